From an optimization exercise on the open Yosys and OpenROAD flow, aimed at a short achievable clock period and few clock cycles; shortcuts taken in it are not production practice.
At most, simulation tests tie the RTL to the original design; equivalence was not proved.
Runs are listed by start time; runs that overlapped did not see each other's results, and the first one shown may already differ from the original design.
Some runs may be left out. An edit can pass the tests and still lose a function that they never use.
Function not checked in run 3: the RTL went through the layout flow alone.

==> flow/design.v <==
`timescale 1ns / 1ps
module M_datapath(input clk,
                  input reset,
                  input MIO_ready,
                  input IorD,
                  input IRWrite,
                  input [1:0] RegDst,
                  input RegWrite,
                  input [1:0] MemtoReg,
                  input ALUSrcA,
                  input[1:0]ALUSrcB,
                  input[1:0]PCSource,
                  input PCWrite,
                  input PCWriteCond,
                  input Branch,
                  input[3:0]ALU_operation,
                  output[31:0]PC_Current,
                  input[31:0]data2CPU,
                  output[31:0]Inst,
                  output[31:0]data_out,
                  output[31:0]M_addr,
                  output zero,
                  output overflow);
    wire [31:0] ALUout;
    wire [31:0] Imm32;
    wire [31:0] res;
    wire [4:0]  Wt_addr;
    wire [31:0] MD;
    wire [31:0] Wt_data;
    wire [31:0] data_B;
    wire [31:0] rdata_A;
    wire [31:0] data_A;
    wire [31:0] PC_out;
    wire [31:0] lui;
    wire [4:0] ra;
    assign ra = 5'd31;
    assign Imm32 = {Inst[15] ? 16'hFFFF : 16'h0, Inst[15:0]};
    assign data_A = ALUSrcA ? rdata_A[31:0] : PC_Current[31:0];
    assign M_addr = IorD ? ALUout[31:0] : PC_Current[31:0];
    assign lui = {Inst[15:0], data_out[15:0]};
    ALU  U1 (.A(data_A[31:0]),
             .ALU_operation(ALU_operation),
             .B(data_B[31:0]),
             .shamt(Inst[10:6]),
             .overflow(overflow),
             .res(res[31:0]),
             .zero(zero));
    Regs U2 (.clk(clk),
             .we(RegWrite),
             .rst(reset),
             .R_addr_A(Inst[25:21]),
             .R_addr_B(Inst[20:16]),
             .Wt_addr(Wt_addr[4:0]),
             .Wt_data(Wt_data[31:0]),
             .rdata_A(rdata_A[31:0]),
             .rdata_B(data_out[31:0]));
    REG32 IR (.CE(IRWrite),
              .clk(clk),
              .D(data2CPU[31:0]),
              .rst(reset),
              .Q(Inst[31:0]));
    REG32 MDR (.CE(1'b1),
               .clk(clk),
               .D(data2CPU[31:0]),
               .rst(1'b0),
               .Q(MD[31:0]));
    REG32 PC_Reg (.CE(((~(zero ^ Branch) & PCWriteCond) | PCWrite) & MIO_ready),
                  .clk(clk),
                  .D(PC_out[31:0]),
                  .rst(reset),
                  .Q(PC_Current[31:0]));
    REG32 ALU_Out_Reg (.CE(1'b1),
                       .clk(clk),
                       .D(res[31:0]),
                       .rst(1'b0),
                       .Q(ALUout[31:0]));
    MUX4T1_32 WtData_4t1 (.I0(ALUout[31:0]),
                          .I1(MD[31:0]),
                          .I2(lui[31:0]),
                          .I3(PC_Current[31:0]),
                          .s(MemtoReg[1:0]),
                          .o(Wt_data[31:0]));
    MUX4T1_32 ALUB_2t1 (.I0(data_out[31:0]),
                        .I1(32'h4),
                        .I2(Imm32[31:0]),
                        .I3({Imm32[29:0], 1'b0, 1'b0}),
                        .s(ALUSrcB[1:0]),
                        .o(data_B[31:0]));
    MUX4T1_32 PC_4t1 (.I0(res[31:0]),
                      .I1(ALUout[31:0]),
                      .I2({PC_Current[31:28], Inst[25:0], 2'b00}),
                      .I3(ALUout[31:0]),
                      .s(PCSource[1:0]),
                      .o(PC_out[31:0]));
    MUX4T1_5 WtAddr_4t1 (.I0(Inst[20:16]),
                         .I1(Inst[15:11]),
                         .I2(ra[4:0]),
                         .I3(5'b0),
                         .s(RegDst[1:0]),
                         .o(Wt_addr[4:0]));
endmodule
module REG32(
           input clk,
           input rst,
           input CE,
           input [31:0] D,
           output reg [31:0] Q);
    always @(posedge clk or posedge rst) begin
        if (rst) begin
                Q <= 0;
            end else if (CE) begin
                Q <= D;
            end
    end
endmodule
module ALU(input [31:0] A, B,
           input [3:0] ALU_operation,
           input [4:0] shamt,
           output reg [31:0] res,
           output zero,
           output reg overflow);
    wire [31:0] res_and, res_or, res_add, res_sub, res_nor, res_slt, res_srl, res_sll, res_xor;
    assign res_and = A & B;
    assign res_or  = A | B;
    assign res_add = A + B;
    assign res_sub = A - B;
    assign res_slt =($signed(A) < $signed(B)) ? 32'h1 : 32'h0;
    wire [31:0] res_sltu;
    assign res_sltu =(A < B) ? 32'h1 : 32'h0;
    assign res_srl = B >> shamt;
    assign res_sll = B << shamt;
    assign res_xor = A ^ B;
    assign zero = (res == 0)? 1: 0;
    always @*
        if(ALU_operation[3] == 1'b0) begin
            case (ALU_operation[2:0])
                3'b000: begin
                    res = res_and;
                    overflow = 1'b0;
                end
                3'b001: begin
                    res = res_or;
                    overflow = 1'b0;
                end
                3'b010: begin
                    res = res_add;
                    overflow = A[31] & ~res[31] | A[31] & B [31] | B[31] & ~res[31];
                end
                3'b110: begin
                    res = res_sub;
                    overflow = ~A[31] & res[31] | ~A[31] & B [31] | B[31] & res[31];
                end
                3'b111: begin
                    res = res_slt;
                    overflow = 1'b0;
                end
                3'b100: begin
                    res = ~res_or;
                    overflow = 1'b0;
                end
                3'b101: begin
                    res = res_srl;
                    overflow = 1'b0;
                end
                3'b011: begin
                    res = res_xor;
                    overflow = 1'b0;
                end
                default: begin
                    res = 32'h0;
                    overflow = 1'b0;
                end
            endcase
        end
        else begin
            case(ALU_operation)
                4'b1000: begin 
                    res = res_sll;
                    overflow = 1'b0;
                end
                4'b1001: begin
                    res = res_sltu;
                    overflow = 1'b0;
                end
                default: begin
                    res = 32'h0;
                    overflow = 1'b0;
                end
            endcase
        end
endmodule
module Regs(input clk, rst, we,
            input [4:0] R_addr_A, R_addr_B, Wt_addr,
            input [31:0] Wt_data,
            output [31:0] rdata_A, rdata_B);
    reg [31:0] register [1:31];
    integer i;
	assign rdata_A = (R_addr_A == 0) ? 32'h0 : register[R_addr_A];
	assign rdata_B = (R_addr_B == 0) ? 32'h0 : register[R_addr_B];
	always @(posedge clk or posedge rst) begin
        if (rst == 1)
            for(i = 1; i < 32; i = i + 1)
                register[i] <= 32'h0;
        else if (Wt_addr != 0 && we == 1)
            register[Wt_addr] <= Wt_data;
    end
endmodule
module MUX4T1_5(input [4:0] I0, I1, I2, I3,
                input [1:0] s,
                output [4:0] o);
    assign o = s[1] ? (s[0] ? I3 :I2) : (s[0] ? I1 : I0);
endmodule
module MUX4T1_32(input [31:0] I0, I1, I2, I3,
                 input [1:0] s,
                 output [31:0] o);
    assign o = s[1] ? (s[0] ? I3 :I2) : (s[0] ? I1 : I0);
endmodule
`timescale 1ns / 1ps
module ctrl(input clk,
            input reset,
            input [31:0] Inst_in,
            input zero,
            input overflow,
            input MIO_ready,
            output reg MemRead,
            output reg MemWrite,
            output reg [3:0] ALU_operation,
            output [4:0] state_out,
            output reg CPU_MIO,
            output reg IorD,
            output reg IRWrite,
            output reg [1:0] RegDst,
            output reg RegWrite,
            output reg [1:0] MemtoReg,
            output reg ALUSrcA,
            output reg [1:0] ALUSrcB,
            output reg [1:0] PCSource,
            output reg PCWrite,
            output reg PCWriteCond,
            output reg Branch);
    localparam
    IF = 4'b0000,
    ID = 4'b0001,
    Mem_Ex = 4'b0010,
    Mem_RD = 4'b0011,
    LW_WB = 4'b0100,
    Mem_WD = 4'b0101,
    R_Exe = 4'b0110,
    R_WB = 4'b0111,
    Beq_Exe = 4'b1000,
    J = 4'b1001,
    I_Exe = 4'b1010,
    I_WB = 4'b1011,
    Lui_WB = 4'b1100,
    Bne_Exe = 4'b1101,
    Jr = 4'b1110,
    Jal = 4'b1111;
    localparam
    ALU_AND = 3'b000,
    ALU_OR = 3'b001,
    ALU_ADD = 3'b010,
    ALU_XOR = 3'b011,
    ALU_NOR = 3'b100,
    ALU_SRL = 3'b101,
    ALU_SUB = 3'b110,
    ALU_SLT = 3'b111,
    ALU_SLL = 4'b1000,
    ALU_SLLV = 4'b1000,
    ALU_SLTU = 4'b1001;
    reg [3:0] state;
    assign state_out = {1'b0, state};
    task GoToIF;
        begin
            {PCWrite, PCWriteCond, IorD, MemRead, MemWrite, IRWrite, MemtoReg[1:0], PCSource[1:0], ALUSrcB[1:0], ALUSrcA, RegWrite, RegDst[1:0], CPU_MIO} <= 17'h12821;
            ALU_operation     <= ALU_ADD;
            state             <= IF;
        end
    endtask
    always @(posedge clk or posedge reset) begin
        if (reset) begin
            GoToIF;
            Branch <= 0;
        end
        else begin
            ALU_operation <= ALU_ADD;
            case (state)
                IF: begin
                    if (MIO_ready) begin
                        {PCWrite, PCWriteCond, IorD, MemRead, MemWrite, IRWrite, MemtoReg[1:0], PCSource[1:0], ALUSrcB[1:0], ALUSrcA, RegWrite, RegDst[1:0], CPU_MIO} <= 17'h00060;
                        ALU_operation     <= ALU_ADD;
                        state             <= ID;
                    end
                    else begin
                        GoToIF;
                    end
                end
                ID: begin
                    case (Inst_in[31:26])
                        6'b000000: begin   
                            {PCWrite, PCWriteCond, IorD, MemRead, MemWrite, IRWrite, MemtoReg[1:0], PCSource[1:0], ALUSrcB[1:0], ALUSrcA, RegWrite, RegDst[1:0], CPU_MIO} <= 17'h00010;
                            state             <= R_Exe;
                            case (Inst_in[5:0])
                                6'b100000: ALU_operation <= ALU_ADD;
                                6'b100010: ALU_operation <= ALU_SUB;
                                6'b100100: ALU_operation <= ALU_AND;
                                6'b100101: ALU_operation <= ALU_OR;
                                6'b100110: ALU_operation <= ALU_XOR;
                                6'b100111: ALU_operation <= ALU_NOR;
                                6'b101010: ALU_operation <= ALU_SLT;
                                6'b101011: ALU_operation <= ALU_SLTU;
                                6'b000010: ALU_operation <= ALU_SRL;
                                6'b000100: ALU_operation <= ALU_SLL;
                                6'b000000: ALU_operation <= ALU_SLLV;
                                6'b001000: begin   
                                    {PCWrite, PCWriteCond, IorD, MemRead, MemWrite, IRWrite, MemtoReg[1:0], PCSource[1:0], ALUSrcB[1:0], ALUSrcA, RegWrite, RegDst[1:0], CPU_MIO} <= 17'h10010;
                                    state             <= Jr;
                                end
                                default: begin
                                    GoToIF;   
                                end
                            endcase
                        end
                        6'b001000: begin   
                            {PCWrite, PCWriteCond, IorD, MemRead, MemWrite, IRWrite, MemtoReg[1:0], PCSource[1:0], ALUSrcB[1:0], ALUSrcA, RegWrite, RegDst[1:0], CPU_MIO} <= 17'h00050;
                            ALU_operation     <= ALU_ADD;
                            state             <= I_Exe;
                        end
                        6'b001100: begin   
                            {PCWrite, PCWriteCond, IorD, MemRead, MemWrite, IRWrite, MemtoReg[1:0], PCSource[1:0], ALUSrcB[1:0], ALUSrcA, RegWrite, RegDst[1:0], CPU_MIO} <= 17'h00050;
                            ALU_operation     <= ALU_AND;
                            state             <= I_Exe;
                        end
                        6'b001101: begin   
                            {PCWrite, PCWriteCond, IorD, MemRead, MemWrite, IRWrite, MemtoReg[1:0], PCSource[1:0], ALUSrcB[1:0], ALUSrcA, RegWrite, RegDst[1:0], CPU_MIO} <= 17'h00050;
                            ALU_operation     <= ALU_OR;
                            state             <= I_Exe;
                        end
                        6'b001110: begin   
                            {PCWrite, PCWriteCond, IorD, MemRead, MemWrite, IRWrite, MemtoReg[1:0], PCSource[1:0], ALUSrcB[1:0], ALUSrcA, RegWrite, RegDst[1:0], CPU_MIO} <= 17'h00050;
                            ALU_operation     <= ALU_XOR;
                            state             <= I_Exe;
                        end
                        6'b001010: begin   
                            {PCWrite, PCWriteCond, IorD, MemRead, MemWrite, IRWrite, MemtoReg[1:0], PCSource[1:0], ALUSrcB[1:0], ALUSrcA, RegWrite, RegDst[1:0], CPU_MIO} <= 17'h00050;
                            ALU_operation     <= ALU_SLT;
                            state             <= I_Exe;
                        end
                        6'b001011: begin   
                            {PCWrite, PCWriteCond, IorD, MemRead, MemWrite, IRWrite, MemtoReg[1:0], PCSource[1:0], ALUSrcB[1:0], ALUSrcA, RegWrite, RegDst[1:0], CPU_MIO} <= 17'h00050;
                            ALU_operation     <= ALU_SLTU;
                            state             <= I_Exe;
                        end
                        6'b001111: begin   
                            {PCWrite, PCWriteCond, IorD, MemRead, MemWrite, IRWrite, MemtoReg[1:0], PCSource[1:0], ALUSrcB[1:0], ALUSrcA, RegWrite, RegDst[1:0], CPU_MIO} <= 17'h00468;
                            state             <= Lui_WB;
                        end
                        6'b100011, 6'b101011: begin   
                            {PCWrite, PCWriteCond, IorD, MemRead, MemWrite, IRWrite, MemtoReg[1:0], PCSource[1:0], ALUSrcB[1:0], ALUSrcA, RegWrite, RegDst[1:0], CPU_MIO} <= 17'h00050;
                            ALU_operation     <= ALU_ADD;
                            state             <= Mem_Ex;
                        end
                        6'b000100: begin   
                            Branch            <= 1;
                            {PCWrite, PCWriteCond, IorD, MemRead, MemWrite, IRWrite, MemtoReg[1:0], PCSource[1:0], ALUSrcB[1:0], ALUSrcA, RegWrite, RegDst[1:0], CPU_MIO} <= 17'h08090;
                            ALU_operation     <= ALU_SUB;
                            state             <= Beq_Exe;
                        end
                        6'b000101: begin   
                            Branch            <= 0;
                            {PCWrite, PCWriteCond, IorD, MemRead, MemWrite, IRWrite, MemtoReg[1:0], PCSource[1:0], ALUSrcB[1:0], ALUSrcA, RegWrite, RegDst[1:0], CPU_MIO} <= 17'h08090;
                            ALU_operation     <= ALU_SUB;
                            state             <= Bne_Exe;
                        end
                        6'b000010: begin   
                            {PCWrite, PCWriteCond, IorD, MemRead, MemWrite, IRWrite, MemtoReg[1:0], PCSource[1:0], ALUSrcB[1:0], ALUSrcA, RegWrite, RegDst[1:0], CPU_MIO} <= 17'h10160;
                            state             <= J;
                        end
                        6'b000011: begin   
                            {PCWrite, PCWriteCond, IorD, MemRead, MemWrite, IRWrite, MemtoReg[1:0], PCSource[1:0], ALUSrcB[1:0], ALUSrcA, RegWrite, RegDst[1:0], CPU_MIO} <= 17'h1076C;
                            state             <= Jal;
                        end
                        default: begin   
                            GoToIF;
                        end
                    endcase
                end
                Mem_Ex: begin
                    case (Inst_in[31:26])
                        6'b100011: begin   
                            {PCWrite, PCWriteCond, IorD, MemRead, MemWrite, IRWrite, MemtoReg[1:0], PCSource[1:0], ALUSrcB[1:0], ALUSrcA, RegWrite, RegDst[1:0], CPU_MIO} <= 17'h06051;
                            state             <= Mem_RD;
                        end
                        6'b101011: begin   
                            {PCWrite, PCWriteCond, IorD, MemRead, MemWrite, IRWrite, MemtoReg[1:0], PCSource[1:0], ALUSrcB[1:0], ALUSrcA, RegWrite, RegDst[1:0], CPU_MIO} <= 17'h05051;
                            state             <= Mem_WD;
                        end
                        default: begin   
                            GoToIF;
                        end
                    endcase
                end
                Mem_RD: begin
                    if (MIO_ready) begin
                        {PCWrite, PCWriteCond, IorD, MemRead, MemWrite, IRWrite, MemtoReg[1:0], PCSource[1:0], ALUSrcB[1:0], ALUSrcA, RegWrite, RegDst[1:0], CPU_MIO} <= 17'h00208;
                        state             <= LW_WB;
                        end else begin
                            {PCWrite, PCWriteCond, IorD, MemRead, MemWrite, IRWrite, MemtoReg[1:0], PCSource[1:0], ALUSrcB[1:0], ALUSrcA, RegWrite, RegDst[1:0], CPU_MIO} <= 17'h06051;
                            state             <= Mem_RD;
                        end
                    end
                    LW_WB: begin
                        GoToIF;
                    end
                    Mem_WD: begin
                        if (MIO_ready) begin
                            GoToIF;
                        end
                        else begin
                            {PCWrite, PCWriteCond, IorD, MemRead, MemWrite, IRWrite, MemtoReg[1:0], PCSource[1:0], ALUSrcB[1:0], ALUSrcA, RegWrite, RegDst[1:0], CPU_MIO} <= 17'h05051;
                            state             <= Mem_WD;
                        end
                    end
                    R_Exe: begin
                        {PCWrite, PCWriteCond, IorD, MemRead, MemWrite, IRWrite, MemtoReg[1:0], PCSource[1:0], ALUSrcB[1:0], ALUSrcA, RegWrite, RegDst[1:0], CPU_MIO} <= 17'h0001A;
                        state             <= R_WB;
                    end
                    R_WB: begin
                        GoToIF;
                    end
                    Beq_Exe: begin
                        GoToIF;
                    end
                    J: begin
                        GoToIF;
                    end
                    I_Exe: begin
                        {PCWrite, PCWriteCond, IorD, MemRead, MemWrite, IRWrite, MemtoReg[1:0], PCSource[1:0], ALUSrcB[1:0], ALUSrcA, RegWrite, RegDst[1:0], CPU_MIO} <= 17'h00058;
                        state             <= I_WB;
                    end
                    I_WB: begin
                        GoToIF;
                    end
                    Lui_WB: begin
                        GoToIF;
                    end
                    Bne_Exe: begin
                        GoToIF;
                    end
                    Jr: begin
                        GoToIF;
                    end
                    Jal: begin
                        GoToIF;
                    end
                    default begin   
                        GoToIF;
                    end
            endcase
        end
    end
endmodule
`timescale 1ns / 1ps
module MCPU(input INT,
            input clk,
            input reset,
            input MIO_ready,
            input [31:0] Data_in,
            output mem_w,
            output [31:0] PC_out,
            output [31:0] inst_out,
            output [31:0] Data_out,
            output [31:0] Addr_out,
            output CPU_MIO,
            output [4:0] state);
    wire MemRead, MemWrite, IorD, IRWrite, RegWrite, ALUSrcA, PCWrite, PCWriteCond, Branch;
    wire zero, overflow;
    wire [1:0] RegDst, MemtoReg, ALUSrcB, PCSource;
    wire [3:0] ALU_operation;
    assign mem_w = (~MemRead) & MemWrite;
    ctrl Controller(.clk(clk), .reset(reset), .zero(zero), .overflow(overflow),
    .MIO_ready(MIO_ready), .Inst_in(inst_out), .MemRead(MemRead), .MemWrite(MemWrite),
    .CPU_MIO(CPU_MIO), .IorD(IorD), .IRWrite(IRWrite), .RegWrite(RegWrite),
    .ALUSrcA(ALUSrcA), .PCWrite(PCWrite), .PCWriteCond(PCWriteCond), .Branch(Branch),
    .RegDst(RegDst), .MemtoReg(MemtoReg), .ALUSrcB(ALUSrcB), .PCSource(PCSource),
    .ALU_operation(ALU_operation), .state_out(state));
    M_datapath Datapath(.clk(clk), .reset(reset), .MIO_ready(MIO_ready), .IorD(IorD),
    .IRWrite(IRWrite), .RegWrite(RegWrite), .ALUSrcA(ALUSrcA), .PCWrite(PCWrite),
    .PCWriteCond(PCWriteCond), .Branch(Branch), .RegDst(RegDst), .MemtoReg(MemtoReg),
    .ALUSrcB(ALUSrcB), .PCSource(PCSource), .ALU_operation(ALU_operation), .data2CPU(Data_in),
    .zero(zero), .overflow(overflow), .PC_Current(PC_out), .Inst(inst_out), .data_out(Data_out),
    .M_addr(Addr_out));
endmodule
`timescale 1ns / 1ps
module mcpu_top(input clk,
                input reset,
                input [31:0] Data_in,
                output mem_w,
                output [31:0] Addr_out,
                output [31:0] Data_out);
    MCPU cpu(.INT(1'b0), .clk(clk), .reset(reset), .MIO_ready(1'b1),
             .Data_in(Data_in), .mem_w(mem_w), .PC_out(), .inst_out(),
             .Data_out(Data_out), .Addr_out(Addr_out), .CPU_MIO(), .state());
endmodule
==> flow/run.sh <==
#!/bin/bash
# synth_recipe.tcl (not shown) runs the flow's synth.tcl, then flattens the netlist and writes it again
# the make line also repeats each setting of config.mk as NAME=value (left out here)
make -C /OpenROAD-flow-scripts/flow DESIGN_CONFIG=/design/flow/config.mk WORK_HOME=/design/flow/orfs CLKGATE_MAP_FILE= SYNTH_SCRIPT=/design/flow/synth_recipe.tcl finish
==> flow/config.mk <==
export PLATFORM = sky130hd
export DESIGN_NAME = mcpu_top
export DESIGN_NICKNAME = mcpu_top
export VERILOG_FILES = /design/flow/design.v
export SDC_FILE = /design/flow/constraint.sdc
export NUM_CORES = 4
export LEC_CHECK = 0
export CAP_MARGIN = 20
export CORE_MARGIN = 2
export CORE_UTILIZATION = 30
export PLACE_DENSITY = 0.45
export SLEW_MARGIN = 20
==> flow/constraint.sdc <==
create_clock -name core_clock -period 12.0 [get_ports {clk}]
set_input_delay 2.4000 -clock core_clock [delete_from_list [all_inputs] [get_ports {clk}]]
set_output_delay 2.4000 -clock core_clock [all_outputs]
set_load 0.01 [all_outputs]
==> notes.md, run 1 <==
fraction of layout cells with a size suffix above 1=0.1180; number of global-route vias before repair=70,020; CTS sink cnt=1,144; dominant synthesized flop cell=dfrtp_1; reg-to-reg startpoint=cpu.Datapath.IR.Q[20]; Synth cell types=107; share of the synthesized area in the top cell type=0.3897; crit path launch type=flip-flop; # setup viols final=0; setup bufs post-CTS=0; pin count of the biggest net entering global routing=157; grt total ovfl=0; DRT antenna net count=0; EDFF count, synth=0; Setup crit start=cpu.Datapath.IR.Q[20]; most common cell after layout, fill and taps aside=nand2_1; wirelength, routed=478.5 mm; Cell Rows=176; CTS resizes=0; post-synth net total=8,396; adder-cell share of the synthesized area=0.02070; sequential cell area=28,350 um^2; Vias per Instance=6.743; Tmin final=10,330 ps; Core ar.=229,500 um^2; R2R depth=27; combinational family with the most area after synthesis=compound AO/OA/AOI/OAI gates; global-route wire length before repair=639.5 mm; Setup crit end kind=flip-flop; initial DRC count=12,380; Synth async-reset ratio=0.9441; most frequent cells in the layout=nand2_1, o21ai_0, dfrtp_1, a22oi_1, nor2_1; Mapped Cells=8,249; final-report max-slew violation count=0; Setup CP Type=reg -> reg; io pins=99; # port buffers=98; cell taking the most area after synthesis=dfrtp_1; worst path arrival time=11,010 ps; post-layout util=0.3470; Die Y=483.7 um; Synth Area in Compound Gates=0.2619; first-pass detailed-route iteration total=10; most used cell, CP=buf_4; maxcap violations=0; CP Data Required Time=12,680 ps; Initial Utilization=0.3009; crit path max fanout=41; Crit Reg-Reg Endpoint=cpu.Datapath.PC_Reg.Q[4]; Syn Std Cell Area=69,040 um^2; CTS tree=done; slew margin rel.=0.08454; Final period util=0.8609; Placer Congestion=1.067; Crit-path slowest cell=mux2i_1; Yosys warning count=5; overall global routing resource usage=0.3950; R2R setup slack=1670 ps; ranking of synthesized cells by area=dfrtp_1, o21ai_0, nand2_1; unrepaired setup endpoints after global routing=false; Max Buffers Root-to-Sink=3; cts hold-fix bufs=0; hpwl dp=334.5 mm; mux contribution to synthesized area=0.04727; flop and latch count out of synthesis=1,144; post-route DRC violation count=0; Final Hold Fails=0; max incr delay on CP=1000 ps; area grow syn2layout=15.34%; die area=234,000 um^2; Setup Skew=78.48 ps; crit path to=cpu.Datapath.PC_Reg.Q[4]; die width=483.7 um; Post-Synth Simple-Gate Area=0.2036; Root Driver=clkbuf_16; # fillers=23,920; via count=75,840; total CTS buffers=141; fin nets=8,216; multi-input logic area=37,960 um^2; Seq/Total Area, Yosys=0.4101; H-tree Lvls=4; Worst-Margin Slew=1363 ps; Hold Crit Class=reg -> reg; antenna violations before repair=62; XOR/XNOR share of the synthesized area=0.002791; Avg Inst Size Synth=8.369 um^2; clock latency (worst-skew pair)=860 ps; Clk pin slew, worst setup/hold paths=60 ps; status=no timing/DRC/antenna violations; Achievable Freq=96.79 MHz; Avg WL per Cell=42.54 um
[critical path: cells and delay by family, from the launching register on]
kind	cells	cell delay [ps]
mux	1	1000
fa+ha+maj	1	390
flops	1	840
buf+inv	6	1530
simple gates	7	2810
compound gates	12	3430
[cells by family after synthesis]
| logic type | Yosys count |
|---|---|
| AND/OR/NAND/NOR | 2958 |
| AO/OA/AOI/OAI | 2792 |
| buffers and inverters | 920 |
| multiplexers | 300 |
| adder cells (fa/ha/maj) | 113 |
| flip-flops | 1144 |
| XOR/XNOR | 22 |
[Yosys cell counts, types with 78 or more instances]
master and instances:
a221oi_1 94, inv_1 142, a2111oi_0 78, a21oi_1 257, mux2i_1 191, a22oi_1 419
nor3_1 102, and3_1 238, a22o_1 79, nor2_1 399, o21ai_0 1215, ha_1 111
mux2_2 97, dfrtp_1 1075, nand4_1 154, nand2_1 1394, clkbuf_1 649, nand3_1 235
[state kept, by name (all words and copies together), names as in the netlist, 2 cells and up]
register / flops
cpu.Controller.state: 4
cpu.Controller.ALU_operation: 4
cpu.Datapath.ALU_Out_Reg.Q: 32
cpu.Datapath.IR.Q: 32
cpu.Datapath.U2.register: 992
cpu.Controller.ALUSrcB: 2
cpu.Controller.MemtoReg: 2
cpu.Datapath.MDR.Q: 32
cpu.Datapath.PC_Reg.Q: 32
cpu.Controller.RegDst: 2
cpu.Controller.PCSource: 2
[worst min path at each step]
stage                                           from                                to  cells past startpoint
floorplan           cpu.Datapath.U2.register[17][25]  cpu.Datapath.U2.register[17][25]                      2
global placement     cpu.Datapath.U2.register[1][13]   cpu.Datapath.U2.register[1][13]                      2
detailed placement  cpu.Datapath.U2.register[12][27]  cpu.Datapath.U2.register[12][27]                      2
CTS                 cpu.Datapath.U2.register[12][27]  cpu.Datapath.U2.register[12][27]                      2
global route        cpu.Datapath.U2.register[11][14]  cpu.Datapath.U2.register[11][14]                      2
finish              cpu.Datapath.U2.register[12][27]  cpu.Datapath.U2.register[12][27]                      2
[per-layer routing]
metal | global-route usage | vias up | part of all wire
met3 | 0.1458 | 1907 | 0.12
met1 | 0.4866 | 37470 | 0.38
met4 | 0.2732 | 54 | 0.085
li1 | - | 30100 | -
met5 | 0.01470 | - | 0.0015
met2 | 0.5690 | 6316 | 0.41
[final cells by class]
type / instances / share of cell area
clock buffers: 199 / 0.05148
diodes: 45 / 0.001414
flip-flops and latches: 1144 / 0.3560
multi-input cells: 6185 / 0.4767
inverters: 145 / 0.006882
clock inverters: 51 / 0.01136
repair buffers: 452 / 0.04862
well taps: 3026 / 0.04755
[stage by stage]
stage,cells,hold slack [ps],setup WS [ps],TNS (ps),area [um^2]
3_3_place_gp,10950,480.3,2186,0,74380
4_1_cts,11200,502.5,2370,0,79440
3_5_place_dp,10950,489.8,2370,0,74440
5_1_grt,11210,528.9,1747,0,79530
6_report,11250,495.5,1669,0,79630
2_1_floorplan,8249,462.2,-5293,-5695210,69040
Testbench counts, summed over its fixed seeds: cycles 39,835.
Power of run 1 is not shown: the default activity estimate is doubtful for this run.
==> run 2: changes to the inputs <==
==> flow/design.v (replaced) <==
`timescale 1ns / 1ps
module mcpu_top(input clk,
                input reset,
                input [31:0] Data_in,
                output mem_w,
                output [31:0] Addr_out,
                output [31:0] Data_out);
    localparam [3:0] A_ADD = 4'd0, A_SUB = 4'd1, A_AND = 4'd2, A_OR = 4'd3,
                     A_XOR = 4'd4, A_NOR = 4'd5, A_SLT = 4'd6, A_SLTU = 4'd7,
                     A_SLL = 4'd8, A_SRL = 4'd9, A_LUI = 4'd10;
    reg [31:0] abus;
    reg [31:0] pcF;
    reg        mw;
    reg [31:0] dout;
    assign Addr_out = abus;
    assign mem_w    = mw;
    assign Data_out = dout;
    reg        mcyc;
    reg        m_we;
    reg [4:0]  m_rd;
    reg        dv;
    reg [31:0] dir;
    reg [31:0] dpc4;
    reg        ev;
    reg [3:0]  eop;
    reg [31:0] ea, eb, esd;
    reg [4:0]  esh;
    reg [4:0]  erd;
    reg        ewe;       
    reg        eldwe;     
    reg        emem, est;
    reg        ebr, ebne, epred;
    reg [31:0] ealt;
    reg [4:0]  ea_idx, eb_idx, ert_idx;
    reg        wwe;
    reg [4:0]  wrd;
    reg [31:0] wval;
    reg [31:0] rf [1:31];
    wire [31:0] e_add = ea + eb;
    wire [32:0] e_dif = {1'b0, ea} - {1'b0, eb};
    wire        e_ltu = e_dif[32];
    wire        e_lts = (ea[31] ^ eb[31]) ? ea[31] : e_dif[31];
    reg  [31:0] alu;
    always @* begin
        case (eop)
            A_ADD:   alu = e_add;
            A_SUB:   alu = e_dif[31:0];
            A_AND:   alu = ea & eb;
            A_OR:    alu = ea | eb;
            A_XOR:   alu = ea ^ eb;
            A_NOR:   alu = ~(ea | eb);
            A_SLT:   alu = {31'b0, e_lts};
            A_SLTU:  alu = {31'b0, e_ltu};
            A_SLL:   alu = eb << esh;
            A_SRL:   alu = eb >> esh;
            A_LUI:   alu = {eb[31:16], ea[15:0]};
            default: alu = 32'b0;
        endcase
    end
    wire e_exec  = ev & ~mcyc;
    wire e_taken = (ea == eb) ^ ebne;
    wire e_redir = e_exec & ebr & (e_taken ^ epred);
    wire e_memst = e_exec & emem;
    wire e_wr    = ewe | eldwe;
    wire [5:0]  d_op = dir[31:26];
    wire [5:0]  d_fn = dir[5:0];
    wire [4:0]  d_rs = dir[25:21];
    wire [4:0]  d_rt = dir[20:16];
    wire [4:0]  d_rdf = dir[15:11];
    wire [31:0] d_imm = {{16{dir[15]}}, dir[15:0]};
    wire d_R    = d_op == 6'h00;
    wire d_jr   = d_R & (d_fn == 6'h08);
    wire d_addi = d_op == 6'h08;
    wire d_andi = d_op == 6'h0c;
    wire d_ori  = d_op == 6'h0d;
    wire d_xori = d_op == 6'h0e;
    wire d_slti = d_op == 6'h0a;
    wire d_sltiu = d_op == 6'h0b;
    wire d_lui  = d_op == 6'h0f;
    wire d_lw   = d_op == 6'h23;
    wire d_sw   = d_op == 6'h2b;
    wire d_beq  = d_op == 6'h04;
    wire d_bne  = d_op == 6'h05;
    wire d_j    = d_op == 6'h02;
    wire d_jal  = d_op == 6'h03;
    wire d_br   = d_beq | d_bne;
    wire d_ialu = d_addi | d_andi | d_ori | d_xori | d_slti | d_sltiu;
    reg [3:0] d_rop;
    reg       d_rok;
    always @* begin
        d_rok = 1'b1;
        case (d_fn)
            6'h20: d_rop = A_ADD;
            6'h22: d_rop = A_SUB;
            6'h24: d_rop = A_AND;
            6'h25: d_rop = A_OR;
            6'h26: d_rop = A_XOR;
            6'h27: d_rop = A_NOR;
            6'h2a: d_rop = A_SLT;
            6'h2b: d_rop = A_SLTU;
            6'h00: d_rop = A_SLL;
            6'h04: d_rop = A_SLL;
            6'h02: d_rop = A_SRL;
            default: begin d_rop = A_ADD; d_rok = 1'b0; end
        endcase
    end
    reg [3:0] d_iop;
    always @* begin
        case (d_op)
            6'h0c:   d_iop = A_AND;
            6'h0d:   d_iop = A_OR;
            6'h0e:   d_iop = A_XOR;
            6'h0a:   d_iop = A_SLT;
            6'h0b:   d_iop = A_SLTU;
            default: d_iop = A_ADD;
        endcase
    end
    wire [3:0] d_aop = d_R ? d_rop : d_lui ? A_LUI : d_jal ? A_OR : d_iop;
    wire [4:0] d_dst = d_R ? d_rdf : d_jal ? 5'd31 : d_rt;
    wire       d_we  = ((d_R & d_rok) | d_ialu | d_lui | d_jal) & (d_dst != 5'd0);
    wire       d_ldwe = d_lw & (d_rt != 5'd0);
    wire [31:0] rf_s = (d_rs == 5'd0) ? 32'b0 : rf[d_rs];
    wire [31:0] rf_t = (d_rt == 5'd0) ? 32'b0 : rf[d_rt];
    wire [31:0] w_s  = (wwe & (wrd == d_rs)) ? wval : rf_s;
    wire [31:0] w_t  = (wwe & (wrd == d_rt)) ? wval : rf_t;
    wire        fe_s = ev & ewe & (erd == d_rs);
    wire        fe_t = ev & ewe & (erd == d_rt);
    wire        a_fe = d_jal ? 1'b0 : d_lui ? fe_t : fe_s;
    wire [31:0] a_ot = d_jal ? dpc4 : d_lui ? w_t : w_s;
    wire [31:0] ea_n = a_fe ? alu : a_ot;
    wire [4:0]  a_ix = d_jal ? 5'd0 : d_lui ? d_rt : d_rs;
    wire        b_reg = d_R | d_br;
    wire        b_fe  = b_reg & fe_t;
    wire [31:0] b_ot  = b_reg ? w_t : d_lui ? {dir[15:0], 16'b0} : d_jal ? 32'b0 : d_imm;
    wire [31:0] eb_n  = b_fe ? alu : b_ot;
    wire [4:0]  b_ix  = b_reg ? d_rt : 5'd0;
    wire [31:0] sd_n  = fe_t ? alu : w_t;
    wire [31:0] d_btgt = dpc4 + {d_imm[29:0], 2'b00};
    wire        d_pred = (d_rs == d_rt) ? d_beq : dir[15];
    wire [31:0] d_jtgt = {dpc4[31:28], dir[25:0], 2'b00};
    wire jr_haz  = d_jr & ev & e_wr & (erd == d_rs);
    wire d_adv   = dv & ~mcyc & ~jr_haz & ~e_redir;
    wire d_redir = d_adv & (d_j | d_jal | d_jr | (d_br & d_pred));
    wire [31:0] d_tgt = (d_j | d_jal) ? d_jtgt : d_jr ? w_s : d_btgt;
    wire        f_acc  = ~mcyc & ~e_redir & ~d_redir & (~dv | d_adv);
    wire [31:0] pcF4   = pcF + 32'd4;
    wire [31:0] pcF_n  = e_redir ? ealt : d_redir ? d_tgt : f_acc ? pcF4 : pcF;
    integer i;
    always @(posedge clk or posedge reset) begin
        if (reset) begin
            abus <= 32'b0; pcF <= 32'b0; mw <= 1'b0; dout <= 32'b0;
            mcyc <= 1'b0; m_we <= 1'b0; m_rd <= 5'b0;
            dv <= 1'b0; dir <= 32'b0; dpc4 <= 32'b0;
            ev <= 1'b0; eop <= 4'b0; ea <= 32'b0; eb <= 32'b0; esd <= 32'b0;
            esh <= 5'b0; erd <= 5'b0; ewe <= 1'b0; eldwe <= 1'b0;
            emem <= 1'b0; est <= 1'b0; ebr <= 1'b0; ebne <= 1'b0; epred <= 1'b0;
            ealt <= 32'b0; ea_idx <= 5'b0; eb_idx <= 5'b0; ert_idx <= 5'b0;
            wwe <= 1'b0; wrd <= 5'b0; wval <= 32'b0;
            for (i = 1; i < 32; i = i + 1)
                rf[i] <= 32'b0;
        end else begin
            pcF  <= pcF_n;
            abus <= e_memst ? alu : pcF_n;
            mw   <= e_memst & est;
            if (e_memst) dout <= esd;
            mcyc <= e_memst;
            m_we <= e_memst & eldwe;
            m_rd <= erd;
            if (f_acc) begin
                dv   <= 1'b1;
                dir  <= Data_in;
                dpc4 <= pcF4;
            end else if (d_adv | e_redir) begin
                dv   <= 1'b0;
            end
            if (mcyc) begin
                if (m_we & (ea_idx == m_rd)) ea <= Data_in;
                if (m_we & (eb_idx == m_rd)) eb <= Data_in;
                if (m_we & (ert_idx == m_rd)) esd <= Data_in;
            end else begin
                ev      <= d_adv;
                eop     <= d_aop;
                ea      <= ea_n;
                eb      <= eb_n;
                esd     <= sd_n;
                esh     <= dir[10:6];
                erd     <= d_dst;
                ewe     <= d_we;
                eldwe   <= d_ldwe;
                emem    <= d_lw | d_sw;
                est     <= d_sw;
                ebr     <= d_br;
                ebne    <= d_bne;
                epred   <= d_pred;
                ealt    <= d_pred ? dpc4 : d_btgt;
                ea_idx  <= a_ix;
                eb_idx  <= b_ix;
                ert_idx <= d_rt;
            end
            if (mcyc) begin
                wwe  <= m_we;
                wrd  <= m_rd;
                wval <= Data_in;
            end else begin
                wwe  <= ev & ewe;
                wrd  <= erd;
                wval <= alu;
            end
            if (wwe)
                rf[wrd] <= wval;
        end
    end
endmodule
==> notes.md, run 2 <==
final-report max-slew violation count=0 (unchanged); post-synth net total=7,922 (-5.6%); Synth async-reset ratio=1.000 (+0.05594); CP Data Required Time=12,710 ps (+30 ps); Setup crit end kind=flip-flop; dominant synthesized flop cell=dfrtp_1; R2R setup slack=5840 ps (+4170 ps); CTS sink cnt=1,364 (+19%); flop and latch count out of synthesis=1,364 (+19%); number of global-route vias before repair=70,570 (+0.78%); # fillers=26,380 (+10%); Yosys warning count=2 (-3); # placed instances=10,920 (-0.27%); most common cell in the netlist=dfrtp_1; Final Hold Fails=0 (unchanged); final worst slack=5836 ps (+4168 ps); share of the synthesized area in the top cell type=0.4332 (+0.04354); maxcap violations=0 (unchanged); Worst-Margin Slew=1389 ps (+26.05 ps); reg-to-reg startpoint=dir[16]; post-place setup slack=6306 ps (+3936 ps); grt total ovfl=0 (unchanged); setup bufs post-CTS=0 (unchanged); Hold Crit Class=reg -> reg; post-route DRC violation count=0 (unchanged); io pins=99 (unchanged); Setup crit start=dir[16]; area grow syn2layout=14.20%; Die Y=516.5 um (+6.8%); status=no timing/DRC/antenna violations; Tmin final=6164 ps (-4168 ps); Avg Inst Size Synth=10.17 um^2 (+21%); wirelength, routed=451.1 mm (-5.7%); slew margin rel.=0.06646 (-0.01808); Clk pin slew, worst setup/hold paths=70 ps (about the same); ranking of synthesized cells by area=dfrtp_1, mux2_2, a22oi_1; die area=266,800 um^2 (+14%); via count=74,090 (-2.3%); Synth cell types=96 (-10%); # setup viols final=0 (unchanged); crit path max fanout=34 (-17%); R2R depth=11 (-59%); Setup Skew=60.71 ps (-17.77 ps); initial DRC count=12,950 (+4.6%); Crit Reg-Reg Endpoint=eb[13]; H-tree Lvls=4 (unchanged); die width=516.5 um (+6.8%); crit path launch type=flip-flop; Cell Rows=188 (+6.8%); Most flops, register=rf; Core ar.=261,800 um^2 (+14%); Vias per Instance=6.604 (-2.1%); Syn Std Cell Area=78,790 um^2 (+14%); Sum Neg Setup Slack=0 ps (unchanged); Seq/Total Area, Yosys=0.4332 (+0.02308); pin count of the biggest net entering global routing=169 (+7.6%); Initial Utilization=0.3010 (about the same); first-pass detailed-route iteration total=11 (+1); antenna violations before repair=23 (-63%); Synth top cells by count=dfrtp_1, mux2_2, a22oi_1, nand2_1, clkbuf_1; CTS resizes=0 (unchanged); Mapped Cells=7,749 (-6.1%); Root Driver=clkbuf_16; Max Buffers Root-to-Sink=3 (unchanged); total CTS buffers=160 (+13%); Avg WL per Cell=40.21 um (-5.5%); fraction of layout cells with a size suffix above 1=0.2404 (+0.1224); cts hold-fix bufs=0 (unchanged); overall global routing resource usage=0.3283 (-0.06673); Final period util=0.5136 (-0.3473); Setup CP Type=reg -> reg; # port buffers=98 (unchanged); unrepaired setup endpoints after global routing=false; max FFs per register=992 (unchanged); EDFF count, synth=0 (unchanged); most frequent cells in the layout=dfrtp_1, mux2_2, a22oi_1, nand2_1, a21oi_1; fin nets=7,742 (-5.8%); Final Non-Filler Cells=11,220 (-0.25%); clock latency (worst-skew pair)=870 ps (about the same); CTS tree=done; Placer Congestion=0.9756 (-8.6%); worst path arrival time=6870 ps (-4140 ps); Achievable Freq=162.2 MHz (+68%); cell taking the most area after synthesis=dfrtp_1; DRT antenna net count=0 (unchanged); hpwl dp=290.3 mm (-13%); global-route wire length before repair=611.0 mm (-4.5%); crit path to=eb[13]; most common cell after layout, fill and taps aside=dfrtp_1
run 2: cell count changes in the layout (fill, tap and decap cells not counted), moves of 112 or more:
| cell | before | now |
|---|---|---|
| a21oi_1 | 254 | 458 |
| a22oi_1 | 419 | 838 |
| and3_1 | 237 | 69 |
| dfrtp_1 | 1061 | 1353 |
| mux2_2 | 97 | 1061 |
| nand2_1 | 1363 | 584 |
| nand3_1 | 235 | 123 |
| o21ai_0 | 1182 | 238 |
run 2: cell families (layout without fill, tap and decap cells):
logic type	count (synthesis)	in the layout	share of synthesized area
AOI/OAI and AO/OA	2271	2271	0.1995
adders and majority gates	139	139	0.02245
muxes	1232	1232	0.1814
buffers and inverters	851	798	0.04281
other	0	8	0
xor gates and xnor gates	139	139	0.01563
and+or+nand+nor	1753	1753	0.1050
DFF	1364	1364	0.4332
run 2: critical path, stage by stage, from the launching register on:
cell and delay (ps):
dfrtp_2 640, buf_4 630, nand2b_1 650, nor2_4 310, buf_4 390, a21oi_1 250
nand4_1 130, nor4_2 990, nor3_1 110, a21oi_1 740, o221ai_1 580, mux2_2 460
run 2: layout make-up:
class	count	area, um^2	share of cell area
antenna	8	20.02	0.0002225
sequential	1364	34150	0.3796
multi-input combinational	5534	42010	0.4669
timing repair buffer	374	3139	0.03489
inverter	135	511.7	0.005687
tap	3515	4398	0.04888
clock inverter	58	1040	0.01156
clock buffer	231	4703	0.05227
run 2: layer usage:
| metal | part of all wire | vias up | track usage |
|---|---|---|---|
| met3 | 0.12 | 1511 | 0.1073 |
| met4 | 0.066 | 20 | 0.1745 |
| met2 | 0.42 | 5901 | 0.4778 |
| met5 | 0.00043 | - | 0.0005407 |
| met1 | 0.39 | 37870 | 0.4295 |
| li1 | - | 28790 | - |
run 2: worst min path at each step:
stage	from	to	depth (start not counted)
final	dout[18]	dout[18]	2
after global routing	dout[2]	dout[2]	2
after CTS	pcF[1]	dpc4[1]	2
after detailed placement	pcF[1]	dpc4[1]	2
after global placement	pcF[1]	dpc4[1]	2
after floorplan	esd[22]	dout[22]	2
run 2: through the flow:
| stage | cell area (um^2) | utilization | hold WS, ps |
|---|---|---|---|
| 4_1_cts | 89920 | 0.3434 | 472.0 |
| 3_3_place_gp | 84110 | 0.3213 | 454.7 |
| 5_1_grt | 89960 | 0.3436 | 504.3 |
| 6_report | 89980 | 0.3437 | 471.9 |
| 2_1_floorplan | 78800 | - | 433.4 |
| 3_5_place_dp | 84170 | 0.3215 | 459.2 |
Testbench counts for the RTL of run 2, summed over its fixed seeds: cycles 13,835.
Power of run 2 is not shown: the default activity estimate is doubtful for this run.
==> run 3: changes to the inputs <==
--- a/flow/design.v
+++ b/flow/design.v
@@ -37,4 +37,9 @@
     reg [31:0] wval;
     reg [31:0] rf [1:31];
+    reg [31:1] rfv;       
+    reg        btv;
+    reg [31:0] btpc, bttgt;
+    reg        dpf;       
+    reg [31:0] dpc;
     wire [31:0] e_add = ea + eb;
     wire [32:0] e_dif = {1'b0, ea} - {1'b0, eb};
@@ -120,6 +125,6 @@
     wire       d_we  = ((d_R & d_rok) | d_ialu | d_lui | d_jal) & (d_dst != 5'd0);
     wire       d_ldwe = d_lw & (d_rt != 5'd0);
-    wire [31:0] rf_s = (d_rs == 5'd0) ? 32'b0 : rf[d_rs];
-    wire [31:0] rf_t = (d_rt == 5'd0) ? 32'b0 : rf[d_rt];
+    wire [31:0] rf_s = ((d_rs != 5'd0) & rfv[d_rs]) ? rf[d_rs] : 32'b0;
+    wire [31:0] rf_t = ((d_rt != 5'd0) & rfv[d_rt]) ? rf[d_rt] : 32'b0;
     wire [31:0] w_s  = (wwe & (wrd == d_rs)) ? wval : rf_s;
     wire [31:0] w_t  = (wwe & (wrd == d_rt)) ? wval : rf_t;
@@ -141,72 +146,79 @@
     wire jr_haz  = d_jr & ev & e_wr & (erd == d_rs);
     wire d_adv   = dv & ~mcyc & ~jr_haz & ~e_redir;
-    wire d_redir = d_adv & (d_j | d_jal | d_jr | (d_br & d_pred));
-    wire [31:0] d_tgt = (d_j | d_jal) ? d_jtgt : d_jr ? w_s : d_btgt;
+    wire d_bp    = d_br & d_pred;
+    wire d_ctl   = d_j | d_jal | d_jr | d_bp;
+    wire d_redir = d_adv & (d_ctl ? ~(dpf & d_bp) : dpf);
+    wire [31:0] d_tgt = (d_j | d_jal) ? d_jtgt : d_jr ? w_s : d_bp ? d_btgt : dpc4;
+    wire d_btw   = d_adv & d_bp & ~dpf & dir[15];
     wire        f_acc  = ~mcyc & ~e_redir & ~d_redir & (~dv | d_adv);
     wire [31:0] pcF4   = pcF + 32'd4;
-    wire [31:0] pcF_n  = e_redir ? ealt : d_redir ? d_tgt : f_acc ? pcF4 : pcF;
-    integer i;
+    wire        f_hit  = btv & (pcF == btpc);
+    wire [31:0] pcF_n  = e_redir ? ealt : d_redir ? d_tgt : f_acc ? (f_hit ? bttgt : pcF4) : pcF;
+    always @(posedge clk) begin
+        if (wwe)
+            rf[wrd] <= wval;
+    end
     always @(posedge clk or posedge reset) begin
         if (reset) begin
-            abus <= 32'b0; pcF <= 32'b0; mw <= 1'b0; dout <= 32'b0;
-            mcyc <= 1'b0; m_we <= 1'b0; m_rd <= 5'b0;
-            dv <= 1'b0; dir <= 32'b0; dpc4 <= 32'b0;
-            ev <= 1'b0; eop <= 4'b0; ea <= 32'b0; eb <= 32'b0; esd <= 32'b0;
-            esh <= 5'b0; erd <= 5'b0; ewe <= 1'b0; eldwe <= 1'b0;
-            emem <= 1'b0; est <= 1'b0; ebr <= 1'b0; ebne <= 1'b0; epred <= 1'b0;
-            ealt <= 32'b0; ea_idx <= 5'b0; eb_idx <= 5'b0; ert_idx <= 5'b0;
-            wwe <= 1'b0; wrd <= 5'b0; wval <= 32'b0;
-            for (i = 1; i < 32; i = i + 1)
-                rf[i] <= 32'b0;
+            abus <= 32'b0; pcF <= 32'b0; mw <= 1'b0;
+            mcyc <= 1'b0; m_we <= 1'b0;
+            dv <= 1'b0; ev <= 1'b0; wwe <= 1'b0;
+            rfv <= 31'b0; btv <= 1'b0;
         end else begin
             pcF  <= pcF_n;
             abus <= e_memst ? alu : pcF_n;
             mw   <= e_memst & est;
-            if (e_memst) dout <= esd;
             mcyc <= e_memst;
             m_we <= e_memst & eldwe;
-            m_rd <= erd;
-            if (f_acc) begin
-                dv   <= 1'b1;
-                dir  <= Data_in;
-                dpc4 <= pcF4;
-            end else if (d_adv | e_redir) begin
-                dv   <= 1'b0;
-            end
-            if (mcyc) begin
-                if (m_we & (ea_idx == m_rd)) ea <= Data_in;
-                if (m_we & (eb_idx == m_rd)) eb <= Data_in;
-                if (m_we & (ert_idx == m_rd)) esd <= Data_in;
-            end else begin
-                ev      <= d_adv;
-                eop     <= d_aop;
-                ea      <= ea_n;
-                eb      <= eb_n;
-                esd     <= sd_n;
-                esh     <= dir[10:6];
-                erd     <= d_dst;
-                ewe     <= d_we;
-                eldwe   <= d_ldwe;
-                emem    <= d_lw | d_sw;
-                est     <= d_sw;
-                ebr     <= d_br;
-                ebne    <= d_bne;
-                epred   <= d_pred;
-                ealt    <= d_pred ? dpc4 : d_btgt;
-                ea_idx  <= a_ix;
-                eb_idx  <= b_ix;
-                ert_idx <= d_rt;
-            end
-            if (mcyc) begin
-                wwe  <= m_we;
-                wrd  <= m_rd;
-                wval <= Data_in;
-            end else begin
-                wwe  <= ev & ewe;
-                wrd  <= erd;
-                wval <= alu;
-            end
+            if (f_acc)
+                dv <= 1'b1;
+            else if (d_adv | e_redir)
+                dv <= 1'b0;
+            if (!mcyc)
+                ev <= d_adv;
+            wwe <= mcyc ? m_we : (ev & ewe);
             if (wwe)
-                rf[wrd] <= wval;
+                rfv[wrd] <= 1'b1;
+            if (d_btw)
+                btv <= 1'b1;
+        end
+    end
+    always @(posedge clk) begin
+        if (e_memst) dout <= esd;
+        m_rd <= erd;
+        if (f_acc) begin
+            dir  <= Data_in;
+            dpc4 <= pcF4;
+            dpc  <= pcF;
+            dpf  <= f_hit;
+        end
+        if (mcyc) begin
+            if (m_we & (ea_idx == m_rd)) ea <= Data_in;
+            if (m_we & (eb_idx == m_rd)) eb <= Data_in;
+            if (m_we & (ert_idx == m_rd)) esd <= Data_in;
+        end else begin
+            eop     <= d_aop;
+            ea      <= ea_n;
+            eb      <= eb_n;
+            esd     <= sd_n;
+            esh     <= dir[10:6];
+            erd     <= d_dst;
+            ewe     <= d_we;
+            eldwe   <= d_ldwe;
+            emem    <= d_lw | d_sw;
+            est     <= d_sw;
+            ebr     <= d_br;
+            ebne    <= d_bne;
+            epred   <= d_pred;
+            ealt    <= d_pred ? dpc4 : d_btgt;
+            ea_idx  <= a_ix;
+            eb_idx  <= b_ix;
+            ert_idx <= d_rt;
+        end
+        wrd  <= mcyc ? m_rd : erd;
+        wval <= mcyc ? Data_in : alu;
+        if (d_btw) begin
+            btpc  <= dpc;
+            bttgt <= d_btgt;
         end
     end
==> notes.md, run 3 <==
hpwl dp=219.4 mm (-24%); initial DRC count=7,496 (-42%); die width=521.4 um (+0.95%); # placed instances=9,033 (-17%); via count=55,350 (-25%); worst path arrival time=7020 ps (+150 ps); Cell Rows=189 (+0.53%); fraction of layout cells with a size suffix above 1=0.2288 (-0.01154); CTS resizes=0 (unchanged); Max Buffers Root-to-Sink=3 (unchanged); Hold Startpoint=esd[5]; antenna violations before repair=28 (+22%); cts hold-fix bufs=0 (unchanged); maxcap violations=0 (unchanged); Synth async-reset ratio=0.06805 (-0.9320); Final Hold Fails=0 (unchanged); cell taking the most area after synthesis=edfxtp_1; pin count of the biggest net entering global routing=113 (-33%); Yosys warning count=1 (-1); slew margin rel.=0.1368 (+0.07035); dominant synthesized flop cell=edfxtp_1; CP Buf/Inv Count=1 (-1); crit path launch type=flip-flop; max FFs per register=992 (unchanged); Final Cell Area=91,690 um^2 (+1.9%); Initial Utilization=0.3021 (+0.001188); Achievable Freq=156.1 MHz (-3.8%); Crit-path slowest cell=o31ai_1; crit path max fanout=12 (-65%); CTS tree=done; # port buffers=98 (unchanged); Syn Std Cell Area=80,310 um^2 (+1.9%); DRT antenna net count=0 (unchanged); wirelength, routed=335.5 mm (-26%); cells along the critical path=inv_1, ha_1, or4_1, nor3_1, a21o_1, o31ai_1, a31oi_1, a2111oi_2, nor3_1, o211ai_1, nand2_1, fa_1, nor3b_1, a21oi_1, o311ai_0, a221oi_1, o2111a_1, a21o_1, a221oi_1; Crit path max-delay family=compound AO/OA/AOI/OAI gates; most frequent cells in the layout=edfxtp_1, mux4_2, nand2_1, nor2_1, a21oi_1; EDFF count, synth=1,345 (+1,345); Vias per Instance=5.910 (-11%); Core ar.=265,800 um^2 (+1.5%); Setup CP Type=reg -> reg; Final Non-Filler Cells=9,366 (-17%); Synth cell types=103 (+7.3%); max incr delay on CP=770 ps (-220 ps); Clk pin slew, worst setup/hold paths=60 ps (about the same); Synth top cells by count=edfxtp_1, mux4_2, nand2_1, nor2_1, a21oi_1; clock latency (worst-skew pair)=890 ps (+20 ps); Placed Area=85,910 um^2 (+2.1%); Setup crit start=eb[6]; Sum Neg Setup Slack=0 ps (unchanged); Placer Congestion=0.9845 (+0.91%); total CTS buffers=175 (+9.4%); Hold Crit Class=reg -> reg; Worst-Margin Slew=1259 ps (-130.0 ps); first-pass detailed-route iteration total=10 (-1); Avg WL per Cell=35.82 um (-11%); CP Data Required Time=12,620 ps (-90 ps); Setup crit end kind=flip-flop; Die Y=521.4 um (+0.95%); setup bufs post-CTS=0 (unchanged); H-tree Lvls=4 (unchanged); share of the synthesized area in the top cell type=0.5029 (+0.06971); # setup viols final=0 (unchanged); unrepaired setup endpoints after global routing=false; Mapped Cells=5,610 (-28%); area grow syn2layout=14.18% (about the same); status=no timing/DRC/antenna violations; Most flops, register=rf; Setup Skew=89.40 ps (+28.70 ps); Root Driver=clkbuf_16; flop and latch count out of synthesis=1,499 (+9.9%); overall global routing resource usage=0.2421 (-0.08620); # fillers=25,600 (-3.0%); grt total ovfl=0 (unchanged); Avg Inst Size Synth=14.32 um^2 (+41%); number of global-route vias before repair=54,090 (-23%); most common cell after layout, fill and taps aside=edfxtp_1; Final period util=0.5339 (+0.02031); post-route DRC violation count=0 (unchanged); ranking of synthesized cells by area=edfxtp_1, mux4_2, dfrtp_1; global-route wire length before repair=458.0 mm (-25%); fin nets=5,855 (-24%); most common cell in the netlist=edfxtp_1; post-synth net total=5,788 (-27%); Tmin final=6407 ps (+243.7 ps); final-report max-slew violation count=0 (unchanged); CTS sink cnt=1,499 (+9.9%); io pins=99 (unchanged); die area=271,900 um^2 (+1.9%); Seq/Total Area, Yosys=0.5477 (+0.1145); reg-to-reg startpoint=eb[6]; post-layout util=0.3450 (+0.001289)
[run 3: cell count changes in the layout (fill, tap and decap cells not counted), moves of 205 or more]
cell,change
mux4_2,+599
a22oi_1,-825
nand2_1,-205
mux2_2,-982
dfrtp_1,-1252
edfxtp_1,+1345
[run 3: worst reg2reg max path: stages (launching register included)]
cell and delay [ps]:
edfxtp_1 590, inv_1 120, ha_1 500, or4_1 240
nor3_1 60, a21o_1 280, o31ai_1 770, a31oi_1 350
a2111oi_2 640, nor3_1 110, o211ai_1 210, nand2_1 100
fa_1 370, nor3b_1 390, a21oi_1 70, o311ai_0 300
a221oi_1 90, o2111a_1 370, a21o_1 300, a221oi_1 340
[run 3: kinds of logic after synthesis]
kind of cell	count (synthesis)	share of synthesized area
AOI/OAI and AO/OA	1133	0.09423
xor gates and xnor gates	150	0.01636
adders and majority gates	145	0.02293
buffers and inverters	561	0.02960
DFF	1499	0.5477
muxes	953	0.2217
and+or+nand+nor	1169	0.06748
[run 3: worst paths after layout]
path | end | slack [ps] | cells past startpoint
setup / recovery | eb[0] | 5590 | 19
hold / removal | dout[5] | 420 | 0
setup reg to reg | eb[0] | 5590 | 19
hold reg to reg | dout[5] | 420 | 0
max in group asynchronous | mcyc | 8520 | 4
min in group asynchronous | abus[2] | 1910 | 2
[run 3: area by class of cell]
cell class | count | area, um^2 | share of cell area
clock buffers | 218 | 4696 | 0.05121
diodes | 8 | 20.02 | 0.0002183
clock inverters | 107 | 1066 | 0.01163
flip-flops and latches | 1499 | 44030 | 0.4802
inverters | 148 | 565.5 | 0.006168
well taps | 3533 | 4420 | 0.04821
repair buffers | 303 | 2570 | 0.02803
multi-input cells | 3550 | 34330 | 0.3744
[run 3: through the flow]
stage | hold slack (ps) | setup slack [ps]
after global routing | 422.5 | 5277
after CTS | 417.1 | 5801
after global placement | 400.4 | 5970
after floorplan | 400.3 | 2932
final | 417.0 | 5593
after detailed placement | 404.5 | 5848
[run 3: routing by layer]
layer  share of wire  vias up  global-route usage  wire length, um
met3           0.078      589             0.04494            26060
met4           0.049       12              0.1048            16330
li1                -    22700                   -                -
met1            0.42    29270              0.3285           139500
met5         0.00024        -                   0               80
met2            0.46     2780              0.3788           153500
Power of run 3 is not shown: the default activity estimate is doubtful for this run.
==> run 4: changes to the inputs <==
==> flow/design.v (replaced) <==
`timescale 1ns / 1ps
module mcpu_top(input clk,
                input reset,
                input [31:0] Data_in,
                output mem_w,
                output [31:0] Addr_out,
                output [31:0] Data_out);
    localparam S_ADD = 0, S_SUB = 1, S_AND = 2, S_OR = 3, S_XOR = 4, S_NOR = 5,
               S_SLT = 6, S_SLTU = 7, S_SLL = 8, S_SRL = 9, S_LUI = 10, NSEL = 11;
    function [32:0] ksadd;
        input [31:0] a, b;
        input        ci;
        reg   [31:0] g, p, g2, p2, c;
        integer k, l, d;
        begin
            p = a ^ b;
            g = a & b;
            g[0] = g[0] | (p[0] & ci);
            for (l = 0; l < 5; l = l + 1) begin
                d = 1 << l;
                g2 = g;
                p2 = p;
                for (k = 0; k < 32; k = k + 1)
                    if (k >= d) begin
                        g2[k] = g[k] | (p[k] & g[k - d]);
                        p2[k] = p[k] & p[k - d];
                    end
                g = g2;
                p = p2;
            end
            c = {g[30:0], ci};
            ksadd = {g[31], (a ^ b) ^ c};
        end
    endfunction
    reg [31:0] abus;
    reg [31:0] pcF;
    reg        mw;
    reg [31:0] dout;
    assign Addr_out = abus;
    assign mem_w    = mw;
    assign Data_out = dout;
    reg        mcyc;
    reg        m_we;
    reg [4:0]  m_rd;
    reg        dv;
    reg [31:0] dir;
    reg [31:0] dpc4;
    reg [31:0] dpc;
    reg        dpf;       
    reg        run;       
    reg [31:0] ras;       
    reg [31:0] djr;       
    reg        ev;
    reg [NSEL-1:0] esel;
    reg [31:0] ea, eb, esd;
    reg [4:0]  esh;
    reg [4:0]  erd;
    reg        ewe;       
    reg        eldwe;     
    reg        emem, est;
    reg        ebr, ebne, epred, ejr;
    reg [31:0] ealt;
    reg [4:0]  ea_idx, eb_idx, ert_idx;
    reg        wwe;
    reg [4:0]  wrd;
    reg [31:0] wval;
    reg [32*32-1:32] rfq;   
    reg [31:1] rfv;       
    reg        btv;
    reg [31:0] btpc, bttgt;
    wire [32:0] e_addc = ksadd(ea, eb, 1'b0);
    wire [32:0] e_subc = ksadd(ea, ~eb, 1'b1);
    wire [31:0] e_sum  = e_addc[31:0];
    wire [31:0] e_dif  = e_subc[31:0];
    wire        e_ltu  = ~e_subc[32];
    wire        e_lts  = (ea[31] ^ eb[31]) ? ea[31] : e_dif[31];
    wire [31:0] alu =
          ({32{esel[S_ADD]}}  & e_sum)
        | ({32{esel[S_SUB]}}  & e_dif)
        | ({32{esel[S_AND]}}  & (ea & eb))
        | ({32{esel[S_OR]}}   & (ea | eb))
        | ({32{esel[S_XOR]}}  & (ea ^ eb))
        | ({32{esel[S_NOR]}}  & ~(ea | eb))
        | {31'b0, (esel[S_SLT] & e_lts) | (esel[S_SLTU] & e_ltu)}
        | ({32{esel[S_SLL]}}  & (eb << esh))
        | ({32{esel[S_SRL]}}  & (eb >> esh))
        | ({32{esel[S_LUI]}}  & {eb[31:16], ea[15:0]});
    wire e_exec  = ev & ~mcyc;
    wire e_eq    = ea == eb;
    wire e_redir = e_exec & ((ebr & (e_eq ^ ebne ^ epred)) | (ejr & ~e_eq));
    wire [31:0] e_tgt = ejr ? ea : ealt;
    wire e_memst = e_exec & emem;
    wire e_wr    = ewe | eldwe;
    wire [5:0]  d_op = dir[31:26];
    wire [5:0]  d_fn = dir[5:0];
    wire [4:0]  d_rs = dir[25:21];
    wire [4:0]  d_rt = dir[20:16];
    wire [4:0]  d_rdf = dir[15:11];
    wire [31:0] d_imm = {{16{dir[15]}}, dir[15:0]};
    wire d_R    = d_op == 6'h00;
    wire d_jr   = d_R & (d_fn == 6'h08);
    wire d_addi = d_op == 6'h08;
    wire d_andi = d_op == 6'h0c;
    wire d_ori  = d_op == 6'h0d;
    wire d_xori = d_op == 6'h0e;
    wire d_slti = d_op == 6'h0a;
    wire d_sltiu = d_op == 6'h0b;
    wire d_lui  = d_op == 6'h0f;
    wire d_lw   = d_op == 6'h23;
    wire d_sw   = d_op == 6'h2b;
    wire d_beq  = d_op == 6'h04;
    wire d_bne  = d_op == 6'h05;
    wire d_j    = d_op == 6'h02;
    wire d_jal  = d_op == 6'h03;
    wire d_br   = d_beq | d_bne;
    wire d_ialu = d_addi | d_andi | d_ori | d_xori | d_slti | d_sltiu;
    reg [NSEL-1:0] d_sel;
    reg            d_rok;
    always @* begin
        d_sel = {NSEL{1'b0}};
        d_rok = 1'b0;
        if (d_R) begin
            d_rok = 1'b1;
            case (d_fn)
                6'h20: d_sel[S_ADD] = 1'b1;
                6'h22: d_sel[S_SUB] = 1'b1;
                6'h24: d_sel[S_AND] = 1'b1;
                6'h25: d_sel[S_OR] = 1'b1;
                6'h26: d_sel[S_XOR] = 1'b1;
                6'h27: d_sel[S_NOR] = 1'b1;
                6'h2a: d_sel[S_SLT] = 1'b1;
                6'h2b: d_sel[S_SLTU] = 1'b1;
                6'h00: d_sel[S_SLL] = 1'b1;
                6'h04: d_sel[S_SLL] = 1'b1;
                6'h02: d_sel[S_SRL] = 1'b1;
                default: d_rok = 1'b0;
            endcase
        end else begin
            case (d_op)
                6'h0c: d_sel[S_AND] = 1'b1;
                6'h0d: d_sel[S_OR] = 1'b1;
                6'h0e: d_sel[S_XOR] = 1'b1;
                6'h0a: d_sel[S_SLT] = 1'b1;
                6'h0b: d_sel[S_SLTU] = 1'b1;
                6'h0f: d_sel[S_LUI] = 1'b1;
                6'h03: d_sel[S_OR] = 1'b1;     
                default: d_sel[S_ADD] = 1'b1;
            endcase
        end
    end
    wire [4:0] d_dst = d_R ? d_rdf : d_jal ? 5'd31 : d_rt;
    wire       d_we  = (d_rok | d_ialu | d_lui | d_jal) & (d_dst != 5'd0);
    wire       d_ldwe = d_lw & (d_rt != 5'd0);
    wire [32*32-1:0] rf_all = {rfq, 32'b0};
    wire [31:0] rf_s = ((d_rs != 5'd0) & rfv[d_rs]) ? rf_all[32*d_rs +: 32] : 32'b0;
    wire [31:0] rf_t = ((d_rt != 5'd0) & rfv[d_rt]) ? rf_all[32*d_rt +: 32] : 32'b0;
    wire [31:0] w_s  = (wwe & (wrd == d_rs)) ? wval : rf_s;
    wire [31:0] w_t  = (wwe & (wrd == d_rt)) ? wval : rf_t;
    wire        fe_s = ev & ewe & (erd == d_rs);
    wire        fe_t = ev & ewe & (erd == d_rt);
    wire        a_fe = d_jal ? 1'b0 : d_lui ? fe_t : fe_s;
    wire [31:0] a_ot = d_jal ? dpc4 : d_lui ? w_t : w_s;
    wire [31:0] ea_n = a_fe ? alu : a_ot;
    wire [4:0]  a_ix = d_jal ? 5'd0 : d_lui ? d_rt : d_rs;
    wire        b_reg = (d_R & ~d_jr) | d_br;
    wire        b_fe  = b_reg & fe_t;
    wire [31:0] b_ot  = b_reg ? w_t : d_lui ? {dir[15:0], 16'b0} : d_jal ? 32'b0 :
                        d_jr ? djr : d_imm;
    wire [31:0] eb_n  = b_fe ? alu : b_ot;
    wire [4:0]  b_ix  = b_reg ? d_rt : 5'd0;
    wire [31:0] sd_n  = fe_t ? alu : w_t;
    wire [32:0] d_btc  = ksadd(dpc4, {d_imm[29:0], 2'b00}, 1'b0);
    wire [31:0] d_btgt = d_btc[31:0];
    wire        d_pred = (d_rs == d_rt) ? d_beq : dir[15];
    wire d_hold  = mcyc | ~run;
    wire d_adv   = dv & ~d_hold & ~e_redir;
    wire d_bp    = d_br & d_pred;
    wire d_redir = d_adv & (d_bp ? ~dpf : dpf);
    wire [31:0] d_tgt = d_bp ? d_btgt : dpc4;
    wire d_btw   = d_adv & d_bp & ~dpf & dir[15];
    wire        f_hit  = btv & (pcF == btpc);
    wire [32:0] pcF4c  = ksadd(pcF, 32'd4, 1'b0);
    wire [31:0] pcF4   = pcF4c[31:0];
    wire [5:0]  f_op   = Data_in[31:26];
    wire        f_jmp  = f_op[5:1] == 5'b00001;                  
    wire        f_jr   = (f_op == 6'h00) & (Data_in[5:0] == 6'h08);
    wire [31:0] f_jtgt = {pcF4[31:28], Data_in[25:0], 2'b00};
    wire        f_bth  = f_hit & ~f_jmp & ~f_jr;
    wire [31:0] f_next = f_jmp ? f_jtgt : f_jr ? ras : f_hit ? bttgt : pcF4;
    wire [31:0] pcF_n  = e_redir ? e_tgt : d_redir ? d_tgt : d_hold ? pcF : f_next;
    integer r;
    always @(posedge clk) begin
        for (r = 1; r < 32; r = r + 1)
            if (wwe && wrd == r)
                rfq[32*r +: 32] <= wval;
    end
    always @(posedge clk or posedge reset) begin
        if (reset) begin
            pcF <= 32'b0; mw <= 1'b0; run <= 1'b0;
            mcyc <= 1'b0; m_we <= 1'b0;
            dv <= 1'b0; ev <= 1'b0; wwe <= 1'b0;
            rfv <= 31'b0; btv <= 1'b0;
        end else begin
            run  <= 1'b1;
            pcF  <= pcF_n;
            mw   <= e_memst & est;
            mcyc <= e_memst;
            m_we <= e_memst & eldwe;
            dv   <= d_hold ? (dv & ~e_redir) : ~(e_redir | d_redir);
            if (!mcyc)
                ev <= d_adv;
            wwe <= mcyc ? m_we : (ev & ewe);
            if (wwe)
                rfv[wrd] <= 1'b1;
            if (d_btw)
                btv <= 1'b1;
        end
    end
    always @(posedge clk) begin
        abus <= e_memst ? e_sum : pcF_n;
        dout <= esd;
        m_rd <= erd;
        if (!d_hold) begin
            dir  <= Data_in;
            dpc4 <= pcF4;
            dpc  <= pcF;
            dpf  <= f_bth;
            djr  <= ras;
            if (f_op == 6'h03)
                ras <= pcF4;
        end
        if (mcyc) begin
            if (m_we & (ea_idx == m_rd)) ea <= Data_in;
            if (m_we & (eb_idx == m_rd)) eb <= Data_in;
            if (m_we & (ert_idx == m_rd)) esd <= Data_in;
        end else begin
            esel    <= d_sel;
            ea      <= ea_n;
            eb      <= eb_n;
            esd     <= sd_n;
            esh     <= dir[10:6];
            erd     <= d_dst;
            ewe     <= d_we;
            eldwe   <= d_ldwe;
            emem    <= d_lw | d_sw;
            est     <= d_sw;
            ebr     <= d_br;
            ebne    <= d_bne;
            ejr     <= d_jr;
            epred   <= d_pred;
            ealt    <= d_pred ? dpc4 : d_btgt;
            ea_idx  <= a_ix;
            eb_idx  <= b_ix;
            ert_idx <= d_rt;
        end
        wrd  <= mcyc ? m_rd : erd;
        wval <= mcyc ? Data_in : alu;
        if (d_btw) begin
            btpc  <= dpc;
            bttgt <= d_btgt;
        end
    end
endmodule
==> flow/flow/run.sh (new file) <==
#!/bin/bash
# Own flow: the standard layout script (standard.sh: the standard flow's synthesis
# script, SDC and ORFS steps) with two ORFS settings changed on its command line:
#  - ADDER_MAP_FILE empty: adders are left to ABC instead of being mapped to
#    full-adder cells, which gives much faster carry logic;
#  - SETUP_SLACK_MARGIN: the timing repair aims for this much extra setup slack,
#    so that the paths come out well below the clock period.
# The SDC (clock period, I/O delays, loads) is the standard flow's, unchanged.
set -uo pipefail
MARGIN=$(cat flow/margin.txt 2>/dev/null || echo 8.5)
bash standard.sh ADDER_MAP_FILE= SETUP_SLACK_MARGIN=$MARGIN finish > standard_flow.log 2>&1
rc=$?
tail -20 standard_flow.log
exit $rc
==> flow/flow/margin.txt (new file) <==
8.5
==> flow/standard.sh (new file) <==
#!/bin/bash
# synth_recipe.tcl (not shown) runs the flow's synth.tcl, then flattens the netlist and writes it again
# the make line also repeats each setting of config.mk as NAME=value (left out here)
make -C /OpenROAD-flow-scripts/flow DESIGN_CONFIG=/design/flow/config.mk WORK_HOME=/design/flow/orfs CLKGATE_MAP_FILE= SYNTH_SCRIPT=/design/flow/synth_recipe.tcl "${@:-finish}"
removed: flow/run.sh
==> notes.md, run 4 <==
Placer Congestion=0.9557 (-2.9%); crit path launch type=flip-flop; Most flops, register=rfq; CTS tree=done; # placed instances=9,189 (+1.7%); Root Driver=clkbuf_16; Mapped Cells=5,814 (+3.6%); post-place setup slack=5619 ps (-229.2 ps); overall global routing resource usage=0.2619 (+0.01983); max FFs per register=992 (unchanged); Hold Startpoint=esd[10]; Avg Inst Size Synth=14.11 um^2 (-1.4%); Setup CP Type=reg -> out; hpwl dp=223.9 mm (+2.0%); dominant synthesized flop cell=edfxtp_1; final worst slack=8196 ps (+2603 ps); die area=277,700 um^2 (+2.2%); total CTS buffers=178 (+1.7%); io pins=99 (unchanged); # port buffers=98 (unchanged); cell taking the most area after synthesis=edfxtp_1; Final period util=0.3170 (-0.2169); hold_ws=340.5 ps (-76.52 ps); Clk pin slew, worst setup/hold paths=60 ps (about the same); Setup crit start=abus[26]; clock latency (worst-skew pair)=880 ps (about the same); Yosys warning count=1 (unchanged); Die Y=527.0 um (+1.1%); Sum Neg Setup Slack=0 ps (unchanged); slew margin rel.=0.2042 (+0.06744); EDFF count, synth=1,385 (+3.0%); first-pass detailed-route iteration total=5 (-5); initial DRC count=8,609 (+15%); Setup crit end kind=output pin; status=no timing/DRC/antenna violations; most frequent cells in the layout=edfxtp_1, mux4_2, buf_4, nand2_1, nor2_1; Achievable Freq=262.9 MHz (+68%); Max Buffers Root-to-Sink=3 (unchanged); H-tree Lvls=4 (unchanged); via count=61,250 (+11%); share of the synthesized area in the top cell type=0.5068 (+0.003933); number of global-route vias before repair=58,680 (+8.5%); grt total ovfl=0 (unchanged); Vias per Instance=6.086 (+3.0%); die width=527.0 um (+1.1%); Core ar.=272,900 um^2 (+2.7%); fraction of layout cells with a size suffix above 1=0.3866 (+0.1578); global-route wire length before repair=505.0 mm (+10%); Final Non-Filler Cells=10,060 (+7.5%); antenna violations before repair=19 (-32%); area grow syn2layout=28.06%; Initial Utilization=0.3007 (-0.001462); crit path max fanout=1 (-11); Crit-path slowest cell=dfxtp_4; Synth top cells by count=edfxtp_1, mux4_2, nand2_1, clkbuf_1, nor2_1; Hold Crit Class=reg -> reg; Avg WL per Cell=37.49 um (+4.7%); maxcap violations=0 (unchanged); Syn Std Cell Area=82,060 um^2 (+2.2%); Seq/Total Area, Yosys=0.5544 (+0.006701); DRT antenna net count=0 (unchanged); post-synth net total=5,848 (+1.0%); worst path arrival time=1400 ps (-5620 ps); CTS sink cnt=1,562 (+4.2%); max incr delay on CP=410 ps (-360 ps); final-report max-slew violation count=0 (unchanged); CP Data Required Time=9600 ps (-3020 ps); ranking of synthesized cells by area=edfxtp_1, mux4_2, mux2i_1; Crit path max-delay family=flip-flops; pin count of the biggest net entering global routing=59 (-48%); reg-to-reg startpoint=ea[11]; CP Buf/Inv Count=1 (unchanged); fin nets=6,348 (+8.4%); Final Hold Fails=0 (unchanged); Cell Rows=192 (+1.6%); cells along the critical path=buf_6; cts hold-fix bufs=0 (unchanged); flop and latch count out of synthesis=1,562 (+4.2%); # setup viols final=0 (unchanged); Tmin final=3804 ps (-2603 ps); Synth async-reset ratio=0.04545 (-0.02259); Setup Skew=72.34 ps (-17.06 ps); unrepaired setup endpoints after global routing=true; most common cell after layout, fill and taps aside=edfxtp_1; wirelength, routed=377.3 mm (+12%); Worst-Margin Slew=1191 ps (-67.59 ps); post-route DRC violation count=0 (unchanged); most common cell in the netlist=edfxtp_1; Synth cell types=101 (-1.9%)
==> run 4: stage by stage <==
step,area (um^2),utilization
finish,105100,0.3851
global route,105100,0.3850
CTS,101300,0.3712
detailed placement,87830,0.3218
global placement,87790,0.3217
floorplan,82490,-
==> run 4: path summary, 6_finish.rpt <==
check	to	slack, ps	cells past startpoint
setup / recovery	Addr_out[26]	8200	1
hold / removal	dout[10]	340	0
setup reg to reg	abus[14]	8300	16
hold reg to reg	dout[10]	340	0
max in group asynchronous	pcF[2]	8790	3
min in group asynchronous	rfv[4]	2060	2
==> run 4: cell type report <==
cell class | count | area [um^2]
antenna | 9 | 22.52
clock buffer | 234 | 4826
clock inverter | 98 | 1031
fill | 25350 | 167800
inverter | 95 | 439.2
multi-input combinational | 3647 | 38670
sequential | 1562 | 45630
tap | 3589 | 4491
timing repair buffer | 828 | 9967
timing repair inverter | 2 | 17.52
==> run 4: timing repair <==
| item | CTS | global route |
|---|---|---|
| resized for setup | 1117 | 419 |
| buffers inserted | 290 | 161 |
| pin swaps | 105 | 213 |
| cloned | 58 | 24 |
| setup endpoints to repair | 412 | 274 |
==> run 4: kinds of logic (layout without fill, tap and decap cells) <==
family                     count (synthesis)  after routing  synth area share
buffers and inverters                    611           1257           0.02932
adders and majority gates                 52             52          0.006435
other                                      1             10        0.00004570
muxes                                    959            959            0.2171
AOI/OAI and AO/OA                       1169           1170           0.09562
and+or+nand+nor                         1179           1184           0.06706
DFF                                     1562           1562            0.5544
xor gates and xnor gates                 281            281           0.03008
==> run 4: routing by layer <==
layer  part of all wire  GRT usage
met1               0.39     0.3432
met2               0.45     0.4092
met3              0.088    0.04514
met4              0.071     0.1505
met5            0.00013          0
Testbench counts for the RTL of run 4, summed over its fixed seeds: cycles 13,055.
Power of run 4 is not shown: the default activity estimate is doubtful for this run.
==> run 5: changes to the inputs <==
--- a/flow/design.v
+++ b/flow/design.v
@@ -61,8 +61,10 @@
     reg        ebr, ebne, epred, ejr;
     reg [31:0] ealt;
-    reg [4:0]  ea_idx, eb_idx, ert_idx;
     reg        wwe;
     reg [4:0]  wrd;
     reg [31:0] wval;
+    reg        wlwe;
+    reg [4:0]  wlrd;
+    reg [31:0] wlval;
     reg [32*32-1:32] rfq;   
     reg [31:1] rfv;       
@@ -86,5 +88,5 @@
         | ({32{esel[S_SRL]}}  & (eb >> esh))
         | ({32{esel[S_LUI]}}  & {eb[31:16], ea[15:0]});
-    wire e_exec  = ev & ~mcyc;
+    wire e_exec  = ev;
     wire e_eq    = ea == eb;
     wire e_redir = e_exec & ((ebr & (e_eq ^ ebne ^ epred)) | (ejr & ~e_eq));
@@ -155,6 +157,10 @@
     wire [31:0] rf_s = ((d_rs != 5'd0) & rfv[d_rs]) ? rf_all[32*d_rs +: 32] : 32'b0;
     wire [31:0] rf_t = ((d_rt != 5'd0) & rfv[d_rt]) ? rf_all[32*d_rt +: 32] : 32'b0;
-    wire [31:0] w_s  = (wwe & (wrd == d_rs)) ? wval : rf_s;
-    wire [31:0] w_t  = (wwe & (wrd == d_rt)) ? wval : rf_t;
+    wire [31:0] l_s  = (wlwe & (wlrd == d_rs)) ? wlval : rf_s;
+    wire [31:0] l_t  = (wlwe & (wlrd == d_rt)) ? wlval : rf_t;
+    wire [31:0] v_s  = (wwe & (wrd == d_rs)) ? wval : l_s;
+    wire [31:0] v_t  = (wwe & (wrd == d_rt)) ? wval : l_t;
+    wire [31:0] w_s  = (mcyc & m_we & (m_rd == d_rs)) ? Data_in : v_s;
+    wire [31:0] w_t  = (mcyc & m_we & (m_rd == d_rt)) ? Data_in : v_t;
     wire        fe_s = ev & ewe & (erd == d_rs);
     wire        fe_t = ev & ewe & (erd == d_rt);
@@ -162,5 +168,4 @@
     wire [31:0] a_ot = d_jal ? dpc4 : d_lui ? w_t : w_s;
     wire [31:0] ea_n = a_fe ? alu : a_ot;
-    wire [4:0]  a_ix = d_jal ? 5'd0 : d_lui ? d_rt : d_rs;
     wire        b_reg = (d_R & ~d_jr) | d_br;
     wire        b_fe  = b_reg & fe_t;
@@ -168,15 +173,16 @@
                         d_jr ? djr : d_imm;
     wire [31:0] eb_n  = b_fe ? alu : b_ot;
-    wire [4:0]  b_ix  = b_reg ? d_rt : 5'd0;
     wire [31:0] sd_n  = fe_t ? alu : w_t;
     wire [32:0] d_btc  = ksadd(dpc4, {d_imm[29:0], 2'b00}, 1'b0);
     wire [31:0] d_btgt = d_btc[31:0];
     wire        d_pred = (d_rs == d_rt) ? d_beq : dir[15];
-    wire d_hold  = mcyc | ~run;
-    wire d_adv   = dv & ~d_hold & ~e_redir;
+    wire d_urs   = ~(d_j | d_jal | d_lui);
+    wire d_urt   = d_R | d_br | d_sw | d_lui;
+    wire ld_use  = ev & eldwe & (((erd == d_rs) & d_urs) | ((erd == d_rt) & d_urt));
+    wire d_adv   = dv & run & ~ld_use & ~e_redir;
     wire d_bp    = d_br & d_pred;
     wire d_redir = d_adv & (d_bp ? ~dpf : dpf);
     wire [31:0] d_tgt = d_bp ? d_btgt : dpc4;
-    wire d_btw   = d_adv & d_bp & ~dpf & dir[15];
+    wire d_btw   = dv & d_bp & ~dpf & dir[15];     
     wire        f_hit  = btv & (pcF == btpc);
     wire [32:0] pcF4c  = ksadd(pcF, 32'd4, 1'b0);
@@ -188,5 +194,6 @@
     wire        f_bth  = f_hit & ~f_jmp & ~f_jr;
     wire [31:0] f_next = f_jmp ? f_jtgt : f_jr ? ras : f_hit ? bttgt : pcF4;
-    wire [31:0] pcF_n  = e_redir ? e_tgt : d_redir ? d_tgt : d_hold ? pcF : f_next;
+    wire        f_acc  = run & ~mcyc & (~dv | d_adv);            
+    wire [31:0] pcF_n  = e_redir ? e_tgt : d_redir ? d_tgt : f_acc ? f_next : pcF;
     integer r;
     always @(posedge clk) begin
@@ -194,4 +201,6 @@
             if (wwe && wrd == r)
                 rfq[32*r +: 32] <= wval;
+            else if (wlwe && wlrd == r)
+                rfq[32*r +: 32] <= wlval;
     end
     always @(posedge clk or posedge reset) begin
@@ -199,5 +208,5 @@
             pcF <= 32'b0; mw <= 1'b0; run <= 1'b0;
             mcyc <= 1'b0; m_we <= 1'b0;
-            dv <= 1'b0; ev <= 1'b0; wwe <= 1'b0;
+            dv <= 1'b0; ev <= 1'b0; wwe <= 1'b0; wlwe <= 1'b0;
             rfv <= 31'b0; btv <= 1'b0;
         end else begin
@@ -207,10 +216,12 @@
             mcyc <= e_memst;
             m_we <= e_memst & eldwe;
-            dv   <= d_hold ? (dv & ~e_redir) : ~(e_redir | d_redir);
-            if (!mcyc)
-                ev <= d_adv;
-            wwe <= mcyc ? m_we : (ev & ewe);
+            dv   <= (e_redir | d_redir) ? 1'b0 : f_acc ? 1'b1 : d_adv ? 1'b0 : dv;
+            ev   <= d_adv;
+            wwe  <= ev & ewe;
+            wlwe <= mcyc & m_we;
             if (wwe)
                 rfv[wrd] <= 1'b1;
+            if (wlwe)
+                rfv[wlrd] <= 1'b1;
             if (d_btw)
                 btv <= 1'b1;
@@ -221,5 +232,5 @@
         dout <= esd;
         m_rd <= erd;
-        if (!d_hold) begin
+        if (f_acc) begin
             dir  <= Data_in;
             dpc4 <= pcF4;
@@ -230,9 +241,5 @@
                 ras <= pcF4;
         end
-        if (mcyc) begin
-            if (m_we & (ea_idx == m_rd)) ea <= Data_in;
-            if (m_we & (eb_idx == m_rd)) eb <= Data_in;
-            if (m_we & (ert_idx == m_rd)) esd <= Data_in;
-        end else begin
+        begin
             esel    <= d_sel;
             ea      <= ea_n;
@@ -250,10 +257,9 @@
             epred   <= d_pred;
             ealt    <= d_pred ? dpc4 : d_btgt;
-            ea_idx  <= a_ix;
-            eb_idx  <= b_ix;
-            ert_idx <= d_rt;
-        end
-        wrd  <= mcyc ? m_rd : erd;
-        wval <= mcyc ? Data_in : alu;
+        end
+        wrd   <= erd;
+        wval  <= alu;
+        wlrd  <= m_rd;
+        wlval <= Data_in;
         if (d_btw) begin
             btpc  <= dpc;
--- a/flow/config.mk
+++ b/flow/config.mk
@@ -8,5 +8,5 @@
 export CAP_MARGIN = 20
 export CORE_MARGIN = 2
-export CORE_UTILIZATION = 30
-export PLACE_DENSITY = 0.45
+export CORE_UTILIZATION = 55
+export PLACE_DENSITY = 0.65
 export SLEW_MARGIN = 20
==> notes.md, run 5 <==
status=no timing/DRC/antenna violations; via count=72,880 (+19%); worst path arrival time=1480 ps (+80 ps); die area=173,600 um^2 (-38%); overall global routing resource usage=0.4515 (+0.1896); CP Data Required Time=9600 ps (about the same); Sum Neg Setup Slack=0 ps (unchanged); wirelength, routed=407.9 mm (+8.1%); Setup CP Type=reg -> out; hold_ws=326.6 ps (-13.90 ps); Syn Std Cell Area=93,630 um^2 (+14%); area grow syn2layout=16.80%; Hold Crit Class=reg -> reg; most common cell after layout, fill and taps aside=edfxtp_1; crit path launch type=flip-flop; Synth cell types=113 (+12%); Crit-path slowest cell=dfxtp_4; slew margin rel.=0.1921 (-0.01213); Seq/Total Area, Yosys=0.4713 (-0.08301); CTS sink cnt=1,580 (+1.2%); Crit path max-delay family=flip-flops; flop and latch count out of synthesis=1,580 (+1.2%); Synth async-reset ratio=0.04557 (+0.0001151); dominant synthesized flop cell=edfxtp_1; Clk pin slew, worst setup/hold paths=70 ps (about the same); # port buffers=98 (unchanged); most frequent cells in the layout=edfxtp_1, mux2_2, mux4_2, buf_4, nand2_1; max FFs per register=992 (unchanged); CTS tree=done; # placed instances=8,877 (-3.4%); # fillers=12,600 (-50%); reg-to-reg startpoint=dpc4[24]; Mapped Cells=7,131 (+23%); Tmin final=3884 ps (+79.12 ps); Most flops, register=rfq; Yosys warning count=1 (unchanged); Final period util=0.3236 (+0.006593); Setup Skew=59.08 ps (-13.26 ps); clock latency (worst-skew pair)=890 ps (about the same); fin nets=7,209 (+14%); cells along the critical path=buf_6; post-route DRC violation count=0 (unchanged); XOR/XNOR share of the synthesized area=0.02445 (-0.005630); Setup crit start=abus[14]; Vias per Instance=7.636 (+25%); combinational family with the most area after synthesis=multiplexers; pin count of the biggest net entering global routing=63 (+6.8%); Synth top cells by count=edfxtp_1, mux2_2, mux4_2, clkbuf_1, nand2_1; Final Hold Fails=0 (unchanged); unrepaired setup endpoints after global routing=true; ranking of synthesized cells by area=edfxtp_1, mux4_2, mux2_2; antenna violations before repair=18 (-1); post-synth net total=7,165 (+23%); max incr delay on CP=450 ps (+40 ps); most common cell in the netlist=edfxtp_1; grt total ovfl=0 (unchanged); first-pass detailed-route iteration total=7 (+2); mux contribution to synthesized area=0.3129 (+0.09584); Max Buffers Root-to-Sink=3 (unchanged); Avg Inst Size Synth=13.13 um^2 (-7.0%); Achievable Freq=257.5 MHz (-2.0%); Hold Startpoint=esd[6]; Cell Rows=151 (-21%); adder-cell share of the synthesized area=0.003421 (-0.003014); share of the synthesized area in the top cell type=0.3890 (-0.1178); final-report max-slew violation count=0 (unchanged); H-tree Lvls=4 (unchanged); Root Driver=clkbuf_16; io pins=99 (unchanged); fraction of layout cells with a size suffix above 1=0.4434 (+0.05679); Die Y=416.6 um (-21%); # setup viols final=0 (unchanged); die width=416.6 um (-21%); CP Buf/Inv Count=1 (unchanged); Initial Utilization=0.5531 (+0.2524); Setup crit end kind=output pin; Final Cell Area=109,400 um^2 (+4.1%); number of global-route vias before repair=68,450 (+17%); EDFF count, synth=1,213 (-12%); Post-Synth Simple-Gate Area=0.06114 (-0.005924); initial DRC count=12,970 (+51%); hpwl dp=240.3 mm (+7.3%); Placed Area=96,750 um^2 (+10%); maxcap violations=0 (unchanged); Final Non-Filler Cells=9,545 (-5.2%); cell taking the most area after synthesis=edfxtp_1; global-route wire length before repair=545.5 mm (+8.0%); total CTS buffers=174 (-2.2%); crit path max fanout=1 (unchanged); Avg WL per Cell=42.73 um (+14%); Synth Area in Compound Gates=0.08889 (-0.006728); Core ar.=169,300 um^2 (-38%); Placer Congestion=1.036 (+8.4%); DRT antenna net count=0 (unchanged); Worst-Margin Slew=1212 ps (+20.65 ps)
run 5: cells by family after synthesis:
logic type	count (synthesis)
multiplexers	1986
flip-flops	1580
AO/OA/AOI/OAI	1196
buffers and inverters	886
adder cells (fa/ha/maj)	32
other	1
AND/OR/NAND/NOR	1192
XOR/XNOR	258
run 5: routing by layer:
| metal | wire [um] | share of wire | vias up | track usage |
|---|---|---|---|---|
| met3 | 55440 | 0.14 | 1756 | 0.1277 |
| li1 | - | - | 28160 | - |
| met4 | 41810 | 0.10 | 10 | 0.3500 |
| met1 | 136000 | 0.33 | 36610 | 0.5670 |
| met5 | 66 | 0.00016 | - | 0 |
| met2 | 174600 | 0.43 | 6346 | 0.6616 |
run 5: final timing paths:
check | end | slack [ps] | cells after the start
max in group asynchronous | pcF[27] | 8710 | 3
worst max-delay path | Addr_out[14] | 8120 | 1
min in group asynchronous | rfv[29] | 2060 | 2
worst min register to register | dout[6] | 330 | 0
worst max register to register | abus[31] | 8300 | 10
worst min-delay path | dout[6] | 330 | 0
run 5: final cells by class:
cell class              instances  area (um^2)  area share
diodes                          9        22.52   0.0002059
clock buffers                 229         4767     0.04359
clock inverters                90        693.2    0.006338
inverters                      90        389.1    0.003558
multi-input cells            4682        48940      0.4475
flip-flops and latches       1580        44380      0.4058
well taps                    2218         2775     0.02538
repair buffers                646         7383     0.06751
repair inverters                1        8.758  0.00008009
run 5: timing repair:
| action | CTS | global route |
|---|---|---|
| gates cloned | 41 | 33 |
| gates resized for setup | 871 | 296 |
| setup buffers | 119 | 147 |
| pin swaps | 78 | 87 |
| setup endpoints to repair | 1013 | 525 |
| hold buffers | 0 | 0 |
run 5: metrics by stage:
stage / util / setup slack [ps]
2_1_floorplan: - / 7664
3_3_place_gp: 0.5714 / 5884
3_5_place_dp: 0.5715 / 5766
4_1_cts: 0.6271 / 8114
5_1_grt: 0.6459 / 8140
6_report: 0.6460 / 8116
Testbench counts for the RTL of run 5, summed over its fixed seeds: cycles 12,982.
Power of run 5 is not shown: the default activity estimate is doubtful for this run.
==> run 6: changes to the inputs <==
==> flow/design.v: back to that of run 4 <==
==> flow/flow/margin.txt (replaced) <==
9.5
--- a/flow/config.mk
+++ b/flow/config.mk
@@ -8,5 +8,5 @@
 export CAP_MARGIN = 20
 export CORE_MARGIN = 2
-export CORE_UTILIZATION = 55
-export PLACE_DENSITY = 0.65
+export CORE_UTILIZATION = 30
+export PLACE_DENSITY = 0.45
 export SLEW_MARGIN = 20
==> notes.md, run 6 <==
status=no timing/DRC/antenna violations; Root Driver=clkbuf_16; overall global routing resource usage=0.2693 (-0.1822); CTS tree=done; Setup crit start=abus[26]; Avg WL per Cell=37.10 um (-13%); combinational family with the most area after synthesis=multiplexers; Crit-path slowest cell=dfxtp_4; dominant synthesized flop cell=edfxtp_1; share of the synthesized area in the top cell type=0.5068 (+0.1178); pin count of the biggest net entering global routing=58 (-7.9%); Vias per Instance=6.020 (-21%); post-route DRC violation count=0 (unchanged); most common cell after layout, fill and taps aside=edfxtp_1; Cell Rows=192 (+27%); io pins=99 (unchanged); crit path max fanout=1 (unchanged); grt total ovfl=0 (unchanged); antenna violations before repair=30 (+12); Most flops, register=rfq; sequential cell area=45,650 um^2 (+2.9%); post-synth net total=5,848 (-18%); Die Y=527.0 um (+26%); fin nets=6,658 (-7.6%); initial DRC count=8,478 (-35%); Achievable Freq=260.4 MHz (+1.1%); Core ar.=272,900 um^2 (+61%); total CTS buffers=184 (+5.7%); final-report max-slew violation count=0 (unchanged); most frequent cells in the layout=edfxtp_1, mux4_2, buf_4, nand2_1, buf_6; fraction of layout cells with a size suffix above 1=0.4596 (+0.01622); Placer Congestion=0.9480 (-8.5%); Post-Synth Simple-Gate Area=0.06706 (+0.005924); Crit path max-delay family=flip-flops; Max Buffers Root-to-Sink=3 (unchanged); cell taking the most area after synthesis=edfxtp_1; maxcap violations=0 (unchanged); worst path arrival time=1440 ps (-40 ps); Seq/Total Area, Yosys=0.5544 (+0.08301); Worst-Margin Slew=1259 ps (+46.86 ps); Setup crit end kind=output pin; flop and latch count out of synthesis=1,562 (-1.1%); Final Hold Fails=0 (unchanged); adder-cell share of the synthesized area=0.006435 (+0.003014); CP Data Required Time=9600 ps (about the same); Yosys warning count=1 (unchanged); ranking of synthesized cells by area=edfxtp_1, mux4_2, mux2i_1; Mapped Cells=5,814 (-18%); # placed instances=9,187 (+3.5%); CP Buf/Inv Count=1 (unchanged); # setup viols final=0 (unchanged); Final period util=0.3200 (-0.003627); unrepaired setup endpoints after global routing=true; post-layout util=0.4100 (-0.2360); XOR/XNOR share of the synthesized area=0.03008 (+0.005630); die area=277,700 um^2 (+60%); EDFF count, synth=1,385 (+14%); first-pass detailed-route iteration total=7 (unchanged); global-route wire length before repair=519.8 mm (-4.7%); Tmin final=3840 ps (-43.53 ps); cts hold-fix bufs=0 (unchanged); H-tree Lvls=4 (unchanged); DRT antenna net count=0 (unchanged); Setup CP Type=reg -> out; cells along the critical path=buf_6; clock latency (worst-skew pair)=880 ps (about the same); max incr delay on CP=430 ps (-20 ps); hpwl dp=228.1 mm (-5.1%); number of global-route vias before repair=60,530 (-12%); Synth cell types=101 (-11%); # fillers=24,710 (+96%); multi-input logic area=40,920 um^2 (-16%); crit path launch type=flip-flop; Initial Utilization=0.3007 (-0.2524); reg-to-reg startpoint=ea[9]; max FFs per register=992 (unchanged); Sum Neg Setup Slack=0 ps (unchanged); slew margin rel.=0.1369 (-0.05525); Syn Std Cell Area=82,060 um^2 (-12%); Synth top cells by count=edfxtp_1, mux4_2, nand2_1, clkbuf_1, nor2_1; # port buffers=98 (unchanged); mux contribution to synthesized area=0.2171 (-0.09584); Synth async-reset ratio=0.04545 (-0.0001151); most common cell in the netlist=edfxtp_1; Clk pin slew, worst setup/hold paths=60 ps (about the same); Avg Inst Size Synth=14.11 um^2 (+7.5%); Final Non-Filler Cells=10,380 (+8.8%); die width=527.0 um (+26%); CTS sink cnt=1,562 (-1.1%); Hold Crit Class=reg -> reg; Hold Startpoint=esd[16]; via count=62,510 (-14%); area grow syn2layout=36.35%; wirelength, routed=385.2 mm (-5.6%); Setup Skew=89.17 ps (+30.08 ps); Synth Area in Compound Gates=0.09562 (+0.006728)
==> run 6: path summary, 6_finish.rpt <==
kind | slack (ps) | cells after the start | end
max | 8160 | 1 | Addr_out[26]
min | 330 | 0 | dout[16]
max reg2reg | 8170 | 13 | abus[21]
min reg2reg | 330 | 0 | dout[16]
max in group asynchronous | 9580 | 4 | m_we
min in group asynchronous | 2010 | 3 | rfv[21]
==> run 6: through the flow <==
stage | hold slack [ps] | worst slack (ps) | cell area (um^2)
after detailed placement | 327.8 | 5815 | 88550
after global placement | 326.9 | 5850 | 88520
final | 330.2 | 8160 | 111900
after CTS | 328.8 | 8115 | 108500
after global routing | 333.6 | 8133 | 111900
after floorplan | 323.2 | 7898 | 83970
==> run 6: timing repair <==
item	4_1_cts	5_1_grt
resized for setup	1750	346
cloned	90	14
buffers inserted	566	170
endpoints found under the setup margin	1662	793
pin swaps	311	222
==> run 6: final cells by class <==
type / instances / area share
diodes: 18 / 0.0004026
repair buffers: 1133 / 0.1260
clock buffers: 243 / 0.04539
inverters: 95 / 0.003881
well taps: 3589 / 0.04014
clock inverters: 96 / 0.01027
repair inverters: 1 / 0.00007828
flip-flops and latches: 1562 / 0.4080
multi-input cells: 3647 / 0.3658
==> run 6: logic make-up (layout without fill, tap and decap cells) <==
| kind of cell | after synthesis | after routing |
|---|---|---|
| and+or+nand+nor | 1179 | 1185 |
| other | 1 | 19 |
| AOI/OAI and AO/OA | 1169 | 1169 |
| muxes | 959 | 959 |
| adders and majority gates | 52 | 52 |
| DFF | 1562 | 1562 |
| xor gates and xnor gates | 281 | 281 |
| buffers and inverters | 611 | 1568 |
==> run 6: routing by layer <==
layer,routed length (um),track usage,share of wire
met1,150200,0.3489,0.39
met2,176000,0.4228,0.46
met3,32500,0.05144,0.084
met4,26470,0.1522,0.069
met5,49,0,0.00013
Testbench counts for the RTL of run 6, summed over its fixed seeds: cycles 13,055.
Power of run 6 is not shown: the default activity estimate is doubtful for this run.
==> run 7: changes to the inputs <==
==> flow/design.v: back to that of run 5 <==
==> flow/flow/margin.txt (replaced) <==
8.5
==> notes.md, run 7 <==
adder-cell share of the synthesized area=0.003421 (-0.003014); R2R depth=12 (-1); DR WL met3=47.45 mm (+46%); R2R setup slack=8300 ps (+130 ps); cell taking the most area after synthesis=edfxtp_1; Vias per Instance=6.239 (+3.6%); share of the synthesized area in the top cell type=0.3890 (-0.1178); max FFs per register=992 (unchanged); EDFF count, synth=1,213 (-12%); Synth Area in Compound Gates=0.08889 (-0.006728); WHS Path Cells=0 (unchanged); CTS tree=done; Achievable Freq=259.1 MHz (-0.51%); Post-Synth Simple-Gate Area=0.06114 (-0.005924); Hold Crit Class=reg -> reg; Max Buffers Root-to-Sink=4 (+1); ranking of synthesized cells by area=edfxtp_1, mux4_2, mux2_2; die area=316,600 um^2 (+14%); Synth cell types=113 (+12%); Hold Path End=dout[1]; initial DRC count=10,490 (+24%); cts hold-fix bufs=0 (unchanged); XOR/XNOR share of the synthesized area=0.02445 (-0.005630); Crit path max-delay family=flip-flops; crit path max fanout=1 (unchanged); io pins=99 (unchanged); antenna violations before repair=32 (+6.7%); CP Data Required Time=9600 ps (about the same); Synth async-reset ratio=0.04557 (+0.0001151); most frequent cells in the layout=edfxtp_1, mux2_2, mux4_2, buf_4, nand2_1; max incr delay on CP=410 ps (-20 ps); Worst-Margin Slew=1165 ps (-93.31 ps); crit path launch type=flip-flop; Crit-path slowest cell=dfxtp_4; hpwl dp=285.0 mm (+25%); number of global-route vias before repair=69,870 (+15%); global-route wire length before repair=633.9 mm (+22%); # setup viols final=0 (unchanged); total CTS buffers=198 (+7.6%); mux contribution to synthesized area=0.3129 (+0.09584); H-tree Lvls=4 (unchanged); fraction of layout cells with a size suffix above 1=0.4820 (+0.02234); Cell Rows=205 (+6.8%); combinational family with the most area after synthesis=multiplexers; Sum Neg Setup Slack=0 ps (unchanged); Yosys warning count=1 (unchanged); WL met1=189.2 mm (+26%); Core ar.=311,100 um^2 (+14%); final-report max-slew violation count=0 (unchanged); Die Y=562.7 um (+6.8%); Final period util=0.3217 (+0.001656); fin nets=7,453 (+12%); overall global routing resource usage=0.2912 (+0.02191); # port buffers=98 (unchanged); DRT antenna net count=0 (unchanged); Crit Reg-Reg Endpoint=ea[5]; Synth top cells by count=edfxtp_1, mux2_2, mux4_2, clkbuf_1, nand2_1; die width=562.7 um (+6.8%); Placer Congestion=0.9354 (-1.3%); most common cell after layout, fill and taps aside=edfxtp_1; Setup CP Type=reg -> out; Setup Skew=105.0 ps (+15.80 ps); pin count of the biggest net entering global routing=64 (+10%); area grow syn2layout=24.60%; CTS sink cnt=1,580 (+1.2%); Syn Std Cell Area=93,630 um^2 (+14%); Avg Inst Size Synth=13.13 um^2 (-7.0%); post-synth net total=7,165 (+23%); Most flops, register=rfq; Final Hold Fails=0 (unchanged); reg-to-reg startpoint=dir[22]; DR top layer=met5; clock latency (worst-skew pair)=940 ps (+60 ps); most common cell in the netlist=edfxtp_1; Setup crit end kind=output pin; dominant synthesized flop cell=edfxtp_1; flop and latch count out of synthesis=1,580 (+1.2%); worst path arrival time=1460 ps (+20 ps); status=no timing/DRC/antenna violations; Avg WL per Cell=40.72 um (+9.8%); Mapped Cells=7,131 (+23%); grt total ovfl=0 (unchanged); post-route DRC violation count=0 (unchanged); Clk pin slew, worst setup/hold paths=70 ps (about the same); cells along the critical path=buf_6; # fillers=29,540 (+20%); wirelength, routed=477.3 mm (+24%); maxcap violations=0 (unchanged); Hold Startpoint=esd[1]; via count=73,130 (+17%); first-pass detailed-route iteration total=7 (unchanged); Tmin final=3860 ps (+19.87 ps); Root Driver=clkbuf_16; metal2 WL=210.9 mm (+20%); Seq/Total Area, Yosys=0.4713 (-0.08301); unrepaired setup endpoints after global routing=true; slew margin rel.=0.2231 (+0.08621); Initial Utilization=0.3009 (about the same); CP Buf/Inv Count=1 (unchanged)
==> run 7: cell types whose count changed after synthesis, sizes merged, moves of 18 or more <==
cell and change:
nor3 -23, o221ai +52, clkbuf +251, o21ai +30, a22o +28, mux2i -18, buf +29, edfxtp -172
a21oi -44, dfxtp +189, maj3 -20, a221oi -24, mux2 +1054, a21o +19
==> run 7: repair_timing <==
item,CTS,global route
resized for setup,1188,395
endpoints found under the setup margin,1130,617
buffers inserted,280,148
cloned,58,16
pin swaps,114,160
==> run 7: worst max path at each step <==
stage,start,end,cells past startpoint
2_1_floorplan,Data_in[31],abus[0],11
3_3_place_gp,Data_in[31],abus[0],10
3_5_place_dp,Data_in[31],abus[0],10
4_1_cts,m_rd[0],rfq[364],6
5_1_grt,abus[17],Addr_out[17],1
6_report,abus[29],Addr_out[29],1
==> run 7: cell families (layout without fill, tap and decap cells) <==
logic type | count (synthesis) | after routing
other cells | 1 | 7
buf+inv | 886 | 1324
flops | 1580 | 1580
simple gates | 1192 | 1198
compound gates | 1196 | 1196
mux | 1986 | 1986
fa+ha+maj | 32 | 32
xor+xnor | 258 | 258
==> run 7: metrics by stage <==
step                worst slack (ps)  instance area, um^2  instances    util  hold WS, ps
finish                          8140               116700      11720  0.3750        313.9
CTS                             7797               113300      11550  0.3642        319.4
detailed placement              5881                99580      10860  0.3201        312.8
floorplan                       7664                93900       7131       -        309.6
global placement                5834                99560      10850  0.3200        313.9
global route                    8129               116700      11720  0.3749        326.8
==> run 7: layout make-up <==
cell class,count,area [um^2],area share
clock buffers,250,5264,0.04512
diodes,6,15.01,0.0001287
clock inverters,106,968.4,0.008301
well taps,4140,5180,0.04440
flip-flops and latches,1580,44380,0.3804
inverters,90,395.4,0.003389
repair inverters,3,26.28,0.0002252
multi-input cells,4671,50050,0.4290
repair buffers,875,10390,0.08904
==> run 7: layer usage <==
metal,GRT usage,vias to the layer above
li1,-,28680
met1,0.3857,38730
met2,0.4471,4606
met5,0,-
met4,0.1442,16
met3,0.06632,1096
Testbench counts for the RTL of run 7, summed over its fixed seeds: cycles 12,982.
Power of run 7 is not shown: the default activity estimate is doubtful for this run.
==> run 8: changes to the inputs <==
--- a/flow/design.v
+++ b/flow/design.v
@@ -60,4 +60,5 @@
     reg        emem, est;
     reg        ebr, ebne, epred, ejr;
+    reg        ezv, ez;   
     reg [31:0] ealt;
     reg        wwe;
@@ -176,5 +177,14 @@
     wire [32:0] d_btc  = ksadd(dpc4, {d_imm[29:0], 2'b00}, 1'b0);
     wire [31:0] d_btgt = d_btc[31:0];
-    wire        d_pred = (d_rs == d_rt) ? d_beq : dir[15];
+    wire        d_spred = (d_rs == d_rt) ? d_beq : dir[15];
+    wire        fm_s = mcyc & m_we & (m_rd == d_rs);
+    wire        fw_s = wwe & (wrd == d_rs);
+    wire        fl_s = wlwe & (wlrd == d_rs);
+    wire        d_zv = (d_addi | d_andi) & ~fe_s & ~fm_s & ~fw_s & ~fl_s;
+    wire        d_z  = d_addi ? ((rf_s ^ d_imm) == {(rf_s[30:0] | d_imm[30:0]), 1'b0})
+                              : ((rf_s & d_imm) == 32'b0);
+    wire        d_zc    = (d_rt == 5'd0) & (d_rs != 5'd0);
+    wire        d_early = d_zc & fe_s & ezv;
+    wire        d_pred  = d_early ? (ez ^ d_bne) : d_spred;
     wire d_urs   = ~(d_j | d_jal | d_lui);
     wire d_urt   = d_R | d_br | d_sw | d_lui;
@@ -184,5 +194,5 @@
     wire d_redir = d_adv & (d_bp ? ~dpf : dpf);
     wire [31:0] d_tgt = d_bp ? d_btgt : dpc4;
-    wire d_btw   = dv & d_bp & ~dpf & dir[15];     
+    wire d_btw   = dv & d_br & d_spred & ~dpf & dir[15];   
     wire        f_hit  = btv & (pcF == btpc);
     wire [32:0] pcF4c  = ksadd(pcF, 32'd4, 1'b0);
@@ -256,4 +266,6 @@
             ejr     <= d_jr;
             epred   <= d_pred;
+            ezv     <= d_zv;
+            ez      <= d_z;
             ealt    <= d_pred ? dpc4 : d_btgt;
         end
==> notes.md, run 8 <==
status=no timing/DRC/antenna violations; Setup CP Type=reg -> reg; Post-Synth Simple-Gate Area=0.06816 (+0.007028); initial DRC count=11,700 (+12%); Cell Rows=205 (unchanged); wirelength, routed=507.0 mm (+6.2%); final-report max-slew violation count=0 (unchanged); cts hold-fix bufs=0 (unchanged); global-route wire length before repair=668.0 mm (+5.4%); unrepaired setup endpoints after global routing=true; Syn Std Cell Area=93,930 um^2 (+0.32%); Placer Congestion=0.9881 (+5.6%); Synth Area in Compound Gates=0.09346 (+0.004569); Most flops, register=rfq; Vias per Instance=6.341 (+1.6%); Setup crit end kind=flip-flop; via count=77,230 (+5.6%); maxcap violations=0 (unchanged); Final period util=0.3328 (+0.01112); area grow syn2layout=28.31%; CTS tree=done; Synth async-reset ratio=0.04551 (-0.00005761); post-route DRC violation count=0 (unchanged); Die Y=563.5 um (+0.16%); die area=317,600 um^2 (+0.31%); Yosys warning count=1 (unchanged); # setup viols final=0 (unchanged); max FFs per register=992 (unchanged); Worst-Margin Slew=1266 ps (+100.2 ps); Synth top cells by count=edfxtp_1, mux2_2, clkbuf_1, mux4_2, nand2_1; most common cell after layout, fill and taps aside=edfxtp_1; R2R depth=14 (+2); fin nets=7,911 (+6.1%); clock latency (worst-skew pair)=920 ps (-20 ps); Synth cell types=100 (-12%); mux contribution to synthesized area=0.2962 (-0.01670); Clk pin slew, worst setup/hold paths=70 ps (about the same); Seq/Total Area, Yosys=0.4703 (-0.001056); Sum Neg Setup Slack=0 ps (unchanged); Crit Reg-Reg Endpoint=ez; CP Data Required Time=12,800 ps (+3200 ps); cell taking the most area after synthesis=edfxtp_1; total CTS buffers=194 (-2.0%); CTS sink cnt=1,582 (+0.13%); hpwl dp=306.4 mm (+7.5%); Mapped Cells=7,448 (+4.4%); die width=563.5 um (+0.16%); Hold Startpoint=esd[9]; Avg Inst Size Synth=12.61 um^2 (-4.0%); worst path arrival time=4800 ps (+3340 ps); adder-cell share of the synthesized area=0.005222 (+0.001801); Final Hold Fails=0 (unchanged); crit path launch type=flip-flop; crit path max fanout=5 (+4); Setup crit start=dir[22]; Max Buffers Root-to-Sink=4 (unchanged); DRT antenna net count=0 (unchanged); combinational family with the most area after synthesis=multiplexers; Avg WL per Cell=41.62 um (+2.2%); pin count of the biggest net entering global routing=56 (-13%); flop and latch count out of synthesis=1,582 (+0.13%); most common cell in the netlist=edfxtp_1; R2R setup slack=8010 ps (-290 ps); EDFF count, synth=1,213 (unchanged); # port buffers=98 (unchanged); number of global-route vias before repair=72,900 (+4.3%); XOR/XNOR share of the synthesized area=0.02670 (+0.002241); Initial Utilization=0.3014 (+0.0004521); Achievable Freq=250.4 MHz (-3.3%); # fillers=29,540 (+0.0068%); slew margin rel.=0.1456 (-0.07749); share of the synthesized area in the top cell type=0.3878 (-0.001223); Tmin final=3993 ps (+133.4 ps); grt total ovfl=0 (unchanged); fraction of layout cells with a size suffix above 1=0.4817 (about the same); Hold Crit Class=reg -> reg; first-pass detailed-route iteration total=6 (-1); Root Driver=clkbuf_16; overall global routing resource usage=0.3070 (+0.01579); antenna violations before repair=43 (+34%); post-synth net total=7,482 (+4.4%); dominant synthesized flop cell=edfxtp_1; io pins=99 (unchanged); most frequent cells in the layout=edfxtp_1, mux2_2, mux4_2, buf_4, nand2_1; ranking of synthesized cells by area=edfxtp_1, mux2_2, mux4_2; Core ar.=311,600 um^2 (+0.16%); reg-to-reg startpoint=dir[22]; H-tree Lvls=4 (unchanged); crit path to=ez; Setup Skew=66.04 ps (-38.92 ps)
-- run 8: changes by cell type in the layout (fill, tap and decap cells not counted), moves of 26 or more --
cell,delta
a221oi_4,+29
nand3_1,+40
dfxtp_2,-32
mux4_2,-79
mux2_4,+35
buf_6,+45
buf_4,+65
nand2_1,+79
mux2i_4,-26
a21oi_1,-26
o221ai_1,-29
buf_16,+32
nor2_1,+64
-- run 8: through the flow --
| step | hold WS, ps | instance area [um^2] | utilization | worst slack, ps | instances |
|---|---|---|---|---|---|
| 3_5_place_dp | 312.1 | 99960 | 0.3207 | 5934 | 11170 |
| 3_3_place_gp | 312.6 | 99800 | 0.3202 | 6010 | 11160 |
| 4_1_cts | 325.4 | 116900 | 0.3750 | 8105 | 11980 |
| 5_1_grt | 328.6 | 120500 | 0.3866 | 7993 | 12170 |
| 6_report | 326.1 | 120500 | 0.3867 | 8007 | 12180 |
| 2_1_floorplan | 309.6 | 94170 | - | 7554 | 7448 |
-- run 8: how the worst min path moves through the flow --
stage               endpoint  cells after the start
floorplan            dout[0]                      0
CTS                  dout[8]                      0
detailed placement  dout[25]                      0
finish               dout[9]                      0
global placement     dout[5]                      0
global route         dout[3]                      0
-- run 8: worst max-delay path, cell delays in order, from the launching register on --
cell and delay, ps:
edfxtp_1 420, buf_4 150, buf_12 120, buf_4 140, nor2b_4 370, buf_12 210, a221oi_1 110, a221oi_1 230
nor2_1 160, nor4_2 680, o211ai_1 160, o21ai_0 280, a41oi_2 160, a311o_1 360, o41ai_2 320
-- run 8: kinds of logic after synthesis --
family | after synthesis
AND/OR/NAND/NOR | 1390
XOR/XNOR | 282
flip-flops | 1582
AO/OA/AOI/OAI | 1288
other | 1
buffers and inverters | 925
adder cells (fa/ha/maj) | 49
multiplexers | 1931
-- run 8: timing repair --
item                       4_1_cts  5_1_grt
resized for setup             1598      394
gates cloned                    86       25
setup endpoints to repair      932      705
pin swaps                      224      188
buffers inserted               382      157
-- run 8: final cells by class --
class | count | area, um^2 | area share
clock inverters | 72 | 623.1 | 0.005170
repair buffers | 1040 | 12740 | 0.1057
well taps | 4140 | 5180 | 0.04298
inverters | 106 | 485.5 | 0.004028
clock buffers | 269 | 5341 | 0.04432
multi-input cells | 4950 | 51590 | 0.4281
repair inverters | 3 | 62.56 | 0.0005191
flip-flops and latches | 1582 | 44450 | 0.3688
diodes | 19 | 47.55 | 0.0003945
-- run 8: routing by layer --
layer / global-route usage / wire, um / vias to the layer above
met5: 0 / 152 / -
met1: 0.3948 / 192600 / 40220
met4: 0.1941 / 40030 / 24
met3: 0.07288 / 54980 / 1442
met2: 0.4641 / 219300 / 5615
li1: - / - / 29940
Testbench counts for the RTL of run 8, summed over its fixed seeds: cycles 12,825.
Power of run 8 is not shown: the default activity estimate is doubtful for this run.
==> run 9: changes to the inputs <==
--- a/flow/design.v
+++ b/flow/design.v
@@ -62,10 +62,8 @@
     reg        ezv, ez;   
     reg [31:0] ealt;
+    reg [4:0]  ea_idx, eb_idx, ert_idx;
     reg        wwe;
     reg [4:0]  wrd;
     reg [31:0] wval;
-    reg        wlwe;
-    reg [4:0]  wlrd;
-    reg [31:0] wlval;
     reg [32*32-1:32] rfq;   
     reg [31:1] rfv;       
@@ -89,5 +87,5 @@
         | ({32{esel[S_SRL]}}  & (eb >> esh))
         | ({32{esel[S_LUI]}}  & {eb[31:16], ea[15:0]});
-    wire e_exec  = ev;
+    wire e_exec  = ev & ~mcyc;
     wire e_eq    = ea == eb;
     wire e_redir = e_exec & ((ebr & (e_eq ^ ebne ^ epred)) | (ejr & ~e_eq));
@@ -158,10 +156,6 @@
     wire [31:0] rf_s = ((d_rs != 5'd0) & rfv[d_rs]) ? rf_all[32*d_rs +: 32] : 32'b0;
     wire [31:0] rf_t = ((d_rt != 5'd0) & rfv[d_rt]) ? rf_all[32*d_rt +: 32] : 32'b0;
-    wire [31:0] l_s  = (wlwe & (wlrd == d_rs)) ? wlval : rf_s;
-    wire [31:0] l_t  = (wlwe & (wlrd == d_rt)) ? wlval : rf_t;
-    wire [31:0] v_s  = (wwe & (wrd == d_rs)) ? wval : l_s;
-    wire [31:0] v_t  = (wwe & (wrd == d_rt)) ? wval : l_t;
-    wire [31:0] w_s  = (mcyc & m_we & (m_rd == d_rs)) ? Data_in : v_s;
-    wire [31:0] w_t  = (mcyc & m_we & (m_rd == d_rt)) ? Data_in : v_t;
+    wire [31:0] w_s  = (wwe & (wrd == d_rs)) ? wval : rf_s;
+    wire [31:0] w_t  = (wwe & (wrd == d_rt)) ? wval : rf_t;
     wire        fe_s = ev & ewe & (erd == d_rs);
     wire        fe_t = ev & ewe & (erd == d_rt);
@@ -169,4 +163,5 @@
     wire [31:0] a_ot = d_jal ? dpc4 : d_lui ? w_t : w_s;
     wire [31:0] ea_n = a_fe ? alu : a_ot;
+    wire [4:0]  a_ix = d_jal ? 5'd0 : d_lui ? d_rt : d_rs;
     wire        b_reg = (d_R & ~d_jr) | d_br;
     wire        b_fe  = b_reg & fe_t;
@@ -174,12 +169,11 @@
                         d_jr ? djr : d_imm;
     wire [31:0] eb_n  = b_fe ? alu : b_ot;
+    wire [4:0]  b_ix  = b_reg ? d_rt : 5'd0;
     wire [31:0] sd_n  = fe_t ? alu : w_t;
     wire [32:0] d_btc  = ksadd(dpc4, {d_imm[29:0], 2'b00}, 1'b0);
     wire [31:0] d_btgt = d_btc[31:0];
     wire        d_spred = (d_rs == d_rt) ? d_beq : dir[15];
-    wire        fm_s = mcyc & m_we & (m_rd == d_rs);
     wire        fw_s = wwe & (wrd == d_rs);
-    wire        fl_s = wlwe & (wlrd == d_rs);
-    wire        d_zv = (d_addi | d_andi) & ~fe_s & ~fm_s & ~fw_s & ~fl_s;
+    wire        d_zv = (d_addi | d_andi) & ~fe_s & ~fw_s;
     wire        d_z  = d_addi ? ((rf_s ^ d_imm) == {(rf_s[30:0] | d_imm[30:0]), 1'b0})
                               : ((rf_s & d_imm) == 32'b0);
@@ -187,8 +181,6 @@
     wire        d_early = d_zc & fe_s & ezv;
     wire        d_pred  = d_early ? (ez ^ d_bne) : d_spred;
-    wire d_urs   = ~(d_j | d_jal | d_lui);
-    wire d_urt   = d_R | d_br | d_sw | d_lui;
-    wire ld_use  = ev & eldwe & (((erd == d_rs) & d_urs) | ((erd == d_rt) & d_urt));
-    wire d_adv   = dv & run & ~ld_use & ~e_redir;
+    wire d_hold  = mcyc | ~run;
+    wire d_adv   = dv & ~d_hold & ~e_redir;
     wire d_bp    = d_br & d_pred;
     wire d_redir = d_adv & (d_bp ? ~dpf : dpf);
@@ -204,6 +196,5 @@
     wire        f_bth  = f_hit & ~f_jmp & ~f_jr;
     wire [31:0] f_next = f_jmp ? f_jtgt : f_jr ? ras : f_hit ? bttgt : pcF4;
-    wire        f_acc  = run & ~mcyc & (~dv | d_adv);            
-    wire [31:0] pcF_n  = e_redir ? e_tgt : d_redir ? d_tgt : f_acc ? f_next : pcF;
+    wire [31:0] pcF_n  = e_redir ? e_tgt : d_redir ? d_tgt : d_hold ? pcF : f_next;
     integer r;
     always @(posedge clk) begin
@@ -211,6 +202,4 @@
             if (wwe && wrd == r)
                 rfq[32*r +: 32] <= wval;
-            else if (wlwe && wlrd == r)
-                rfq[32*r +: 32] <= wlval;
     end
     always @(posedge clk or posedge reset) begin
@@ -218,5 +207,5 @@
             pcF <= 32'b0; mw <= 1'b0; run <= 1'b0;
             mcyc <= 1'b0; m_we <= 1'b0;
-            dv <= 1'b0; ev <= 1'b0; wwe <= 1'b0; wlwe <= 1'b0;
+            dv <= 1'b0; ev <= 1'b0; wwe <= 1'b0;
             rfv <= 31'b0; btv <= 1'b0;
         end else begin
@@ -226,12 +215,10 @@
             mcyc <= e_memst;
             m_we <= e_memst & eldwe;
-            dv   <= (e_redir | d_redir) ? 1'b0 : f_acc ? 1'b1 : d_adv ? 1'b0 : dv;
-            ev   <= d_adv;
-            wwe  <= ev & ewe;
-            wlwe <= mcyc & m_we;
+            dv   <= d_hold ? (dv & ~e_redir) : ~(e_redir | d_redir);
+            if (!mcyc)
+                ev <= d_adv;
+            wwe <= mcyc ? m_we : (ev & ewe);
             if (wwe)
                 rfv[wrd] <= 1'b1;
-            if (wlwe)
-                rfv[wlrd] <= 1'b1;
             if (d_btw)
                 btv <= 1'b1;
@@ -242,5 +229,5 @@
         dout <= esd;
         m_rd <= erd;
-        if (f_acc) begin
+        if (!d_hold) begin
             dir  <= Data_in;
             dpc4 <= pcF4;
@@ -251,5 +238,10 @@
                 ras <= pcF4;
         end
-        begin
+        if (mcyc) begin
+            if (m_we & (ea_idx == m_rd)) ea <= Data_in;
+            if (m_we & (eb_idx == m_rd)) eb <= Data_in;
+            if (m_we & (ert_idx == m_rd)) esd <= Data_in;
+            if (m_we & (ea_idx == m_rd)) ezv <= 1'b0;
+        end else begin
             esel    <= d_sel;
             ea      <= ea_n;
@@ -269,9 +261,10 @@
             ez      <= d_z;
             ealt    <= d_pred ? dpc4 : d_btgt;
-        end
-        wrd   <= erd;
-        wval  <= alu;
-        wlrd  <= m_rd;
-        wlval <= Data_in;
+            ea_idx  <= a_ix;
+            eb_idx  <= b_ix;
+            ert_idx <= d_rt;
+        end
+        wrd  <= mcyc ? m_rd : erd;
+        wval <= mcyc ? Data_in : alu;
         if (d_btw) begin
             btpc  <= dpc;
==> notes.md, run 9 <==
Synth async-reset ratio=0.04540 (-0.0001156); Clk pin slew, worst setup/hold paths=70 ps (about the same); initial DRC count=8,589 (-27%); Most flops, register=rfq; Die Y=530.4 um (-5.9%); final-report max-slew violation count=0 (unchanged); crit path max fanout=55 (+50); Mapped Cells=6,160 (-17%); DRT antenna net count=0 (unchanged); clock latency (worst-skew pair)=910 ps (about the same); # setup viols final=0 (unchanged); die area=281,300 um^2 (-11%); fraction of layout cells with a size suffix above 1=0.3906 (-0.09110); most common cell after layout, fill and taps aside=edfxtp_1; Cell Rows=193 (-5.9%); Sum Neg Setup Slack=0 ps (unchanged); hpwl dp=229.6 mm (-25%); post-synth net total=6,194 (-17%); sequential cell area=45,700 um^2 (+2.8%); multi-input logic area=40,800 um^2 (-21%); CP Data Required Time=12,700 ps (-100 ps); Achievable Freq=254.4 MHz (+1.6%); Max Buffers Root-to-Sink=4 (unchanged); global-route wire length before repair=519.6 mm (-22%); max FFs per register=992 (unchanged); status=no timing/DRC/antenna violations; # port buffers=98 (unchanged); cts hold-fix bufs=0 (unchanged); Yosys warning count=1 (unchanged); R2R depth=13 (-1); unrepaired setup endpoints after global routing=true; Setup crit end kind=flip-flop; # placed instances=9,639 (-14%); fin nets=6,765 (-14%); Synth cell types=96 (-4.0%); slew margin rel.=0.1849 (+0.03934); Setup Skew=103.1 ps (+37.03 ps); Vias per Instance=6.027 (-4.9%); most common cell in the netlist=edfxtp_1; Placer Congestion=0.9483 (-4.0%); EDFF count, synth=1,387 (+14%); via count=63,820 (-17%); maxcap violations=0 (unchanged); Root Driver=clkbuf_16; hold_ws=339.4 ps (+13.31 ps); CTS sink cnt=1,564 (-1.1%); Avg WL per Cell=36.64 um (-12%); wirelength, routed=387.9 mm (-23%); share of the synthesized area in the top cell type=0.5011 (+0.1133); overall global routing resource usage=0.2667 (-0.04024); die width=530.4 um (-5.9%); total CTS buffers=184 (-5.2%); Initial Utilization=0.3011 (about the same); Synth top cells by count=edfxtp_1, mux4_2, nand2_1, nor2_1, clkbuf_1; H-tree Lvls=4 (unchanged); Syn Std Cell Area=83,110 um^2 (-12%); crit path launch type=flip-flop; Final Hold Fails=0 (unchanged); Final Non-Filler Cells=10,590 (-13%); Setup CP Type=reg -> reg; Final period util=0.3276 (-0.005147); ranking of synthesized cells by area=edfxtp_1, mux4_2, mux2i_1; CTS tree=done; worst path arrival time=4640 ps (-160 ps); cell taking the most area after synthesis=edfxtp_1; Avg Inst Size Synth=13.49 um^2 (+7.0%); pin count of the biggest net entering global routing=100 (+79%); dominant synthesized flop cell=edfxtp_1; Tmin final=3932 ps (-61.76 ps); Worst-Margin Slew=1221 ps (-44.29 ps); io pins=99 (unchanged); Core ar.=276,000 um^2 (-11%); Seq/Total Area, Yosys=0.5480 (+0.07774); R2R setup slack=8070 ps (+60 ps); first-pass detailed-route iteration total=6 (unchanged); WHS Path Cells=0 (unchanged); Hold Crit Class=reg -> reg; antenna violations before repair=12 (-72%); grt total ovfl=0 (unchanged); # fillers=25,650 (-13%); post-route DRC violation count=0 (unchanged); area grow syn2layout=30.50%; flop and latch count out of synthesis=1,564 (-1.1%); most frequent cells in the layout=edfxtp_1, mux4_2, buf_4, nand2_1, nor2_1; number of global-route vias before repair=60,820 (-17%)
==> run 9: cell count changes after synthesis, sizes merged, moves of 39 or more <==
cell and change:
o21ai +53, clkbuf -261, a221oi -45, nand2 +39, mux2 -1059, edfxtp +174, mux2i +81, dfxtp -191
==> run 9: layout make-up <==
type / instances / area share
antenna: 6 / 0.0001384
clock buffer: 241 / 0.04632
clock inverter: 91 / 0.007360
inverter: 100 / 0.004130
multi-input combinational: 3973 / 0.3762
sequential: 1564 / 0.4214
tap: 3705 / 0.04274
timing repair buffer: 908 / 0.1018
==> run 9: kinds of logic (layout without fill, tap and decap cells) <==
kind of cell	Yosys count	count (layout)	share of synthesized area
other cells	1	7	0.00004512
buf+inv	625	1340	0.03184
simple gates	1403	1405	0.07873
flops	1564	1564	0.5480
fa+ha+maj	57	57	0.006865
mux	975	975	0.2071
xor+xnor	273	273	0.02877
compound gates	1262	1262	0.09865
==> run 9: metrics by stage <==
stage | utilization | setup slack (ps) | cell area [um^2]
after floorplan | - | 7939 | 83330
final | 0.3930 | 8068 | 108500
after global placement | 0.3206 | 6103 | 88490
after CTS | 0.3798 | 8142 | 104800
after global routing | 0.3929 | 7977 | 108400
after detailed placement | 0.3210 | 6105 | 88610
==> run 9: path summary, 6_finish.rpt <==
path | start | endpoint
max in group asynchronous | reset | pcF[11]
min in group asynchronous | reset | rfv[9]
setup / recovery | dir[22] | ez
hold / removal | esd[0] | dout[0]
setup reg to reg | dir[22] | ez
hold reg to reg | esd[0] | dout[0]
==> run 9: timing repair <==
action                                  in CTS  in global routing
pin swaps                                  222                217
buffers inserted                           392                126
endpoints found under the setup margin     426                273
gates resized for setup                   1553                454
gates cloned                                76                 17
==> run 9: layer usage <==
layer	routed length, um	global-route usage	vias to the layer above
li1	-	-	25570
met1	152400	0.3499	33490
met2	177100	0.4166	3886
met3	33910	0.04916	869
met4	24540	0.1464	0
met5	0	0	-
==> run 9: worst max-delay path: stages, from the launching register on <==
cell	delay, ps
edfxtp_1	370
buf_6	150
bufbuf_16	320
buf_12	360
mux4_2	380
mux4_2	560
a21oi_4	310
inv_1	70
a221oi_1	270
a31o_2	190
a31oi_1	100
a2111oi_2	260
nand4_1	170
o31ai_2	190
Testbench counts for the RTL of run 9, summed over its fixed seeds: cycles 12,859.
Power of run 9 is not shown: the default activity estimate is doubtful for this run.
==> run 10: changes to the inputs <==
--- a/flow/design.v
+++ b/flow/design.v
@@ -176,6 +176,6 @@
     wire        fw_s = wwe & (wrd == d_rs);
     wire        d_zv = (d_addi | d_andi) & ~fe_s & ~fw_s;
-    wire        d_z  = d_addi ? ((rf_s ^ d_imm) == {(rf_s[30:0] | d_imm[30:0]), 1'b0})
-                              : ((rf_s & d_imm) == 32'b0);
+    wire [31:0] d_nimm = 32'b0 - d_imm;
+    wire        d_z  = d_addi ? (rf_s == d_nimm) : ((rf_s & d_imm) == 32'b0);
     wire        d_zc    = (d_rt == 5'd0) & (d_rs != 5'd0);
     wire        d_early = d_zc & fe_s & ezv;
@@ -205,5 +205,5 @@
     always @(posedge clk or posedge reset) begin
         if (reset) begin
-            pcF <= 32'b0; mw <= 1'b0; run <= 1'b0;
+            pcF <= 32'b0; mw <= 1'b0; run <= 1'b0; ras <= 32'b0;
             mcyc <= 1'b0; m_we <= 1'b0;
             dv <= 1'b0; ev <= 1'b0; wwe <= 1'b0;
@@ -223,4 +223,6 @@
             if (d_btw)
                 btv <= 1'b1;
+            if (!d_hold && f_op == 6'h03)
+                ras <= pcF4;
         end
     end
@@ -235,6 +237,4 @@
             dpf  <= f_bth;
             djr  <= ras;
-            if (f_op == 6'h03)
-                ras <= pcF4;
         end
         if (mcyc) begin
==> notes.md, run 10 <==
status=no timing/DRC/antenna violations; most common cell in the netlist=edfxtp_1; Syn Std Cell Area=82,770 um^2 (-0.41%); CP Data Required Time=12,690 ps (about the same); share of the synthesized area in the top cell type=0.4916 (-0.009541); wirelength, routed=394.3 mm (+1.6%); initial DRC count=8,846 (+3.0%); Most flops, register=rfq; Setup Skew=81.20 ps (-21.87 ps); final-report max-slew violation count=0 (unchanged); # placed instances=9,578 (-0.63%); EDFF count, synth=1,355 (-2.3%); cts hold-fix bufs=0 (unchanged); hpwl dp=236.9 mm (+3.2%); Initial Utilization=0.3020 (+0.0008527); # setup viols final=0 (unchanged); R2R setup slack=8030 ps (-40 ps); Setup crit end kind=flip-flop; crit path max fanout=5 (-91%); dominant synthesized flop cell=edfxtp_1; Final period util=0.3404 (+0.01274); Vias per Instance=6.076 (+0.81%); Hold Crit Class=reg -> reg; clock latency (worst-skew pair)=870 ps (-40 ps); Final Non-Filler Cells=10,530 (-0.55%); pin count of the biggest net entering global routing=125 (+25%); Clk pin slew, worst setup/hold paths=60 ps (about the same); unrepaired setup endpoints after global routing=true; ranking of synthesized cells by area=edfxtp_1, mux4_2, mux2i_1; Setup CP Type=in -> reg; post-synth net total=6,137 (-0.92%); die area=280,100 um^2 (-0.41%); Hold Startpoint=esd[29]; flop and latch count out of synthesis=1,564 (unchanged); most frequent cells in the layout=edfxtp_1, mux4_2, buf_4, nand2_1, nor2_1; Core ar.=274,100 um^2 (-0.69%); Placer Congestion=0.9755 (+2.9%); global-route wire length before repair=524.8 mm (+1.0%); DRT antenna net count=0 (unchanged); Root Driver=clkbuf_16; Achievable Freq=244.8 MHz (-3.7%); slew margin rel.=0.1386 (-0.04631); worst path arrival time=4770 ps (+130 ps); # port buffers=98 (unchanged); Avg WL per Cell=37.45 um (+2.2%); CTS sink cnt=1,564 (unchanged); Worst-Margin Slew=1287 ps (+66.05 ps); Synth top cells by count=edfxtp_1, mux4_2, nand2_1, clkbuf_1, nor2_1; area grow syn2layout=29.88%; Mapped Cells=6,103 (-0.93%); Avg Inst Size Synth=13.56 um^2 (+0.52%); first-pass detailed-route iteration total=6 (unchanged); Yosys warning count=1 (unchanged); most common cell after layout, fill and taps aside=edfxtp_1; Final Hold Fails=0 (unchanged); maxcap violations=0 (unchanged); io pins=99 (unchanged); CTS tree=done; post-route DRC violation count=0 (unchanged); reg-to-reg startpoint=ea[13]; Synth cell types=88 (-8.3%); antenna violations before repair=23 (+11); Sum Neg Setup Slack=0 ps (unchanged); grt total ovfl=0 (unchanged); overall global routing resource usage=0.2708 (+0.004027); post-layout util=0.3922 (-0.0007440); max FFs per register=992 (unchanged); R2R depth=12 (-1); H-tree Lvls=4 (unchanged); crit path launch type=input port; die width=529.3 um (-0.20%); WHS Path Cells=0 (unchanged); fin nets=6,736 (-0.43%); Tmin final=4084 ps (+152.9 ps); Seq/Total Area, Yosys=0.5484 (about the same); cell taking the most area after synthesis=edfxtp_1; Crit Reg-Reg Endpoint=abus[24]; via count=63,980 (+0.26%); fraction of layout cells with a size suffix above 1=0.3927 (+0.002139); number of global-route vias before repair=60,510 (-0.52%); Die Y=529.3 um (-0.20%); Synth async-reset ratio=0.06586 (+0.02046); Hold Path End=dout[29]; Max Buffers Root-to-Sink=4 (unchanged); Cell Rows=192 (-0.52%); total CTS buffers=180 (-2.2%)
==> run 10: cell families after synthesis <==
family,count (synthesis),synth area share
AOI/OAI and AO/OA,1252,0.1005
DFF,1564,0.5484
other,1,0.00004531
buffers and inverters,625,0.02981
muxes,992,0.2066
adders and majority gates,66,0.007981
and+or+nand+nor,1323,0.07685
xor gates and xnor gates,280,0.02985
==> run 10: layer usage <==
| layer | track usage | share of wire |
|---|---|---|
| met4 | 0.1353 | 0.061 |
| met1 | 0.3594 | 0.39 |
| met2 | 0.4244 | 0.45 |
| met3 | 0.04894 | 0.093 |
| met5 | 0 | 0.00015 |
==> run 10: metrics by stage <==
| stage | instance area [um^2] | hold slack, ps | worst slack, ps |
|---|---|---|---|
| finish | 107500 | 339.9 | 7916 |
| global route | 107500 | 345.7 | 7776 |
| CTS | 103700 | 340.5 | 7940 |
| detailed placement | 88490 | 326.9 | 5610 |
| global placement | 88460 | 324.1 | 5522 |
| floorplan | 83070 | 323.3 | 7309 |
==> run 10: critical path, cell delays in order <==
cell and delay [ps]:
buf_8 100, or4b_4 560, nor4_4 180, and3b_2 360, buf_12 170, buf_12 110, o211ai_1 90, o21ai_1 110
nor2_1 70, a211oi_2 240, o22ai_2 110, mux2_4 270
==> run 10: worst max-delay path by stage <==
stage                      from        to  cells after the start
floorplan            Data_in[2]  abus[11]                     12
global placement        dir[21]        ez                     14
detailed placement      dir[21]        ez                     13
CTS                 Data_in[26]  abus[24]                     10
global route         Data_in[1]   abus[4]                     12
finish               Data_in[1]   abus[4]                     12
==> run 10: repair_timing <==
item / CTS / global route
buffers inserted: 375 / 173
resized for setup: 1423 / 435
pin swaps: 253 / 230
setup endpoints to repair: 414 / 345
cloned: 65 / 14
==> run 10: cell type report <==
class | count | area (um^2)
tap | 3686 | 4612
clock buffer | 233 | 4989
fill | 25550 | 166600
clock inverter | 84 | 809.5
sequential | 1564 | 45540
timing repair buffer | 935 | 11210
antenna | 7 | 17.52
multi-input combinational | 3918 | 39910
inverter | 102 | 420.4
timing repair inverter | 1 | 5.005
Testbench counts for the RTL of run 10, summed over its fixed seeds: cycles 12,859.
Power of run 10 is not shown: the default activity estimate is doubtful for this run.
==> run 11: changes to the inputs <==
--- a/flow/design.v
+++ b/flow/design.v
@@ -60,5 +60,4 @@
     reg        emem, est;
     reg        ebr, ebne, epred, ejr;
-    reg        ezv, ez;   
     reg [31:0] ealt;
     reg [4:0]  ea_idx, eb_idx, ert_idx;
@@ -173,12 +172,5 @@
     wire [32:0] d_btc  = ksadd(dpc4, {d_imm[29:0], 2'b00}, 1'b0);
     wire [31:0] d_btgt = d_btc[31:0];
-    wire        d_spred = (d_rs == d_rt) ? d_beq : dir[15];
-    wire        fw_s = wwe & (wrd == d_rs);
-    wire        d_zv = (d_addi | d_andi) & ~fe_s & ~fw_s;
-    wire [31:0] d_nimm = 32'b0 - d_imm;
-    wire        d_z  = d_addi ? (rf_s == d_nimm) : ((rf_s & d_imm) == 32'b0);
-    wire        d_zc    = (d_rt == 5'd0) & (d_rs != 5'd0);
-    wire        d_early = d_zc & fe_s & ezv;
-    wire        d_pred  = d_early ? (ez ^ d_bne) : d_spred;
+    wire        d_pred = (d_rs == d_rt) ? d_beq : dir[15];
     wire d_hold  = mcyc | ~run;
     wire d_adv   = dv & ~d_hold & ~e_redir;
@@ -186,5 +178,5 @@
     wire d_redir = d_adv & (d_bp ? ~dpf : dpf);
     wire [31:0] d_tgt = d_bp ? d_btgt : dpc4;
-    wire d_btw   = dv & d_br & d_spred & ~dpf & dir[15];   
+    wire d_btw   = d_adv & d_bp & ~dpf & dir[15];
     wire        f_hit  = btv & (pcF == btpc);
     wire [32:0] pcF4c  = ksadd(pcF, 32'd4, 1'b0);
@@ -205,5 +197,5 @@
     always @(posedge clk or posedge reset) begin
         if (reset) begin
-            pcF <= 32'b0; mw <= 1'b0; run <= 1'b0; ras <= 32'b0;
+            pcF <= 32'b0; mw <= 1'b0; run <= 1'b0;
             mcyc <= 1'b0; m_we <= 1'b0;
             dv <= 1'b0; ev <= 1'b0; wwe <= 1'b0;
@@ -223,6 +215,4 @@
             if (d_btw)
                 btv <= 1'b1;
-            if (!d_hold && f_op == 6'h03)
-                ras <= pcF4;
         end
     end
@@ -237,4 +227,6 @@
             dpf  <= f_bth;
             djr  <= ras;
+            if (f_op == 6'h03)
+                ras <= pcF4;
         end
         if (mcyc) begin
@@ -242,5 +234,4 @@
             if (m_we & (eb_idx == m_rd)) eb <= Data_in;
             if (m_we & (ert_idx == m_rd)) esd <= Data_in;
-            if (m_we & (ea_idx == m_rd)) ezv <= 1'b0;
         end else begin
             esel    <= d_sel;
@@ -258,6 +249,4 @@
             ejr     <= d_jr;
             epred   <= d_pred;
-            ezv     <= d_zv;
-            ez      <= d_z;
             ealt    <= d_pred ? dpc4 : d_btgt;
             ea_idx  <= a_ix;
--- a/flow/config.mk
+++ b/flow/config.mk
@@ -9,4 +9,6 @@
 export CORE_MARGIN = 2
 export CORE_UTILIZATION = 30
+export CTS_CLUSTER_DIAMETER = 60
+export CTS_CLUSTER_SIZE = 30
 export PLACE_DENSITY = 0.45
 export SLEW_MARGIN = 20
==> notes.md, run 11 <==
Setup Skew=67.69 ps (-13.51 ps); Hold Crit Class=reg -> reg; Seq/Total Area, Yosys=0.5544 (+0.006003); Sum Neg Setup Slack=0 ps (unchanged); die area=277,700 um^2 (-0.86%); DRT antenna net count=0 (unchanged); grt total ovfl=0 (unchanged); Setup crit start=abus[21]; worst path arrival time=1410 ps (-3360 ps); initial DRC count=8,229 (-7.0%); Synth cell types=101 (+15%); max incr delay on CP=410 ps (-150 ps); crit path max fanout=1 (-4); crit path launch type=flip-flop; Setup CP Type=reg -> out; post-route DRC violation count=0 (unchanged); CTS tree=done; CTS sink cnt=1,562 (-0.13%); Avg WL per Cell=37.40 um (-0.13%); Placer Congestion=0.9557 (-2.0%); fraction of layout cells with a size suffix above 1=0.3937 (+0.001009); Die Y=527.0 um (-0.43%); Final period util=0.3172 (-0.02314); EDFF count, synth=1,385 (+2.2%); clock latency (worst-skew pair)=860 ps (about the same); number of global-route vias before repair=58,350 (-3.6%); total CTS buffers=146 (-19%); cells along the critical path=buf_6; Initial Utilization=0.3007 (-0.001293); via count=60,410 (-5.6%); final-report max-slew violation count=0 (unchanged); die width=527.0 um (-0.43%); flop and latch count out of synthesis=1,562 (-0.13%); post-layout util=0.3808 (-0.01145); Crit path max-delay family=flip-flops; Crit Reg-Reg Endpoint=eb[1]; # port buffers=98 (unchanged); Worst-Margin Slew=1262 ps (-25.69 ps); overall global routing resource usage=0.2603 (-0.01043); io pins=99 (unchanged); Max Buffers Root-to-Sink=3 (-1); Most flops, register=rfq; Crit-path slowest cell=dfxtp_4; R2R setup slack=8350 ps (+320 ps); slew margin rel.=0.1572 (+0.01857); wirelength, routed=373.3 mm (-5.3%); Synth top cells by count=edfxtp_1, mux4_2, nand2_1, clkbuf_1, nor2_1; max FFs per register=992 (unchanged); status=no timing/DRC/antenna violations; Clk pin slew, worst setup/hold paths=80 ps (+20 ps); Syn Std Cell Area=82,060 um^2 (-0.86%); Synth async-reset ratio=0.04545 (-0.02040); R2R depth=17 (+5); share of the synthesized area in the top cell type=0.5068 (+0.01527); critical path depth=1 (-11); reg-to-reg startpoint=dir[16]; first-pass detailed-route iteration total=7 (+1); ranking of synthesized cells by area=edfxtp_1, mux4_2, mux2i_1; unrepaired setup endpoints after global routing=true; CP Data Required Time=9600 ps (-3090 ps); global-route wire length before repair=502.0 mm (-4.3%); post-synth net total=5,848 (-4.7%); most frequent cells in the layout=edfxtp_1, mux4_2, buf_4, nand2_1, nor2_1; Cell Rows=192 (unchanged); Achievable Freq=262.7 MHz (+7.3%); fin nets=6,286 (-6.7%); area grow syn2layout=26.63%; Tmin final=3807 ps (-277.6 ps); Final Hold Fails=0 (unchanged); most common cell after layout, fill and taps aside=edfxtp_1; crit path to=Addr_out[21]; H-tree Lvls=4 (unchanged); Final Cell Area=103,900 um^2 (-3.3%); antenna violations before repair=21 (-8.7%); Yosys warning count=1 (unchanged); cts hold-fix bufs=0 (unchanged); Vias per Instance=6.053 (-0.38%); dominant synthesized flop cell=edfxtp_1; pin count of the biggest net entering global routing=60 (-52%); cell taking the most area after synthesis=edfxtp_1; # setup viols final=0 (unchanged); Placed Area=87,830 um^2 (-0.74%); Core ar.=272,900 um^2 (-0.44%); Avg Inst Size Synth=14.11 um^2 (+4.1%); Setup crit end kind=output pin; most common cell in the netlist=edfxtp_1; Mapped Cells=5,814 (-4.7%); CP Buf/Inv Count=1 (-2); hpwl dp=223.9 mm (-5.5%); Root Driver=clkbuf_16; maxcap violations=0 (unchanged)
## run 11: changes by cell type in the layout (fill, tap and decap cells not counted), moves of 28 or more
cell,delta
mux2_2,-94
dfrtp_1,-33
o22ai_1,-38
edfxtp_1,+30
o21ai_1,-28
nand2_1,-48
a21oi_1,+52
a22o_1,-41
buf_6,-32
buf_4,-65
clkbuf_16,-35
mux4_2,+94
## run 11: final cells by class
class / count / area [um^2]
antenna: 16 / 40.04
clock buffer: 168 / 3872
clock inverter: 103 / 1191
fill: 25410 / 169000
inverter: 95 / 430.4
multi-input combinational: 3645 / 38790
sequential: 1562 / 45630
tap: 3589 / 4491
timing repair buffer: 800 / 9450
timing repair inverter: 2 / 17.52
## run 11: cells by family (layout without fill, tap and decap cells)
group / after synthesis / after routing / synth area share
fa+ha+maj: 52 / 52 / 0.006435
mux: 959 / 959 / 0.2171
other cells: 1 / 17 / 0.00004570
xor+xnor: 281 / 281 / 0.03008
flops: 1562 / 1562 / 0.5544
simple gates: 1179 / 1182 / 0.06706
compound gates: 1169 / 1170 / 0.09562
buf+inv: 611 / 1168 / 0.02932
## run 11: how the worst min path moves through the flow
stage	from	to	slack [ps]	cells after the start
2_1_floorplan	esd[0]	dout[0]	320	0
3_3_place_gp	esd[1]	dout[1]	330	0
3_5_place_dp	esd[10]	dout[10]	330	0
4_1_cts	esd[10]	dout[10]	340	0
5_1_grt	esd[10]	dout[10]	350	0
6_report	esd[7]	dout[7]	340	0
## run 11: metal layers
layer / track usage / wire (um)
met1: 0.3411 / 146600
met2: 0.4056 / 168900
met3: 0.04811 / 32070
met4: 0.1470 / 25610
met5: 0 / 76
## run 11: timing repair
| action | CTS | global route |
|---|---|---|
| pin swaps | 114 | 230 |
| gates resized for setup | 1133 | 452 |
| setup buffers | 282 | 149 |
| gates cloned | 56 | 15 |
| setup endpoints to repair | 418 | 283 |
## run 11: metrics by stage
| stage | hold WS (ps) | std cells | setup WS [ps] |
|---|---|---|---|
| finish | 341.2 | 9980 | 8193 |
| CTS | 344.4 | 9798 | 8152 |
| detailed placement | 330.4 | 9189 | 5619 |
| floorplan | 323.3 | 5814 | 7932 |
| global placement | 327.5 | 9186 | 5607 |
| global route | 346.0 | 9970 | 8163 |
Testbench counts for the RTL of run 11, summed over its fixed seeds: cycles 13,055.
Power of run 11 is not shown: the default activity estimate is doubtful for this run.
==> run 12: changes to the inputs <==
--- a/flow/design.v
+++ b/flow/design.v
@@ -197,5 +197,5 @@
     always @(posedge clk or posedge reset) begin
         if (reset) begin
-            pcF <= 32'b0; mw <= 1'b0; run <= 1'b0;
+            pcF <= 32'b0; mw <= 1'b0; run <= 1'b0; ras <= 32'b0;
             mcyc <= 1'b0; m_we <= 1'b0;
             dv <= 1'b0; ev <= 1'b0; wwe <= 1'b0;
@@ -215,4 +215,6 @@
             if (d_btw)
                 btv <= 1'b1;
+            if (!d_hold && f_op == 6'h03)
+                ras <= pcF4;
         end
     end
@@ -227,6 +229,4 @@
             dpf  <= f_bth;
             djr  <= ras;
-            if (f_op == 6'h03)
-                ras <= pcF4;
         end
         if (mcyc) begin
==> notes.md, run 12 <==
via count=61,390 (+1.6%); Cell Rows=192 (unchanged); Setup crit end kind=output pin; Achievable Freq=262.4 MHz (-0.10%); Die Y=528.3 um (+0.25%); max incr delay on CP=430 ps (+20 ps); worst path arrival time=1410 ps (about the same); total CTS buffers=143 (-2.1%); Avg Inst Size Synth=13.91 um^2 (-1.5%); Vias per Instance=6.064 (+0.18%); most common cell in the netlist=edfxtp_1; Placer Congestion=0.9682 (+1.3%); Clk pin slew, worst setup/hold paths=80 ps (about the same); Synth async-reset ratio=0.06594 (+0.02049); die area=279,100 um^2 (+0.49%); Max Buffers Root-to-Sink=3 (unchanged); Final Non-Filler Cells=10,120 (+1.4%); Setup CP Type=reg -> out; Mapped Cells=5,930 (+2.0%); Most flops, register=rfq; Sum Neg Setup Slack=0 ps (unchanged); # placed instances=9,331 (+1.5%); CTS sink cnt=1,562 (unchanged); grt total ovfl=0 (unchanged); most common cell after layout, fill and taps aside=edfxtp_1; wirelength, routed=382.9 mm (+2.6%); dominant synthesized flop cell=edfxtp_1; die width=528.3 um (+0.25%); mux contribution to synthesized area=0.2203 (+0.003190); CP Buf/Inv Count=1 (unchanged); unrepaired setup endpoints after global routing=true; Crit path max-delay family=flip-flops; Seq/Total Area, Yosys=0.5497 (-0.004684); Yosys warning count=1 (unchanged); Final period util=0.3176 (+0.0003308); global-route wire length before repair=507.9 mm (+1.2%); DRT antenna net count=0 (unchanged); Setup Skew=97.59 ps (+29.90 ps); ranking of synthesized cells by area=edfxtp_1, mux4_2, dfrtp_1; share of the synthesized area in the top cell type=0.4927 (-0.01416); # fillers=25,500 (+0.38%); hpwl dp=229.4 mm (+2.5%); Crit-path slowest cell=dfxtp_4; maxcap violations=0 (unchanged); CTS tree=done; crit path launch type=flip-flop; flop and latch count out of synthesis=1,562 (unchanged); io pins=99 (unchanged); first-pass detailed-route iteration total=5 (-2); number of global-route vias before repair=58,310 (-0.063%); Final Cell Area=103,900 um^2 (about the same); Final Hold Fails=0 (unchanged); status=no timing/DRC/antenna violations; clock latency (worst-skew pair)=870 ps (about the same); post-layout util=0.3799 (-0.0008660); Hold Crit Class=reg -> reg; CP Data Required Time=9600 ps (about the same); overall global routing resource usage=0.2627 (+0.002381); Placed Area=88,250 um^2 (+0.47%); # port buffers=98 (unchanged); Synth cell types=94 (-6.9%); cell taking the most area after synthesis=edfxtp_1; Post-Synth Simple-Gate Area=0.07318 (+0.006117); Root Driver=clkbuf_16; slew margin rel.=0.2112 (+0.05404); post-synth net total=5,964 (+2.0%); area grow syn2layout=26.05%; most frequent cells in the layout=edfxtp_1, mux4_2, buf_4, nand2_1, nor2_1; Tmin final=3811 ps (+3.970 ps); H-tree Lvls=4 (unchanged); # setup viols final=0 (unchanged); fraction of layout cells with a size suffix above 1=0.3774 (-0.01633); max FFs per register=992 (unchanged); EDFF count, synth=1,353 (-2.3%); Initial Utilization=0.3014 (+0.0006988); fin nets=6,433 (+2.3%); cells along the critical path=buf_6; Synth Area in Compound Gates=0.09286 (-0.002764); crit path max fanout=1 (unchanged); combinational family with the most area after synthesis=multiplexers; initial DRC count=8,371 (+1.7%); Core ar.=273,600 um^2 (+0.26%); antenna violations before repair=18 (-14%); Synth top cells by count=edfxtp_1, mux4_2, nand2_1, nor2_1, clkbuf_1; pin count of the biggest net entering global routing=59 (-1.7%); adder-cell share of the synthesized area=0.005235 (-0.001200); post-route DRC violation count=0 (unchanged); Syn Std Cell Area=82,460 um^2 (+0.50%); XOR/XNOR share of the synthesized area=0.02909 (-0.0009985); final-report max-slew violation count=0 (unchanged); Worst-Margin Slew=1179 ps (-82.81 ps); Avg WL per Cell=37.82 um (+1.1%)
run 12: logic make-up after synthesis:
logic type,count (synthesis)
AOI/OAI and AO/OA,1161
adders and majority gates,43
buffers and inverters,617
xor gates and xnor gates,273
muxes,983
and+or+nand+nor,1290
DFF,1562
other,1
run 12: cell type report:
cell class	instances	area (um^2)	area share
flip-flops and latches	1562	45470	0.4374
multi-input cells	3759	38820	0.3735
repair buffers	826	9543	0.09181
well taps	3589	4491	0.04320
clock buffers	158	3709	0.03568
clock inverters	109	1401	0.01348
inverters	105	464.2	0.004466
diodes	13	32.53	0.0003130
repair inverters	2	13.76	0.0001324
run 12: per-layer routing:
layer	GRT usage	wire, um	vias up
li1	-	-	24630
met1	0.3489	151700	32480
met2	0.4094	173500	3528
met3	0.05031	33660	750
met4	0.1327	23990	2
met5	0	13	-
run 12: path summary, 6_finish.rpt:
path	endpoint	startpoint	cells past startpoint	slack, ps
min	dout[5]	esd[5]	0	320
min in group asynchronous	rfv[13]	reset	2	2200
max	Addr_out[23]	abus[23]	1	8190
max in group asynchronous	mcyc	reset	4	8890
min reg2reg	dout[5]	esd[5]	0	320
max reg2reg	abus[16]	dir[17]	13	8310
run 12: stage by stage:
| stage | setup slack, ps | hold WS, ps |
|---|---|---|
| after floorplan | 7888 | 323.3 |
| after global placement | 6161 | 329.3 |
| after detailed placement | 6242 | 326.9 |
| after CTS | 8134 | 334.2 |
| after global routing | 8150 | 337.7 |
| final | 8189 | 324.1 |
run 12: repair_timing:
item                       in CTS  in global routing
resized for setup            1031                434
setup endpoints to repair     451                290
setup buffers                 246                185
hold buffers                    0                  0
gates cloned                   56                 25
pin swaps                      79                147
Testbench counts for the RTL of run 12, summed over its fixed seeds: cycles 13,055.
Power of run 12 is not shown: the default activity estimate is doubtful for this run.

==> static timing again, ports no longer ideal <==
In the flow no input, the clock included, has a driving cell. The finished layouts below were timed again as built, in two steps.
Step 1 (the two cells are an assumption about what drives the block):
set clk [get_ports {clk}]
set_driving_cell -lib_cell sky130_fd_sc_hd__clkbuf_16 $clk
set_driving_cell -lib_cell sky130_fd_sc_hd__buf_2 [delete_from_list [all_inputs] $clk]
Step 2 also shifts input and output timing later by t, the mid clock arrival at the registers, as if the neighbouring blocks saw the same clock.
a / b / c = no drivers / after step 1 / after step 2; a / b = the first two.
run	t (ns)	slack for setup (ns)	latest minus earliest clock arrival (ns)	worst slew at a driven data input, ns
run 1	0.917	1.669 / 1.669 / 1.669	0.081 / 0.081	0.06
run 2	0.927	5.836 / 5.836 / 5.836	0.062 / 0.062	0.07
run 3	0.929	5.593 / 5.593 / 5.593	0.090 / 0.089	0.05
run 4	0.933	8.196 / 8.102 / 7.375	0.072 / 0.073	0.07
run 5	0.951	8.116 / 8.029 / 7.353	0.059 / 0.060	0.11
run 6	0.925	8.160 / 8.071 / 7.386	0.089 / 0.089	0.06
run 7	0.976	8.140 / 8.050 / 7.253	0.107 / 0.108	0.09
run 8	0.988	8.007 / 8.007 / 7.098	0.066 / 0.067	0.12
run 9	0.953	8.068 / 8.068 / 7.336	0.103 / 0.103	0.23
run 10	0.929	7.916 / 7.970 / 7.040	0.087 / 0.087	0.08
run 11	0.927	8.193 / 8.094 / 7.424	0.069 / 0.068	0.07
run 12	0.918	8.189 / 8.096 / 7.474	0.098 / 0.098	0.06
After both steps setup and hold are still met in every run listed. The setup slack of run 8, which loses most, moves by 0.000 ns with the drivers and by -0.909 ns with both steps.
